From an optimization exercise on the open Yosys and OpenROAD flow, aimed at small area; shortcuts taken in it are not production practice.
At most, simulation tests tie the RTL to the original design; equivalence was not proved.
The runs stand in the order in which they began. Some may have run side by side, so a run need not build on the results above it, and the first need not be the original design.
Not every run is shown, and edits may drop behaviour that the tests do not exercise.
The RTL of run 5 was laid out without a check of its function.
Power is estimated from default activity; no workload was simulated.

File: design/flow/run.sh
#!/bin/bash
# synth_recipe.tcl (not shown) runs the flow's synth.tcl, then flattens the netlist and writes it again
# the make line also repeats each setting of config.mk as NAME=value (left out here)
make -C /OpenROAD-flow-scripts/flow DESIGN_CONFIG=/design/flow/config.mk WORK_HOME=/design/flow/orfs CLKGATE_MAP_FILE= SYNTH_SCRIPT=/design/flow/synth_recipe.tcl finish
File: design/flow/design.v
module simproc_system #(
    parameter CLK_BITS = 10
) (
    input  logic                        clk,
    input  logic                        rst,
    input  logic    [CLK_BITS - 1 : 0]  clk_per_bit,
    input  logic                        uart_rx,
    output logic                        uart_tx,
    output logic                        halt,
    output logic                        done
);
    logic [7:0] cmd_byte;
    logic [7:0] addr_byte;
    logic [7:0] data_byte;
    logic [7:0] tx_reg;
    logic [7:0] mem_din;
    logic [7:0] mem_dout;
    logic [7:0] mem_addr;
    logic       mem_we;
    logic [7:0] din_b;
    logic [7:0] addr_b;
    logic       we_b;
    logic [7:0] dout_b;
    logic [7:0] rx_data;
    logic       rx_done;
    logic [7:0] tx_data;
    logic       tx_en;
    logic       tx_busy;
    logic       tx_done;
    logic [7:0] pc_set_val;
    logic       pc_set_wr;
    logic       run;
    logic [7:0] pc_val;
    dp_ram #(
        .DATA_WIDTH(8),
        .MEM_DEPTH(64)
    ) RAM1 (
        .clk(clk),
        .din_a(mem_din),
        .addr_a(mem_addr),
        .we_a(mem_we),
        .dout_a(mem_dout),
        .din_b(din_b),
        .addr_b(addr_b),
        .we_b(we_b),
        .dout_b(dout_b)
    );
    simproc CPU1 (
        .clk(clk),
        .rst(rst),
        .mem_din(mem_din),
        .mem_addr(mem_addr),
        .mem_we(mem_we),
        .mem_dout(mem_dout),
        .pc_set_val(pc_set_val),
        .pc_set_wr(pc_set_wr),
        .run(run),
        .pc_val(pc_val),
        .halt(halt),
        .done(done)
    );
    UART_wrapper #(
        .CLK_BITS(CLK_BITS),
        .DATA_WIDTH(8),
        .PARITY_BITS(0),
        .STOP_BITS(1)
    ) UART1 (
        .clk(clk),
        .rst(rst),
        .clk_per_bit(clk_per_bit),
        .TX_dataIn(tx_data),
        .TX_en(tx_en),
        .RX_dataIn(uart_rx),
        .TX_out(uart_tx),
        .TX_done(tx_done),
        .TX_busy(tx_busy),
        .RX_dataOut(rx_data),
        .RX_done(rx_done),
        .RX_parityError()
    );
    typedef enum logic [2:0] { 
        UART_IDLE,
        WAIT_CMD,
        WAIT_ADDR,
        WAIT_DATA,
        EXEC,
        SEND_RESP,
        SEND_WAIT
    } uart_state_t;
    typedef enum logic [7:0] {
        CMD_READ    = 8'hA3,
        CMD_WRITE   = 8'h5C,
        CMD_PING    = 8'hF0,
        CMD_RUN     = 8'h3F,
        CMD_HALT    = 8'hC7,
        CMD_STEP    = 8'h6D,
        CMD_SET_PC  = 8'h99,
        CMD_GET_PC  = 8'hB2 
    } cmd_t;
    uart_state_t uart_curr_state, uart_next_state;
    logic       tx_start;
    logic [7:0] tx_buffer;
    logic       run_reg;
    logic       step_pulse;
    always_comb begin
        uart_next_state = uart_curr_state;
        tx_data         = 8'h00;
        tx_en           = 0;
        tx_buffer       = 8'b0;
        run             = step_pulse | run_reg;
        pc_set_val      = 8'b0;
        pc_set_wr       = 0;
        din_b           = 8'b0;
        addr_b          = 8'b0;
        we_b            = 0;
        case(uart_curr_state)
            UART_IDLE: begin
                uart_next_state = WAIT_CMD;
            end
            WAIT_CMD: begin
                if (rx_done) begin
                    uart_next_state = WAIT_ADDR;
                end
            end
            WAIT_ADDR: begin
                if (rx_done) begin
                    uart_next_state = WAIT_DATA;
                end
            end
            WAIT_DATA: begin
                if (rx_done) begin
                    uart_next_state = EXEC;
                end
            end 
            EXEC: begin
                uart_next_state = WAIT_CMD;
                case (cmd_byte)
                    CMD_READ: begin
                        addr_b          = addr_byte;
                        tx_buffer       = dout_b;
                        uart_next_state = SEND_RESP;
                    end
                    CMD_WRITE: begin
                        addr_b          = addr_byte;
                        din_b           = data_byte;
                        we_b            = 1;
                        uart_next_state = WAIT_CMD;
                    end
                    CMD_PING: begin
                        tx_buffer       = 8'hAA;
                        uart_next_state = SEND_RESP;
                    end
                    CMD_RUN: begin
                        uart_next_state = WAIT_CMD;
                    end
                    CMD_HALT: begin
                        uart_next_state = WAIT_CMD;
                    end
                    CMD_STEP: begin
                        uart_next_state = WAIT_CMD;
                    end
                    CMD_SET_PC: begin
                        pc_set_val      = addr_byte;
                        pc_set_wr       = 1; 
                        uart_next_state = WAIT_CMD;
                    end
                    CMD_GET_PC: begin
                        tx_buffer       = pc_val;
                        uart_next_state = SEND_RESP;
                    end
                    default: begin
                        uart_next_state = WAIT_CMD;
                    end
                endcase
            end
            SEND_RESP: begin
                tx_data = tx_reg;
                tx_en   = 1;
                uart_next_state = SEND_WAIT;
            end
            SEND_WAIT: begin
                tx_data = tx_reg;
                if (tx_done) begin
                    uart_next_state = WAIT_CMD;
                end
                else begin
                    uart_next_state = SEND_WAIT;
                end
            end
            default: uart_next_state = UART_IDLE;
        endcase
    end
    always_ff @(posedge clk) begin
        if (rst) begin
            uart_curr_state <= UART_IDLE;
            cmd_byte        <= 8'b0;
            addr_byte       <= 8'b0;
            data_byte       <= 8'b0;
            tx_reg          <= 8'b0;
            run_reg         <= 0;
            step_pulse      <= 0;
        end
        else begin
            uart_curr_state <= uart_next_state;
            if (rx_done) begin
                case (uart_curr_state)
                    WAIT_CMD:   cmd_byte    <= rx_data;
                    WAIT_ADDR:  addr_byte   <= rx_data;
                    WAIT_DATA:  data_byte   <= rx_data;
                endcase
            end
            if (uart_curr_state == EXEC && uart_next_state == SEND_RESP) begin
                tx_reg <= tx_buffer;
            end
            if (uart_curr_state == EXEC && cmd_byte == CMD_RUN) begin
                run_reg <= 1;
            end
            else if (uart_curr_state == EXEC && cmd_byte == CMD_HALT) begin
                run_reg <= 0;
            end
            if (uart_curr_state == EXEC && cmd_byte == CMD_STEP) begin
                step_pulse <= 1;
            end
            else begin
                step_pulse <= 0;
            end
        end
    end
endmodule
module simproc (
    input  logic            clk,
    input  logic            rst,
    output logic    [7:0]   mem_din,
    output logic    [7:0]   mem_addr,
    output logic            mem_we,
    input  logic    [7:0]   mem_dout,
    input  logic    [7:0]   pc_set_val,
    input  logic            pc_set_wr,
    input  logic            run,
    output logic    [7:0]   pc_val,
    output logic            halt,
    output logic            done
);
    logic [2:0] alu_op;
    logic [7:0] alu_in_a;
    logic [7:0] alu_in_b;
    logic       alu_n, alu_z;
    logic [7:0] alu_out;
    logic       rf_write;
    logic [1:0] rf_reg_a_in;
    logic [1:0] rf_reg_b_in;
    logic [1:0] rf_reg_w_in;
    logic [7:0] rf_data_w_in;
    logic [7:0] rf_data_a_out;
    logic [7:0] rf_data_b_out;
    logic [7:0] pc_in;
    logic       pc_wr;
    logic [7:0] pc_out;
    ALU ALU1 (
        .ALUop(alu_op),
        .A(alu_in_a),
        .B(alu_in_b),
        .N(alu_n),
        .Z(alu_z),
        .ALUout(alu_out)
    );
    register_file RF1 (
        .clk(clk),
        .rst(rst),
        .RFWrite(rf_write),
        .regA(rf_reg_a_in),
        .regB(rf_reg_b_in),
        .regW(rf_reg_w_in),
        .dataW(rf_data_w_in),
        .dataA(rf_data_a_out),
        .dataB(rf_data_b_out)
    );
    program_counter PC1 (
        .clk(clk),
        .rst(rst),
        .pc_in(pc_in),
        .pc_wr(pc_wr),
        .pc_out(pc_out)
    );
    logic [7:0] instr_reg_in;
    logic [7:0] instr_reg_out;
    logic [7:0] mdr_in;
    logic [7:0] mdr_out;
    logic [7:0] reg_a_in;
    logic [7:0] reg_a_out;
    logic [7:0] reg_b_in;
    logic [7:0] reg_b_out;
    logic [7:0] alu_reg_in;
    logic [7:0] alu_reg_out;
    logic       n_flag_in, z_flag_in;
    logic       n_flag_out, z_flag_out;
    logic       ir_load;
    logic       mdr_load;
    logic       ab_load;
    logic       alu_out_load;
    logic       flag_wr;
    always_comb begin
        n_flag_in       = alu_n;
        z_flag_in       = alu_z;
        alu_reg_in      = alu_out;
        reg_a_in        = rf_data_a_out;
        reg_b_in        = rf_data_b_out;
        mdr_in          = mem_dout;
        instr_reg_in    = mem_dout;
        pc_val          = pc_out;
    end
    typedef enum logic[2:0] { 
        IDLE, CYCLE_1, CYCLE_2, CYCLE_3, CYCLE_4, CYCLE_5
    } state_t;
    typedef enum logic [2:0] {
        ALU_ADD  = 3'b000,
        ALU_SUB  = 3'b001,
        ALU_OR   = 3'b010,
        ALU_NAND = 3'b011,
        ALU_SHL  = 3'b100,
        ALU_SHR  = 3'b101
    } aluop_t;
    typedef enum logic [3:0] {
        OP_ADD   = 4'b0100,
        OP_SUB   = 4'b0110,
        OP_NAND  = 4'b1000,
        OP_ORI   = 4'b0111,   
        OP_LOAD  = 4'b0000,
        OP_STORE = 4'b0010,
        OP_BNZ   = 4'b1001,
        OP_BPZ   = 4'b0101,
        OP_BZ    = 4'b1010,
        OP_SHIFT = 4'b0011,   
        OP_JUMP  = 4'b0001    
    } opcode_t;
    typedef enum logic {
        SHIFT_R  = 1'b0,
        SHIFT_L  = 1'b1
    } shift_t;
    state_t curr_state, next_state;
    always_comb begin
        next_state      = curr_state;
        done            = 0;
        halt            = 0;
        pc_in           = 8'b0;
        pc_wr           = 0;
        alu_in_a        = 8'b0;
        alu_in_b        = 8'b0;
        mem_addr        = 8'b0;
        mem_we          = 0;
        mem_din         = 8'b0;
        ir_load         = 0;
        rf_write        = 0;
        rf_data_w_in    = 8'b0;
        alu_op          = ALU_ADD;
        alu_out_load    = 0;
        flag_wr         = 0;
        rf_reg_a_in     = 2'b0;
        rf_reg_b_in     = 2'b0;
        ab_load         = 0;
        mdr_load        = 0;
        rf_reg_w_in     = 2'b0;
        case (curr_state)
            IDLE: begin
                halt = 1;
                pc_in = pc_set_val;
                pc_wr = pc_set_wr;
                if (run) begin
                    next_state = CYCLE_1;
                end
                else begin
                    next_state = IDLE;
                end
            end
            CYCLE_1: begin
                mem_addr        = pc_out;
                ir_load         = 1;
                alu_in_a        = pc_out;
                alu_in_b        = 8'h01;
                alu_op          = ALU_ADD;
                pc_in           = alu_out;
                pc_wr           = 1;
                next_state      = CYCLE_2;
            end
            CYCLE_2: begin
                rf_reg_a_in     = instr_reg_out[7:6];
                rf_reg_b_in     = instr_reg_out[5:4];
                ab_load         = 1;
                next_state      = CYCLE_3;
            end
            CYCLE_3: begin
                next_state = IDLE;
                if (instr_reg_out[3:0] == OP_ADD || instr_reg_out[3:0] == OP_SUB ||
                    instr_reg_out[3:0] == OP_NAND) begin
                    case (instr_reg_out[3:0])
                        OP_ADD:  alu_op = ALU_ADD;
                        OP_SUB:  alu_op = ALU_SUB;
                        OP_NAND: alu_op = ALU_NAND;
                        default: alu_op = ALU_ADD;
                    endcase
                    alu_in_a        = reg_a_out;
                    alu_in_b        = reg_b_out;
                    alu_out_load    = 1;
                    flag_wr         = 1;
                    next_state = CYCLE_4;
                end
                else if (instr_reg_out[2:0] == OP_SHIFT[2:0]) begin
                    if (instr_reg_out[5] == 1)
                        alu_op = ALU_SHL;
                    else
                        alu_op = ALU_SHR;
                    alu_in_a        = reg_a_out;
                    alu_in_b        = {6'b0, instr_reg_out[4:3]};
                    alu_out_load    = 1;
                    flag_wr         = 1;
                    next_state      = CYCLE_4;
                end
                else if (instr_reg_out[3:0] == OP_LOAD) begin
                    mem_addr        = reg_b_out;
                    mdr_load        = 1;
                    next_state      = CYCLE_4;
                end
                else if (instr_reg_out[3:0] == OP_STORE) begin
                    mem_addr        = reg_b_out;
                    mem_din         = reg_a_out;
                    mem_we          = 1;
                    done            = 1;
                    if (run)
                        next_state = CYCLE_1;
                    else
                        next_state = IDLE;
                end
                else if (instr_reg_out[3:0] == OP_BNZ || instr_reg_out[3:0] == OP_BPZ ||
                    instr_reg_out[3:0] == OP_BZ || instr_reg_out[3:0] == OP_JUMP) begin
                    case (instr_reg_out[3:0])
                        OP_BNZ: if (!z_flag_out) pc_wr = 1;
                        OP_BPZ: if (!n_flag_out) pc_wr = 1;
                        OP_BZ:  if (z_flag_out)  pc_wr = 1;
                        OP_JUMP:                 pc_wr = 1;
                    endcase
                    alu_in_a        = pc_out;
                    alu_in_b        = {{4{instr_reg_out[7]}}, instr_reg_out[7:4]};
                    alu_op          = ALU_ADD;
                    pc_in           = alu_out;
                    done            = 1;
                    if (run)
                        next_state = CYCLE_1;
                    else
                        next_state = IDLE;
                end
                else if (instr_reg_out[2:0] == OP_ORI[2:0]) begin
                    rf_reg_a_in     = 2'b0;  
                    ab_load         = 1;
                    next_state      = CYCLE_4;
                end
            end
            CYCLE_4: begin
                next_state = IDLE;
                if (instr_reg_out[3:0] == OP_ADD || instr_reg_out[3:0] == OP_SUB ||
                    instr_reg_out[3:0] == OP_NAND || instr_reg_out[2:0] == OP_SHIFT[2:0]) 
                    begin
                    rf_reg_w_in     = instr_reg_out[7:6];
                    rf_data_w_in    = alu_reg_out;
                    rf_write        = 1;
                    done            = 1;
                    if (run)
                        next_state = CYCLE_1;
                    else
                        next_state = IDLE;
                end
                else if (instr_reg_out[3:0] == OP_LOAD) begin
                    rf_reg_w_in     = instr_reg_out[7:6];
                    rf_data_w_in    = mdr_out;
                    rf_write        = 1;
                    done            = 1;
                    if (run)
                        next_state = CYCLE_1;
                    else
                        next_state = IDLE;
                end
                else if (instr_reg_out[2:0] == OP_ORI[2:0]) begin
                    alu_in_a        = reg_a_out;
                    alu_in_b        = {3'b0, instr_reg_out[7:3]};
                    alu_op          = ALU_OR;
                    alu_out_load    = 1;
                    flag_wr         = 1;
                    next_state      = CYCLE_5;
                end
            end
            CYCLE_5: begin
                    rf_reg_w_in     = 2'b0;  
                    rf_data_w_in    = alu_reg_out;
                    rf_write        = 1;
                    done            = 1;
                    if (run)
                        next_state = CYCLE_1;
                    else
                        next_state = IDLE;
            end
            default: next_state = IDLE;
        endcase
    end
    always_ff @(posedge clk) begin
        if (rst) begin
            curr_state      <= IDLE;
            instr_reg_out   <= 8'b0;
            mdr_out         <= 8'b0;
            reg_a_out       <= 8'b0;
            reg_b_out       <= 8'b0;
            alu_reg_out     <= 8'b0;
            n_flag_out      <= 0;
            z_flag_out      <= 0;
        end
        else begin
            curr_state <= next_state;
            if (ir_load) begin
                instr_reg_out   <= instr_reg_in;
            end
            if (mdr_load) begin
                mdr_out         <= mdr_in;
            end
            if (ab_load) begin
                reg_a_out       <= reg_a_in;
                reg_b_out       <= reg_b_in;
            end
            if (alu_out_load) begin
                alu_reg_out     <= alu_reg_in;
            end
            if (flag_wr) begin
                n_flag_out      <= n_flag_in;
                z_flag_out      <= z_flag_in;
            end
        end
    end
endmodule
module register_file (
	input  logic            clk,
    input  logic            rst,
	input  logic            RFWrite,
	input  logic    [1:0]   regA,
	input  logic    [1:0]   regB,
	input  logic    [1:0]   regW,
	input  logic    [7:0]   dataW,
	output logic    [7:0]   dataA,
	output logic    [7:0]   dataB
);
    logic [7:0] rf[0:3];
	always_ff @ (posedge clk) begin
        if (rst) begin
            rf[0] <= 8'b0;
            rf[1] <= 8'b0;
            rf[2] <= 8'b0;
            rf[3] <= 8'b0;
        end
		else if (RFWrite) begin
            rf[regW] <= dataW;
		end
	end
	always_comb begin
        dataA = rf[regA];
        dataB = rf[regB];
    end
endmodule
module program_counter (
    input  logic            clk,
    input  logic            rst,
    input  logic    [7:0]   pc_in,
    input  logic            pc_wr,
    output logic    [7:0]   pc_out
); 
    always_ff @ (posedge clk) begin
        if (rst) begin
            pc_out <= 8'b0;
        end
        else if (pc_wr) begin
            pc_out <= pc_in;
        end
    end
endmodule
module ALU (
    input  logic    [2:0]   ALUop,
    input  logic    [7:0]   A,
    input  logic    [7:0]   B,
    output logic            N,
    output logic            Z,
    output logic    [7:0]   ALUout
);
    typedef enum logic [2:0] {
        ADD  = 3'b000,
        SUB  = 3'b001,
        OR   = 3'b010,
        NAND = 3'b011,
        SHL  = 3'b100,
        SHR  = 3'b101
    } aluop_t;
    always @ (*) begin
        case(ALUop) 
            ADD:        ALUout = A + B;
            SUB:        ALUout = A - B;
            OR:         ALUout = A | B;
            NAND:       ALUout = ~(A & B);
            SHL:        ALUout = A << B[1:0];
            SHR:        ALUout = A >> B[1:0];
            default:    ALUout = 8'h00; 
        endcase
    end
    assign N = ALUout[7];
    assign Z = ~(|ALUout);
endmodule
module dp_ram #(
    parameter DATA_WIDTH = 8,
    parameter MEM_DEPTH = 32
) (
    input  logic            clk,
	input  logic    [7:0]   din_a,
    input  logic    [7:0]   addr_a,
    input  logic            we_a,
    output logic    [7:0]   dout_a,
    input  logic    [7:0]   din_b,
    input  logic    [7:0]   addr_b,
    input  logic            we_b,
    output logic    [7:0]   dout_b
);
    logic [7:0] mem [0:MEM_DEPTH-1];
    localparam MEM_ABITS = $clog2(MEM_DEPTH);
    always_ff @ (posedge clk) begin
        if (we_a) begin
            mem[addr_a[MEM_ABITS-1:0]] <= din_a;
        end
        if (we_b) begin
            mem[addr_b[MEM_ABITS-1:0]] <= din_b;
        end
    end
    always_comb begin
        dout_a = mem[addr_a[MEM_ABITS-1:0]];
        dout_b = mem[addr_b[MEM_ABITS-1:0]];
    end    
endmodule
module UART_wrapper #(
    parameter CLK_BITS     = 8,  
    parameter DATA_WIDTH   = 8,
    parameter PARITY_BITS  = 0,
    parameter STOP_BITS    = 1
) (
    input  logic                    clk,
    input  logic                    rst,
    input  logic   [CLK_BITS-1:0]   clk_per_bit,
    input  logic   [DATA_WIDTH-1:0] TX_dataIn,
    input  logic                    TX_en,
    input  logic                    RX_dataIn,
    output logic                    TX_out,
    output logic                    TX_done,
    output logic                    TX_busy,
    output logic   [DATA_WIDTH-1:0] RX_dataOut,
    output logic                    RX_done,
    output logic                    RX_parityError
);
    UART_TX #(
        .CLK_BITS(CLK_BITS),
        .DATA_WIDTH(DATA_WIDTH),
        .PARITY_BITS(PARITY_BITS),
        .STOP_BITS(STOP_BITS)
        ) 
        UART_TX1 ( 
        .clk(clk),
        .rst(rst),
        .clk_per_bit(clk_per_bit),
        .dataIn(TX_dataIn),
        .TXen(TX_en),
        .TXout(TX_out),
        .TXdone(TX_done),
        .busy(TX_busy)
    );
    UART_RX #(
        .CLK_BITS(CLK_BITS),
        .DATA_WIDTH(DATA_WIDTH),
        .PARITY_BITS(PARITY_BITS),
        .STOP_BITS(STOP_BITS)
        )
        UART_RX1 (
        .clk(clk),
        .rst(rst),
        .clk_per_bit(clk_per_bit),
        .dataIn(RX_dataIn),
        .RXout(RX_dataOut),
        .RXdone(RX_done),
        .parityError(RX_parityError)
    );
endmodule
module UART_RX #(
    parameter CLK_BITS = 8,    
    parameter DATA_WIDTH = 8,
    parameter STOP_BITS = 2,   
    parameter PARITY_BITS = 1,
    parameter PACKET_SIZE = DATA_WIDTH + STOP_BITS + PARITY_BITS + 1
) ( 
    input  logic                                clk,
    input  logic                                rst,
    input  logic    [CLK_BITS - 1 : 0]          clk_per_bit,
    input  logic                                dataIn,
    output logic    [DATA_WIDTH - 1 : 0]        RXout,
    output logic                                RXdone,
    output logic                                parityError
);
    localparam indexBits = $clog2(PACKET_SIZE);
    logic   [indexBits - 1 : 0]     index;
    logic   [CLK_BITS - 1 : 0]      clkCount;
    logic                           regInMeta;
    logic                           regIn;
    logic                           parity;
    logic    [DATA_WIDTH - 1 : 0]    dataOut;
    logic                           dataDone;
    always_ff @(posedge clk) begin
        regInMeta <= dataIn;
        regIn <= regInMeta;
    end
    typedef enum logic [1:0] {
        IDLE,
        START,
        RECEIVE,
        DONE
    } 
    state_t;
    state_t state;
    always_ff @(posedge clk) begin
        if (rst) begin
            dataOut <= 0;
            state <= IDLE;
            index <= 1'b0;
            clkCount <= 0;
            dataDone <= 0;
        end
        else begin
            case (state)
                IDLE: begin
                    clkCount <= 0;
                    index <= 0;
                    dataOut <= 0;
                    dataDone <= 0;
                    if (regIn == 1'b0) begin     
                        state <= START;
                    end
                    else begin
                        state <= IDLE;
                    end
                end
                START: begin
                    if (clkCount == ((clk_per_bit - 1) >> 1)) begin
                        clkCount <= 0;
                        state <= RECEIVE;
                    end
                    else begin
                        clkCount <= clkCount + 1;
                        state <= START;
                    end
                end
                RECEIVE: begin
                    if (clkCount < clk_per_bit - 1) begin
                        clkCount <= clkCount + 1;
                        state <= RECEIVE;
                    end
                    else begin
                        clkCount <= 0;
                        if (index < DATA_WIDTH) begin
                            dataOut[index] <= regIn;
                            index <= index + 1;
                            state <= RECEIVE;
                        end
                        else if (index == DATA_WIDTH && PARITY_BITS > 0) begin
                            parity <= regIn;
                            state <= DONE;
                        end
                        else begin
                            state <= DONE;
                        end
                    end
                end
                DONE: begin
                    if (clkCount < clk_per_bit - 1) begin
                        clkCount <= clkCount + 1;
                        state <= DONE;
                    end
                    else begin
                        clkCount <= 0;
                        state <= IDLE;
                        dataDone <= 1'b1;
                        index <= 0;
                        RXout <= dataOut;
                    end
                end
                default: begin
                    state <= IDLE;
                end
            endcase
        end 
    end
    always_comb begin
        RXdone = dataDone;
        if (PARITY_BITS > 0) begin
            parityError = (^RXout) ^ parity;
        end
        else begin
            parityError = 0;
        end
    end
endmodule
module UART_TX #(
    parameter CLK_BITS = 8,          
    parameter DATA_WIDTH = 8,
    parameter STOP_BITS = 1,         
    parameter PARITY_BITS = 1,       
    parameter PACKET_SIZE = DATA_WIDTH + STOP_BITS + PARITY_BITS + 1 
) ( 
    input  logic                                clk,
    input  logic                                rst,
    input  logic      [CLK_BITS - 1 : 0]        clk_per_bit,
    input  logic      [DATA_WIDTH - 1 : 0]      dataIn,
    input  logic                                TXen,
    output logic                                TXout,
    output logic                                TXdone,
    output logic                                busy
);
    localparam indexBits = $clog2(PACKET_SIZE);
    logic   [PACKET_SIZE - 1 : 0]       packet;
    logic                               parityBit;
    logic   [indexBits - 1 : 0]         index;
    logic   [CLK_BITS - 1 : 0]          clkCount;
    typedef enum logic [1:0] {
        IDLE,
        TRANSMIT,
        DONE
    } 
    state_t;
    state_t state;
    always_comb begin
        parityBit = ^dataIn;     
    end
    always_ff @(posedge clk) begin
        if (rst) begin
            TXout       <= 1'b1;
            state       <= IDLE;
            busy        <= 1'b0;
            index       <= 1'b0;
            clkCount    <= 0;
            TXdone      <= 0;
        end
        else begin
            case (state)
                IDLE: begin
                    TXout       <= 1'b1;
                    index       <= 1'b0;
                    clkCount    <= 0;
                    TXdone      <= 0;
                    if (TXen) begin
                        if (PARITY_BITS > 0) begin
                            packet <= {{STOP_BITS{1'b1}}, parityBit, dataIn, 1'b0};
                        end 
                        else begin
                            packet <= {{STOP_BITS{1'b1}}, dataIn, 1'b0};
                        end
                        busy <= 1'b1;
                        state <= TRANSMIT;
                    end
                    else begin
                        state <= IDLE;
                    end
                end
                TRANSMIT: begin
                    TXout <= packet[index];
                    if (clkCount < clk_per_bit - 1) begin
                        clkCount <= clkCount + 1;
                        state <= TRANSMIT;
                    end
                    else begin
                        clkCount <= 0;
                        if (index == PACKET_SIZE - 1) begin
                            state <= DONE;
                        end
                        else begin
                            index <= index + 1;
                            state <= TRANSMIT;
                        end
                    end
                end
                DONE: begin
                    state       <= IDLE;
                    busy        <= 1'b0;
                    TXdone      <= 1'b1;
                    index       <= 1'b0;
                    clkCount    <= 0;
                end
                default: begin
                    state <= IDLE;
                end
            endcase
        end 
    end
endmodule
`default_nettype none
module tt_um_ieeeuoftasic_simproc (
    input  wire [7:0] ui_in,     
    output wire [7:0] uo_out,    
    input  wire [7:0] uio_in,    
    output wire [7:0] uio_out,   
    output wire [7:0] uio_oe,    
    input  wire       ena,       
    input  wire       clk,       
    input  wire       rst_n      
);
  wire rst;
  wire [9:0] clk_per_bit;
  assign clk_per_bit = {uio_in[7:0], 2'b00};  
  assign rst = ~rst_n;
  assign uio_oe = 8'b0000_0000;  
  assign uio_out = 8'b0000_0000;  
  assign uo_out[7:3] = 5'b0_0000;  
  simproc_system #(
     .CLK_BITS(10)
  ) U1 (
      .clk(clk),
      .rst(rst),
      .clk_per_bit(clk_per_bit),
      .uart_rx(ui_in[0]),
      .uart_tx(uo_out[0]),
      .halt(uo_out[1]),
      .done(uo_out[2])
  );
  wire _unused = &{ui_in[7:1], ena, 1'b0};
endmodule
File: design/flow/config.mk
export PLATFORM = sky130hd
export DESIGN_NAME = tt_um_ieeeuoftasic_simproc
export DESIGN_NICKNAME = tt_um_ieeeuoftasic_simproc
export VERILOG_FILES = /design/flow/design.v
export SDC_FILE = /design/flow/constraint.sdc
export NUM_CORES = 4
export LEC_CHECK = 0
export CAP_MARGIN = 20
export CORE_MARGIN = 2
export CORE_UTILIZATION = 45
export SLEW_MARGIN = 20
File: design/flow/constraint.sdc
create_clock -name core_clock -period 20.0 [get_ports {clk}]
set_input_delay 4.0000 -clock core_clock [delete_from_list [all_inputs] [get_ports {clk}]]
set_output_delay 4.0000 -clock core_clock [all_outputs]
set_load 0.01 [all_outputs]
==> results_dict.tcl, run 1 <==
set metrics [dict create \
    fill_cells 8329 \
    period_share_pct 36.11 \
    syn_area_sq_um 40500 \
    grt_overflow 0 \
    busiest_layer "met2" \
    skew_ns 0.03550 \
    required_ns 16.00 \
    finalCriticalPeriod_ns 7.221 \
    cts_buffers 81 \
    drt_iter0_drc 7000 \
    clkLatencyLatePin_ns 0.70 \
    cp.buffers_inverters 1 \
    reg2regPathDepth 7 \
    vias_per_cell 6.980 \
    num_rows 110 \
    die_x_microns 304.0 \
    regToRegStartpoint "U1.CPU1.curr_state[0]" \
    io_pins 43 \
    die-area_sq_um 92410 \
    routed_wl_microns 187300 \
    setup_viol 0 \
    synth_seq_area_share_pct 48.15 \
    fin_nets 4348 \
    endpoint "uo_out[2]" \
    slew_headroom_pct 11.46 \
    seq_area_sq_um 19520 \
    met2_usage_pct 53.98 \
    fin_cells 5540 \
    slew_violations 0 \
    cp_cell_sequence "nand2_1 > nor2_1 > nor3_1 > o21ai_0 > clkdlybuf4s50_1" \
    start_util_pct 45.20 \
    setup_tns_ns 0 \
    use_met3_pct 16.55 \
    hp-class "reg2reg" \
    grt_pass1_vias 34950 \
    placed_cells 5382 \
    dp_hpwl_microns 118900 \
    core_sq_um 89600 \
    fmax_mhz 138.5 \
    yosys.cell_types.count 106 \
    cts.clk_slew.worst_paths_ns 0.06 \
    grt_first_pass_wirelength_microns 263000 \
    synthArstFlopShare_pct 0 \
    slowest_stage "dfxtp_1" \
    postCtsSetupBuffers 0 \
    r2r_slack_ns 13.66 \
    htreeDepth 3 \
    hold_viol_final 0 \
    status "timing/DRC/antenna clean" \
    area_delta_synth_final_pct 9.809 \
    dr.pass1.iters 9 \
    postRouteAntennaNets 0 \
    end_kind "output pin" \
    r2r_end "U1.RAM1.mem[25][5]" \
    postSynthCellCount 4461 \
    grt_max_degree 66 \
    hold_buffers 0 \
    worstPathMaxFanout 20 \
    gr-usage-met1_pct 51.01 \
    arrival_ns 3.22 \
    num_vias 38670 \
    cap_violations 0 \
    cts.path.max_buffers 3 \
    multi_input_area_sq_um 19460 \
    worstSetupPathType "reg2out" \
    cts-root-buf "clkbuf_16" \
    post_cts_resized 0 \
    crit_start "U1.CPU1.instr_reg_out[0]" \
    largest_register_ffs 512 \
    gr-usage-all-layers_pct 39.53 \
    io_buffers 13 \
    wl_per_cell_microns 33.81 \
    synth_flop_cell "edfxtp_1" \
    ys.warnings.count 8 \
    clkSinkCount 694 \
    cp_top_family "flip-flops" \
    tightest_slew_ns 1.310 \
    start_kind "flip-flop" \
    drcViolationCount 0 \
    gp_congestion 1.070 \
    min_from "U1.UART1.UART_RX1.regInMeta" \
    die_h_microns 304.0 \
    synth_edf_count 560 \
    path_depth 5 \
    cts_tree "built" \
    cp_slowest_stage_delay_ns 0.83 \
    synth-seq-cells 694 \
    drive_gt1_share_pct 9.589 \
    grt_setup_unrepaired "false" \
    postSynthAreaPerCell_sq_um 9.078 \
    antenna_found_initial 11 \
]
==> worst min path at each step <==
| stage | depth (start not counted) | end | slack [ns] |
|---|---|---|---|
| floorplan | 0 | U1.UART1.UART_RX1.regIn | 0.31 |
| detailed placement | 0 | U1.UART1.UART_RX1.regIn | 0.31 |
| finish | 0 | U1.UART1.UART_RX1.regIn | 0.34 |
| CTS | 0 | U1.UART1.UART_RX1.regIn | 0.34 |
| global route | 0 | U1.UART1.UART_RX1.regIn | 0.35 |
| global placement | 0 | U1.UART1.UART_RX1.regIn | 0.32 |
==> cell usage after synthesis, drive strengths merged, types with 28 or more instances <==
cell type	n	area (sq um)
nand3	65	325.3
edfxtp	560	16820
o221ai	41	359.1
buf	106	553.0
and3	33	206.5
a21oi	204	1028
nor2	276	1064
a22oi	47	352.8
a31oi	49	312.8
nand2b	28	177.7
o211ai	32	240.2
o21ai	640	3207
mux2i	146	1461
ha	36	450.4
nor3	71	365.3
nand2	889	3337
and2	36	227.7
a211oi	52	442.9
nor2b	45	281.5
dfxtp	134	2683
a221oi	66	578.1
o22ai	154	963.4
clkbuf	316	1189
==> final cells by class <==
type,count,area share [%]
flip-flops and latches,694,43.89
well taps,1176,3.309
clock inverters,40,1.069
multi-input cells,3337,43.77
clock buffers,110,5.079
inverters,28,0.2476
diodes,5,0.02814
repair buffers,150,2.614
==> cells in the final DEF, fill, tap and decap left out, types with 83 or more instances in the layout <==
master       n
a21oi_1    200
buf_4      137
clkbuf_16   83
dfxtp_1    123
edfxtp_1   560
mux2i_1    146
nand2_1    877
nor2_1     255
o21ai_0    623
o22ai_1    150
==> per-stage QoR <==
stage	util, %	hold slack (ns)	area (sq um)	worst slack [ns]
floorplan	-	0.3096	40570	13.47
global placement	46.45	0.3213	41620	12.24
detailed placement	46.46	0.3121	41620	12.29
CTS	49.51	0.3419	44360	12.78
global route	49.62	0.3502	44460	12.60
finish	49.63	0.3406	44470	12.78
==> per-layer routing <==
| layer | wire length [microns] | share of wire [%] | vias up |
|---|---|---|---|
| met3 | 30420 | 16 | 920 |
| met2 | 73050 | 39 | 3426 |
| li1 | - | - | 16220 |
| met5 | 127 | 0.068 | - |
| met1 | 67980 | 36 | 18090 |
| met4 | 15750 | 8.4 | 12 |
==> worst register-to-register path: stages (launching register included) <==
cell	delay [ns]
dfxtp_1	0.78
and4bb_2	0.61
a31o_2	0.22
buf_4	0.47
nand2_1	0.86
nor2_2	1.19
nand2_1	0.72
o21ai_1	1.11
==> cell families (layout without fill, tap and decap cells) <==
family	count (synthesis)	count (layout)	share of synthesized area, %
other	1	26	0.009260
XOR/XNOR	42	42	0.9083
adder cells (fa/ha/maj)	37	37	1.162
buffers and inverters	450	328	4.573
AND/OR/NAND/NOR	1543	1543	16.71
multiplexers	187	187	5.203
AO/OA/AOI/OAI	1507	1507	23.29
flip-flops	694	694	48.15
Power of run 1 is not shown: the default activity estimate is doubtful for this run.
==> run 2: changes to the inputs <==
==> design/flow/design.v (replaced) <==
module simproc_system #(
    parameter CLK_BITS = 10
) (
    input  logic                        clk,
    input  logic                        rst,
    input  logic    [CLK_BITS - 1 : 0]  clk_per_bit,
    input  logic                        uart_rx,
    output logic                        uart_tx,
    output logic                        halt,
    output logic                        done
);
    logic [7:0] u;
    assign u = clk_per_bit[9:2];
    localparam logic [1:0] R_IDLE = 2'd0, R_START = 2'd1, R_RECV = 2'd2, R_DONE = 2'd3;
    logic       rx_meta, rx_in;
    logic [1:0] rx_state;
    logic [9:0] rx_cnt;
    logic [8:0] rx_sr;           
    logic       rx_done;
    logic       rx_tick;
    assign rx_tick = (rx_cnt == 10'd1);
    always_ff @(posedge clk) begin
        rx_meta <= uart_rx;
        rx_in   <= rx_meta;
    end
    always_ff @(posedge clk) begin
        if (rst) begin
            rx_state <= R_IDLE;
            rx_done  <= 1'b0;
        end else begin
            rx_done <= 1'b0;
            case (rx_state)
                R_IDLE:  if (!rx_in) rx_state <= R_START;
                R_START: if (rx_tick) rx_state <= R_RECV;
                R_RECV:  if (rx_tick && rx_sr[0]) rx_state <= R_DONE;
                default: if (rx_tick) begin
                    rx_state <= R_IDLE;
                    rx_done  <= 1'b1;
                end
            endcase
        end
    end
    always_ff @(posedge clk) begin
        if (rx_state == R_IDLE)
            rx_cnt <= {1'b0, u, 1'b0};
        else if (rx_tick)
            rx_cnt <= {u, 2'b00};
        else
            rx_cnt <= rx_cnt - 10'd1;
        if (rx_tick) begin
            if (rx_state == R_START)
                rx_sr <= 9'h100;
            else if (rx_state == R_RECV && !rx_sr[0])
                rx_sr <= {rx_in, rx_sr[8:1]};
        end
    end
    logic [7:0] rx_byte;
    assign rx_byte = rx_sr[8:1];
    localparam logic [2:0] S_WCMD = 3'd0, S_WADDR = 3'd1, S_WDATA = 3'd2, S_EXEC = 3'd3,
                           S_RESP = 3'd4, S_XMIT = 3'd5, S_XDONE = 3'd6, S_XFIN = 3'd7;
    localparam logic [3:0] K_NOP = 4'd0, K_READ = 4'd1, K_WRITE = 4'd2, K_PING = 4'd3,
                           K_RUN = 4'd4, K_HALT = 4'd5, K_STEP = 4'd6, K_SETPC = 4'd7,
                           K_GETPC = 4'd8;
    logic [2:0] cs;
    logic [3:0] ci;              
    logic [7:0] ad;              
    logic       late;            
    logic       run_reg, step_pulse;
    logic       tx_out;
    logic [9:0] tx_cnt;
    logic       tx_tick;
    logic [3:0] rx_code;
    always_comb begin
        case (rx_byte)
            8'hA3:   rx_code = K_READ;
            8'h5C:   rx_code = K_WRITE;
            8'hF0:   rx_code = K_PING;
            8'h3F:   rx_code = K_RUN;
            8'hC7:   rx_code = K_HALT;
            8'h6D:   rx_code = K_STEP;
            8'h99:   rx_code = K_SETPC;
            8'hB2:   rx_code = K_GETPC;
            default: rx_code = K_NOP;
        endcase
    end
    assign tx_tick = (tx_cnt == 10'd1);
    logic exec, is_read, is_ping, is_getpc, is_resp;
    assign exec     = (cs == S_EXEC);
    assign is_read  = (ci == K_READ);
    assign is_ping  = (ci == K_PING);
    assign is_getpc = (ci == K_GETPC);
    assign is_resp  = is_read | is_ping | is_getpc;
    logic [7:0] pc;
    logic       cpu_rd;          
    logic [7:0] rdata;
    logic [7:0] resp_val;
    always_comb begin
        if (is_ping)       resp_val = 8'hAA;
        else if (is_getpc) resp_val = pc;
        else               resp_val = rdata;
    end
    always_ff @(posedge clk) begin
        if (rst) begin
            cs         <= S_WCMD;
            run_reg    <= 1'b0;
            step_pulse <= 1'b0;
            tx_out     <= 1'b1;
        end else begin
            step_pulse <= exec && ci == K_STEP;
            if (exec && ci == K_RUN)  run_reg <= 1'b1;
            if (exec && ci == K_HALT) run_reg <= 1'b0;
            tx_out <= (cs == S_XMIT) ? (ci != 4'd0 ? ad[0] : 1'b0) : 1'b1;
            case (cs)
                S_WCMD:  if (rx_done) cs <= S_WADDR;
                S_WADDR: if (rx_done) cs <= S_WDATA;
                S_WDATA: if (rx_done) cs <= S_EXEC;
                S_EXEC:  cs <= is_resp ? S_RESP : S_WCMD;
                S_RESP:  cs <= S_XMIT;
                S_XMIT:  if (tx_tick && ci == 4'd9) cs <= S_XDONE;
                S_XDONE: cs <= S_XFIN;
                default: cs <= S_WCMD;
            endcase
        end
    end
    always_ff @(posedge clk) begin
        case (cs)
            S_WCMD:  if (rx_done) ci <= rx_code;
            S_RESP:  ci <= 4'd0;
            S_XMIT:  if (tx_tick) ci <= ci + 4'd1;
            default: ;
        endcase
        case (cs)
            S_WADDR: if (rx_done) ad <= rx_byte;
            S_EXEC:  if (is_resp && !(is_read && cpu_rd)) ad <= resp_val;
            S_RESP:  if (late) ad <= rdata;
            S_XMIT:  if (tx_tick && ci != 4'd0) ad <= {1'b1, ad[7:1]};
            default: ;
        endcase
        if (exec) late <= is_read && cpu_rd;
        if (cs == S_RESP || tx_tick)
            tx_cnt <= {u, 2'b00};
        else
            tx_cnt <= tx_cnt - 10'd1;
    end
    assign uart_tx = tx_out;
    logic run;
    assign run = step_pulse | run_reg;
    logic uart_we, pc_set_wr;
    assign uart_we   = exec && ci == K_WRITE;
    assign pc_set_wr = exec && ci == K_SETPC;
    logic [7:0] mem [0:63];
    logic [5:0] raddr, waddr;
    logic [7:0] wdata;
    logic       mem_we;
    logic       pend;            
    assign rdata = mem[raddr];
    always_ff @(posedge clk) begin
        if (mem_we) mem[waddr] <= wdata;
    end
    localparam logic [2:0] C_IDLE = 3'd0, C_1 = 3'd1, C_2 = 3'd2, C_3 = 3'd3,
                           C_4 = 3'd4, C_5 = 3'd5;
    logic [2:0] st;
    logic [7:0] ir;
    logic       nf, zf;
    logic [7:0] rf [0:3];
    logic [3:0] op;
    assign op = ir[3:0];
    logic op_arith, op_shift, op_load, op_store, op_br, op_ori;
    assign op_arith = (op == 4'b0100) || (op == 4'b0110) || (op == 4'b1000);
    assign op_shift = !op_arith && (op[2:0] == 3'b011);
    assign op_load  = (op == 4'b0000);
    assign op_store = (op == 4'b0010);
    assign op_br    = (op == 4'b1001) || (op == 4'b0101) || (op == 4'b1010) || (op == 4'b0001);
    assign op_ori   = (op[2:0] == 3'b111);
    logic [1:0] ra;
    logic [7:0] a, b;
    assign ra = op_ori ? 2'b00 : ir[7:6];
    assign a  = rf[ra];
    assign b  = rf[ir[5:4]];
    logic [7:0] alu;
    always_comb begin
        case (op)
            4'b0100: alu = a + b;
            4'b0110: alu = a - b;
            4'b1000: alu = ~(a & b);
            4'b0011, 4'b1011: alu = ir[5] ? (a << ir[4:3]) : (a >> ir[4:3]);
            default: alu = a | {3'b000, ir[7:3]};
        endcase
    end
    logic taken;
    always_comb begin
        case (op)
            4'b1001: taken = !zf;
            4'b0101: taken = !nf;
            4'b1010: taken = zf;
            default: taken = 1'b1;
        endcase
    end
    logic in_c3, fin;
    assign in_c3 = (st == C_3);
    assign cpu_rd = (st == C_1) || (in_c3 && op_load);
    always_comb begin
        case (st)
            C_3:     fin = op_store || op_br;
            C_4:     fin = !op_ori;
            C_5:     fin = 1'b1;
            default: fin = 1'b0;
        endcase
    end
    assign done = fin;
    assign halt = (st == C_IDLE);
    logic cpu_we;
    assign cpu_we = in_c3 && op_store;
    assign raddr  = (st == C_1) ? pc[5:0] : (in_c3 && op_load) ? b[5:0] : ad[5:0];
    assign mem_we = cpu_we || uart_we || pend;
    assign waddr  = cpu_we ? b[5:0] : ad[5:0];
    assign wdata  = cpu_we ? a : rx_byte;
    always_ff @(posedge clk) begin
        pend <= cpu_we && uart_we;
    end
    always_ff @(posedge clk) begin
        if (rst) begin
            st <= C_IDLE;
        end else begin
            case (st)
                C_IDLE:  if (run) st <= C_1;
                C_1:     st <= C_2;
                C_2:     st <= C_3;
                C_3:     begin
                    if (op_arith || op_shift || op_load || op_ori) st <= C_4;
                    else if (op_store || op_br) st <= run ? C_1 : C_IDLE;
                    else st <= C_IDLE;
                end
                C_4:     st <= op_ori ? C_5 : (run ? C_1 : C_IDLE);
                C_5:     st <= run ? C_1 : C_IDLE;
                default: st <= C_IDLE;
            endcase
        end
    end
    always_ff @(posedge clk) begin
        if (st == C_1)
            ir <= (pend && pc[5:0] == ad[5:0]) ? rx_byte : rdata;
    end
    always_ff @(posedge clk) begin
        if (rst) begin
            pc <= 8'h00;
        end else if (st == C_1) begin
            pc <= pc + 8'd1;
        end else if (in_c3 && op_br && taken) begin
            pc <= pc + {{4{ir[7]}}, ir[7:4]};
        end else if (st == C_IDLE && pc_set_wr) begin
            pc <= ad;
        end
    end
    logic rf_we, fl_we;
    assign rf_we = in_c3 && (op_arith || op_shift || op_load || op_ori);
    assign fl_we = in_c3 && (op_arith || op_shift || op_ori);
    always_ff @(posedge clk) begin
        if (rst) begin
            nf <= 1'b0;
            zf <= 1'b0;
            rf[0] <= 8'h00;
            rf[1] <= 8'h00;
            rf[2] <= 8'h00;
            rf[3] <= 8'h00;
        end else begin
            if (fl_we) begin
                nf <= alu[7];
                zf <= (alu == 8'h00);
            end
            if (rf_we) rf[ra] <= op_load ? rdata : alu;
        end
    end
endmodule
`default_nettype none
module tt_um_ieeeuoftasic_simproc (
    input  wire [7:0] ui_in,     
    output wire [7:0] uo_out,    
    input  wire [7:0] uio_in,    
    output wire [7:0] uio_out,   
    output wire [7:0] uio_oe,    
    input  wire       ena,       
    input  wire       clk,       
    input  wire       rst_n      
);
  wire rst;
  wire [9:0] clk_per_bit;
  assign clk_per_bit = {uio_in[7:0], 2'b00};  
  assign rst = ~rst_n;
  assign uio_oe = 8'b0000_0000;  
  assign uio_out = 8'b0000_0000;  
  assign uo_out[7:3] = 5'b0_0000;  
  simproc_system #(
     .CLK_BITS(10)
  ) U1 (
      .clk(clk),
      .rst(rst),
      .clk_per_bit(clk_per_bit),
      .uart_rx(ui_in[0]),
      .uart_tx(uo_out[0]),
      .halt(uo_out[1]),
      .done(uo_out[2])
  );
  wire _unused = &{ui_in[7:1], ena, 1'b0};
endmodule
==> results_dict.tcl, run 2 <==
set metrics [dict create \
    gr-usage-met1_pct 34.59 \
    grt_first_pass_wirelength_microns 125100 \
    grt_max_degree 100 \
    start_util_pct 45.45 \
    synth_edf_count 574 \
    slew_headroom_pct 21.27 \
    die_x_microns 258.9 \
    final_common_cell "edfxtp_1" \
    synth_top_area_share_pct 58.93 \
    p_switching_mw 0.8873 \
    setup_tns_ns 0 \
    die-area_sq_um 67050 \
    r2r_slack_ns 13.89 \
    regToRegStartpoint "U1.ir[3]" \
    worstSetupPathType "reg2out" \
    num_vias 20440 \
    vdd_drop_max_mv 0.05486 \
    syn_area_sq_um 29250 \
    cts.path.max_buffers 3 \
    slew_violations 0 \
    busiest_layer "met2" \
    gp_congestion 0.8937 \
    use_met3_pct 4.687 \
    status "timing/DRC/antenna clean" \
    largest_register_ffs 512 \
    n_antenna_cell 0 \
    synth_flop_cell "edfxtp_1" \
    hold_path_depth 0 \
    switching_share_pct 28.16 \
    vias_per_cell 6.198 \
    power.density_nw_per_um2 98.32 \
    io_buffers 13 \
    whs_endpoint "U1.rx_in" \
    dp_hpwl_microns 51810 \
    skew_ns 0.03856 \
    clockPowerShare_pct 37.8 \
    p_total_mw 3.150 \
    synth_seq_area_share_pct 62.15 \
    postSynthCellCount 2428 \
    synth_most_common_cell "edfxtp_1" \
    synthArstFlopShare_pct 0 \
    worstPathMaxFanout 26 \
    r2r_end "U1.rf[0][3]" \
    synth-seq-cells 621 \
    end_kind "output pin" \
    postSynthAreaPerCell_sq_um 12.05 \
    core_sq_um 64350 \
    cap_violations 0 \
    power_leakage_nw 10.80 \
    post_cts_resized 0 \
    drive_gt1_share_pct 8.473 \
    hold_buffers 0 \
    met2_usage_pct 39.51 \
    reg2regPathDepth 11 \
    final_cell_mix "edfxtp_1 (574), nand2_1 (329), nor2_1 (155), o21ai_0 (106), a21oi_1 (99)" \
    htreeDepth 3 \
    routed_wl_microns 84250 \
    cts_tree "built" \
    antenna_found_initial 0 \
    share_comb_of_total_power_pct 15.8 \
    wl_per_cell_microns 25.54 \
    yosys.cell_types.count 99 \
    drcViolationCount 0 \
    drt_iter0_drc 2297 \
    hold_viol_final 0 \
    hp-class "reg2reg" \
    min_from "U1.rx_meta" \
    post-synth-top-area-cell "edfxtp_1" \
    synth_commonest_cells "edfxtp_1 (574), nand2_1 (329), nor2_1 (155), o21ai_0 (109), a21oi_1 (99)" \
    postCtsSetupBuffers 0 \
    grt_overflow 0 \
    start_kind "flip-flop" \
    synth_area_leaders "edfxtp_1 (59%), nand2_1 (4.2%), dfxtp_1 (3.2%), mux2i_1 (2.9%), a211oi_1 (2.1%)" \
    cts-root-buf "clkbuf_16" \
    fmax_mhz 143.7 \
    grt_pass1_vias 19260 \
    period_share_pct 34.80 \
    ys.warnings.count 1 \
    num_rows 93 \
    tightest_slew_ns 1.179 \
    grt_setup_unrepaired "false" \
    clkSinkCount 621 \
    gr-usage-all-layers_pct 24.93 \
    required_ns 16.00 \
    p_int_mw 2.263 \
    dr.pass1.iters 8 \
    die_h_microns 258.9 \
    io_pins 43 \
    cts_buffers 67 \
    fin_nets 2439 \
    finalCriticalPeriod_ns 6.959 \
    clkLatencyLatePin_ns 0.63 \
    seqPwrFrac_pct 46.4 \
    arrival_ns 2.96 \
    setup_viol 0 \
    cts.clk_slew.worst_paths_ns 0.06 \
    postRouteAntennaNets 0 \
    area_delta_synth_final_pct 9.548 \
]
[run 2: cell count changes after synthesis, moves of 59 or more]
cell and change:
dfxtp_1 -87, a21oi_1 -103, nor2_1 -112, mux2i_1 -61
a221oi_1 -59, o22ai_1 -128, clkbuf_1 -230, nand2_1 -560
o21ai_0 -524
[run 2: cells by family (layout without fill, tap and decap cells)]
family                   Yosys count  count (layout)  synth area share (%)
AO/OA/AOI/OAI                    570             570                 13.54
XOR/XNOR                          41              41                 1.228
adder cells (fa/ha/maj)           30              30                 1.335
buffers and inverters            231             226                 3.867
flip-flops                       621             621                 62.15
multiplexers                     112             112                 4.449
other                              1              21               0.01282
AND/OR/NAND/NOR                  822             822                 13.42
[run 2: worst max path at each step]
stage | start | to | slack [ns] | cells after the start
after floorplan | U1.ir[3] | uo_out[2] | 13.85 | 9
after CTS | U1.ir[3] | uo_out[2] | 13.01 | 4
final | U1.ir[3] | uo_out[2] | 13.04 | 4
after detailed placement | rst_n | U1.rf[1][0] | 13.64 | 6
after global routing | U1.ir[3] | uo_out[2] | 12.87 | 4
after global placement | rst_n | U1.rf[1][0] | 13.66 | 6
[run 2: stage by stage]
stage	utilization (%)	instances	hold slack (ns)	area (sq um)	setup slack (ns)
6_report	49.79	3298	0.3269	32040	13.04
4_1_cts	49.78	3297	0.3301	32030	13.01
3_5_place_dp	46.55	3175	0.3164	29960	13.64
5_1_grt	49.79	3298	0.3435	32040	12.87
3_3_place_gp	46.55	3175	0.3153	29960	13.66
2_1_floorplan	-	2448	0.3096	29320	13.85
[run 2: power groups by stage]
| stage | Sequential, mW | Combinational (mW) | Clock [mW] |
|---|---|---|---|
| finish | 1.46 | 0.499 | 1.19 |
| global route | 1.46 | 0.538 | 1.25 |
| CTS | 1.46 | 0.490 | 1.20 |
| detailed placement | 1.49 | 0.487 | 0 |
| global placement | 1.49 | 0.481 | 0 |
| floorplan | 1.47 | 0.355 | 0 |
[run 2: metal layers]
layer  share of wire (%)  vias to the layer above
met5                   0                        -
met4                 3.2                        0
met3                 8.6                      184
met2                  47                     1015
met1                  42                    10090
li1                    -                     9154
[run 2: cell type report]
type	instances	area [sq um]
fill	5579	32310
inverter	46	173.9
multi-input combinational	1596	10070
sequential	621	18180
timing repair buffer	58	471.7
tap	855	1070
clock buffer	81	1782
clock inverter	41	292.8
[run 2: worst max-delay path, stage by stage, from the launching register on]
cell and delay (ns):
edfxtp_1 0.97, nor4bb_1 0.44, o21ai_0 0.21, o211ai_1 0.15
clkdlybuf4s50_1 0.57
==> run 3: changes to the inputs <==
--- a/design/flow/design.v
+++ b/design/flow/design.v
@@ -12,12 +12,46 @@
     logic [7:0] u;
     assign u = clk_per_bit[9:2];
+    logic       rx_done;
+    logic [7:0] rx_byte;
+    logic [7:0] pc, ad, rdata, wdata;
+    logic [5:0] raddr, waddr;
+    logic       cpu_rd, run, uart_we, pc_set_wr, mem_we;
+    uart_rx_unit RX (
+        .clk(clk), .rst(rst), .u(u), .uart_rx(uart_rx),
+        .rx_done(rx_done), .rx_byte(rx_byte)
+    );
+    cmd_unit CMD (
+        .clk(clk), .rst(rst), .u(u), .rx_done(rx_done), .rx_byte(rx_byte),
+        .pc(pc), .cpu_rd(cpu_rd), .rdata(rdata),
+        .uart_tx(uart_tx), .run(run), .uart_we(uart_we), .pc_set_wr(pc_set_wr), .ad(ad)
+    );
+    cpu_unit CPU (
+        .clk(clk), .rst(rst), .run(run), .uart_we(uart_we), .pc_set_wr(pc_set_wr),
+        .ad(ad), .rdata(rdata), .rx_byte(rx_byte),
+        .pc(pc), .cpu_rd(cpu_rd), .halt(halt), .done(done),
+        .raddr(raddr), .waddr(waddr), .wdata(wdata), .mem_we(mem_we)
+    );
+    mem_unit MEM (
+        .clk(clk), .raddr(raddr), .waddr(waddr), .wdata(wdata), .we(mem_we),
+        .rdata(rdata)
+    );
+endmodule
+module uart_rx_unit (
+    input  logic       clk,
+    input  logic       rst,
+    input  logic [7:0] u,
+    input  logic       uart_rx,
+    output logic       rx_done,
+    output logic [7:0] rx_byte
+);
     localparam logic [1:0] R_IDLE = 2'd0, R_START = 2'd1, R_RECV = 2'd2, R_DONE = 2'd3;
     logic       rx_meta, rx_in;
-    logic [1:0] rx_state;
-    logic [9:0] rx_cnt;
-    logic [8:0] rx_sr;           
-    logic       rx_done;
-    logic       rx_tick;
-    assign rx_tick = (rx_cnt == 10'd1);
+    logic [1:0] state;
+    logic [9:0] cnt;             
+    logic [8:0] sr;              
+    logic       start, tick;
+    assign start   = (state == R_START);
+    assign tick    = start ? (cnt == 10'd2) : (cnt == 10'd1);
+    assign rx_byte = sr[8:1];
     always_ff @(posedge clk) begin
         rx_meta <= uart_rx;
@@ -26,15 +60,15 @@
     always_ff @(posedge clk) begin
         if (rst) begin
-            rx_state <= R_IDLE;
-            rx_done  <= 1'b0;
+            state   <= R_IDLE;
+            rx_done <= 1'b0;
         end else begin
             rx_done <= 1'b0;
-            case (rx_state)
-                R_IDLE:  if (!rx_in) rx_state <= R_START;
-                R_START: if (rx_tick) rx_state <= R_RECV;
-                R_RECV:  if (rx_tick && rx_sr[0]) rx_state <= R_DONE;
-                default: if (rx_tick) begin
-                    rx_state <= R_IDLE;
-                    rx_done  <= 1'b1;
+            case (state)
+                R_IDLE:  if (!rx_in) state <= R_START;
+                R_START: if (tick) state <= R_RECV;
+                R_RECV:  if (tick && sr[0]) state <= R_DONE;
+                default: if (tick) begin
+                    state   <= R_IDLE;
+                    rx_done <= 1'b1;
                 end
             endcase
@@ -42,19 +76,31 @@
     end
     always_ff @(posedge clk) begin
-        if (rx_state == R_IDLE)
-            rx_cnt <= {1'b0, u, 1'b0};
-        else if (rx_tick)
-            rx_cnt <= {u, 2'b00};
+        if (state == R_IDLE || tick)
+            cnt <= {u, 2'b00};
         else
-            rx_cnt <= rx_cnt - 10'd1;
-        if (rx_tick) begin
-            if (rx_state == R_START)
-                rx_sr <= 9'h100;
-            else if (rx_state == R_RECV && !rx_sr[0])
-                rx_sr <= {rx_in, rx_sr[8:1]};
+            cnt <= cnt - {8'd0, start, !start};
+        if (tick) begin
+            if (start)
+                sr <= 9'h100;
+            else if (state == R_RECV && !sr[0])
+                sr <= {rx_in, sr[8:1]};
         end
     end
-    logic [7:0] rx_byte;
-    assign rx_byte = rx_sr[8:1];
+endmodule
+module cmd_unit (
+    input  logic       clk,
+    input  logic       rst,
+    input  logic [7:0] u,
+    input  logic       rx_done,
+    input  logic [7:0] rx_byte,
+    input  logic [7:0] pc,
+    input  logic       cpu_rd,
+    input  logic [7:0] rdata,
+    output logic       uart_tx,
+    output logic       run,
+    output logic       uart_we,
+    output logic       pc_set_wr,
+    output logic [7:0] ad
+);
     localparam logic [2:0] S_WCMD = 3'd0, S_WADDR = 3'd1, S_WDATA = 3'd2, S_EXEC = 3'd3,
                            S_RESP = 3'd4, S_XMIT = 3'd5, S_XDONE = 3'd6, S_XFIN = 3'd7;
@@ -64,8 +110,6 @@
     logic [2:0] cs;
     logic [3:0] ci;              
-    logic [7:0] ad;              
     logic       late;            
     logic       run_reg, step_pulse;
-    logic       tx_out;
     logic [9:0] tx_cnt;
     logic       tx_tick;
@@ -91,7 +135,4 @@
     assign is_getpc = (ci == K_GETPC);
     assign is_resp  = is_read | is_ping | is_getpc;
-    logic [7:0] pc;
-    logic       cpu_rd;          
-    logic [7:0] rdata;
     logic [7:0] resp_val;
     always_comb begin
@@ -105,10 +146,10 @@
             run_reg    <= 1'b0;
             step_pulse <= 1'b0;
-            tx_out     <= 1'b1;
+            uart_tx    <= 1'b1;
         end else begin
             step_pulse <= exec && ci == K_STEP;
             if (exec && ci == K_RUN)  run_reg <= 1'b1;
             if (exec && ci == K_HALT) run_reg <= 1'b0;
-            tx_out <= (cs == S_XMIT) ? (ci != 4'd0 ? ad[0] : 1'b0) : 1'b1;
+            uart_tx <= (cs == S_XMIT) ? (ci != 4'd0 ? ad[0] : 1'b0) : 1'b1;
             case (cs)
                 S_WCMD:  if (rx_done) cs <= S_WADDR;
@@ -143,19 +184,26 @@
             tx_cnt <= tx_cnt - 10'd1;
     end
-    assign uart_tx = tx_out;
-    logic run;
-    assign run = step_pulse | run_reg;
-    logic uart_we, pc_set_wr;
+    assign run       = step_pulse | run_reg;
     assign uart_we   = exec && ci == K_WRITE;
     assign pc_set_wr = exec && ci == K_SETPC;
-    logic [7:0] mem [0:63];
-    logic [5:0] raddr, waddr;
-    logic [7:0] wdata;
-    logic       mem_we;
-    logic       pend;            
-    assign rdata = mem[raddr];
-    always_ff @(posedge clk) begin
-        if (mem_we) mem[waddr] <= wdata;
-    end
+endmodule
+module cpu_unit (
+    input  logic       clk,
+    input  logic       rst,
+    input  logic       run,
+    input  logic       uart_we,
+    input  logic       pc_set_wr,
+    input  logic [7:0] ad,
+    input  logic [7:0] rdata,
+    input  logic [7:0] rx_byte,
+    output logic [7:0] pc,
+    output logic       cpu_rd,
+    output logic       halt,
+    output logic       done,
+    output logic [5:0] raddr,
+    output logic [5:0] waddr,
+    output logic [7:0] wdata,
+    output logic       mem_we
+);
     localparam logic [2:0] C_IDLE = 3'd0, C_1 = 3'd1, C_2 = 3'd2, C_3 = 3'd3,
                            C_4 = 3'd4, C_5 = 3'd5;
@@ -164,9 +212,13 @@
     logic       nf, zf;
     logic [7:0] rf [0:3];
+    logic       pend;            
     logic [3:0] op;
     assign op = ir[3:0];
-    logic op_arith, op_shift, op_load, op_store, op_br, op_ori;
-    assign op_arith = (op == 4'b0100) || (op == 4'b0110) || (op == 4'b1000);
-    assign op_shift = !op_arith && (op[2:0] == 3'b011);
+    logic op_add, op_sub, op_nand, op_arith, op_shift, op_load, op_store, op_br, op_ori;
+    assign op_add   = (op == 4'b0100);
+    assign op_sub   = (op == 4'b0110);
+    assign op_nand  = (op == 4'b1000);
+    assign op_arith = op_add | op_sub | op_nand;
+    assign op_shift = (op[2:0] == 3'b011);
     assign op_load  = (op == 4'b0000);
     assign op_store = (op == 4'b0010);
@@ -178,13 +230,28 @@
     assign a  = rf[ra];
     assign b  = rf[ir[5:4]];
+    logic [7:0] sum;
+    assign sum = a + (b ^ {8{op_sub}}) + {7'd0, op_sub};
+    logic [6:0] sh;              
+    logic       pass_a;
+    always_comb begin
+        sh = 7'd0;
+        if (op_shift) begin
+            if (ir[5]) sh[3 - ir[4:3]] = 1'b1;      
+            else       sh[3 + ir[4:3]] = 1'b1;      
+        end
+    end
+    assign pass_a = sh[3] | op_ori;
     logic [7:0] alu;
     always_comb begin
-        case (op)
-            4'b0100: alu = a + b;
-            4'b0110: alu = a - b;
-            4'b1000: alu = ~(a & b);
-            4'b0011, 4'b1011: alu = ir[5] ? (a << ir[4:3]) : (a >> ir[4:3]);
-            default: alu = a | {3'b000, ir[7:3]};
-        endcase
+        for (int i = 0; i < 8; i++) begin
+            alu[i] = (op_add | op_sub) & sum[i]
+                   | op_nand & ~(a[i] & b[i])
+                   | op_load & rdata[i]
+                   | pass_a & a[i]
+                   | (i < 5 ? op_ori & ir[(i + 3) % 8] : 1'b0);
+            for (int k = 0; k < 7; k++)
+                if (k != 3 && i + k - 3 >= 0 && i + k - 3 < 8)
+                    alu[i] = alu[i] | sh[k] & a[(i + k + 5) % 8];
+        end
     end
     logic taken;
@@ -197,20 +264,20 @@
         endcase
     end
-    logic in_c3, fin;
-    assign in_c3 = (st == C_3);
-    assign cpu_rd = (st == C_1) || (in_c3 && op_load);
+    logic in_c1, in_c3;
+    assign in_c1  = (st == C_1);
+    assign in_c3  = (st == C_3);
+    assign cpu_rd = in_c1 || (in_c3 && op_load);
     always_comb begin
         case (st)
-            C_3:     fin = op_store || op_br;
-            C_4:     fin = !op_ori;
-            C_5:     fin = 1'b1;
-            default: fin = 1'b0;
+            C_3:     done = op_store || op_br;
+            C_4:     done = !op_ori;
+            C_5:     done = 1'b1;
+            default: done = 1'b0;
         endcase
     end
-    assign done = fin;
     assign halt = (st == C_IDLE);
     logic cpu_we;
     assign cpu_we = in_c3 && op_store;
-    assign raddr  = (st == C_1) ? pc[5:0] : (in_c3 && op_load) ? b[5:0] : ad[5:0];
+    assign raddr  = in_c1 ? pc[5:0] : (in_c3 && op_load) ? b[5:0] : ad[5:0];
     assign mem_we = cpu_we || uart_we || pend;
     assign waddr  = cpu_we ? b[5:0] : ad[5:0];
@@ -239,14 +306,14 @@
     end
     always_ff @(posedge clk) begin
-        if (st == C_1)
+        if (in_c1)
             ir <= (pend && pc[5:0] == ad[5:0]) ? rx_byte : rdata;
     end
+    logic [7:0] pc_sum;
+    assign pc_sum = pc + (in_c1 ? 8'd1 : {{4{ir[7]}}, ir[7:4]});
     always_ff @(posedge clk) begin
         if (rst) begin
             pc <= 8'h00;
-        end else if (st == C_1) begin
-            pc <= pc + 8'd1;
-        end else if (in_c3 && op_br && taken) begin
-            pc <= pc + {{4{ir[7]}}, ir[7:4]};
+        end else if (in_c1 || (in_c3 && op_br && taken)) begin
+            pc <= pc_sum;
         end else if (st == C_IDLE && pc_set_wr) begin
             pc <= ad;
@@ -269,8 +336,49 @@
                 zf <= (alu == 8'h00);
             end
-            if (rf_we) rf[ra] <= op_load ? rdata : alu;
+            if (rf_we) rf[ra] <= alu;
         end
     end
 endmodule
+module mem_unit (
+    input  logic       clk,
+    input  logic [5:0] raddr,
+    input  logic [5:0] waddr,
+    input  logic [7:0] wdata,
+    input  logic       we,
+    output logic [7:0] rdata
+);
+    logic [7:0] mem [0:63];
+    always_ff @(posedge clk) begin
+        if (we) mem[waddr] <= wdata;
+    end
+    logic [65:0] sel;
+    always_comb begin
+        sel = 66'd0;
+        sel[raddr] = 1'b1;
+    end
+    genvar bi, k;
+    generate
+        for (bi = 0; bi < 8; bi++) begin : g_bit
+            logic [21:0] part;
+            for (k = 0; k < 22; k++) begin : g_slice
+                logic [2:0] d;
+                if (3 * k + 2 < 64) begin : g_full
+                    assign d = {mem[3 * k + 2][bi], mem[3 * k + 1][bi], mem[3 * k][bi]};
+                end else begin : g_part
+                    assign d = {2'b00, mem[3 * k][bi]};
+                end
+                ao222_slice S (.s(sel[3 * k + 2 : 3 * k]), .d(d), .y(part[k]));
+            end
+            assign rdata[bi] = ~&part;
+        end
+    endgenerate
+endmodule
+module ao222_slice (
+    input  logic [2:0] s,
+    input  logic [2:0] d,
+    output logic       y
+);
+    assign y = ~|(s & d);
+endmodule
 `default_nettype none
 module tt_um_ieeeuoftasic_simproc (
--- a/design/flow/config.mk
+++ b/design/flow/config.mk
@@ -10,2 +10,3 @@
 export CORE_UTILIZATION = 45
 export SLEW_MARGIN = 20
+export SYNTH_HIERARCHICAL = 1
==> results_dict.tcl, run 3 <==
set metrics [dict create \
    status "timing/DRC/antenna clean" \
    largest_register_ffs 512 \
    antenna_found_initial 0 \
    grt_max_degree 65 \
    cts.path.max_buffers 3 \
    dp_hpwl_microns 46740 \
    clkSinkCount 621 \
    post-synth-top-area-cell "edfxtp_1" \
    ys.warnings.count 10 \
    cts_tree "built" \
    regToRegStartpoint "U1.CPU.ir[1]" \
    slew_headroom_pct 23.52 \
    synth_edf_count 574 \
    drive_gt1_share_pct 10.75 \
    synthArstFlopShare_pct 0 \
    io_pins 43 \
    vias_per_cell 6.374 \
    area_delta_synth_final_pct 11.83 \
    final_cell_mix "edfxtp_1 (574), nor2_1 (240), a222oi_1 (178), clkbuf_16 (69), a21oi_1 (61)" \
    required_ns 20.55 \
    setup_tns_ns 0 \
    cp_cell_sequence "nor4_2 > buf_4 > nor2b_1 > a22oi_1 > nand2_1 > inv_1 > ha_1 > nand2b_1 > o32ai_2 > a21oi_1 > nor2_1 > a222oi_1 > nand4_1 > nor4_1 > nand4_1 > a22oi_1 > o21ai_0 > a221o_1 > nor4_2 > and2_1 > and4_1 > a31o_1" \
    r2r_slack_ns 11.51 \
    htreeDepth 3 \
    cts-root-buf "clkbuf_16" \
    syn_area_sq_um 26740 \
    postCtsSetupBuffers 0 \
    gr-usage-all-layers_pct 23.41 \
    gp_congestion 0.9384 \
    n_antenna_cell 0 \
    start_util_pct 45.39 \
    fill_cells 4876 \
    tightest_slew_ns 1.137 \
    final_common_cell "edfxtp_1" \
    cap_violations 0 \
    synth_commonest_cells "edfxtp_1 (574), nor2_1 (240), a222oi_1 (178), a21oi_1 (61), nand2_1 (53)" \
    fin_nets 1977 \
    hold_buffers 0 \
    io_buffers 13 \
    slowest_stage "a21oi_1" \
    die-area_sq_um 61390 \
    postSynthCellCount 1857 \
    hold_viol_final 0 \
    synth-seq-cells 621 \
    cts_buffers 66 \
    die_x_microns 247.8 \
    power.density_nw_per_um2 101.7 \
    num_rows 89 \
    fmax_mhz 117.8 \
    grt_setup_unrepaired "false" \
    power_leakage_nw 9.543 \
    period_share_pct 42.44 \
    routed_wl_microns 71340 \
    setup_viol 0 \
    worstSetupPathType "reg2reg" \
    grt_pass1_vias 16960 \
    min_from "U1.RX.rx_meta" \
    end_kind "flip-flop" \
    num_vias 17500 \
    cp_slowest_stage_delay_ns 0.92 \
    arrival_ns 9.04 \
    post_cts_resized 0 \
    synth_top_area_share_pct 64.46 \
    vdd_drop_max_mv 0.08568 \
    postRouteAntennaNets 0 \
    hp-class "reg2reg" \
    core_sq_um 58910 \
    worstPathMaxFanout 20 \
    grt_first_pass_wirelength_microns 106800 \
    slew_violations 0 \
    synth_area_leaders "edfxtp_1 (64%), a222oi_1 (6.7%), dfxtp_1 (3.5%), nor2_1 (3.4%), ha_1 (1.5%)" \
    synth_flop_cell "edfxtp_1" \
    cts.clk_slew.worst_paths_ns 0.06 \
    drt_iter0_drc 2605 \
    dr.pass1.iters 6 \
    clkLatencyLatePin_ns 0.62 \
    yosys.cell_types.count 99 \
    grt_overflow 0 \
    wl_per_cell_microns 25.99 \
    finalCriticalPeriod_ns 8.488 \
    synth_seq_area_share_pct 67.98 \
    whs_ns 0.3253 \
    start_kind "flip-flop" \
    drcViolationCount 0 \
    die_h_microns 247.8 \
    crit_start "U1.CPU.ir[1]" \
    skew_ns 0.03214 \
    postSynthAreaPerCell_sq_um 14.40 \
    synth_most_common_cell "edfxtp_1" \
]
## run 3: cell type report
cell class	count	area (sq um)	share of cell area, %
inverter	46	172.7	0.5774
timing repair buffer	39	325.3	1.088
multi-input combinational	1149	8154	27.27
tap	773	967.2	3.234
sequential	621	18180	60.79
clock buffer	89	1832	6.126
clock inverter	28	274.0	0.9164
## run 3: critical path: cells and delay by family (launching register included)
kind            cells  cell delay (ns)
compound gates      8             2.61
buf+inv             2             0.36
fa+ha+maj           1             0.36
flops               1             0.74
simple gates       11             4.32
## run 3: path summary, 6_finish.rpt
kind                  to  cells past startpoint
min          U1.RX.rx_in                      0
max reg2reg    U1.CPU.zf                     22
max            U1.CPU.zf                     22
min reg2reg  U1.RX.rx_in                      0
## run 3: per-layer routing
layer | wire [microns] | global-route usage, % | up-vias
li1 | - | - | 7710
met1 | 29720 | 31.68 | 8855
met2 | 33640 | 37.66 | 783
met3 | 5546 | 4.369 | 150
met4 | 2437 | 8.947 | 0
met5 | 0 | 0 | -
## run 3: per-stage QoR
step | util (%) | power [mW] | std cells | instance area, sq um | worst slack (ns)
floorplan | - | 1.749 | 1900 | 26900 | 14.09
global placement | 47.13 | 1.853 | 2627 | 27760 | 11.93
detailed placement | 47.16 | 1.862 | 2627 | 27780 | 11.86
CTS | 50.73 | 3.051 | 2744 | 29880 | 11.82
global route | 50.76 | 3.137 | 2745 | 29900 | 11.28
finish | 50.76 | 3.040 | 2745 | 29900 | 11.51
## run 3: cells by family after synthesis
logic type,Yosys count,share of synthesized area [%]
fa+ha+maj,35,1.722
other cells,2,0.02809
flops,621,67.98
compound gates,432,13.28
mux,38,1.886
xor+xnor,44,1.441
simple gates,555,11.14
buf+inv,130,2.527
## run 3: modules after synthesis, one instance, submodules excluded, excerpt
module / cells / cell area, sq um / flip-flops and latches / copies in the design
ao222_slice: 1 / 10.01 / 0 / 176
cmd_unit: 231 / 2023 / 29 / 1
cpu_unit: 522 / 4750 / 56 / 1
mem_unit: 795 / 16890 / 512 / 1
tt_um_ieeeuoftasic_simproc: 23 / 165.2 / 0 / 1
uart_rx_unit: 110 / 1152 / 24 / 1
## run 3: report_power, final
part,internal [mW],switching [mW]
clock network,0.698,0.500
logic,0.137,0.231
registers,1.43,0.0421
==> run 4: changes to the inputs <==
--- a/design/flow/config.mk
+++ b/design/flow/config.mk
@@ -9,4 +9,7 @@
 export CORE_MARGIN = 2
 export CORE_UTILIZATION = 45
+export CTS_BUF_LIST = sky130_fd_sc_hd__clkbuf_8
+export CTS_CLUSTER_DIAMETER = 60
+export CTS_CLUSTER_SIZE = 20
 export SLEW_MARGIN = 20
 export SYNTH_HIERARCHICAL = 1
==> results_dict.tcl, run 4 <==
set metrics [dict create \
    status "timing/DRC/antenna clean" \
    cp_top_family "simple AND/OR/NAND/NOR gates" \
    grt_max_degree 65 \
    worstPathMaxFanout 20 \
    io_buffers 13 \
    slew_headroom_pct 20.48 \
    yosys.cell_types.count 99 \
    placed_cell_area_sq_um 27780 \
    grt_setup_unrepaired "false" \
    dr.pass1.iters 6 \
    gp_congestion 0.9384 \
    area_delta_synth_final_pct 7.571 \
    cts_tree "built" \
    post-synth-top-area-cell "edfxtp_1" \
    cp_slowest_stage_delay_ns 0.95 \
    synth_commonest_cells "edfxtp_1 (574), nor2_1 (240), a222oi_1 (178), a21oi_1 (61), nand2_1 (53)" \
    drive_gt1_share_pct 10.04 \
    path_depth 22 \
    synth_seq_area_share_pct 67.98 \
    largest_register_ffs 512 \
    slowest_stage "a21oi_1" \
    crit_start "U1.CPU.ir[0]" \
    reg2regPathDepth 22 \
    postSynthCellCount 1857 \
    start_kind "flip-flop" \
    final_cell_mix "edfxtp_1 (574), nor2_1 (240), a222oi_1 (178), a21oi_1 (61), nand2_1 (53)" \
    hold_buffers 0 \
    start_util_pct 45.39 \
    placed_cells 2627 \
    synth_top_area_share_pct 64.46 \
    grt_first_pass_wirelength_microns 105600 \
    cts-root-buf "clkbuf_8" \
    synth-seq-cells 621 \
    required_ns 20.63 \
    num_rows 89 \
    wl_per_cell_microns 26.05 \
    dp_hpwl_microns 46740 \
    n_antenna_cell 0 \
    die_x_microns 247.8 \
    synth_top_family_by_area "compound AO/OA/AOI/OAI gates" \
    cts.path.max_buffers 3 \
    power_leakage_nw 9.012 \
    r2r_slack_ns 11.47 \
    slew_violations 0 \
    drt_iter0_drc 2458 \
    setup_tns_ns 0 \
    core_sq_um 58910 \
    antenna_found_initial 0 \
    cp_cell_sequence "nor4_2 > buf_4 > nor2b_1 > a22oi_1 > nand2_1 > inv_1 > ha_1 > nand2b_1 > o32ai_2 > a21oi_1 > nor2_1 > a222oi_1 > nand4_1 > nor4_1 > nand4_1 > a22oi_1 > o21ai_0 > a221o_1 > nor4_2 > and2_1 > and4_1 > a31o_1" \
    cp.buffers_inverters 2 \
    io_pins 43 \
    synth_edf_count 574 \
    dp_slack_ns 11.86 \
    fin_cells 2705 \
    endpoint "U1.CPU.zf" \
    fin_ws_ns 11.47 \
    syn_area_sq_um 26740 \
    fmax_mhz 117.2 \
    drcViolationCount 0 \
    worstSetupPathType "reg2reg" \
    synthAdderAreaFrac_pct 1.722 \
    regToRegStartpoint "U1.CPU.ir[0]" \
    hp-class "reg2reg" \
    cts.clk_slew.worst_paths_ns 0.10 \
    grt_overflow 0 \
    arrival_ns 9.16 \
    muxShareOfSynthArea_pct 1.886 \
    end_kind "flip-flop" \
    skew_ns 0.03635 \
    grt_pass1_vias 16570 \
    final_common_cell "edfxtp_1" \
    vias_per_cell 6.380 \
    clkSinkCount 621 \
    die_h_microns 247.8 \
    power.density_nw_per_um2 88.62 \
    ys.warnings.count 10 \
    whs_ns 0.3368 \
    postSynthAreaPerCell_sq_um 14.40 \
    postRouteAntennaNets 0 \
    setup_viol 0 \
    cap_violations 0 \
    synth_area_leaders "edfxtp_1 (64%), a222oi_1 (6.7%), dfxtp_1 (3.5%), nor2_1 (3.4%), ha_1 (1.5%)" \
    synth_most_common_cell "edfxtp_1" \
    routed_wl_microns 70480 \
    r2r_end "U1.CPU.zf" \
    tightest_slew_ns 1.193 \
    clkLatencyLatePin_ns 0.70 \
    postCtsSetupBuffers 0 \
    htreeDepth 2 \
    hold_viol_final 0 \
    post_cts_resized 0 \
    vdd_drop_max_mv 0.08782 \
    design_area_sq_um 28760 \
    synthArstFlopShare_pct 0 \
    synth-simple-area-share_pct 11.14 \
    period_share_pct 42.65 \
    fin_nets 1957 \
    num_vias 17260 \
    finalCriticalPeriod_ns 8.529 \
    synth_xor_area_share_pct 1.441 \
    synth_flop_cell "edfxtp_1" \
    gr-usage-all-layers_pct 23.08 \
    cts_buffers 46 \
    die-area_sq_um 61390 \
    synth_compound_area_share_pct 13.27 \
]
==> run 4: cell counts after synthesis <==
Identical to the previous run, type by type.
==> run 4: how the worst min path moves through the flow <==
| stage | from | end | slack [ns] | depth (start not counted) |
|---|---|---|---|---|
| after floorplan | U1.RX.rx_meta | U1.RX.rx_in | 0.31 | 0 |
| after global placement | U1.RX.rx_meta | U1.RX.rx_in | 0.31 | 0 |
| after detailed placement | U1.RX.rx_meta | U1.RX.rx_in | 0.31 | 0 |
| after CTS | U1.RX.rx_meta | U1.RX.rx_in | 0.34 | 0 |
| after global routing | U1.RX.rx_meta | U1.RX.rx_in | 0.34 | 0 |
| final | U1.RX.rx_meta | U1.RX.rx_in | 0.34 | 0 |
==> run 4: metal layers <==
metal	global-route usage, %	routed length, microns
met1	31.43	29090
met2	37.57	33190
met3	4.271	5790
met4	7.450	2399
met5	0	0
==> run 4: kinds of logic (layout without fill, tap and decap cells) <==
group                    count (synthesis)  in the layout
adder cells (fa/ha/maj)                 35             35
XOR/XNOR                                44             44
buffers and inverters                  130            162
AND/OR/NAND/NOR                        555            555
AO/OA/AOI/OAI                          432            432
flip-flops                             621            621
other                                    2             45
multiplexers                            38             38
==> run 4: modules after synthesis, one instance, submodules excluded, a selection <==
module	cells inside	copies in the design
cpu_unit	522	1
tt_um_ieeeuoftasic_simproc	23	1
ao222_slice	1	176
uart_rx_unit	110	1
mem_unit	795	1
cmd_unit	231	1
==> run 4: per-stage QoR <==
stage                     total power, mW  util (%)
after CTS                           2.561     48.80
final                               2.549     48.83
after global routing                2.646     48.83
after detailed placement            1.862     47.16
after global placement              1.853     47.13
after floorplan                     1.749         -
==> run 4: layout make-up <==
type / count / area, sq um
clock buffers: 48 / 660.6
repair buffers: 39 / 325.3
clock inverters: 29 / 306.5
flip-flops and latches: 621 / 18180
fillers: 4991 / 30140
inverters: 46 / 172.7
well taps: 773 / 967.2
multi-input cells: 1149 / 8154
==> run 4: worst reg2reg max path: stages (launching register included) <==
cell	delay (ns)
edfxtp_1	0.74
nor4_2	0.38
buf_4	0.23
nor2b_1	0.48
a22oi_1	0.13
nand2_1	0.45
inv_1	0.15
ha_1	0.36
nand2b_1	0.17
o32ai_2	0.10
a21oi_1	0.95
nor2_1	0.48
a222oi_1	0.60
nand4_1	0.34
nor4_1	0.65
nand4_1	0.48
a22oi_1	0.30
o21ai_0	0.12
a221o_1	0.29
nor4_2	0.53
and2_1	0.21
and4_1	0.19
a31o_1	0.14
==> run 4: report_power, final <==
part | switching [mW] | internal (mW) | total, mW | leakage, nW
logic | 0.230 | 0.137 | 0.367 | 2.92
clock network | 0.450 | 0.260 | 0.710 | 0.503
registers | 0.0421 | 1.43 | 1.47 | 5.59
total | 0.723 | 1.83 | 2.55 | 9.01
==> run 5: changes to the inputs <==
--- a/design/flow/design.v
+++ b/design/flow/design.v
@@ -141,4 +141,11 @@
         else               resp_val = rdata;
     end
+    logic       ad_en;
+    logic [7:0] ad_d;
+    assign ad_en = (cs == S_WADDR && rx_done)
+                 || (exec && is_resp && !(is_read && cpu_rd))
+                 || (cs == S_RESP && late)
+                 || (cs == S_XMIT && tx_tick && ci != 4'd0);
+    assign ad_d  = (cs == S_WADDR) ? rx_byte : (cs == S_XMIT) ? {1'b1, ad[7:1]} : resp_val;
     always_ff @(posedge clk) begin
         if (rst) begin
@@ -171,11 +178,5 @@
             default: ;
         endcase
-        case (cs)
-            S_WADDR: if (rx_done) ad <= rx_byte;
-            S_EXEC:  if (is_resp && !(is_read && cpu_rd)) ad <= resp_val;
-            S_RESP:  if (late) ad <= rdata;
-            S_XMIT:  if (tx_tick && ci != 4'd0) ad <= {1'b1, ad[7:1]};
-            default: ;
-        endcase
+        if (ad_en) ad <= ad_d;
         if (exec) late <= is_read && cpu_rd;
         if (cs == S_RESP || tx_tick)
@@ -228,31 +229,10 @@
     logic [7:0] a, b;
     assign ra = op_ori ? 2'b00 : ir[7:6];
-    assign a  = rf[ra];
-    assign b  = rf[ir[5:4]];
-    logic [7:0] sum;
-    assign sum = a + (b ^ {8{op_sub}}) + {7'd0, op_sub};
-    logic [6:0] sh;              
-    logic       pass_a;
-    always_comb begin
-        sh = 7'd0;
-        if (op_shift) begin
-            if (ir[5]) sh[3 - ir[4:3]] = 1'b1;      
-            else       sh[3 + ir[4:3]] = 1'b1;      
-        end
-    end
-    assign pass_a = sh[3] | op_ori;
+    rf_read RR (.r0(rf[0]), .r1(rf[1]), .r2(rf[2]), .r3(rf[3]), .ra(ra), .rb(ir[5:4]), .a(a), .b(b));
     logic [7:0] alu;
-    always_comb begin
-        for (int i = 0; i < 8; i++) begin
-            alu[i] = (op_add | op_sub) & sum[i]
-                   | op_nand & ~(a[i] & b[i])
-                   | op_load & rdata[i]
-                   | pass_a & a[i]
-                   | (i < 5 ? op_ori & ir[(i + 3) % 8] : 1'b0);
-            for (int k = 0; k < 7; k++)
-                if (k != 3 && i + k - 3 >= 0 && i + k - 3 < 8)
-                    alu[i] = alu[i] | sh[k] & a[(i + k + 5) % 8];
-        end
-    end
+    alu_unit ALU (
+        .a(a), .b(b), .ir(ir), .rdata(rdata), .op_add(op_add), .op_sub(op_sub),
+        .op_nand(op_nand), .op_shift(op_shift), .op_load(op_load), .op_ori(op_ori), .alu(alu)
+    );
     logic taken;
     always_comb begin
@@ -279,8 +259,11 @@
     logic cpu_we;
     assign cpu_we = in_c3 && op_store;
-    assign raddr  = in_c1 ? pc[5:0] : (in_c3 && op_load) ? b[5:0] : ad[5:0];
+    logic [7:0] ir_d;
+    mem_ports MP (
+        .in_c1(in_c1), .ld(in_c3 && op_load), .cpu_we(cpu_we), .pend(pend),
+        .pc(pc), .b(b), .a(a), .ad(ad), .rx_byte(rx_byte), .rdata(rdata),
+        .raddr(raddr), .waddr(waddr), .wdata(wdata), .ir_d(ir_d)
+    );
     assign mem_we = cpu_we || uart_we || pend;
-    assign waddr  = cpu_we ? b[5:0] : ad[5:0];
-    assign wdata  = cpu_we ? a : rx_byte;
     always_ff @(posedge clk) begin
         pend <= cpu_we && uart_we;
@@ -306,37 +289,34 @@
     end
     always_ff @(posedge clk) begin
-        if (in_c1)
-            ir <= (pend && pc[5:0] == ad[5:0]) ? rx_byte : rdata;
+        if (in_c1) ir <= ir_d;
     end
     logic [7:0] pc_sum;
     assign pc_sum = pc + (in_c1 ? 8'd1 : {{4{ir[7]}}, ir[7:4]});
+    logic       pc_en;
+    logic [7:0] pc_d;
+    assign pc_en = rst || in_c1 || (in_c3 && op_br && taken) || (halt && pc_set_wr);
+    assign pc_d  = {8{!rst}} & (halt ? ad : pc_sum);
     always_ff @(posedge clk) begin
-        if (rst) begin
-            pc <= 8'h00;
-        end else if (in_c1 || (in_c3 && op_br && taken)) begin
-            pc <= pc_sum;
-        end else if (st == C_IDLE && pc_set_wr) begin
-            pc <= ad;
-        end
+        if (pc_en) pc <= pc_d;
     end
     logic rf_we, fl_we;
     assign rf_we = in_c3 && (op_arith || op_shift || op_load || op_ori);
     assign fl_we = in_c3 && (op_arith || op_shift || op_ori);
+    logic [7:0] rf_d;
+    assign rf_d = {8{!rst}} & alu;
     always_ff @(posedge clk) begin
-        if (rst) begin
-            nf <= 1'b0;
-            zf <= 1'b0;
-            rf[0] <= 8'h00;
-            rf[1] <= 8'h00;
-            rf[2] <= 8'h00;
-            rf[3] <= 8'h00;
-        end else begin
-            if (fl_we) begin
-                nf <= alu[7];
-                zf <= (alu == 8'h00);
-            end
-            if (rf_we) rf[ra] <= alu;
+        if (rst || fl_we) begin
+            nf <= rf_d[7];
+            zf <= !rst && (alu == 8'h00);
         end
     end
+    genvar w;
+    generate
+        for (w = 0; w < 4; w++) begin : g_rf
+            always_ff @(posedge clk) begin
+                if (rst || (rf_we && ra == w)) rf[w] <= rf_d;
+            end
+        end
+    endgenerate
 endmodule
 module mem_unit (
@@ -352,7 +332,7 @@
         if (we) mem[waddr] <= wdata;
     end
-    logic [65:0] sel;
+    logic [63:0] sel;
     always_comb begin
-        sel = 66'd0;
+        sel = 64'd0;
         sel[raddr] = 1'b1;
     end
@@ -361,13 +341,12 @@
         for (bi = 0; bi < 8; bi++) begin : g_bit
             logic [21:0] part;
-            for (k = 0; k < 22; k++) begin : g_slice
-                logic [2:0] d;
-                if (3 * k + 2 < 64) begin : g_full
-                    assign d = {mem[3 * k + 2][bi], mem[3 * k + 1][bi], mem[3 * k][bi]};
-                end else begin : g_part
-                    assign d = {2'b00, mem[3 * k][bi]};
-                end
-                ao222_slice S (.s(sel[3 * k + 2 : 3 * k]), .d(d), .y(part[k]));
+            for (k = 0; k < 21; k++) begin : g_slice
+                ao222_slice S (
+                    .s(sel[3 * k + 2 : 3 * k]),
+                    .d({mem[3 * k + 2][bi], mem[3 * k + 1][bi], mem[3 * k][bi]}),
+                    .y(part[k])
+                );
             end
+            assign part[21] = ~(sel[63] & mem[63][bi]);
             assign rdata[bi] = ~&part;
         end
@@ -381,4 +360,74 @@
     assign y = ~|(s & d);
 endmodule
+module rf_read (
+    input  logic [7:0] r0, r1, r2, r3,
+    input  logic [1:0] ra, rb,
+    output logic [7:0] a, b
+);
+    always_comb begin
+        case (ra)
+            2'd0:    a = r0;
+            2'd1:    a = r1;
+            2'd2:    a = r2;
+            default: a = r3;
+        endcase
+        case (rb)
+            2'd0:    b = r0;
+            2'd1:    b = r1;
+            2'd2:    b = r2;
+            default: b = r3;
+        endcase
+    end
+endmodule
+module mem_ports (
+    input  logic       in_c1, ld, cpu_we, pend,
+    input  logic [7:0] pc, b, a, ad, rx_byte, rdata,
+    output logic [5:0] raddr, waddr,
+    output logic [7:0] wdata, ir_d
+);
+    assign raddr = in_c1 ? pc[5:0] : ld ? b[5:0] : ad[5:0];
+    assign waddr = cpu_we ? b[5:0] : ad[5:0];
+    assign wdata = cpu_we ? a : rx_byte;
+    assign ir_d  = (pend && pc[5:0] == ad[5:0]) ? rx_byte : rdata;
+endmodule
+module alu_unit (
+    input  logic [7:0] a, b, ir, rdata,
+    input  logic       op_add, op_sub, op_nand, op_shift, op_load, op_ori,
+    output logic [7:0] alu
+);
+    logic [7:0] sum;
+    logic [8:0] c;
+    logic [7:0] bb;
+    assign bb   = b ^ {8{op_sub}};
+    always_comb begin
+        c[0] = op_sub;
+        for (int i = 0; i < 8; i++) begin
+            sum[i]   = a[i] ^ bb[i] ^ c[i];
+            c[i + 1] = (a[i] & bb[i]) | (c[i] & (a[i] ^ bb[i]));
+        end
+    end
+    logic [6:0] sh;              
+    logic       pass_a;
+    always_comb begin
+        sh = 7'd0;
+        if (op_shift) begin
+            if (ir[5]) sh[3 - ir[4:3]] = 1'b1;      
+            else       sh[3 + ir[4:3]] = 1'b1;      
+        end
+    end
+    assign pass_a = sh[3] | op_ori;
+    always_comb begin
+        for (int i = 0; i < 8; i++) begin
+            alu[i] = (op_add | op_sub) & sum[i]
+                   | op_nand & ~(a[i] & b[i])
+                   | op_load & rdata[i]
+                   | pass_a & a[i]
+                   | (i < 5 ? op_ori & ir[(i + 3) % 8] : 1'b0);
+            for (int k = 0; k < 7; k++)
+                if (k != 3 && i + k - 3 >= 0 && i + k - 3 < 8)
+                    alu[i] = alu[i] | sh[k] & a[(i + k + 5) % 8];
+        end
+    end
+endmodule
 `default_nettype none
 module tt_um_ieeeuoftasic_simproc (
--- a/design/flow/config.mk
+++ b/design/flow/config.mk
@@ -8,8 +8,8 @@
 export CAP_MARGIN = 20
 export CORE_MARGIN = 2
-export CORE_UTILIZATION = 45
+export CORE_UTILIZATION = 65
 export CTS_BUF_LIST = sky130_fd_sc_hd__clkbuf_8
-export CTS_CLUSTER_DIAMETER = 60
-export CTS_CLUSTER_SIZE = 20
+export CTS_CLUSTER_DIAMETER = 50
+export CTS_CLUSTER_SIZE = 16
 export SLEW_MARGIN = 20
 export SYNTH_HIERARCHICAL = 1
==> results_dict.tcl, run 5 <==
set metrics [dict create \
    synth_seq_area_share_pct 70.01 \
    synth_compound_area_share_pct 11.19 \
    vdd_drop_max_mv 0.08560 \
    final_common_cell "edfxtp_1" \
    synth_most_common_cell "edfxtp_1" \
    post_cts_resized 0 \
    start_util_pct 65.72 \
    synth_area_leaders "edfxtp_1 (67%), a222oi_1 (6.6%), dfxtp_1 (2.7%), nor2_1 (2.5%), mux4_2 (1.4%)" \
    drive_gt1_share_pct 11.36 \
    cts.clk_slew.worst_paths_ns 0.08 \
    fill_cells 2710 \
    status "timing/DRC/antenna clean" \
    io_buffers 13 \
    placed_cell_area_sq_um 26710 \
    grt_setup_unrepaired "false" \
    hp-class "reg2reg" \
    reg2regPathDepth 24 \
    grt_overflow 0 \
    power_leakage_nw 8.786 \
    cts.path.max_buffers 3 \
    postSynthAreaPerCell_sq_um 15.33 \
    synth-simple-area-share_pct 10.24 \
    period_share_pct 38.19 \
    vias_per_cell 6.978 \
    setup_viol 0 \
    muxShareOfSynthArea_pct 3.319 \
    hold_viol_final 0 \
    design_area_sq_um 27750 \
    gr-usage-all-layers_pct 29.85 \
    arrival_ns 8.10 \
    cap_violations 0 \
    drcViolationCount 0 \
    clkLatencyLatePin_ns 0.68 \
    synthArstFlopShare_pct 0 \
    finalCriticalPeriod_ns 7.637 \
    final_cell_mix "edfxtp_1 (584), a222oi_1 (172), nor2_1 (171), nand2_1 (67), clkbuf_8 (54)" \
    dr.pass1.iters 10 \
    routed_wl_microns 61460 \
    num_rows 73 \
    synth_top_area_share_pct 67.32 \
    worstSetupPathType "reg2reg" \
    slew_violations 0 \
    n_antenna_cell 0 \
    postRouteAntennaNets 0 \
    syn_area_sq_um 26050 \
    synth_xor_area_share_pct 1.076 \
    cp_slowest_stage_delay_ns 0.74 \
    worstPathMaxFanout 23 \
    dp_hpwl_microns 40200 \
    yosys.cell_types.count 95 \
    power.density_nw_per_um2 93.42 \
    cts_tree "built" \
    fmax_mhz 130.9 \
    synth-seq-cells 619 \
    grt_max_degree 65 \
    tightest_slew_ns 1.144 \
    postCtsSetupBuffers 0 \
    path_depth 24 \
    required_ns 20.46 \
    hold_buffers 0 \
    largest_register_ffs 512 \
    cts_buffers 52 \
    slowest_stage "edfxtp_1" \
    core_sq_um 39640 \
    setup_tns_ns 0 \
    ys.warnings.count 14 \
    die-area_sq_um 41690 \
    cp_top_family "simple AND/OR/NAND/NOR gates" \
    fin_nets 1786 \
    hold_path_depth 0 \
    postSynthCellCount 1699 \
    drt_iter0_drc 2286 \
    start_kind "flip-flop" \
    grt_first_pass_wirelength_microns 92150 \
    synth_edf_count 584 \
    critPathMostFrequentCell "nor4_1" \
    gp_congestion 0.8833 \
    cts-root-buf "clkbuf_8" \
    cp_cell_sequence "nor2_1 > nand2_1 > nor3_1 > buf_4 > mux2i_1 > o21ai_1 > buf_4 > inv_1 > ha_1 > or3b_1 > o31a_1 > nand3_1 > nor2_1 > a222oi_1 > nand4_1 > nor4_1 > o311ai_2 > a22o_1 > a221oi_1 > o221ai_1 > a221o_1 > nor4_1 > nand2_1 > nor4_1" \
    skew_ns 0.03476 \
    die_h_microns 204.2 \
    synthAdderAreaFrac_pct 1.623 \
    num_vias 15950 \
    synth_commonest_cells "edfxtp_1 (584), a222oi_1 (172), nor2_1 (171), nand2_1 (67), nand3_1 (44)" \
    wl_per_cell_microns 26.89 \
    die_x_microns 204.2 \
    antenna_found_initial 1 \
    synth_top_family_by_area "compound AO/OA/AOI/OAI gates" \
    area_delta_synth_final_pct 6.508 \
    cp.buffers_inverters 3 \
    synth_flop_cell "edfxtp_1" \
    post-synth-top-area-cell "edfxtp_1" \
    clkSinkCount 619 \
    io_pins 43 \
    slew_headroom_pct 23.57 \
    htreeDepth 2 \
    grt_pass1_vias 15120 \
    end_kind "flip-flop" \
]
## run 5: power by group
part	internal (mW)	switching, mW
combinational	0.151	0.224
sequential	1.44	0.0428
clock	0.311	0.421
## run 5: per-module statistics from Yosys (local to each module, per instance), a selection
module                      cell area [sq um]  times used  cells  flops+latches
tt_um_ieeeuoftasic_simproc              165.2           1     23              0
cmd_unit                                 1903           1    200             29
mem_ports                               451.7           1     51              0
alu_unit                                762.0           1     96              0
ao222_slice                             10.01         168      1              0
mem_unit                                17080           1    830            512
uart_rx_unit                             1152           1    110             24
rf_read                                 392.9           1     20              0
cpu_unit                                 2464           1    201             54
## run 5: kinds of logic after synthesis
group	count (synthesis)
compound gates	335
xor+xnor	32
fa+ha+maj	29
buf+inv	121
flops	619
mux	63
other cells	1
simple gates	499
## run 5: per-stage QoR
step	hold slack [ns]	utilization (%)	total power, mW	instances	setup slack (ns)
floorplan	0.3096	-	1.772	1719	14.14
global placement	0.3206	67.32	1.870	2209	12.64
detailed placement	0.3180	67.38	1.880	2209	12.59
CTS	0.3452	69.94	2.598	2286	12.54
global route	0.3594	69.99	2.683	2286	12.01
finish	0.3417	69.99	2.592	2286	12.36
## run 5: cell type report
type                    instances  area, sq um  area share (%)
clock buffers                  54        743.2           2.679
clock inverters                23        274.0          0.9876
inverters                      38        142.6          0.5141
multi-input cells             979         7298           26.30
flip-flops and latches        619        18240           65.73
well taps                     525        656.9           2.368
repair buffers                 48        392.9           1.416
## run 5: per-layer routing
| layer | vias up | routed length (microns) | GRT usage, % |
|---|---|---|---|
| li1 | 7041 | - | - |
| met1 | 7943 | 24240 | 42.57 |
| met2 | 847 | 29760 | 48.21 |
| met3 | 120 | 5453 | 3.827 |
| met4 | 0 | 2001 | 10.33 |
| met5 | - | 0 | 0 |
## run 5: worst paths after layout
path / slack, ns / startpoint / to
max: 12.36 / U1.CPU.ir[3] / U1.CPU.zf
min reg2reg: 0.34 / U1.RX.rx_meta / U1.RX.rx_in
max reg2reg: 12.36 / U1.CPU.ir[3] / U1.CPU.zf
min: 0.34 / U1.RX.rx_meta / U1.RX.rx_in
==> run 6: changes to the inputs <==
--- a/design/flow/design.v
+++ b/design/flow/design.v
@@ -329,11 +329,25 @@
 );
     logic [7:0] mem [0:63];
-    always_ff @(posedge clk) begin
-        if (we) mem[waddr] <= wdata;
+    logic [7:0] wlo, whi;
+    logic [7:0] rlo, rhi;
+    always_comb begin
+        for (int i = 0; i < 8; i++) begin
+            wlo[i] = we && waddr[2:0] == i;
+            whi[i] = waddr[5:3] == i;
+            rlo[i] = raddr[2:0] == i;
+            rhi[i] = raddr[5:3] == i;
+        end
     end
+    genvar wi;
+    generate
+        for (wi = 0; wi < 64; wi++) begin : g_word
+            always_ff @(posedge clk) begin
+                if (wlo[wi % 8] && whi[wi / 8]) mem[wi] <= wdata;
+            end
+        end
+    endgenerate
     logic [63:0] sel;
     always_comb begin
-        sel = 64'd0;
-        sel[raddr] = 1'b1;
+        for (int i = 0; i < 64; i++) sel[i] = rlo[i % 8] & rhi[i / 8];
     end
     genvar bi, k;
==> results_dict.tcl, run 6 <==
set metrics [dict create \
    cts-root-buf "clkbuf_8" \
    io_pins 43 \
    fin_ws_ns 12.97 \
    synth_top_area_share_pct 68.54 \
    antenna_found_initial 2 \
    postSynthCellCount 1634 \
    synth_most_common_cell "edfxtp_1" \
    grt_overflow 0 \
    seqPwrFrac_pct 59.8 \
    clockPowerShare_pct 27.5 \
    postRouteAntennaNets 0 \
    grt_pass1_vias 14590 \
    die-area_sq_um 40960 \
    p_int_mw 1.837 \
    syn_area_sq_um 25580 \
    skew_ns 0.02546 \
    period_share_pct 35.17 \
    post-synth-top-area-cell "edfxtp_1" \
    final_cell_mix "edfxtp_1 (584), nor2_1 (187), a222oi_1 (173), nand2_1 (66), clkbuf_8 (50)" \
    final_common_cell "edfxtp_1" \
    hold_buffers 0 \
    synthArstFlopShare_pct 0 \
    grt_max_degree 65 \
    switching_share_pct 25.90 \
    num_vias 15300 \
    fill_cells 2612 \
    vdd_drop_max_mv 0.09842 \
    status "timing/DRC/antenna clean" \
    fmax_mhz 142.2 \
    synth_edf_count 584 \
    regToRegStartpoint "U1.CPU.ir[5]" \
    end_kind "flip-flop" \
    r2r_end "U1.CPU.zf" \
    cts.path.max_buffers 3 \
    drcViolationCount 0 \
    core_sq_um 38740 \
    synth_area_leaders "edfxtp_1 (69%), a222oi_1 (6.8%), nor2_1 (2.7%), dfxtp_1 (2.7%), mux4_2 (1.4%)" \
    worstPathMaxFanout 17 \
    tightest_slew_ns 1.072 \
    power.density_nw_per_um2 91.66 \
    routed_wl_microns 59610 \
    gr-usage-all-layers_pct 29.35 \
    n_antenna_cell 0 \
    die_x_microns 202.4 \
    whs_endpoint "U1.RX.rx_in" \
    drive_gt1_share_pct 9.247 \
    yosys.cell_types.count 86 \
    met2_usage_pct 45.50 \
    required_ns 20.48 \
    slew_violations 0 \
    dp_hpwl_microns 38460 \
    io_buffers 13 \
    share_comb_of_total_power_pct 12.7 \
    min_from "U1.RX.rx_meta" \
    finalCriticalPeriod_ns 7.033 \
    busiest_layer "met2" \
    placed_cell_area_sq_um 26120 \
    htreeDepth 2 \
    gp_congestion 0.8589 \
    fin_nets 1704 \
    start_kind "flip-flop" \
    slew_headroom_pct 27.79 \
    vias_per_cell 6.939 \
    placed_cells 2126 \
    p_total_mw 2.479 \
    r2r_slack_ns 12.97 \
    clkSinkCount 619 \
    gr-usage-met1_pct 43.18 \
    clkLatencyLatePin_ns 0.69 \
    area_delta_synth_final_pct 5.697 \
    design_area_sq_um 27040 \
    fin_cells 2205 \
    power_leakage_nw 8.590 \
    post_cts_resized 0 \
    arrival_ns 7.51 \
    grt_setup_unrepaired "false" \
    largest_register_ffs 512 \
    setup_viol 0 \
    grt_first_pass_wirelength_microns 89420 \
    reg2regPathDepth 16 \
    cts.clk_slew.worst_paths_ns 0.10 \
    use_met3_pct 5.256 \
    hp-class "reg2reg" \
    drt_iter0_drc 2254 \
    die_h_microns 202.4 \
    synth_seq_area_share_pct 71.28 \
    dr.pass1.iters 9 \
    worstSetupPathType "reg2reg" \
    hold_path_depth 0 \
    postCtsSetupBuffers 0 \
    ys.warnings.count 15 \
    setup_tns_ns 0 \
    synth_flop_cell "edfxtp_1" \
    synth-seq-cells 619 \
    cap_violations 0 \
    hold_viol_final 0 \
    synth_commonest_cells "edfxtp_1 (584), nor2_1 (187), a222oi_1 (173), nand2_1 (66), nand4_1 (41)" \
    wl_per_cell_microns 27.03 \
    p_switching_mw 0.6421 \
    dp_slack_ns 13.12 \
    postSynthAreaPerCell_sq_um 15.66 \
    start_util_pct 66.05 \
    cts_tree "built" \
    cts_buffers 50 \
    num_rows 72 \
]
## run 6: critical path, stage by stage, from the launching register on
cell and delay (ns):
edfxtp_1 0.88, mux4_2 0.45, mux2i_1 0.09, o21ai_0 0.74, nand3b_1 0.77, nor2_1 0.37
a222oi_1 0.52, nand4_1 0.24, or4_1 0.64, a2111o_1 0.53, a22o_1 0.24, a221oi_1 0.28
o221ai_1 0.18, a221o_1 0.29, nor4_1 0.30, nand2_1 0.10, nor4_1 0.19
## run 6: cell type report
class                   count  area [sq um]  area share [%]
clock buffers              50         688.2           2.545
repair buffers             31         265.3          0.9809
inverters                  28         105.1          0.3887
well taps                 518         648.1           2.397
multi-input cells         930          6864           25.38
clock inverters            29         234.0          0.8652
flip-flops and latches    619         18240           67.44
## run 6: per-stage QoR
stage / utilization [%] / hold WS (ns)
6_report: 69.81 / 0.3336
5_1_grt: 69.81 / 0.3557
4_1_cts: 69.80 / 0.3335
3_5_place_dp: 67.42 / 0.3121
3_3_place_gp: 67.40 / 0.3129
2_1_floorplan: - / 0.3096
## run 6: cells by family after synthesis
logic type | synth area share [%]
xor gates and xnor gates | 1.095
other | 0.01466
muxes | 3.418
AOI/OAI and AO/OA | 10.60
DFF | 71.28
adders and majority gates | 1.457
buffers and inverters | 2.240
and+or+nand+nor | 9.893
## run 6: Yosys stat by module (local to each module, per instance), a selection
| module | cell area, sq um | copies in the design | cells | flip-flops and latches |
|---|---|---|---|---|
| mem_unit | 16670 | 1 | 763 | 512 |
| tt_um_ieeeuoftasic_simproc | 165.2 | 1 | 23 | 0 |
| cpu_unit | 2464 | 1 | 201 | 54 |
| cmd_unit | 1833 | 1 | 200 | 29 |
| ao222_slice | 10.01 | 168 | 1 | 0 |
| mem_ports | 451.7 | 1 | 51 | 0 |
| alu_unit | 777.0 | 1 | 98 | 0 |
| uart_rx_unit | 1152 | 1 | 110 | 24 |
| rf_read | 392.9 | 1 | 20 | 0 |
## run 6: worst max-delay path by stage
| stage | start | cells after the start | slack, ns | end |
|---|---|---|---|---|
| 5_1_grt | U1.CPU.ir[5] | 16 | 12.73 | U1.CPU.zf |
| 6_report | U1.CPU.ir[5] | 16 | 12.97 | U1.CPU.zf |
| 2_1_floorplan | rst_n | 4 | 14.71 | U1.CPU.rf[3][0] |
| 3_3_place_gp | U1.CPU.ir[5] | 16 | 13.10 | U1.CPU.zf |
| 3_5_place_dp | U1.CPU.ir[5] | 16 | 13.12 | U1.CPU.zf |
| 4_1_cts | U1.CPU.ir[5] | 16 | 13.09 | U1.CPU.zf |
## run 6: per-layer routing
layer  share of wire, %  vias to the layer above
met5              0.013                        -
met4                2.7                        2
met3                9.4                      105
met2                 47                      731
met1                 41                     7696
li1                   -                     6766
## run 6: power by group through the flow
stage          Sequential (mW)  Combinational [mW]  Clock (mW)
2_1_floorplan             1.50               0.234           0
3_3_place_gp              1.51               0.303           0
3_5_place_dp              1.51               0.310           0
4_1_cts                   1.48               0.312       0.686
5_1_grt                   1.49               0.347       0.728
6_report                  1.48               0.316       0.680
==> run 7: changes to the inputs <==
--- a/design/flow/config.mk
+++ b/design/flow/config.mk
@@ -6,5 +6,5 @@
 export NUM_CORES = 4
 export LEC_CHECK = 0
-export CAP_MARGIN = 20
+export CAP_MARGIN = 0
 export CORE_MARGIN = 2
 export CORE_UTILIZATION = 65
@@ -12,4 +12,4 @@
 export CTS_CLUSTER_DIAMETER = 50
 export CTS_CLUSTER_SIZE = 16
-export SLEW_MARGIN = 20
+export SLEW_MARGIN = 0
 export SYNTH_HIERARCHICAL = 1
==> results_dict.tcl, run 7 <==
set metrics [dict create \
    status "timing/DRC/antenna clean" \
    cap_violations 0 \
    vdd_drop_max_mv 0.09505 \
    hold_path_depth 0 \
    grt_overflow 0 \
    synth-seq-cells 619 \
    io_buffers 13 \
    postCtsSetupBuffers 0 \
    antenna_found_initial 1 \
    fmax_mhz 139.5 \
    tightest_slew_ns 1.195 \
    synth_area_leaders "edfxtp_1 (69%), a222oi_1 (6.8%), nor2_1 (2.7%), dfxtp_1 (2.7%), mux4_2 (1.4%)" \
    synth_compound_area_share_pct 10.60 \
    final_cell_mix "edfxtp_1 (584), nor2_1 (187), a222oi_1 (173), nand2_1 (66), clkbuf_8 (52)" \
    postSynthCellCount 1634 \
    dp_hpwl_microns 38470 \
    htreeDepth 2 \
    gr-usage-all-layers_pct 29.49 \
    synth_top_family_by_area "compound AO/OA/AOI/OAI gates" \
    area_delta_synth_final_pct 5.614 \
    gp_congestion 0.8589 \
    grt_first_pass_wirelength_microns 90070 \
    die-area_sq_um 40960 \
    grt_setup_unrepaired "false" \
    synthArstFlopShare_pct 0 \
    cts.clk_slew.worst_paths_ns 0.09 \
    whs_endpoint "U1.RX.rx_in" \
    num_rows 72 \
    synth_commonest_cells "edfxtp_1 (584), nor2_1 (187), a222oi_1 (173), nand2_1 (66), nand4_1 (41)" \
    core_sq_um 38740 \
    hold_buffers 0 \
    synth-simple-area-share_pct 9.893 \
    synth_top_area_share_pct 68.54 \
    setup_tns_ns 0 \
    synth_seq_area_share_pct 71.28 \
    clkLatencyLatePin_ns 0.67 \
    regToRegStartpoint "U1.CPU.ir[5]" \
    reg2regPathDepth 16 \
    slowest_stage "edfxtp_1" \
    n_antenna_cell 0 \
    cts.path.max_buffers 3 \
    grt_max_degree 65 \
    power.density_nw_per_um2 91.38 \
    die_h_microns 202.4 \
    num_vias 15370 \
    period_share_pct 35.84 \
    cp.buffers_inverters 0 \
    dr.pass1.iters 8 \
    drive_gt1_share_pct 9.394 \
    vias_per_cell 6.986 \
    die_x_microns 202.4 \
    drcViolationCount 0 \
    fin_util_pct 69.75 \
    r2r_end "U1.CPU.zf" \
    postSynthAreaPerCell_sq_um 15.66 \
    cts-root-buf "clkbuf_8" \
    postRouteAntennaNets 0 \
    required_ns 20.45 \
    power_leakage_nw 8.568 \
    post_cts_resized 0 \
    ys.warnings.count 15 \
    io_pins 43 \
    final_common_cell "edfxtp_1" \
    finalCriticalPeriod_ns 7.168 \
    post-synth-top-area-cell "edfxtp_1" \
    design_area_sq_um 27020 \
    min_from "U1.RX.rx_meta" \
    muxShareOfSynthArea_pct 3.418 \
    fin_nets 1704 \
    setup_viol 0 \
    synth_flop_cell "edfxtp_1" \
    cp_top_family "compound AO/OA/AOI/OAI gates" \
    routed_wl_microns 59970 \
    start_kind "flip-flop" \
    grt_pass1_vias 14740 \
    r2r_slack_ns 12.83 \
    start_util_pct 66.05 \
    skew_ns 0.03667 \
    yosys.cell_types.count 86 \
    largest_register_ffs 512 \
    hp-class "reg2reg" \
    fill_cells 2594 \
    cp_cell_sequence "mux4_2 > mux2i_1 > o21ai_0 > nand3b_1 > nor2_1 > a222oi_1 > nand4_1 > or4_1 > a2111o_1 > a22o_1 > a221oi_1 > o221ai_1 > a221o_1 > nor4_1 > nand2_1 > nor4_1" \
    synthAdderAreaFrac_pct 1.457 \
    hold_viol_final 0 \
    p_total_mw 2.469 \
    syn_area_sq_um 25580 \
    cts_tree "built" \
    critPathMostFrequentCell "nor4_1" \
    worstPathMaxFanout 17 \
    synth_most_common_cell "edfxtp_1" \
    clkSinkCount 619 \
    end_kind "flip-flop" \
    synth_edf_count 584 \
    wl_per_cell_microns 27.26 \
    slew_headroom_pct 20.36 \
    cp_slowest_stage_delay_ns 0.88 \
    arrival_ns 7.61 \
    synth_xor_area_share_pct 1.095 \
    drt_iter0_drc 2443 \
    slew_violations 0 \
    worstSetupPathType "reg2reg" \
    placed_cell_area_sq_um 26110 \
    cts_buffers 50 \
]
-- run 7: final cells by class --
| type | instances | area [sq um] | share of cell area [%] |
|---|---|---|---|
| clock inverter | 22 | 188.9 | 0.6992 |
| tap | 518 | 648.1 | 2.399 |
| sequential | 619 | 18240 | 67.49 |
| inverter | 28 | 105.1 | 0.3890 |
| multi-input combinational | 930 | 6860 | 25.39 |
| timing repair buffer | 31 | 265.3 | 0.9817 |
| clock buffer | 52 | 715.7 | 2.649 |
-- run 7: through the flow --
step	hold slack (ns)	setup WS [ns]	instances
floorplan	0.3096	14.71	1654
detailed placement	0.3121	13.07	2126
global placement	0.3129	13.10	2126
CTS	0.3282	13.02	2200
finish	0.3302	12.83	2200
global route	0.3450	12.69	2200
-- run 7: modules after synthesis (local to each module, per instance), excerpt --
module | copies in the design | cells inside | flops+latches
mem_unit | 1 | 763 | 512
cpu_unit | 1 | 201 | 54
cmd_unit | 1 | 200 | 29
uart_rx_unit | 1 | 110 | 24
alu_unit | 1 | 98 | 0
mem_ports | 1 | 51 | 0
rf_read | 1 | 20 | 0
tt_um_ieeeuoftasic_simproc | 1 | 23 | 0
ao222_slice | 168 | 1 | 0
-- run 7: layer usage --
layer | vias up | global-route usage [%] | routed length [microns]
li1 | 6755 | - | -
met1 | 7743 | 43.81 | 24690
met2 | 765 | 45.77 | 28050
met3 | 104 | 4.628 | 5520
met4 | 2 | 8.863 | 1688
met5 | - | 0.7143 | 14
-- run 7: worst max path at each step --
stage,slack [ns],start,cells past startpoint,end
after floorplan,14.71,rst_n,4,U1.CPU.rf[3][0]
after detailed placement,13.07,U1.CPU.ir[5],16,U1.CPU.zf
after CTS,13.02,U1.CPU.ir[5],16,U1.CPU.zf
after global routing,12.69,U1.CPU.ir[3],20,U1.CPU.zf
after global placement,13.10,U1.CPU.ir[5],16,U1.CPU.zf
final,12.83,U1.CPU.ir[5],16,U1.CPU.zf
-- run 7: kinds of logic after synthesis --
| group | after synthesis |
|---|---|
| AO/OA/AOI/OAI | 313 |
| buffers and inverters | 105 |
| AND/OR/NAND/NOR | 475 |
| XOR/XNOR | 32 |
| adder cells (fa/ha/maj) | 25 |
| other | 1 |
| multiplexers | 64 |
| flip-flops | 619 |
-- run 7: power by group --
group | internal, mW | total [mW] | leakage [nW] | switching [mW]
registers | 1.44 | 1.48 | 5.60 | 0.0413
logic | 0.128 | 0.316 | 2.50 | 0.188
clock network | 0.261 | 0.670 | 0.474 | 0.409
==> run 8: changes to the inputs <==
==> design/flow/flow/run.sh (new file) <==
#!/bin/bash
set -euo pipefail
work=$(pwd)
here=$(cd "$(dirname "${BASH_SOURCE[0]}")" && pwd)

# The standard flow's synthesis script with the ABC mapping script swapped
{
  echo 'proc abc {args} {'
  echo '  set i [lsearch -exact $args -script]'
  echo '  if {$i >= 0} { lset args [expr {$i + 1}] $::env(AREA_ABC_SCRIPT) }'
  echo '  yosys abc {*}$args'
  echo '}'
  cat "$work/synth_recipe.tcl"
} > "$work/synth_area.tcl"

cts="-sink_clustering_enable -repair_clock_nets -sink_clustering_size 16"
cts="$cts -sink_clustering_max_diameter 50 -buf_list sky130_fd_sc_hd__clkbuf_8"
cts="$cts -dont_use_dummy_load"

bash "$work/standard.sh" \
  "SYNTH_SCRIPT=$work/synth_area.tcl" \
  "AREA_ABC_SCRIPT=$here/abc_area.script" \
  "CTS_ARGS=$cts" \
  finish > "$work/standard.log" 2>&1
==> design/flow/flow/abc_area.script (new file) <==
strash
&get -n
&fraig -x
&put
scorr
dc2
strash
&get -n
&dch -f
&nf -R 1000 -p
&put
==> design/flow/standard.sh (new file) <==
#!/bin/bash
# synth_recipe.tcl (not shown) runs the flow's synth.tcl, then flattens the netlist and writes it again
# the make line also repeats each setting of config.mk as NAME=value (left out here)
make -C /OpenROAD-flow-scripts/flow DESIGN_CONFIG=/design/flow/config.mk WORK_HOME=/design/flow/orfs CLKGATE_MAP_FILE= SYNTH_SCRIPT=/design/flow/synth_recipe.tcl "${@:-finish}"
--- a/design/flow/config.mk
+++ b/design/flow/config.mk
@@ -6,5 +6,5 @@
 export NUM_CORES = 4
 export LEC_CHECK = 0
-export CAP_MARGIN = 0
+export CAP_MARGIN = 20
 export CORE_MARGIN = 2
 export CORE_UTILIZATION = 65
@@ -12,4 +12,4 @@
 export CTS_CLUSTER_DIAMETER = 50
 export CTS_CLUSTER_SIZE = 16
-export SLEW_MARGIN = 0
+export SLEW_MARGIN = 20
 export SYNTH_HIERARCHICAL = 1
removed: design/flow/run.sh
==> results_dict.tcl, run 8 <==
set metrics [dict create \
    hold_viol_final 0 \
    largest_register_ffs 512 \
    hp-class "reg2reg" \
    grt_overflow 0 \
    cts.path.max_buffers 3 \
    grt_setup_unrepaired "false" \
    period_share_pct 35.76 \
    final_common_cell "edfxtp_1" \
    skew_ns 0.08812 \
    synth_flop_cell "edfxtp_1" \
    power.density_nw_per_um2 87.97 \
    postRouteAntennaNets 0 \
    synth_commonest_cells "edfxtp_1 (584), nor2_1 (210), a222oi_1 (200), nand2_1 (124)" \
    area_delta_synth_final_pct 5.919 \
    slew_violations 0 \
    drive_gt1_share_pct 4.706 \
    clkLatencyLatePin_ns 0.67 \
    ys.warnings.count 15 \
    syn_area_sq_um 24860 \
    worstSetupPathType "reg2reg" \
    placed_cells 2161 \
    dr.pass1.iters 8 \
    tightest_slew_ns 1.094 \
    power_leakage_nw 8.192 \
    die-area_sq_um 39820 \
    required_ns 20.44 \
    post_cts_resized 0 \
    grt_first_pass_wirelength_microns 88870 \
    grt_max_degree 65 \
    cap_violations 0 \
    die_h_microns 199.6 \
    antenna_found_initial 0 \
    cts_tree "built" \
    setup_viol 0 \
    synth_edf_count 584 \
    fin_util_pct 69.90 \
    synthArstFlopShare_pct 0 \
    fin_nets 1746 \
    grt_pass1_vias 14670 \
    synth_area_leaders "edfxtp_1 (71%), a222oi_1 (8.1%), nor2_1 (3.2%), dfxtp_1 (2.8%), nand2_1 (1.9%)" \
    gp_congestion 0.8757 \
    wl_per_cell_microns 27.21 \
    finalCriticalPeriod_ns 7.151 \
    r2r_slack_ns 12.85 \
    fmax_mhz 139.8 \
    postSynthAreaPerCell_sq_um 15.27 \
    n_antenna_cell 0 \
    clkSinkCount 619 \
    htreeDepth 2 \
    final_cell_mix "edfxtp_1 (584), nor2_1 (210), a222oi_1 (200), nand2_1 (124), clkbuf_8 (50)" \
    post-synth-top-area-cell "edfxtp_1" \
    slew_headroom_pct 26.04 \
    io_pins 43 \
    hold_buffers 0 \
    num_rows 71 \
    yosys.cell_types.count 51 \
    min_from "U1.RX.rx_meta" \
    io_buffers 13 \
    cts.clk_slew.worst_paths_ns 0.09 \
    vias_per_cell 7.012 \
    synth-seq-cells 619 \
    dp_slack_ns 13.18 \
    drt_iter0_drc 2634 \
    core_sq_um 37670 \
    reg2regPathDepth 18 \
    gr-usage-all-layers_pct 30.69 \
    fin_cells 2211 \
    fin_ws_ns 12.85 \
    regToRegStartpoint "U1.CPU.ir[5]" \
    dp_hpwl_microns 38110 \
    num_vias 15500 \
    hold_path_depth 0 \
    synth_top_area_share_pct 70.55 \
    die_x_microns 199.6 \
    worstPathMaxFanout 11 \
    synth_seq_area_share_pct 73.37 \
    vdd_drop_max_mv 0.08253 \
    end_kind "flip-flop" \
    start_kind "flip-flop" \
    routed_wl_microns 60170 \
    cts-root-buf "clkbuf_8" \
    crit_start "U1.CPU.ir[5]" \
    start_util_pct 65.99 \
    synth_most_common_cell "edfxtp_1" \
    drcViolationCount 0 \
    postCtsSetupBuffers 0 \
    cts_buffers 50 \
    postSynthCellCount 1628 \
    status "timing/DRC/antenna clean" \
    arrival_ns 7.59 \
    setup_tns_ns 0 \
]
-- run 8: changes by cell type in the layout (fill, tap and decap cells not counted), sizes merged, moves of 10 or more --
| cell | before | now |
|---|---|---|
| or4 | 13 | 3 |
| mux2i | 21 | 6 |
| nor2 | 188 | 210 |
| clkinv | 7 | 23 |
| inv | 39 | 0 |
| mux4 | 16 | 0 |
| a222oi | 173 | 200 |
| nor2b | 28 | 39 |
| nand2 | 66 | 124 |
-- run 8: final timing paths --
kind / end
setup / recovery: U1.CPU.zf
hold / removal: U1.RX.rx_in
setup reg to reg: U1.CPU.zf
hold reg to reg: U1.RX.rx_in
-- run 8: cell type report --
cell class	instances	area (sq um)
Tap cell	511	639.4
Fill cell	2549	11340
Inverter	23	86.33
Timing Repair Buffer	31	265.3
Sequential cell	619	18240
Multi-Input combinational cell	977	6412
Clock buffer	50	688.2
-- run 8: critical path: stages, from the launching register on --
cell and delay [ns]:
edfxtp_1 0.57, nor2b_1 0.61, a222oi_1 0.24, nand2_1 0.29, mux2i_1 0.12, o21ai_0 0.52
or3b_1 0.77, nor2_1 0.34, a222oi_1 0.63, nand4_1 0.29, nor4_1 0.63, nand3_1 0.40
a222oi_1 0.48, nand2_1 0.10, a221oi_1 0.25, nand3_1 0.14, nor4_1 0.25, nand2_1 0.10
nor3_1 0.22
-- run 8: power by group --
group	total [mW]	switching (mW)	internal (mW)
Combinational	0.248	0.155	0.0934
Clock	0.600	0.377	0.223
Sequential	1.47	0.0311	1.44
-- run 8: per-layer routing --
metal / up-vias / share of wire, % / GRT usage (%)
li1: 6811 / - / -
met1: 7615 / 38 / 44.04
met2: 930 / 47 / 47.83
met3: 147 / 11 / 5.975
met4: 0 / 3.5 / 10.48
met5: - / 0 / 0
-- run 8: logic make-up (layout without fill, tap and decap cells) --
group | count (synthesis) | count (layout) | synth area share, %
flip-flops | 619 | 619 | 73.37
AND/OR/NAND/NOR | 548 | 548 | 10.49
AO/OA/AOI/OAI | 321 | 321 | 10.98
buffers and inverters | 52 | 104 | 1.223
XOR/XNOR | 35 | 35 | 1.233
adder cells (fa/ha/maj) | 26 | 26 | 1.540
multiplexers | 26 | 26 | 1.148
other | 1 | 21 | 0.01509
-- run 8: modules after synthesis, one instance, submodules excluded, excerpt --
module	cells inside	copies in the design
alu_unit	91	1
cpu_unit	182	1
mem_unit	759	1
mem_ports	52	1
rf_read	56	1
ao222_slice	1	168
cmd_unit	191	1
uart_rx_unit	106	1
tt_um_ieeeuoftasic_simproc	23	1
-- run 8: per-stage QoR --
step / area [sq um] / power, mW / hold slack [ns]
floorplan: 24930 / 1.666 / 0.3096
global placement: 25630 / 1.730 / 0.3172
detailed placement: 25630 / 1.740 / 0.3212
CTS: 26320 / 2.318 / 0.3413
global route: 26330 / 2.395 / 0.3455
finish: 26330 / 2.316 / 0.3388
==> run 9: changes to the inputs <==
--- a/design/flow/design.v
+++ b/design/flow/design.v
@@ -16,5 +16,5 @@
     logic [7:0] pc, ad, rdata, wdata;
     logic [5:0] raddr, waddr;
-    logic       cpu_rd, run, uart_we, pc_set_wr, mem_we;
+    logic       cpu_rd, cpu_mid, run, uart_we, pc_set_wr, mem_we;
     uart_rx_unit RX (
         .clk(clk), .rst(rst), .u(u), .uart_rx(uart_rx),
@@ -23,5 +23,5 @@
     cmd_unit CMD (
         .clk(clk), .rst(rst), .u(u), .rx_done(rx_done), .rx_byte(rx_byte),
-        .pc(pc), .cpu_rd(cpu_rd), .rdata(rdata),
+        .pc(pc), .cpu_rd(cpu_rd), .cpu_mid(cpu_mid), .rdata(rdata),
         .uart_tx(uart_tx), .run(run), .uart_we(uart_we), .pc_set_wr(pc_set_wr), .ad(ad)
     );
@@ -29,5 +29,5 @@
         .clk(clk), .rst(rst), .run(run), .uart_we(uart_we), .pc_set_wr(pc_set_wr),
         .ad(ad), .rdata(rdata), .rx_byte(rx_byte),
-        .pc(pc), .cpu_rd(cpu_rd), .halt(halt), .done(done),
+        .pc(pc), .cpu_rd(cpu_rd), .cpu_mid(cpu_mid), .halt(halt), .done(done),
         .raddr(raddr), .waddr(waddr), .wdata(wdata), .mem_we(mem_we)
     );
@@ -96,4 +96,5 @@
     input  logic [7:0] pc,
     input  logic       cpu_rd,
+    input  logic       cpu_mid,
     input  logic [7:0] rdata,
     output logic       uart_tx,
@@ -110,5 +111,4 @@
     logic [2:0] cs;
     logic [3:0] ci;              
-    logic       late;            
     logic       run_reg, step_pulse;
     logic [9:0] tx_cnt;
@@ -145,5 +145,5 @@
     assign ad_en = (cs == S_WADDR && rx_done)
                  || (exec && is_resp && !(is_read && cpu_rd))
-                 || (cs == S_RESP && late)
+                 || (cs == S_RESP && is_read && cpu_mid)
                  || (cs == S_XMIT && tx_tick && ci != 4'd0);
     assign ad_d  = (cs == S_WADDR) ? rx_byte : (cs == S_XMIT) ? {1'b1, ad[7:1]} : resp_val;
@@ -179,5 +179,4 @@
         endcase
         if (ad_en) ad <= ad_d;
-        if (exec) late <= is_read && cpu_rd;
         if (cs == S_RESP || tx_tick)
             tx_cnt <= {u, 2'b00};
@@ -200,4 +199,5 @@
     output logic [7:0] pc,
     output logic       cpu_rd,
+    output logic       cpu_mid,
     output logic       halt,
     output logic       done,
@@ -248,4 +248,5 @@
     assign in_c3  = (st == C_3);
     assign cpu_rd = in_c1 || (in_c3 && op_load);
+    assign cpu_mid = (st == C_2) || (st == C_4 && op_load);
     always_comb begin
         case (st)
==> results_dict.tcl, run 9 <==
set metrics [dict create \
    whs_ns 0.3325 \
    cap_violations 0 \
    synth_compound_area_share_pct 11.13 \
    required_ns 20.44 \
    cts.path.max_buffers 3 \
    dr.pass1.iters 10 \
    num_vias 15430 \
    postSynthCellCount 1624 \
    arrival_ns 7.71 \
    finalCriticalPeriod_ns 7.273 \
    synth_commonest_cells "edfxtp_1 (583), nor2_1 (205), a222oi_1 (199), nand2_1 (114), a21oi_1 (46)" \
    end_kind "flip-flop" \
    cp_slowest_stage_delay_ns 0.74 \
    start_util_pct 65.96 \
    start_kind "flip-flop" \
    wl_per_cell_microns 27.32 \
    gr-usage-met1_pct 44.69 \
    use_met3_pct 5.080 \
    fin_nets 1740 \
    synth_most_common_cell "edfxtp_1" \
    muxShareOfSynthArea_pct 1.269 \
    cts_tree "built" \
    fill_cells 2632 \
    cts-root-buf "clkbuf_8" \
    post-synth-top-area-cell "edfxtp_1" \
    cp.buffers_inverters 0 \
    ys.warnings.count 15 \
    synth-simple-area-share_pct 10.25 \
    slowest_stage "or3b_1" \
    routed_wl_microns 60240 \
    tightest_slew_ns 1.016 \
    cp_top_family "simple AND/OR/NAND/NOR gates" \
    antenna_found_initial 0 \
    io_buffers 13 \
    setup_viol 0 \
    core_sq_um 37670 \
    synthAdderAreaFrac_pct 1.541 \
    power_leakage_nw 8.175 \
    synth_top_family_by_area "compound AO/OA/AOI/OAI gates" \
    synth_flop_cell "edfxtp_1" \
    postSynthAreaPerCell_sq_um 15.30 \
    hold_viol_final 0 \
    drive_gt1_share_pct 4.664 \
    synth_xor_area_share_pct 1.269 \
    num_rows 71 \
    worstPathMaxFanout 8 \
    dp_slack_ns 13.08 \
    drcViolationCount 0 \
    io_pins 43 \
    die_x_microns 199.5 \
    met2_usage_pct 48.69 \
    post_cts_resized 0 \
    worstSetupPathType "reg2reg" \
    p_total_mw 2.319 \
    grt_max_degree 65 \
    synth_top_area_share_pct 70.46 \
    grt_first_pass_wirelength_microns 89960 \
    htreeDepth 2 \
    cp_cell_sequence "or4_1 > nor2_1 > mux2i_1 > o21ai_0 > or3b_1 > nor2_1 > a222oi_1 > nand4_1 > nor4_1 > nand3_1 > a222oi_1 > nand2_1 > a21oi_1 > nand2_1 > nor4_1 > nand2_1 > nor3_1" \
    largest_register_ffs 512 \
    syn_area_sq_um 24850 \
    period_share_pct 36.37 \
    hp-class "reg2reg" \
    skew_ns 0.1088 \
    synth_seq_area_share_pct 73.28 \
    grt_overflow 0 \
    slew_headroom_pct 31.76 \
    synthArstFlopShare_pct 0 \
    cts.clk_slew.worst_paths_ns 0.10 \
    slew_violations 0 \
    drt_iter0_drc 2674 \
    hold_buffers 0 \
    die_h_microns 199.5 \
    busiest_layer "met2" \
    synth_area_leaders "edfxtp_1 (70%), a222oi_1 (8.0%), nor2_1 (3.1%), dfxtp_1 (2.8%), nand2_1 (1.7%)" \
    clkSinkCount 618 \
    grt_pass1_vias 14700 \
    postCtsSetupBuffers 0 \
    synth_edf_count 583 \
    postRouteAntennaNets 0 \
    n_antenna_cell 0 \
    grt_setup_unrepaired "false" \
    power.density_nw_per_um2 88.09 \
    vdd_drop_max_mv 0.09117 \
    final_cell_mix "edfxtp_1 (583), nor2_1 (205), a222oi_1 (199), nand2_1 (114), clkbuf_8 (51)" \
    gp_congestion 0.8708 \
    fmax_mhz 137.5 \
    die-area_sq_um 39800 \
    status "timing/DRC/antenna clean" \
    yosys.cell_types.count 51 \
    cts_buffers 51 \
    clkLatencyLatePin_ns 0.67 \
    setup_tns_ns 0 \
    critPathMostFrequentCell "nand2_1" \
    final_common_cell "edfxtp_1" \
    fin_ws_ns 12.73 \
    area_delta_synth_final_pct 5.973 \
    vias_per_cell 6.996 \
    gr-usage-all-layers_pct 30.93 \
    synth-seq-cells 618 \
    dp_hpwl_microns 38500 \
]
[run 9: cell types whose count changed after synthesis, moves of 3 or more]
cell | previous run | this run
a21oi_1 | 39 | 46
a22oi_1 | 2 | 6
a31oi_1 | 9 | 6
mux2i_1 | 6 | 9
nand2_1 | 124 | 114
nand3_1 | 30 | 35
nor2_1 | 210 | 205
o21a_1 | 1 | 4
[run 9: cell type report]
class,count,area (sq um),share of cell area [%]
Clock buffer,51,701.9,2.666
Multi-Input combinational cell,973,6447,24.49
Tap cell,511,639.4,2.428
Timing Repair Buffer,28,242.7,0.9219
Inverter,24,90.09,0.3422
Sequential cell,618,18210,69.15
[run 9: where the power goes]
group | switching (mW) | total (mW) | internal, mW | leakage, nW
logic | 0.157 | 0.251 | 0.0935 | 2.22
registers | 0.0319 | 1.47 | 1.44 | 5.59
clock network | 0.375 | 0.602 | 0.227 | 0.367
[run 9: routing by layer]
metal | up-vias | part of all wire (%)
li1 | 6795 | -
met1 | 7646 | 40
met2 | 856 | 47
met3 | 129 | 10
met4 | 0 | 3.2
met5 | - | 0
[run 9: worst paths after layout]
check | startpoint | slack (ns) | end | depth (start not counted)
setup / recovery | U1.CPU.ir[2] | 12.73 | U1.CPU.zf | 17
hold / removal | U1.RX.rx_meta | 0.33 | U1.RX.rx_in | 0
setup reg to reg | U1.CPU.ir[2] | 12.73 | U1.CPU.zf | 17
hold reg to reg | U1.RX.rx_meta | 0.33 | U1.RX.rx_in | 0
[run 9: cells by family after synthesis]
logic type               count (synthesis)
AND/OR/NAND/NOR                        533
flip-flops                             618
adder cells (fa/ha/maj)                 26
XOR/XNOR                                36
other                                    1
buffers and inverters                   53
AO/OA/AOI/OAI                          328
multiplexers                            29
[run 9: modules after synthesis, one instance, submodules excluded, a selection]
module | times used | area (sq um) | cells
ao222_slice | 168 | 10.01 | 1
cpu_unit | 1 | 2341 | 184
mem_unit | 1 | 16510 | 759
tt_um_ieeeuoftasic_simproc | 1 | 165.2 | 23
alu_unit | 1 | 675.6 | 91
uart_rx_unit | 1 | 1097 | 106
cmd_unit | 1 | 1622 | 185
rf_read | 1 | 325.3 | 56
[run 9: per-stage QoR]
step	instances	utilization, %	instance area (sq um)
final	2205	69.90	26330
after global routing	2205	69.90	26330
after CTS	2205	69.85	26310
after detailed placement	2154	67.98	25610
after global placement	2154	67.98	25610
after floorplan	1644	-	24920
==> run 10: changes to the inputs <==
--- a/design/flow/flow/run.sh
+++ b/design/flow/flow/run.sh
@@ -22,3 +22,5 @@
   "AREA_ABC_SCRIPT=$here/abc_area.script" \
   "CTS_ARGS=$cts" \
+  "BUFFER_PORTS_ARGS=-buffer_cell sky130_fd_sc_hd__buf_1" \
+  "RECOVER_POWER=100" \
   finish > "$work/standard.log" 2>&1
==> results_dict.tcl, run 10 <==
set metrics [dict create \
    dp_slack_ns 13.05 \
    synth_edf_count 583 \
    clockPowerShare_pct 26.0 \
    cts_buffers 50 \
    final_cell_mix "edfxtp_1 (583), nor2_1 (205), a222oi_1 (199), nand2_1 (114), clkbuf_8 (50)" \
    fill_cells 2667 \
    synth_area_leaders "edfxtp_1 (70%), a222oi_1 (8.0%), nor2_1 (3.1%), dfxtp_1 (2.8%), nand2_1 (1.7%)" \
    p_switching_mw 0.5675 \
    num_vias 15560 \
    drive_gt1_share_pct 3.662 \
    vias_per_cell 7.059 \
    design_area_sq_um 26170 \
    yosys.cell_types.count 51 \
    finalCriticalPeriod_ns 7.237 \
    synth_seq_area_share_pct 73.28 \
    syn_area_sq_um 24850 \
    drt_iter0_drc 2501 \
    io_pins 43 \
    fmax_mhz 138.2 \
    htreeDepth 2 \
    grt_pass1_vias 14640 \
    power.density_nw_per_um2 88.52 \
    clkSinkCount 618 \
    area_delta_synth_final_pct 5.323 \
    arrival_ns 7.65 \
    status "failed layout checks" \
    routed_wl_microns 60890 \
    dp_hpwl_microns 38540 \
    setup_viol 0 \
    cp_slowest_stage_delay_ns 0.79 \
    dr.pass1.iters 8 \
    antenna_found_initial 0 \
    clkLatencyLatePin_ns 0.69 \
    fin_cells 2204 \
    whs_ns 0.3303 \
    violations "max-capacitance violations, max-slew violations" \
    postSynthAreaPerCell_sq_um 15.30 \
    slowest_stage "nand3b_1" \
    gp_congestion 0.8512 \
    worstSetupPathType "reg2reg" \
    grt_max_degree 65 \
    fin_nets 1739 \
    cts.path.max_buffers 3 \
    start_util_pct 65.96 \
    grt_overflow 0 \
    grt_setup_unrepaired "false" \
    slew_violations 529 \
    core_sq_um 37670 \
    ys.warnings.count 15 \
    end_kind "flip-flop" \
    p_int_mw 1.749 \
    fin_ws_ns 12.76 \
    cap_violations 9 \
    synth_top_area_share_pct 70.46 \
    largest_register_ffs 512 \
    gr-usage-all-layers_pct 31.01 \
    num_rows 71 \
    die_h_microns 199.5 \
    cts_tree "built" \
    slew_headroom_pct -110.8 \
    cts-root-buf "clkbuf_8" \
    power_leakage_nw 8.077 \
    cp_cell_sequence "or4_1 > nor2_1 > mux2i_1 > o21ai_0 > nand3b_1 > nor2_1 > a222oi_1 > nand4_1 > nor4_1 > nand3_1 > a222oi_1 > nand3_1 > nor3_1 > nand2_1 > nor3_1" \
    synthArstFlopShare_pct 0 \
    hold_viol_final 0 \
    die-area_sq_um 39800 \
    post-synth-top-area-cell "edfxtp_1" \
    skew_ns 0.07905 \
    grt_first_pass_wirelength_microns 89490 \
    seqPwrFrac_pct 63.3 \
    placed_cells 2154 \
    required_ns 20.41 \
    postRouteAntennaNets 0 \
    n_antenna_cell 0 \
    post_cts_resized 0 \
    placed_cell_area_sq_um 25520 \
    cts.clk_slew.worst_paths_ns 0.08 \
    die_x_microns 199.5 \
    drcViolationCount 0 \
    synth_most_common_cell "edfxtp_1" \
    period_share_pct 36.19 \
    setup_tns_ns 0 \
    hp-class "reg2reg" \
    postCtsSetupBuffers 0 \
    synth_commonest_cells "edfxtp_1 (583), nor2_1 (205), a222oi_1 (199), nand2_1 (114), a21oi_1 (46)" \
    vdd_drop_max_mv 0.09086 \
    wl_per_cell_microns 27.63 \
    worstPathMaxFanout 8 \
    io_buffers 13 \
    switching_share_pct 24.50 \
    postSynthCellCount 1624 \
    final_common_cell "edfxtp_1" \
    share_comb_of_total_power_pct 10.7 \
    tightest_slew_ns 3.161 \
    start_kind "flip-flop" \
    synth-seq-cells 618 \
    synth_flop_cell "edfxtp_1" \
    hold_buffers 0 \
]
run 10: per-module statistics from Yosys, one instance, submodules excluded, excerpt:
| module | copies in the design | flip-flops and latches |
|---|---|---|
| cpu_unit | 1 | 54 |
| uart_rx_unit | 1 | 24 |
| alu_unit | 1 | 0 |
| mem_ports | 1 | 0 |
| rf_read | 1 | 0 |
| tt_um_ieeeuoftasic_simproc | 1 | 0 |
| ao222_slice | 168 | 0 |
run 10: final timing paths:
| kind | from | endpoint | slack (ns) | depth (start not counted) |
|---|---|---|---|---|
| min reg2reg | U1.RX.rx_meta | U1.RX.rx_in | 0.33 | 0 |
| min | U1.RX.rx_meta | U1.RX.rx_in | 0.33 | 0 |
| max | U1.CPU.ir[2] | U1.CPU.zf | 12.76 | 15 |
| max reg2reg | U1.CPU.ir[2] | U1.CPU.zf | 12.76 | 15 |
run 10: cells by family (layout without fill, tap and decap cells):
logic type                 count (synthesis)  in the layout  synth area share, %
DFF                                      618            618                73.28
and+or+nand+nor                          533            533                10.25
AOI/OAI and AO/OA                        328            328                11.13
buffers and inverters                     53            102                1.239
xor gates and xnor gates                  36             36                1.269
muxes                                     29             29                1.269
adders and majority gates                 26             26                1.541
other                                      1             21              0.01509
run 10: power by group through the flow:
stage	logic [mW]	clock network [mW]	registers (mW)
2_1_floorplan	0.177	0	1.49
3_3_place_gp	0.235	0	1.49
3_5_place_dp	0.243	0	1.49
4_1_cts	0.244	0.608	1.47
5_1_grt	0.273	0.649	1.47
6_report	0.248	0.603	1.47
run 10: metrics by stage:
step / total power [mW] / util, %
2_1_floorplan: 1.664 / -
3_3_place_gp: 1.727 / 67.76
3_5_place_dp: 1.737 / 67.76
4_1_cts: 2.318 / 69.58
5_1_grt: 2.393 / 69.47
6_report: 2.316 / 69.47
run 10: layout make-up:
class | instances | area [sq um] | area share (%)
Clock buffer | 50 | 688.2 | 2.630
Inverter | 24 | 90.09 | 0.3443
Multi-Input combinational cell | 973 | 6430 | 24.57
Sequential cell | 618 | 18210 | 69.58
Tap cell | 511 | 639.4 | 2.443
Timing Repair Buffer | 28 | 112.6 | 0.4303
run 10: worst max-delay path, delay by kind of cell (launching register included):
kind             cells  cell delay, ns
AO/OA/AOI/OAI        3            1.64
flip-flops           1            0.47
multiplexers         1            0.17
AND/OR/NAND/NOR     11            4.73
run 10: routing by layer:
layer | wire, microns | GRT usage (%) | vias to the layer above
li1 | - | - | 6811
met1 | 24090 | 45.55 | 7787
met2 | 28860 | 48.41 | 841
met3 | 6063 | 4.591 | 118
met4 | 1872 | 10.29 | 0
met5 | 0 | 0 | -
==> run 11: changes to the inputs <==
--- a/design/flow/flow/run.sh
+++ b/design/flow/flow/run.sh
@@ -23,4 +23,3 @@
   "CTS_ARGS=$cts" \
   "BUFFER_PORTS_ARGS=-buffer_cell sky130_fd_sc_hd__buf_1" \
-  "RECOVER_POWER=100" \
   finish > "$work/standard.log" 2>&1
==> results_dict.tcl, run 11 <==
set metrics [dict create \
    status "timing/DRC/antenna clean" \
    gp_congestion 0.8512 \
    setup_viol 0 \
    cp_cell_sequence "or4_1 > nor2_1 > mux2i_1 > o21ai_0 > nand3b_1 > nor2_1 > a222oi_1 > nand4_1 > nor4_1 > nand3_1 > a222oi_1 > nand3_1 > nor3_1 > nand2_1 > nor3_1" \
    grt_overflow 0 \
    fin_cells 2204 \
    synth-seq-cells 618 \
    fin_nets 1739 \
    grt_first_pass_wirelength_microns 89490 \
    r2r_end "U1.CPU.zf" \
    dr.pass1.iters 8 \
    min_from "U1.RX.rx_meta" \
    core_sq_um 37670 \
    post-synth-top-area-cell "edfxtp_1" \
    cp.buffers_inverters 0 \
    start_kind "flip-flop" \
    drive_gt1_share_pct 4.607 \
    synth_commonest_cells "edfxtp_1 (583), nor2_1 (205), a222oi_1 (199), nand2_1 (114), a21oi_1 (46)" \
    cts_buffers 50 \
    slew_violations 0 \
    routed_wl_microns 60850 \
    design_area_sq_um 26230 \
    postSynthAreaPerCell_sq_um 15.30 \
    io_pins 43 \
    postCtsSetupBuffers 0 \
    placed_cells 2154 \
    postSynthCellCount 1624 \
    cts.path.max_buffers 3 \
    grt_max_degree 65 \
    fill_cells 2652 \
    synth_top_area_share_pct 70.46 \
    skew_ns 0.07636 \
    grt_setup_unrepaired "false" \
    die_x_microns 199.5 \
    cp_top_family "simple AND/OR/NAND/NOR gates" \
    die_h_microns 199.5 \
    synth_most_common_cell "edfxtp_1" \
    power_leakage_nw 8.129 \
    end_kind "flip-flop" \
    vias_per_cell 7.081 \
    area_delta_synth_final_pct 5.565 \
    synth_seq_area_share_pct 73.28 \
    final_common_cell "edfxtp_1" \
    slowest_stage "nand3b_1" \
    clkSinkCount 618 \
    seq_area_sq_um 18210 \
    num_rows 71 \
    worstSetupPathType "reg2reg" \
    io_buffers 13 \
    worstPathMaxFanout 8 \
    slew_headroom_pct 27.68 \
    tightest_slew_ns 1.070 \
    required_ns 20.41 \
    hold_viol_final 0 \
    syn_area_sq_um 24850 \
    antenna_found_initial 0 \
    setup_tns_ns 0 \
    finalCriticalPeriod_ns 7.249 \
    hold_buffers 0 \
    period_share_pct 36.24 \
    cts-root-buf "clkbuf_8" \
    hp-class "reg2reg" \
    power.density_nw_per_um2 88.38 \
    synthArstFlopShare_pct 0 \
    cts.clk_slew.worst_paths_ns 0.08 \
    drcViolationCount 0 \
    placed_cell_area_sq_um 25520 \
    reg2regPathDepth 15 \
    postRouteAntennaNets 0 \
    fmax_mhz 138.0 \
    post_cts_resized 0 \
    cts_tree "built" \
    cp_slowest_stage_delay_ns 0.81 \
    synth_edf_count 583 \
    yosys.cell_types.count 51 \
    clkLatencyLatePin_ns 0.69 \
    r2r_slack_ns 12.75 \
    final_cell_mix "edfxtp_1 (583), nor2_1 (205), a222oi_1 (199), nand2_1 (114), clkbuf_8 (50)" \
    whs_endpoint "U1.RX.rx_in" \
    largest_register_ffs 512 \
    multi_input_area_sq_um 6441 \
    n_antenna_cell 0 \
    grt_pass1_vias 14640 \
    arrival_ns 7.66 \
    ys.warnings.count 15 \
    gr-usage-all-layers_pct 31.01 \
    cap_violations 0 \
    wl_per_cell_microns 27.61 \
    start_util_pct 65.96 \
    drt_iter0_drc 2510 \
    synth_flop_cell "edfxtp_1" \
    hold_path_depth 0 \
    dp_hpwl_microns 38540 \
    num_vias 15610 \
    die-area_sq_um 39800 \
    synth_area_leaders "edfxtp_1 (70%), a222oi_1 (8.0%), nor2_1 (3.1%), dfxtp_1 (2.8%), nand2_1 (1.7%)" \
    regToRegStartpoint "U1.CPU.ir[2]" \
    vdd_drop_max_mv 0.09091 \
    htreeDepth 2 \
]
run 11: cell counts after synthesis:
No cell type changed its count.
run 11: metrics by stage:
stage / utilization [%] / hold slack (ns) / setup WS (ns) / power (mW)
6_report: 69.63 / 0.3305 / 12.75 / 2.318
3_5_place_dp: 67.76 / 0.3136 / 13.05 / 1.737
5_1_grt: 69.63 / 0.3446 / 12.41 / 2.394
2_1_floorplan: - / 0.3096 / 13.33 / 1.664
3_3_place_gp: 67.76 / 0.3106 / 13.13 / 1.727
4_1_cts: 69.58 / 0.3336 / 13.00 / 2.318
run 11: per-module statistics from Yosys, one instance, submodules excluded, a selection:
module | area, sq um | cells inside
tt_um_ieeeuoftasic_simproc | 165.2 | 23
ao222_slice | 10.01 | 1
uart_rx_unit | 1097 | 106
cmd_unit | 1622 | 185
mem_ports | 425.4 | 52
cpu_unit | 2341 | 184
mem_unit | 16510 | 759
rf_read | 325.3 | 56
alu_unit | 675.6 | 91
run 11: cell families after synthesis:
family / after synthesis / synth area share (%)
other cells: 1 / 0.01509
xor+xnor: 36 / 1.269
compound gates: 328 / 11.13
mux: 29 / 1.269
buf+inv: 53 / 1.239
simple gates: 533 / 10.25
flops: 618 / 73.28
fa+ha+maj: 26 / 1.541
run 11: worst max path at each step:
stage	from	end	slack [ns]	cells after the start
floorplan	U1.CPU.ir[0]	uo_out[2]	13.33	4
CTS	U1.CPU.ir[2]	U1.CPU.zf	13.00	17
global placement	U1.CPU.ir[2]	U1.CPU.zf	13.13	17
global route	U1.CPU.ir[2]	U1.CPU.zf	12.41	17
detailed placement	U1.CPU.ir[2]	U1.CPU.zf	13.05	17
finish	U1.CPU.ir[2]	U1.CPU.zf	12.75	15
run 11: report_power, final:
group	switching, mW	internal [mW]	total (mW)
clock	0.380	0.223	0.603
combinational	0.157	0.0914	0.249
sequential	0.0310	1.43	1.47
run 11: area by class of cell:
class | count | area share [%]
Sequential cell | 618 | 69.42
Clock buffer | 50 | 2.624
Inverter | 24 | 0.3435
Timing Repair Buffer | 28 | 0.6154
Tap cell | 511 | 2.438
Multi-Input combinational cell | 973 | 24.56
run 11: metal layers:
| metal | part of all wire [%] | vias to the layer above | track usage, % |
|---|---|---|---|
| li1 | - | 6808 | - |
| met1 | 40 | 7855 | 45.55 |
| met2 | 47 | 837 | 48.41 |
| met3 | 9.7 | 107 | 4.591 |
| met4 | 2.9 | 0 | 10.29 |
| met5 | 0 | - | 0 |
run 11: worst register-to-register path: stages (launching register included):
cell	delay, ns
edfxtp_1	0.47
or4_1	0.64
nor2_1	0.66
mux2i_1	0.17
o21ai_0	0.59
nand3b_1	0.81
nor2_1	0.36
a222oi_1	0.61
nand4_1	0.37
nor4_1	0.73
nand3_1	0.40
a222oi_1	0.44
nand3_1	0.18
nor3_1	0.25
nand2_1	0.09
nor3_1	0.28
==> run 12: changes to the inputs <==
--- a/design/flow/flow/run.sh
+++ b/design/flow/flow/run.sh
@@ -14,6 +14,6 @@
 } > "$work/synth_area.tcl"
 
-cts="-sink_clustering_enable -repair_clock_nets -sink_clustering_size 16"
-cts="$cts -sink_clustering_max_diameter 50 -buf_list sky130_fd_sc_hd__clkbuf_8"
+cts="-sink_clustering_enable -repair_clock_nets -sink_clustering_size 20"
+cts="$cts -sink_clustering_max_diameter 35 -buf_list sky130_fd_sc_hd__clkbuf_8"
 cts="$cts -dont_use_dummy_load"
 
==> results_dict.tcl, run 12 <==
set metrics [dict create \
    status "timing/DRC/antenna clean" \
    grt_setup_unrepaired "false" \
    end_kind "flip-flop" \
    cp_cell_sequence "or4_1 > nor2_1 > mux2i_1 > o21ai_0 > nand3b_1 > nor2_1 > a222oi_1 > nand4_1 > nor4_1 > nand3_1 > a222oi_1 > nand3_1 > nor3_1 > nand2_1 > nor3_1" \
    postSynthAreaPerCell_sq_um 15.30 \
    dr.pass1.iters 12 \
    antenna_found_initial 0 \
    worstSetupPathType "reg2reg" \
    hold_buffers 0 \
    n_antenna_cell 0 \
    vias_per_cell 7.059 \
    cp_slowest_stage_delay_ns 0.80 \
    cp.buffers_inverters 0 \
    worstPathMaxFanout 8 \
    num_rows 71 \
    htreeDepth 3 \
    drt_iter0_drc 2491 \
    grt_overflow 0 \
    clkSinkCount 618 \
    r2r_slack_ns 12.75 \
    die-area_sq_um 39800 \
    cts.clk_slew.worst_paths_ns 0.05 \
    postCtsSetupBuffers 0 \
    cap_violations 0 \
    cp_top_family "simple AND/OR/NAND/NOR gates" \
    gr-usage-all-layers_pct 31.39 \
    setup_tns_ns 0 \
    grt_first_pass_wirelength_microns 90400 \
    final_cell_mix "edfxtp_1 (583), nor2_1 (205), a222oi_1 (199), nand2_1 (114), clkbuf_8 (90)" \
    synth_seq_area_share_pct 73.28 \
    slew_violations 0 \
    postRouteAntennaNets 0 \
    skew_ns 0.08490 \
    io_pins 43 \
    gp_congestion 0.8512 \
    fin_ws_ns 12.75 \
    final_common_cell "edfxtp_1" \
    crit_start "U1.CPU.ir[2]" \
    postSynthCellCount 1624 \
    period_share_pct 36.24 \
    power.density_nw_per_um2 94.62 \
    cts-root-buf "clkbuf_8" \
    fin_nets 1779 \
    synth-seq-cells 618 \
    drcViolationCount 0 \
    vdd_drop_max_mv 0.08418 \
    synth_flop_cell "edfxtp_1" \
    post_cts_resized 0 \
    io_buffers 13 \
    core_sq_um 37670 \
    cts_tree "built" \
    die_h_microns 199.5 \
    slowest_stage "nand3b_1" \
    ys.warnings.count 15 \
    largest_register_ffs 512 \
    start_kind "flip-flop" \
    wl_per_cell_microns 27.36 \
    min_from "U1.RX.rx_meta" \
    post-synth-top-area-cell "edfxtp_1" \
    arrival_ns 7.62 \
    synth_most_common_cell "edfxtp_1" \
    setup_viol 0 \
    start_util_pct 65.96 \
    power_leakage_nw 8.416 \
    synth_edf_count 583 \
    whs_ns 0.3152 \
    fin_util_pct 71.06 \
    required_ns 20.38 \
    yosys.cell_types.count 51 \
    regToRegStartpoint "U1.CPU.ir[2]" \
    dp_hpwl_microns 38540 \
    synth_commonest_cells "edfxtp_1 (583), nor2_1 (205), a222oi_1 (199), nand2_1 (114), a21oi_1 (46)" \
    fmax_mhz 138.0 \
    dp_slack_ns 13.05 \
    die_x_microns 199.5 \
    p_total_mw 2.532 \
    num_vias 15840 \
    syn_area_sq_um 24850 \
    tightest_slew_ns 1.071 \
    grt_max_degree 65 \
    slew_headroom_pct 28.46 \
    cts.path.max_buffers 3 \
    finalCriticalPeriod_ns 7.249 \
    synth_area_leaders "edfxtp_1 (70%), a222oi_1 (8.0%), nor2_1 (3.1%), dfxtp_1 (2.8%), nand2_1 (1.7%)" \
    synthArstFlopShare_pct 0 \
    routed_wl_microns 61390 \
    grt_pass1_vias 14920 \
    clkLatencyLatePin_ns 0.68 \
    hold_viol_final 0 \
    hp-class "reg2reg" \
    drive_gt1_share_pct 6.809 \
    synth_top_area_share_pct 70.46 \
    area_delta_synth_final_pct 7.730 \
    cts_buffers 90 \
]
-- run 12: per-module statistics from Yosys (local to each module, per instance), a selection --
module                      times used  cells
cpu_unit                             1    184
tt_um_ieeeuoftasic_simproc           1     23
uart_rx_unit                         1    106
cmd_unit                             1    185
mem_ports                            1     52
alu_unit                             1     91
mem_unit                             1    759
ao222_slice                        168      1
rf_read                              1     56
-- run 12: path summary, 6_finish.rpt --
| check | end | depth (start not counted) |
|---|---|---|
| setup / recovery | U1.CPU.zf | 15 |
| hold / removal | U1.RX.rx_in | 0 |
| setup reg to reg | U1.CPU.zf | 15 |
| hold reg to reg | U1.RX.rx_in | 0 |
-- run 12: worst reg2reg max path, stage by stage, from the launching register on --
cell and delay (ns):
edfxtp_1 0.47, or4_1 0.64, nor2_1 0.68, mux2i_1 0.18, o21ai_0 0.59, nand3b_1 0.80
nor2_1 0.36, a222oi_1 0.59, nand4_1 0.37, nor4_1 0.71, nand3_1 0.39, a222oi_1 0.43
nand3_1 0.17, nor3_1 0.24, nand2_1 0.09, nor3_1 0.31
-- run 12: metrics by stage --
stage / area [sq um] / cells
finish: 26770 / 2244
global route: 26770 / 2244
CTS: 26760 / 2244
detailed placement: 25520 / 2154
global placement: 25520 / 2154
floorplan: 24920 / 1644
-- run 12: where the power goes --
group	internal [mW]	switching, mW	leakage [nW]
Sequential	1.44	0.0310	5.59
Clock	0.395	0.419	0.647
Combinational	0.0916	0.158	2.18
-- run 12: final cells by class --
class,instances,area [sq um]
inverter,24,90.09
sequential,618,18210
tap,511,639.4
multi-input combinational,973,6429
timing repair buffer,28,161.4
clock buffer,90,1239
fill,2603,10900
-- run 12: layer usage --
layer | routed length [microns] | vias to the layer above | track usage, %
li1 | - | 6881 | -
met1 | 24250 | 7948 | 45.40
met2 | 29160 | 908 | 48.33
met3 | 6233 | 103 | 5.941
met4 | 1744 | 0 | 11.39
met5 | 0 | - | 0
-- run 12: logic make-up (layout without fill, tap and decap cells) --
family	after synthesis	count (layout)	share of synthesized area (%)
multiplexers	29	29	1.269
adder cells (fa/ha/maj)	26	26	1.541
XOR/XNOR	36	36	1.269
other	1	21	0.01509
buffers and inverters	53	142	1.239
AO/OA/AOI/OAI	328	328	11.13
AND/OR/NAND/NOR	533	533	10.25
flip-flops	618	618	73.28
==> run 13: changes to the inputs <==
--- a/design/flow/flow/run.sh
+++ b/design/flow/flow/run.sh
@@ -14,6 +14,6 @@
 } > "$work/synth_area.tcl"
 
-cts="-sink_clustering_enable -repair_clock_nets -sink_clustering_size 20"
-cts="$cts -sink_clustering_max_diameter 35 -buf_list sky130_fd_sc_hd__clkbuf_8"
+cts="-sink_clustering_enable -repair_clock_nets -sink_clustering_size 16"
+cts="$cts -sink_clustering_max_diameter 80 -buf_list sky130_fd_sc_hd__clkbuf_8"
 cts="$cts -dont_use_dummy_load"
 
==> results_dict.tcl, run 13 <==
set metrics [dict create \
    grt_max_degree 65 \
    setup_tns_ns 0 \
    clkSinkCount 618 \
    end_kind "flip-flop" \
    synthArstFlopShare_pct 0 \
    grt_pass1_vias 14560 \
    dp_slack_ns 13.05 \
    status "timing/DRC/antenna clean" \
    met1_length_microns 23880 \
    fin_nets 1733 \
    synth_top_area_share_pct 70.46 \
    synth_edf_count 583 \
    hold_viol_final 0 \
    synth_most_common_cell "edfxtp_1" \
    cts_buffers 44 \
    postSynthAreaPerCell_sq_um 15.30 \
    required_ns 20.43 \
    fin_ws_ns 12.74 \
    setup_viol 0 \
    power_leakage_nw 8.086 \
    postCtsSetupBuffers 0 \
    synth-seq-cells 618 \
    period_share_pct 36.28 \
    p_total_mw 2.278 \
    postRouteAntennaNets 0 \
    drcViolationCount 0 \
    slew_headroom_pct 26.87 \
    synth_area_leaders "edfxtp_1 (70%), a222oi_1 (8.0%), nor2_1 (3.1%), dfxtp_1 (2.8%), nand2_1 (1.7%)" \
    yosys.cell_types.count 51 \
    io_buffers 13 \
    whs_ns 0.3341 \
    die_h_microns 199.5 \
    grt_setup_unrepaired "false" \
    start_kind "flip-flop" \
    cts_tree "built" \
    dr.pass1.iters 9 \
    drive_gt1_share_pct 4.268 \
    dp_hpwl_microns 38540 \
    synth_commonest_cells "edfxtp_1 (583), nor2_1 (205), a222oi_1 (199), nand2_1 (114), a21oi_1 (46)" \
    vdd_drop_max_mv 0.09660 \
    post_cts_resized 0 \
    post-synth-top-area-cell "edfxtp_1" \
    ys.warnings.count 15 \
    cts-root-buf "clkbuf_8" \
    synth_flop_cell "edfxtp_1" \
    core_sq_um 37670 \
    num_rows 71 \
    routed_wl_microns 60610 \
    worstPathMaxFanout 8 \
    fmax_mhz 137.8 \
    hold_buffers 0 \
    final_cell_mix "edfxtp_1 (583), nor2_1 (205), a222oi_1 (199), nand2_1 (114), a21oi_1 (45)" \
    htreeDepth 2 \
    met2_length_microns 28780 \
    cts.path.max_buffers 3 \
    slew_violations 0 \
    worstSetupPathType "reg2reg" \
    placed_cell_area_sq_um 25520 \
    final_common_cell "edfxtp_1" \
    syn_area_sq_um 24850 \
    finalCriticalPeriod_ns 7.255 \
    gp_congestion 0.8512 \
    io_pins 43 \
    arrival_ns 7.69 \
    synth_seq_area_share_pct 73.28 \
    die_x_microns 199.5 \
    die-area_sq_um 39800 \
    cap_violations 0 \
    cts.clk_slew.worst_paths_ns 0.10 \
    start_util_pct 65.96 \
    drt_iter0_drc 2574 \
    grt_first_pass_wirelength_microns 89080 \
    n_antenna_cell 0 \
    gr-usage-all-layers_pct 30.88 \
    postSynthCellCount 1624 \
    skew_ns 0.04166 \
    vias_per_cell 7.089 \
    antenna_found_initial 0 \
    wl_met3_microns 6063 \
    num_vias 15580 \
    design_area_sq_um 26150 \
    power.density_nw_per_um2 87.14 \
    top_layer "met4" \
    hp-class "reg2reg" \
    largest_register_ffs 512 \
    wl_per_cell_microns 27.58 \
    grt_overflow 0 \
    tightest_slew_ns 1.082 \
    area_delta_synth_final_pct 5.233 \
    clkLatencyLatePin_ns 0.66 \
]
==> run 13: layout make-up <==
| type | count | area, sq um |
|---|---|---|
| sequential | 618 | 18210 |
| fill | 2665 | 11520 |
| multi-input combinational | 973 | 6441 |
| tap | 511 | 639.4 |
| clock buffer | 44 | 605.6 |
| timing repair buffer | 28 | 161.4 |
| inverter | 24 | 90.09 |
==> run 13: through the flow <==
step                utilization, %  instances
floorplan                        -       1644
global placement             67.76       2154
detailed placement           67.76       2154
CTS                          69.36       2198
global route                 69.41       2198
finish                       69.41       2198
==> run 13: kinds of logic after synthesis <==
kind of cell	Yosys count	share of synthesized area (%)
flops	618	73.28
xor+xnor	36	1.269
buf+inv	53	1.239
other cells	1	0.01509
mux	29	1.269
compound gates	328	11.13
fa+ha+maj	26	1.541
simple gates	533	10.25
==> run 13: path summary, 6_finish.rpt <==
kind,start,to,slack (ns),cells after the start
worst min-delay path,U1.RX.rx_meta,U1.RX.rx_in,0.33,0
worst max register to register,U1.CPU.ir[2],U1.CPU.zf,12.74,15
worst min register to register,U1.RX.rx_meta,U1.RX.rx_in,0.33,0
worst max-delay path,U1.CPU.ir[2],U1.CPU.zf,12.74,15
==> run 13: report_power, final <==
part,total [mW],internal [mW],switching [mW]
clock,0.565,0.198,0.367
sequential,1.47,1.43,0.0310
combinational,0.248,0.0913,0.157
total,2.28,1.72,0.555
==> run 13: per-layer routing <==
metal / GRT usage, % / vias to the layer above
met4: 9.986 / 0
met2: 48.26 / 895
met3: 5.165 / 117
met1: 45.00 / 7778
met5: 0 / -
li1: - / 6791
==> run 13: modules after synthesis, one instance, submodules excluded, excerpt <==
module	cell area (sq um)	times used	flops+latches	cells
mem_ports	425.4	1	0	52
cpu_unit	2341	1	54	184
mem_unit	16510	1	512	759
tt_um_ieeeuoftasic_simproc	165.2	1	0	23
uart_rx_unit	1097	1	24	106
rf_read	325.3	1	0	56
ao222_slice	10.01	168	0	1
alu_unit	675.6	1	0	91
cmd_unit	1622	1	28	185
==> run 13: worst max-delay path, stage by stage, from the launching register on <==
cell and delay, ns:
edfxtp_1 0.49, or4_1 0.64, nor2_1 0.66, mux2i_1 0.17, o21ai_0 0.60, nand3b_1 0.80, nor2_1 0.35, a222oi_1 0.60
nand4_1 0.35, nor4_1 0.78, nand3_1 0.41, a222oi_1 0.44, nand3_1 0.17, nor3_1 0.23, nand2_1 0.09, nor3_1 0.26
==> run 14: changes to the inputs <==
--- a/design/flow/flow/run.sh
+++ b/design/flow/flow/run.sh
@@ -14,6 +14,6 @@
 } > "$work/synth_area.tcl"
 
-cts="-sink_clustering_enable -repair_clock_nets -sink_clustering_size 16"
-cts="$cts -sink_clustering_max_diameter 80 -buf_list sky130_fd_sc_hd__clkbuf_8"
+cts="-sink_clustering_enable -repair_clock_nets -sink_clustering_size 18"
+cts="$cts -sink_clustering_max_diameter 70 -buf_list sky130_fd_sc_hd__clkbuf_8"
 cts="$cts -dont_use_dummy_load"
 
==> results_dict.tcl, run 14 <==
set metrics [dict create \
    synth_edf_count 583 \
    cp_top_family "simple AND/OR/NAND/NOR gates" \
    end_kind "flip-flop" \
    routed_wl_microns 60670 \
    worstPathMaxFanout 8 \
    cp_slowest_stage_delay_ns 0.83 \
    drive_gt1_share_pct 4.097 \
    slew_headroom_pct 25.96 \
    io_pins 43 \
    drcViolationCount 0 \
    vdd_drop_max_mv 0.09793 \
    cp_cell_sequence "or4_1 > nor2_1 > mux2i_1 > o21ai_0 > nand3b_1 > nor2_1 > a222oi_1 > nand4_1 > nor4_1 > nand3_1 > a222oi_1 > nand3_1 > nor3_1 > nand2_1 > nor3_1" \
    fill_cells 2668 \
    skew_ns 0.07369 \
    required_ns 20.43 \
    setup_tns_ns 0 \
    met1_length_microns 24220 \
    status "timing/DRC/antenna clean" \
    placed_cells 2154 \
    gr-usage-all-layers_pct 30.80 \
    cts-root-buf "clkbuf_8" \
    die_h_microns 199.5 \
    postSynthCellCount 1624 \
    fin_cells 2195 \
    core_sq_um 37670 \
    postRouteAntennaNets 0 \
    switching_share_pct 24.43 \
    die-area_sq_um 39800 \
    syn_area_sq_um 24850 \
    num_vias 15490 \
    io_buffers 13 \
    slowest_stage "nand3b_1" \
    synthArstFlopShare_pct 0 \
    n_antenna_cell 0 \
    grt_setup_unrepaired "false" \
    hold_path_depth 0 \
    yosys.cell_types.count 51 \
    area_delta_synth_final_pct 5.066 \
    synth_most_common_cell "edfxtp_1" \
    whs_ns 0.3351 \
    reg2regPathDepth 15 \
    cts.clk_slew.worst_paths_ns 0.11 \
    period_share_pct 35.53 \
    path_depth 15 \
    cts_buffers 41 \
    dr.pass1.iters 13 \
    cts_tree "built" \
    dp_hpwl_microns 38540 \
    cap_violations 0 \
    fin_nets 1730 \
    synth_flop_cell "edfxtp_1" \
    die_x_microns 199.5 \
    fmax_mhz 140.7 \
    ys.warnings.count 15 \
    gp_congestion 0.8512 \
    largest_register_ffs 512 \
    antenna_found_initial 0 \
    hold_buffers 0 \
    cp.buffers_inverters 0 \
    final_cell_mix "edfxtp_1 (583), nor2_1 (205), a222oi_1 (199), nand2_1 (114), a21oi_1 (45)" \
    start_kind "flip-flop" \
    grt_max_degree 65 \
    synth_commonest_cells "edfxtp_1 (583), nor2_1 (205), a222oi_1 (199), nand2_1 (114), a21oi_1 (46)" \
    synth_area_leaders "edfxtp_1 (70%), a222oi_1 (8.0%), nor2_1 (3.1%), dfxtp_1 (2.8%), nand2_1 (1.7%)" \
    drt_iter0_drc 2527 \
    start_util_pct 65.96 \
    wl_met3_microns 5925 \
    cts.path.max_buffers 3 \
    post-synth-top-area-cell "edfxtp_1" \
    wl_per_cell_microns 27.64 \
    arrival_ns 7.54 \
    post_cts_resized 0 \
    finalCriticalPeriod_ns 7.107 \
    grt_overflow 0 \
    worstSetupPathType "reg2reg" \
    power.density_nw_per_um2 86.75 \
    tightest_slew_ns 1.096 \
    synth_top_area_share_pct 70.46 \
    vias_per_cell 7.058 \
    postSynthAreaPerCell_sq_um 15.30 \
    synth_seq_area_share_pct 73.28 \
    slew_violations 0 \
    setup_viol 0 \
    share_comb_of_total_power_pct 11.0 \
    final_common_cell "edfxtp_1" \
    clkSinkCount 618 \
    top_layer "met4" \
    hp-class "reg2reg" \
    grt_first_pass_wirelength_microns 88930 \
    power_leakage_nw 8.065 \
    seqPwrFrac_pct 64.7 \
    hold_viol_final 0 \
    p_total_mw 2.265 \
    grt_pass1_vias 14470 \
    met2_length_microns 28570 \
    clkLatencyLatePin_ns 0.66 \
    p_int_mw 1.711 \
    num_rows 71 \
    clockPowerShare_pct 24.3 \
    htreeDepth 2 \
    synth-seq-cells 618 \
    p_switching_mw 0.5533 \
    postCtsSetupBuffers 0 \
]
[run 14: cell count changes in the layout (fill, tap and decap cells not counted)]
cell      before  now
clkbuf_8      44   41
[run 14: worst register-to-register path: cells and delay by family (launching register included)]
kind | cells | cell delay [ns]
simple gates | 11 | 4.72
compound gates | 3 | 1.57
flops | 1 | 0.47
mux | 1 | 0.18
[run 14: cell families after synthesis]
group	Yosys count	synth area share, %
buf+inv	53	1.239
fa+ha+maj	26	1.541
xor+xnor	36	1.269
mux	29	1.269
other cells	1	0.01509
simple gates	533	10.25
compound gates	328	11.13
flops	618	73.28
[run 14: modules after synthesis (local to each module, per instance), a selection]
module                      cells  copies in the design  flip-flops and latches
rf_read                        56                     1                       0
uart_rx_unit                  106                     1                      24
ao222_slice                     1                   168                       0
cpu_unit                      184                     1                      54
tt_um_ieeeuoftasic_simproc     23                     1                       0
alu_unit                       91                     1                       0
cmd_unit                      185                     1                      28
mem_unit                      759                     1                     512
mem_ports                      52                     1                       0
[run 14: metrics by stage]
step / area, sq um / utilization [%] / setup slack, ns
5_1_grt: 26100 / 69.30 / 12.46
2_1_floorplan: 24920 / - / 13.33
3_3_place_gp: 25520 / 67.76 / 13.13
3_5_place_dp: 25520 / 67.76 / 13.05
6_report: 26100 / 69.30 / 12.89
4_1_cts: 26090 / 69.25 / 13.03
[run 14: path summary, 6_finish.rpt]
kind / from / endpoint / slack [ns]
max: U1.CPU.ir[2] / U1.CPU.zf / 12.89
min reg2reg: U1.RX.rx_meta / U1.RX.rx_in / 0.34
min: U1.RX.rx_meta / U1.RX.rx_in / 0.34
max reg2reg: U1.CPU.ir[2] / U1.CPU.zf / 12.89
[run 14: routing by layer]
| metal | global-route usage, % | vias to the layer above |
|---|---|---|
| met2 | 48.14 | 830 |
| met5 | 0 | - |
| met3 | 4.895 | 119 |
| met1 | 44.83 | 7756 |
| li1 | - | 6787 |
| met4 | 10.51 | 0 |
[run 14: power by group through the flow]
stage               combinational, mW  clock [mW]  sequential, mW
floorplan                       0.177           0            1.49
global placement                0.235           0            1.49
detailed placement              0.243           0            1.49
CTS                             0.244       0.555            1.47
global route                    0.274       0.595            1.47
finish                          0.248       0.551            1.47
[run 14: final cells by class]
cell class	instances	area [sq um]	share of cell area [%]
Clock buffer	41	564.3	2.162
Inverter	24	90.09	0.3451
Multi-Input combinational cell	973	6441	24.68
Sequential cell	618	18210	69.75
Tap cell	511	639.4	2.449
Timing Repair Buffer	28	161.4	0.6183
==> run 15: changes to the inputs <==
--- a/design/flow/config.mk
+++ b/design/flow/config.mk
@@ -8,5 +8,5 @@
 export CAP_MARGIN = 20
 export CORE_MARGIN = 2
-export CORE_UTILIZATION = 65
+export CORE_UTILIZATION = 75
 export CTS_BUF_LIST = sky130_fd_sc_hd__clkbuf_8
 export CTS_CLUSTER_DIAMETER = 50
==> results_dict.tcl, run 15 <==
set metrics [dict create \
    status "timing/DRC/antenna clean" \
    yosys.cell_types.count 51 \
    final_common_cell "edfxtp_1" \
    skew_ns 0.07521 \
    cp.buffers_inverters 0 \
    synth_edf_count 583 \
    io_pins 43 \
    core_sq_um 32620 \
    cp_cell_sequence "or4_1 > nor2_1 > mux2i_1 > o21ai_0 > nand3b_1 > nor2_1 > a222oi_1 > nand4_1 > nor4_1 > nand3_1 > a222oi_1 > nand2_1 > a221oi_1 > nand3_1 > nor4_1 > nand2_1 > nor3_1" \
    die_h_microns 186.0 \
    drcViolationCount 0 \
    grt_max_degree 65 \
    cts.clk_slew.worst_paths_ns 0.12 \
    setup_tns_ns 0 \
    io_buffers 13 \
    power.density_nw_per_um2 86.74 \
    p_total_mw 2.257 \
    hold_viol_final 0 \
    worstPathMaxFanout 8 \
    die_x_microns 186.0 \
    arrival_ns 7.59 \
    clkSinkCount 618 \
    setup_viol 0 \
    cap_violations 0 \
    final_cell_mix "edfxtp_1 (583), nor2_1 (205), a222oi_1 (199), nand2_1 (114), a21oi_1 (45)" \
    post-synth-top-area-cell "edfxtp_1" \
    vias_per_cell 7.490 \
    grt_first_pass_wirelength_microns 88390 \
    die-area_sq_um 34600 \
    dr.pass1.iters 10 \
    largest_register_ffs 512 \
    cts.path.max_buffers 3 \
    num_vias 15950 \
    synth_flop_cell "edfxtp_1" \
    htreeDepth 2 \
    gr-usage-all-layers_pct 34.87 \
    cts-root-buf "clkbuf_8" \
    grt_pass1_vias 14750 \
    power_leakage_nw 8.075 \
    drt_iter0_drc 2937 \
    clkLatencyLatePin_ns 0.61 \
    n_antenna_cell 0 \
    start_kind "flip-flop" \
    area_delta_synth_final_pct 4.709 \
    slew_violations 0 \
    postSynthCellCount 1624 \
    cp_slowest_stage_delay_ns 0.82 \
    postCtsSetupBuffers 0 \
    required_ns 20.37 \
    grt_setup_unrepaired "false" \
    cts_buffers 41 \
    fill_cells 1795 \
    synth-seq-cells 618 \
    postRouteAntennaNets 0 \
    synth_most_common_cell "edfxtp_1" \
    wl_per_cell_microns 27.75 \
    synth_seq_area_share_pct 73.28 \
    routed_wl_microns 59090 \
    hp-class "reg2reg" \
    finalCriticalPeriod_ns 7.230 \
    postSynthAreaPerCell_sq_um 15.30 \
    synth_area_leaders "edfxtp_1 (70%), a222oi_1 (8.0%), nor2_1 (3.1%), dfxtp_1 (2.8%), nand2_1 (1.7%)" \
    hold_buffers 0 \
    slew_headroom_pct 31.41 \
    grt_overflow 0 \
    num_rows 66 \
    cts_tree "built" \
    end_kind "flip-flop" \
    slowest_stage "nand3b_1" \
    period_share_pct 36.15 \
    post_cts_resized 0 \
    synth_commonest_cells "edfxtp_1 (583), nor2_1 (205), a222oi_1 (199), nand2_1 (114), a21oi_1 (46)" \
    drive_gt1_share_pct 4.090 \
    syn_area_sq_um 24850 \
    worstSetupPathType "reg2reg" \
    synth_top_area_share_pct 70.46 \
    fmax_mhz 138.3 \
    vdd_drop_max_mv 0.09432 \
    fin_nets 1733 \
    gp_congestion 0.8875 \
    start_util_pct 76.17 \
    cp_top_family "simple AND/OR/NAND/NOR gates" \
    dp_hpwl_microns 37630 \
    tightest_slew_ns 1.021 \
    synthArstFlopShare_pct 0 \
    antenna_found_initial 0 \
    ys.warnings.count 15 \
]
==> run 15: layer usage <==
layer  global-route usage, %  up-vias  wire (microns)
met2                   54.93     1213           27890
met4                   12.85        0            2454
met5                       0        -               0
met1                   50.29     7778           21510
met3                   5.615      173            7235
li1                        -     6783               -
==> run 15: cell type report <==
cell class | count | area [sq um] | share of cell area [%]
Sequential cell | 618 | 18210 | 69.99
Multi-Input combinational cell | 973 | 6416 | 24.66
Tap cell | 442 | 553.0 | 2.126
Inverter | 24 | 90.09 | 0.3463
Clock buffer | 41 | 564.3 | 2.169
Timing Repair Buffer | 31 | 183.9 | 0.7070
==> run 15: modules after synthesis (local to each module, per instance), excerpt <==
module,times used,flops+latches
alu_unit,1,0
tt_um_ieeeuoftasic_simproc,1,0
ao222_slice,168,0
mem_ports,1,0
rf_read,1,0
cmd_unit,1,28
cpu_unit,1,54
uart_rx_unit,1,24
mem_unit,1,512
==> run 15: metrics by stage <==
stage | hold slack [ns] | util, % | cell area [sq um] | instances | setup WS [ns]
CTS | 0.3446 | 79.74 | 26010 | 2129 | 13.08
detailed placement | 0.3222 | 78.01 | 25450 | 2088 | 13.19
floorplan | 0.3096 | - | 24920 | 1644 | 13.33
global placement | 0.3140 | 78.01 | 25450 | 2088 | 13.20
global route | 0.3481 | 79.75 | 26020 | 2129 | 12.60
finish | 0.3396 | 79.75 | 26020 | 2129 | 12.77
==> run 15: worst paths after layout <==
path	from	endpoint	slack (ns)	cells past startpoint
setup / recovery	U1.CPU.ir[2]	U1.CPU.zf	12.77	17
hold / removal	U1.RX.rx_meta	U1.RX.rx_in	0.34	0
setup reg to reg	U1.CPU.ir[2]	U1.CPU.zf	12.77	17
hold reg to reg	U1.RX.rx_meta	U1.RX.rx_in	0.34	0
==> run 15: where the power goes <==
part	switching (mW)	internal (mW)	total [mW]
clock network	0.360	0.185	0.545
registers	0.0303	1.43	1.46
logic	0.155	0.0912	0.246
==> run 15: cells by family (layout without fill, tap and decap cells) <==
family	after synthesis	after routing	synth area share, %
compound gates	328	328	11.13
xor+xnor	36	36	1.269
fa+ha+maj	26	26	1.541
buf+inv	53	96	1.239
flops	618	618	73.28
mux	29	29	1.269
other cells	1	21	0.01509
simple gates	533	533	10.25
==> run 16: changes to the inputs <==
--- a/design/flow/flow/run.sh
+++ b/design/flow/flow/run.sh
@@ -15,5 +15,5 @@
 
 cts="-sink_clustering_enable -repair_clock_nets -sink_clustering_size 18"
-cts="$cts -sink_clustering_max_diameter 70 -buf_list sky130_fd_sc_hd__clkbuf_8"
+cts="$cts -sink_clustering_max_diameter 70 -buf_list \"sky130_fd_sc_hd__clkbuf_4 sky130_fd_sc_hd__clkbuf_8\""
 cts="$cts -dont_use_dummy_load"
 
--- a/design/flow/config.mk
+++ b/design/flow/config.mk
@@ -8,5 +8,5 @@
 export CAP_MARGIN = 20
 export CORE_MARGIN = 2
-export CORE_UTILIZATION = 75
+export CORE_UTILIZATION = 65
 export CTS_BUF_LIST = sky130_fd_sc_hd__clkbuf_8
 export CTS_CLUSTER_DIAMETER = 50
==> results_dict.tcl, run 16 <==
set metrics [dict create \
    stop_stage "4_1_cts" \
    postSynthCellCount 1624 \
    num_rows 71 \
    synth_flop_cell "edfxtp_1" \
    io_pins 43 \
    dp_hpwl_microns 38540 \
    dp_slack_ns 13.05 \
    placed_cells 2154 \
    synth_most_common_cell "edfxtp_1" \
    synthArstFlopShare_pct 0 \
    post-synth-top-area-cell "edfxtp_1" \
    firstError "[ERROR STA-0564] clock_tree_synthesis positional arguments not supported." \
    ys.warnings.count 15 \
    yosys.cell_types.count 51 \
    synth_commonest_cells "edfxtp_1 (583), nor2_1 (205), a222oi_1 (199), nand2_1 (114), a21oi_1 (46)" \
    start_util_pct 65.96 \
    synth-seq-cells 618 \
    die_x_microns 199.5 \
    synth_area_leaders "edfxtp_1 (70%), a222oi_1 (8.0%), nor2_1 (3.1%), dfxtp_1 (2.8%), nand2_1 (1.7%)" \
    io_buffers 13 \
    synth_seq_area_share_pct 73.28 \
    synth_top_area_share_pct 70.46 \
    die_h_microns 199.5 \
    status "did not finish" \
    postSynthAreaPerCell_sq_um 15.30 \
    synth_edf_count 583 \
    gp_congestion 0.8512 \
    syn_area_sq_um 24850 \
]
-- run 16: kinds of logic after synthesis --
| logic type | after synthesis | synth area share [%] |
|---|---|---|
| fa+ha+maj | 26 | 1.541 |
| buf+inv | 53 | 1.239 |
| other cells | 1 | 0.01509 |
| simple gates | 533 | 10.25 |
| mux | 29 | 1.269 |
| compound gates | 328 | 11.13 |
| xor+xnor | 36 | 1.269 |
| flops | 618 | 73.28 |
-- run 16: metrics by stage --
| step | power [mW] | area, sq um |
|---|---|---|
| 3_5_place_dp | 1.737 | 25520 |
| 3_3_place_gp | 1.727 | 25520 |
| 2_1_floorplan | 1.664 | 24920 |
-- run 16: power by group through the flow --
stage / combinational [mW] / clock (mW) / sequential (mW)
floorplan: 0.177 / 0 / 1.49
global placement: 0.235 / 0 / 1.49
detailed placement: 0.243 / 0 / 1.49
-- run 16: per-module statistics from Yosys (local to each module, per instance), a selection --
| module | cells | area (sq um) | flip-flops and latches |
|---|---|---|---|
| cpu_unit | 184 | 2341 | 54 |
| alu_unit | 91 | 675.6 | 0 |
| tt_um_ieeeuoftasic_simproc | 23 | 165.2 | 0 |
| uart_rx_unit | 106 | 1097 | 24 |
| ao222_slice | 1 | 10.01 | 0 |
| mem_unit | 759 | 16510 | 512 |
| rf_read | 56 | 325.3 | 0 |
| cmd_unit | 185 | 1622 | 28 |
| mem_ports | 52 | 425.4 | 0 |
-- run 16: how the worst max path moves through the flow --
stage / from / to / slack [ns] / cells after the start
after detailed placement: U1.CPU.ir[2] / U1.CPU.zf / 13.05 / 17
after floorplan: U1.CPU.ir[0] / uo_out[2] / 13.33 / 4
after global placement: U1.CPU.ir[2] / U1.CPU.zf / 13.13 / 17
==> run 17: changes to the inputs <==
--- a/design/flow/flow/run.sh
+++ b/design/flow/flow/run.sh
@@ -15,5 +15,5 @@
 
 cts="-sink_clustering_enable -repair_clock_nets -sink_clustering_size 18"
-cts="$cts -sink_clustering_max_diameter 70 -buf_list \"sky130_fd_sc_hd__clkbuf_4 sky130_fd_sc_hd__clkbuf_8\""
+cts="$cts -sink_clustering_max_diameter 70 -buf_list {sky130_fd_sc_hd__clkbuf_4 sky130_fd_sc_hd__clkbuf_8}"
 cts="$cts -dont_use_dummy_load"
 
==> results_dict.tcl, run 17 <==
set metrics [dict create \
    yosys.cell_types.count 51 \
    met2_usage_pct 48.14 \
    slew_violations 0 \
    core_sq_um 37670 \
    postSynthCellCount 1624 \
    hold_buffers 0 \
    die_x_microns 199.5 \
    cts.path.max_buffers 3 \
    drt_iter0_drc 2527 \
    power_leakage_nw 8.065 \
    antenna_found_initial 0 \
    hold_viol_final 0 \
    worstSetupPathType "reg2reg" \
    synthArstFlopShare_pct 0 \
    synth_area_leaders "edfxtp_1 (70%), a222oi_1 (8.0%), nor2_1 (3.1%), dfxtp_1 (2.8%), nand2_1 (1.7%)" \
    gr-usage-all-layers_pct 30.80 \
    fill_cells 2668 \
    skew_ns 0.07369 \
    fmax_mhz 140.7 \
    slowest_stage "nand3b_1" \
    clkLatencyLatePin_ns 0.66 \
    synth_flop_cell "edfxtp_1" \
    drive_gt1_share_pct 4.097 \
    setup_tns_ns 0 \
    gr-usage-met1_pct 44.83 \
    setup_viol 0 \
    grt_setup_unrepaired "false" \
    cts_buffers 41 \
    cp_cell_sequence "or4_1 > nor2_1 > mux2i_1 > o21ai_0 > nand3b_1 > nor2_1 > a222oi_1 > nand4_1 > nor4_1 > nand3_1 > a222oi_1 > nand3_1 > nor3_1 > nand2_1 > nor3_1" \
    grt_max_degree 65 \
    cp_top_family "simple AND/OR/NAND/NOR gates" \
    n_antenna_cell 0 \
    post-synth-top-area-cell "edfxtp_1" \
    required_ns 20.43 \
    reg2regPathDepth 15 \
    synth_edf_count 583 \
    fin_nets 1730 \
    cts-root-buf "clkbuf_8" \
    vdd_drop_max_mv 0.09793 \
    whs_endpoint "U1.RX.rx_in" \
    routed_wl_microns 60670 \
    synth_most_common_cell "edfxtp_1" \
    end_kind "flip-flop" \
    period_share_pct 35.53 \
    cts_tree "built" \
    synth_top_area_share_pct 70.46 \
    die-area_sq_um 39800 \
    r2r_end "U1.CPU.zf" \
    arrival_ns 7.54 \
    regToRegStartpoint "U1.CPU.ir[2]" \
    cp.buffers_inverters 0 \
    grt_first_pass_wirelength_microns 88930 \
    start_util_pct 65.96 \
    hp-class "reg2reg" \
    synth_commonest_cells "edfxtp_1 (583), nor2_1 (205), a222oi_1 (199), nand2_1 (114), a21oi_1 (46)" \
    fin_util_pct 69.30 \
    syn_area_sq_um 24850 \
    cp_slowest_stage_delay_ns 0.83 \
    start_kind "flip-flop" \
    power.density_nw_per_um2 86.75 \
    use_met3_pct 4.895 \
    dr.pass1.iters 13 \
    slew_headroom_pct 25.96 \
    tightest_slew_ns 1.096 \
    worstPathMaxFanout 8 \
    seq_area_sq_um 18210 \
    gp_congestion 0.8512 \
    design_area_sq_um 26100 \
    die_h_microns 199.5 \
    io_buffers 13 \
    synth_seq_area_share_pct 73.28 \
    htreeDepth 2 \
    num_rows 71 \
    wl_per_cell_microns 27.64 \
    cap_violations 0 \
    io_pins 43 \
    cts.clk_slew.worst_paths_ns 0.11 \
    area_delta_synth_final_pct 5.066 \
    r2r_slack_ns 12.89 \
    postSynthAreaPerCell_sq_um 15.30 \
    postRouteAntennaNets 0 \
    final_cell_mix "edfxtp_1 (583), nor2_1 (205), a222oi_1 (199), nand2_1 (114), a21oi_1 (45)" \
    busiest_layer "met2" \
    multi_input_area_sq_um 6441 \
    post_cts_resized 0 \
    status "timing/DRC/antenna clean" \
    finalCriticalPeriod_ns 7.107 \
    synth-seq-cells 618 \
    final_common_cell "edfxtp_1" \
    placed_cell_area_sq_um 25520 \
    hold_path_depth 0 \
    clkSinkCount 618 \
    min_from "U1.RX.rx_meta" \
    drcViolationCount 0 \
    num_vias 15490 \
    dp_hpwl_microns 38540 \
    largest_register_ffs 512 \
    postCtsSetupBuffers 0 \
    vias_per_cell 7.058 \
    grt_overflow 0 \
    grt_pass1_vias 14470 \
    ys.warnings.count 15 \
]
## run 17: cell counts after synthesis
No cell type changed its count.
## run 17: final cells by class
type | count | area share, %
multi-input combinational | 973 | 24.68
timing repair buffer | 28 | 0.6183
inverter | 24 | 0.3451
sequential | 618 | 69.75
clock buffer | 41 | 2.162
tap | 511 | 2.449
## run 17: where the power goes
| part | leakage [nW] | switching [mW] | internal (mW) |
|---|---|---|---|
| sequential | 5.59 | 0.0311 | 1.43 |
| clock | 0.295 | 0.366 | 0.185 |
| combinational | 2.18 | 0.157 | 0.0913 |
| total | 8.06 | 0.553 | 1.71 |
## run 17: how the worst max path moves through the flow
stage	start	endpoint	slack (ns)	cells after the start
floorplan	U1.CPU.ir[0]	uo_out[2]	13.33	4
global placement	U1.CPU.ir[2]	U1.CPU.zf	13.13	17
detailed placement	U1.CPU.ir[2]	U1.CPU.zf	13.05	17
CTS	U1.CPU.ir[2]	U1.CPU.zf	13.03	17
global route	U1.CPU.ir[2]	U1.CPU.zf	12.46	17
finish	U1.CPU.ir[2]	U1.CPU.zf	12.89	15
## run 17: per-module statistics from Yosys (local to each module, per instance), a selection
module / cells inside / flip-flops and latches / copies in the design / cell area (sq um)
mem_unit: 759 / 512 / 1 / 16510
cpu_unit: 184 / 54 / 1 / 2341
uart_rx_unit: 106 / 24 / 1 / 1097
alu_unit: 91 / 0 / 1 / 675.6
mem_ports: 52 / 0 / 1 / 425.4
rf_read: 56 / 0 / 1 / 325.3
ao222_slice: 1 / 0 / 168 / 10.01
## run 17: cells by family (layout without fill, tap and decap cells)
family	after synthesis	count (layout)	synth area share (%)
DFF	618	618	73.28
and+or+nand+nor	533	533	10.25
AOI/OAI and AO/OA	328	328	11.13
buffers and inverters	53	93	1.239
xor gates and xnor gates	36	36	1.269
muxes	29	29	1.269
adders and majority gates	26	26	1.541
other	1	21	0.01509
## run 17: per-stage QoR
stage               worst slack [ns]  cells  hold slack (ns)  power [mW]
floorplan                      13.33   1644           0.3096       1.664
CTS                            13.03   2195           0.3389       2.264
global route                   12.46   2195           0.3495       2.339
detailed placement             13.05   2154           0.3136       1.737
finish                         12.89   2195           0.3351       2.265
global placement               13.13   2154           0.3106       1.727
## run 17: routing by layer
layer  wire (microns)  share of wire [%]  up-vias
li1                 -                  -     6787
met3             5925                9.8      119
met1            24220                 40     7756
met4             1955                3.2        0
met2            28570                 47      830
met5                0                  0        -
==> run 18: changes to the inputs <==
--- a/design/flow/flow/run.sh
+++ b/design/flow/flow/run.sh
@@ -15,5 +15,5 @@
 
 cts="-sink_clustering_enable -repair_clock_nets -sink_clustering_size 18"
-cts="$cts -sink_clustering_max_diameter 70 -buf_list {sky130_fd_sc_hd__clkbuf_4 sky130_fd_sc_hd__clkbuf_8}"
+cts="$cts -sink_clustering_max_diameter 70 -buf_list sky130_fd_sc_hd__clkbuf_8"
 cts="$cts -dont_use_dummy_load"
 
--- a/design/flow/config.mk
+++ b/design/flow/config.mk
@@ -12,4 +12,5 @@
 export CTS_CLUSTER_DIAMETER = 50
 export CTS_CLUSTER_SIZE = 16
+export GPL_TIMING_DRIVEN = 0
 export SLEW_MARGIN = 20
 export SYNTH_HIERARCHICAL = 1
==> results_dict.tcl, run 18 <==
set metrics [dict create \
    gp_congestion 0.8734 \
    crit_start "U1.CPU.ir[2]" \
    critPathMostFrequentCell "nand2_1" \
    setup_viol 0 \
    finalCriticalPeriod_ns 7.115 \
    synth-seq-cells 618 \
    hold_viol_final 0 \
    power.density_nw_per_um2 86.28 \
    slew_headroom_pct 28.18 \
    synth_seq_area_share_pct 73.28 \
    hp-class "reg2reg" \
    slowest_stage "nand3b_1" \
    design_area_sq_um 26260 \
    cp.buffers_inverters 0 \
    gr-usage-met1_pct 42.99 \
    switching_share_pct 24.37 \
    drcViolationCount 0 \
    die-area_sq_um 39800 \
    arrival_ns 7.55 \
    start_kind "flip-flop" \
    yosys.cell_types.count 51 \
    p_switching_mw 0.5520 \
    seqPwrFrac_pct 64.7 \
    cts.path.max_buffers 3 \
    postSynthCellCount 1624 \
    largest_register_ffs 512 \
    use_met3_pct 6.143 \
    met2_usage_pct 48.17 \
    postSynthAreaPerCell_sq_um 15.30 \
    required_ns 20.44 \
    synth_commonest_cells "edfxtp_1 (583), nor2_1 (205), a222oi_1 (199), nand2_1 (114), a21oi_1 (46)" \
    grt_setup_unrepaired "false" \
    worstSetupPathType "reg2reg" \
    vdd_drop_max_mv 0.1070 \
    cts_buffers 41 \
    path_depth 17 \
    dp_hpwl_microns 38180 \
    htreeDepth 2 \
    clkLatencyLatePin_ns 0.65 \
    synth_most_common_cell "edfxtp_1" \
    p_int_mw 1.713 \
    post-synth-top-area-cell "edfxtp_1" \
    drt_iter0_drc 2485 \
    r2r_slack_ns 12.89 \
    io_buffers 13 \
    setup_tns_ns 0 \
    io_pins 43 \
    tightest_slew_ns 1.063 \
    start_util_pct 65.96 \
    area_delta_synth_final_pct 5.680 \
    regToRegStartpoint "U1.CPU.ir[2]" \
    synthArstFlopShare_pct 0 \
    cts_tree "built" \
    synth_area_leaders "edfxtp_1 (70%), a222oi_1 (8.0%), nor2_1 (3.1%), dfxtp_1 (2.8%), nand2_1 (1.7%)" \
    final_cell_mix "edfxtp_1 (583), nor2_1 (205), a222oi_1 (199), nand2_1 (114), a21oi_1 (45)" \
    end_kind "flip-flop" \
    postCtsSetupBuffers 0 \
    cp_cell_sequence "or4_1 > nor2_1 > mux2i_1 > o21ai_0 > nand3b_1 > nor2_1 > a222oi_1 > nand4_1 > nor4_1 > nand3_1 > a222oi_1 > nand2_1 > a21oi_1 > nand2_1 > nor4_1 > nand2_1 > nor3_1" \
    vias_per_cell 6.988 \
    routed_wl_microns 59660 \
    dr.pass1.iters 8 \
    slew_violations 0 \
    post_cts_resized 0 \
    status "timing/DRC/antenna clean" \
    die_x_microns 199.5 \
    fmax_mhz 140.6 \
    cts.clk_slew.worst_paths_ns 0.11 \
    reg2regPathDepth 17 \
    gr-usage-all-layers_pct 30.46 \
    fin_util_pct 69.71 \
    postRouteAntennaNets 0 \
    share_comb_of_total_power_pct 11.0 \
    die_h_microns 199.5 \
    cp_top_family "simple AND/OR/NAND/NOR gates" \
    final_common_cell "edfxtp_1" \
    synth_edf_count 583 \
    synth_flop_cell "edfxtp_1" \
    cts-root-buf "clkbuf_8" \
    grt_first_pass_wirelength_microns 88130 \
    wl_per_cell_microns 26.96 \
    power_leakage_nw 8.194 \
    grt_pass1_vias 14650 \
    period_share_pct 35.57 \
    num_rows 71 \
    antenna_found_initial 0 \
    cap_violations 0 \
    r2r_end "U1.CPU.zf" \
    drive_gt1_share_pct 5.170 \
    endpoint "U1.CPU.zf" \
    fin_nets 1748 \
    cp_slowest_stage_delay_ns 0.81 \
    grt_overflow 0 \
    placed_cell_area_sq_um 25690 \
    busiest_layer "met2" \
    n_antenna_cell 0 \
    num_vias 15460 \
    core_sq_um 37670 \
    grt_max_degree 65 \
    clkSinkCount 618 \
    ys.warnings.count 15 \
    hold_buffers 0 \
    syn_area_sq_um 24850 \
    worstPathMaxFanout 8 \
    synth_top_area_share_pct 70.46 \
    skew_ns 0.06509 \
    clockPowerShare_pct 24.3 \
]
-- run 18: cell counts after synthesis --
No cell type changed its count.
-- run 18: power groups by stage --
stage,clock [mW],combinational (mW),sequential (mW)
finish,0.549,0.250,1.47
global route,0.601,0.276,1.47
CTS,0.554,0.245,1.47
detailed placement,0,0.243,1.50
global placement,0,0.237,1.49
floorplan,0,0.177,1.49
-- run 18: cell families after synthesis --
group,after synthesis,share of synthesized area (%)
other,1,0.01509
buffers and inverters,53,1.239
AOI/OAI and AO/OA,328,11.13
adders and majority gates,26,1.541
xor gates and xnor gates,36,1.269
and+or+nand+nor,533,10.25
muxes,29,1.269
DFF,618,73.28
-- run 18: per-module statistics from Yosys, one instance, submodules excluded, a selection --
module / times used / flip-flops and latches / cells
uart_rx_unit: 1 / 24 / 106
tt_um_ieeeuoftasic_simproc: 1 / 0 / 23
alu_unit: 1 / 0 / 91
mem_unit: 1 / 512 / 759
rf_read: 1 / 0 / 56
mem_ports: 1 / 0 / 52
ao222_slice: 168 / 0 / 1
cmd_unit: 1 / 28 / 185
cpu_unit: 1 / 54 / 184
-- run 18: worst min path at each step --
stage | startpoint | to | slack [ns] | depth (start not counted)
2_1_floorplan | U1.RX.rx_meta | U1.RX.rx_in | 0.31 | 0
3_3_place_gp | U1.RX.rx_meta | U1.RX.rx_in | 0.34 | 0
3_5_place_dp | U1.RX.rx_meta | U1.RX.rx_in | 0.34 | 0
4_1_cts | U1.RX.rx_meta | U1.RX.rx_in | 0.36 | 0
5_1_grt | U1.RX.rx_meta | U1.RX.rx_in | 0.36 | 0
6_report | U1.RX.rx_meta | U1.RX.rx_in | 0.35 | 0
-- run 18: layer usage --
| layer | wire length (microns) | share of wire [%] |
|---|---|---|
| met1 | 23170 | 39 |
| met2 | 28350 | 48 |
| met3 | 6287 | 11 |
| met4 | 1849 | 3.1 |
| met5 | 0 | 0 |
-- run 18: final cells by class --
| class | count | area (sq um) |
|---|---|---|
| clock buffers | 41 | 564.3 |
| well taps | 511 | 639.4 |
| flip-flops and latches | 618 | 18210 |
| fillers | 2618 | 11410 |
| inverters | 24 | 90.09 |
| plain buffers | 29 | 217.7 |
| repair buffers | 17 | 71.32 |
| multi-input cells | 973 | 6466 |
-- run 18: per-stage QoR --
step / worst slack (ns) / instances / total power, mW / hold WS, ns
after floorplan: 13.33 / 1644 / 1.664 / 0.3096
after global placement: 12.38 / 2168 / 1.730 / 0.3446
after detailed placement: 13.15 / 2172 / 1.738 / 0.3438
after CTS: 13.08 / 2213 / 2.266 / 0.3630
after global routing: 12.68 / 2213 / 2.348 / 0.3613
final: 12.89 / 2213 / 2.265 / 0.3525
==> run 19: changes to the inputs <==
--- a/design/flow/config.mk
+++ b/design/flow/config.mk
@@ -12,5 +12,5 @@
 export CTS_CLUSTER_DIAMETER = 50
 export CTS_CLUSTER_SIZE = 16
-export GPL_TIMING_DRIVEN = 0
+export PLACE_DENSITY = 0.85
 export SLEW_MARGIN = 20
 export SYNTH_HIERARCHICAL = 1
==> results_dict.tcl, run 19 <==
set metrics [dict create \
    status "timing/DRC/antenna clean" \
    synth_seq_area_share_pct 73.28 \
    clockPowerShare_pct 24.1 \
    post_cts_resized 0 \
    postCtsSetupBuffers 0 \
    start_kind "flip-flop" \
    grt_pass1_vias 15080 \
    crit_start "U1.CPU.ir[2]" \
    synth_most_common_cell "edfxtp_1" \
    worstPathMaxFanout 8 \
    synth_commonest_cells "edfxtp_1 (583), nor2_1 (205), a222oi_1 (199), nand2_1 (114), a21oi_1 (46)" \
    hold_buffers 0 \
    p_total_mw 2.258 \
    cp_cell_sequence "or4_1 > nor2_1 > mux2i_1 > o21ai_0 > or3b_1 > nor2_1 > a222oi_1 > nand4_1 > nor4_1 > nand3_1 > a222oi_1 > nand2_1 > a221oi_1 > nand3_1 > nor4_1 > nand2_1 > nor3_1" \
    power.density_nw_per_um2 86.64 \
    grt_setup_unrepaired "false" \
    synth_flop_cell "edfxtp_1" \
    syn_area_sq_um 24850 \
    worstSetupPathType "reg2reg" \
    busiest_layer "met2" \
    io_buffers 13 \
    grt_max_degree 65 \
    final_cell_mix "edfxtp_1 (583), nor2_1 (205), a222oi_1 (199), nand2_1 (114), a21oi_1 (46)" \
    cp_slowest_stage_delay_ns 0.71 \
    die_x_microns 199.5 \
    placed_cell_area_sq_um 25510 \
    hp-class "reg2reg" \
    gr-usage-met1_pct 40.38 \
    htreeDepth 2 \
    grt_first_pass_wirelength_microns 88500 \
    p_switching_mw 0.5511 \
    num_rows 71 \
    routed_wl_microns 59040 \
    design_area_sq_um 26070 \
    postSynthCellCount 1624 \
    gr-usage-all-layers_pct 30.03 \
    synth_top_area_share_pct 70.46 \
    cts_buffers 40 \
    setup_viol 0 \
    synth-seq-cells 618 \
    fin_nets 1728 \
    cp_top_family "simple AND/OR/NAND/NOR gates" \
    use_met3_pct 5.536 \
    slew_violations 0 \
    dp_hpwl_microns 37850 \
    setup_tns_ns 0 \
    regToRegStartpoint "U1.CPU.ir[2]" \
    synthArstFlopShare_pct 0 \
    post-synth-top-area-cell "edfxtp_1" \
    fin_ws_ns 12.82 \
    synth_edf_count 583 \
    cts.path.max_buffers 3 \
    cts-root-buf "clkbuf_8" \
    gp_congestion 0.9461 \
    end_kind "flip-flop" \
    cts.clk_slew.worst_paths_ns 0.12 \
    area_delta_synth_final_pct 4.915 \
    slew_headroom_pct 29.97 \
    wl_per_cell_microns 26.92 \
    switching_share_pct 24.40 \
    hold_viol_final 0 \
    fill_cells 2435 \
    postSynthAreaPerCell_sq_um 15.30 \
    final_common_cell "edfxtp_1" \
    cap_violations 0 \
    vdd_drop_max_mv 0.08607 \
    yosys.cell_types.count 51 \
    dr.pass1.iters 8 \
    fin_util_pct 69.20 \
    drive_gt1_share_pct 3.805 \
    period_share_pct 35.90 \
    met2_usage_pct 48.96 \
    cp.buffers_inverters 0 \
    finalCriticalPeriod_ns 7.180 \
    p_int_mw 1.707 \
    antenna_found_initial 0 \
    start_util_pct 65.96 \
    clkLatencyLatePin_ns 0.67 \
    tightest_slew_ns 1.036 \
    seqPwrFrac_pct 64.9 \
    r2r_slack_ns 12.82 \
    io_pins 43 \
    die_h_microns 199.5 \
    n_antenna_cell 0 \
    postRouteAntennaNets 0 \
    fmax_mhz 139.3 \
    dp_slack_ns 13.11 \
    cts_tree "built" \
    min_from "U1.RX.rx_meta" \
    arrival_ns 7.61 \
    ys.warnings.count 15 \
    drt_iter0_drc 2607 \
    num_vias 15820 \
    required_ns 20.43 \
    power_leakage_nw 8.054 \
    drcViolationCount 0 \
    skew_ns 0.06530 \
    clkSinkCount 618 \
    vias_per_cell 7.213 \
    largest_register_ffs 512 \
    core_sq_um 37670 \
    grt_overflow 0 \
    share_comb_of_total_power_pct 11.0 \
    synth_area_leaders "edfxtp_1 (70%), a222oi_1 (8.0%), nor2_1 (3.1%), dfxtp_1 (2.8%), nand2_1 (1.7%)" \
    die-area_sq_um 39800 \
    slowest_stage "nor2_1" \
]
run 19: cell families after synthesis:
| family | share of synthesized area (%) |
|---|---|
| AO/OA/AOI/OAI | 11.13 |
| other | 0.01509 |
| multiplexers | 1.269 |
| AND/OR/NAND/NOR | 10.25 |
| XOR/XNOR | 1.269 |
| flip-flops | 73.28 |
| adder cells (fa/ha/maj) | 1.541 |
| buffers and inverters | 1.239 |
run 19: metal layers:
metal  wire length, microns  up-vias
li1                       -     6765
met5                      0        -
met4                   2445        0
met3                   7435      180
met2                  28490     1162
met1                  20670     7711
run 19: layout make-up:
type                    instances  area (sq um)  area share (%)
flip-flops and latches        618         18210           69.85
multi-input cells             973          6425           24.65
well taps                     511         639.4           2.453
clock buffers                  40         550.5           2.112
repair buffers                 27         153.9          0.5904
inverters                      24         90.09          0.3456
run 19: metrics by stage:
step                      hold WS (ns)  instances
after global placement          0.3100       2153
after CTS                       0.3404       2193
final                           0.3383       2193
after global routing            0.3507       2193
after detailed placement        0.3147       2153
after floorplan                 0.3096       1644
run 19: modules after synthesis (local to each module, per instance), excerpt:
module / cells inside / copies in the design
cpu_unit: 184 / 1
ao222_slice: 1 / 168
tt_um_ieeeuoftasic_simproc: 23 / 1
uart_rx_unit: 106 / 1
mem_unit: 759 / 1
mem_ports: 52 / 1
cmd_unit: 185 / 1
alu_unit: 91 / 1
rf_read: 56 / 1
run 19: final timing paths:
kind / end / depth (start not counted)
max: U1.CPU.zf / 17
min: U1.RX.rx_in / 0
max reg2reg: U1.CPU.zf / 17
min reg2reg: U1.RX.rx_in / 0
run 19: power by group through the flow:
| stage | combinational [mW] | sequential, mW | clock, mW |
|---|---|---|---|
| detailed placement | 0.240 | 1.50 | 0 |
| floorplan | 0.177 | 1.49 | 0 |
| global route | 0.272 | 1.47 | 0.580 |
| CTS | 0.242 | 1.47 | 0.540 |
| finish | 0.248 | 1.47 | 0.544 |
| global placement | 0.228 | 1.49 | 0 |
==> run 20: changes to the inputs <==
--- a/design/flow/design.v
+++ b/design/flow/design.v
@@ -105,5 +105,5 @@
 );
     localparam logic [2:0] S_WCMD = 3'd0, S_WADDR = 3'd1, S_WDATA = 3'd2, S_EXEC = 3'd3,
-                           S_RESP = 3'd4, S_XMIT = 3'd5, S_XDONE = 3'd6, S_XFIN = 3'd7;
+                           S_RESP = 3'd4, S_XMIT = 3'd5, S_RESP2 = 3'd6, S_XFIN = 3'd7;
     localparam logic [3:0] K_NOP = 4'd0, K_READ = 4'd1, K_WRITE = 4'd2, K_PING = 4'd3,
                            K_RUN = 4'd4, K_HALT = 4'd5, K_STEP = 4'd6, K_SETPC = 4'd7,
@@ -153,10 +153,8 @@
             run_reg    <= 1'b0;
             step_pulse <= 1'b0;
-            uart_tx    <= 1'b1;
         end else begin
             step_pulse <= exec && ci == K_STEP;
             if (exec && ci == K_RUN)  run_reg <= 1'b1;
             if (exec && ci == K_HALT) run_reg <= 1'b0;
-            uart_tx <= (cs == S_XMIT) ? (ci != 4'd0 ? ad[0] : 1'b0) : 1'b1;
             case (cs)
                 S_WCMD:  if (rx_done) cs <= S_WADDR;
@@ -164,7 +162,7 @@
                 S_WDATA: if (rx_done) cs <= S_EXEC;
                 S_EXEC:  cs <= is_resp ? S_RESP : S_WCMD;
-                S_RESP:  cs <= S_XMIT;
-                S_XMIT:  if (tx_tick && ci == 4'd9) cs <= S_XDONE;
-                S_XDONE: cs <= S_XFIN;
+                S_RESP:  cs <= S_RESP2;
+                S_RESP2: cs <= S_XMIT;
+                S_XMIT:  if (tx_tick && ci == 4'd9) cs <= S_XFIN;
                 default: cs <= S_WCMD;
             endcase
@@ -179,9 +177,10 @@
         endcase
         if (ad_en) ad <= ad_d;
-        if (cs == S_RESP || tx_tick)
+        if (cs == S_RESP2 || tx_tick)
             tx_cnt <= {u, 2'b00};
         else
             tx_cnt <= tx_cnt - 10'd1;
     end
+    assign uart_tx   = (cs != S_XMIT) || (ci != 4'd0 && ad[0]);
     assign run       = step_pulse | run_reg;
     assign uart_we   = exec && ci == K_WRITE;
@@ -230,8 +229,9 @@
     assign ra = op_ori ? 2'b00 : ir[7:6];
     rf_read RR (.r0(rf[0]), .r1(rf[1]), .r2(rf[2]), .r3(rf[3]), .ra(ra), .rb(ir[5:4]), .a(a), .b(b));
-    logic [7:0] alu;
+    logic [7:0] alu, pc_sum;
     alu_unit ALU (
         .a(a), .b(b), .ir(ir), .rdata(rdata), .op_add(op_add), .op_sub(op_sub),
-        .op_nand(op_nand), .op_shift(op_shift), .op_load(op_load), .op_ori(op_ori), .alu(alu)
+        .op_nand(op_nand), .op_shift(op_shift), .op_load(op_load), .op_ori(op_ori),
+        .op_br(op_br), .in_c1(in_c1), .pc(pc), .sum(pc_sum), .alu(alu)
     );
     logic taken;
@@ -292,6 +292,4 @@
         if (in_c1) ir <= ir_d;
     end
-    logic [7:0] pc_sum;
-    assign pc_sum = pc + (in_c1 ? 8'd1 : {{4{ir[7]}}, ir[7:4]});
     logic       pc_en;
     logic [7:0] pc_d;
@@ -409,15 +407,18 @@
     input  logic [7:0] a, b, ir, rdata,
     input  logic       op_add, op_sub, op_nand, op_shift, op_load, op_ori,
+    input  logic       op_br, in_c1,
+    input  logic [7:0] pc,
+    output logic [7:0] sum,
     output logic [7:0] alu
 );
-    logic [7:0] sum;
     logic [8:0] c;
-    logic [7:0] bb;
-    assign bb   = b ^ {8{op_sub}};
+    logic [7:0] aa, bb;
+    assign aa = (in_c1 || op_br) ? pc : a;
+    assign bb = in_c1 ? 8'd0 : op_br ? {{4{ir[7]}}, ir[7:4]} : b ^ {8{op_sub}};
     always_comb begin
-        c[0] = op_sub;
+        c[0] = in_c1 | op_sub;
         for (int i = 0; i < 8; i++) begin
-            sum[i]   = a[i] ^ bb[i] ^ c[i];
-            c[i + 1] = (a[i] & bb[i]) | (c[i] & (a[i] ^ bb[i]));
+            sum[i]   = aa[i] ^ bb[i] ^ c[i];
+            c[i + 1] = (aa[i] & bb[i]) | (c[i] & (aa[i] ^ bb[i]));
         end
     end
--- a/design/flow/config.mk
+++ b/design/flow/config.mk
@@ -12,5 +12,4 @@
 export CTS_CLUSTER_DIAMETER = 50
 export CTS_CLUSTER_SIZE = 16
-export PLACE_DENSITY = 0.85
 export SLEW_MARGIN = 20
 export SYNTH_HIERARCHICAL = 1
==> results_dict.tcl, run 20 <==
set metrics [dict create \
    status "timing/DRC/antenna clean" \
    grt_pass1_vias 14510 \
    vias_per_cell 7.031 \
    cp.buffers_inverters 0 \
    final_cell_mix "edfxtp_1 (583), nor2_1 (221), a222oi_1 (196), nand2_1 (110), a21oi_1 (42)" \
    cts_buffers 41 \
    drive_gt1_share_pct 4.080 \
    synth_most_common_cell "edfxtp_1" \
    synth_commonest_cells "edfxtp_1 (583), nor2_1 (221), a222oi_1 (196), nand2_1 (110), a21oi_1 (43)" \
    reg2regPathDepth 17 \
    r2r_slack_ns 12.95 \
    largest_register_ffs 512 \
    area_delta_synth_final_pct 5.069 \
    grt_overflow 0 \
    synth_flop_cell "edfxtp_1" \
    dr.pass1.iters 8 \
    routed_wl_microns 60400 \
    synth_area_leaders "edfxtp_1 (71%), a222oi_1 (7.9%), nor2_1 (3.3%), dfxtp_1 (2.7%), nand2_1 (1.7%)" \
    p_switching_mw 0.5639 \
    setup_viol 0 \
    cts.path.max_buffers 3 \
    clockPowerShare_pct 24.1 \
    tightest_slew_ns 1.043 \
    cp_top_family "simple AND/OR/NAND/NOR gates" \
    slowest_stage "nand3b_1" \
    grt_first_pass_wirelength_microns 89090 \
    period_share_pct 35.27 \
    ys.warnings.count 15 \
    gr-usage-all-layers_pct 30.99 \
    cap_violations 0 \
    htreeDepth 2 \
    arrival_ns 7.49 \
    core_sq_um 37580 \
    skew_ns 0.05904 \
    antenna_found_initial 0 \
    r2r_end "U1.CPU.zf" \
    cts-root-buf "clkbuf_8" \
    power.density_nw_per_um2 87.59 \
    min_from "U1.RX.rx_meta" \
    p_int_mw 1.717 \
    cts.clk_slew.worst_paths_ns 0.11 \
    dp_hpwl_microns 38440 \
    die_h_microns 199.3 \
    required_ns 20.44 \
    num_vias 15480 \
    hold_path_depth 0 \
    n_antenna_cell 0 \
    p_total_mw 2.281 \
    fill_cells 2593 \
    worstSetupPathType "reg2reg" \
    num_rows 71 \
    drcViolationCount 0 \
    power_leakage_nw 8.014 \
    vdd_drop_max_mv 0.07061 \
    synth_seq_area_share_pct 73.40 \
    post_cts_resized 0 \
    fin_nets 1733 \
    setup_tns_ns 0 \
    io_buffers 13 \
    switching_share_pct 24.73 \
    start_kind "flip-flop" \
    synthArstFlopShare_pct 0 \
    synth-seq-cells 617 \
    hold_viol_final 0 \
    hp-class "reg2reg" \
    wl_per_cell_microns 27.43 \
    cts_tree "built" \
    die-area_sq_um 39700 \
    grt_setup_unrepaired "false" \
    multi_input_area_sq_um 6356 \
    slew_violations 0 \
    clkLatencyLatePin_ns 0.65 \
    cp_slowest_stage_delay_ns 0.69 \
    grt_max_degree 65 \
    start_util_pct 65.94 \
    io_pins 43 \
    final_common_cell "edfxtp_1" \
    share_comb_of_total_power_pct 11.8 \
    cp_cell_sequence "or4_1 > nor2_1 > mux2i_1 > o21ai_0 > nand3b_1 > nor2_1 > a222oi_1 > nand4_1 > nor4_1 > nand3_1 > a22oi_1 > o21ai_0 > a221oi_1 > nand3_1 > nor4_1 > nand2_1 > nor3_1" \
    post-synth-top-area-cell "edfxtp_1" \
    whs_endpoint "U1.RX.rx_in" \
    slew_headroom_pct 30.21 \
    syn_area_sq_um 24780 \
    finalCriticalPeriod_ns 7.053 \
    gp_congestion 0.8696 \
    drt_iter0_drc 2254 \
    clkSinkCount 617 \
    hold_buffers 0 \
    postRouteAntennaNets 0 \
    die_x_microns 199.3 \
    regToRegStartpoint "U1.CPU.ir[3]" \
    yosys.cell_types.count 47 \
    seq_area_sq_um 18190 \
    end_kind "flip-flop" \
    postSynthAreaPerCell_sq_um 15.22 \
    fin_util_pct 69.29 \
    synth_edf_count 583 \
    fmax_mhz 141.8 \
    worstPathMaxFanout 12 \
    seqPwrFrac_pct 64.2 \
    postCtsSetupBuffers 0 \
    synth_top_area_share_pct 70.65 \
    postSynthCellCount 1628 \
]
-- run 20: worst max-delay path by stage --
stage	startpoint	cells past startpoint	end	slack (ns)
2_1_floorplan	U1.CPU.ir[0]	5	uo_out[2]	13.24
3_3_place_gp	U1.CPU.ir[3]	17	U1.CPU.zf	13.19
3_5_place_dp	U1.CPU.ir[3]	17	U1.CPU.zf	13.12
4_1_cts	U1.CPU.ir[3]	17	U1.CPU.zf	13.05
5_1_grt	U1.CPU.ir[3]	17	U1.CPU.zf	12.60
6_report	U1.CPU.ir[3]	17	U1.CPU.zf	12.95
-- run 20: Yosys stat by module (local to each module, per instance), a selection --
| module | cell area (sq um) | flip-flops and latches | times used | cells inside |
|---|---|---|---|---|
| cmd_unit | 1625 | 27 | 1 | 194 |
| uart_rx_unit | 1097 | 24 | 1 | 106 |
| alu_unit | 863.3 | 0 | 1 | 116 |
| mem_ports | 425.4 | 0 | 1 | 52 |
| ao222_slice | 10.01 | 0 | 168 | 1 |
| mem_unit | 16510 | 512 | 1 | 759 |
| cpu_unit | 2084 | 54 | 1 | 154 |
-- run 20: cell families after synthesis --
group | Yosys count | share of synthesized area [%]
compound gates | 330 | 11.12
xor+xnor | 29 | 1.025
fa+ha+maj | 21 | 1.303
buf+inv | 57 | 1.303
flops | 617 | 73.40
mux | 36 | 1.555
other cells | 1 | 0.01513
simple gates | 537 | 10.28
-- run 20: final cells by class --
| cell class | count | share of cell area, % |
|---|---|---|
| multi-input combinational | 974 | 24.41 |
| tap | 511 | 2.456 |
| inverter | 28 | 0.4037 |
| sequential | 617 | 69.85 |
| timing repair buffer | 31 | 0.7064 |
| clock buffer | 41 | 2.167 |
-- run 20: stage by stage --
stage               setup slack, ns  instances  hold WS, ns  instance area, sq um
floorplan                     13.24       1648       0.3096                 24860
global placement              13.19       2161       0.3641                 25470
detailed placement            13.12       2161       0.3606                 25470
CTS                           13.05       2202       0.3750                 26030
global route                  12.60       2202       0.3782                 26040
finish                        12.95       2202       0.3714                 26040
-- run 20: routing by layer --
| layer | track usage [%] | vias to the layer above | part of all wire (%) |
|---|---|---|---|
| met1 | 44.96 | 7700 | 39 |
| met2 | 47.83 | 867 | 47 |
| li1 | - | 6789 | - |
| met3 | 6.093 | 127 | 11 |
| met4 | 10.36 | 0 | 3.2 |
| met5 | 0 | - | 0 |
-- run 20: power by group through the flow --
stage	logic, mW	clock network (mW)	registers, mW
finish	0.268	0.549	1.46
global route	0.297	0.595	1.47
CTS	0.264	0.555	1.46
detailed placement	0.262	0	1.49
global placement	0.257	0	1.49
floorplan	0.190	0	1.48
==> run 21: changes to the inputs <==
--- a/design/flow/config.mk
+++ b/design/flow/config.mk
@@ -12,4 +12,5 @@
 export CTS_CLUSTER_DIAMETER = 50
 export CTS_CLUSTER_SIZE = 16
+export PLACE_DENSITY = 0.85
 export SLEW_MARGIN = 20
 export SYNTH_HIERARCHICAL = 1
==> results_dict.tcl, run 21 <==
set metrics [dict create \
    status "timing/DRC/antenna clean" \
    num_rows 71 \
    synth_most_common_cell "edfxtp_1" \
    worstSetupPathType "reg2reg" \
    cts-root-buf "clkbuf_8" \
    slew_violations 0 \
    vias_per_cell 7.153 \
    wl_per_cell_microns 26.70 \
    met1_length_microns 20650 \
    cts.path.max_buffers 3 \
    grt_pass1_vias 14790 \
    io_pins 43 \
    tightest_slew_ns 1.007 \
    fmax_mhz 137.3 \
    grt_overflow 0 \
    hp-class "reg2reg" \
    core_sq_um 37580 \
    finalCriticalPeriod_ns 7.282 \
    synth_top_area_share_pct 70.65 \
    whs_ns 0.3367 \
    io_buffers 13 \
    wl_met3_microns 7509 \
    hold_viol_final 0 \
    yosys.cell_types.count 47 \
    worstPathMaxFanout 12 \
    postRouteAntennaNets 0 \
    synthArstFlopShare_pct 0 \
    area_delta_synth_final_pct 4.893 \
    cts_buffers 40 \
    cap_violations 0 \
    power.density_nw_per_um2 87.41 \
    dr.pass1.iters 7 \
    clkSinkCount 617 \
    post-synth-top-area-cell "edfxtp_1" \
    drive_gt1_share_pct 3.739 \
    setup_tns_ns 0 \
    synth-seq-cells 617 \
    postSynthAreaPerCell_sq_um 15.22 \
    start_kind "flip-flop" \
    power_leakage_nw 7.990 \
    grt_setup_unrepaired "false" \
    met2_length_microns 27990 \
    required_ns 20.42 \
    grt_max_degree 65 \
    antenna_found_initial 0 \
    ys.warnings.count 15 \
    die-area_sq_um 39700 \
    vdd_drop_max_mv 0.08885 \
    post_cts_resized 0 \
    die_h_microns 199.3 \
    cts.clk_slew.worst_paths_ns 0.11 \
    gr-usage-all-layers_pct 29.87 \
    drcViolationCount 0 \
    grt_first_pass_wirelength_microns 87300 \
    setup_viol 0 \
    arrival_ns 7.70 \
    hold_buffers 0 \
    end_kind "flip-flop" \
    skew_ns 0.06190 \
    synth_edf_count 583 \
    largest_register_ffs 512 \
    synth_commonest_cells "edfxtp_1 (583), nor2_1 (221), a222oi_1 (196), nand2_1 (110), a21oi_1 (43)" \
    postCtsSetupBuffers 0 \
    gp_congestion 0.9255 \
    htreeDepth 2 \
    n_antenna_cell 0 \
    num_vias 15710 \
    synth_seq_area_share_pct 73.40 \
    final_cell_mix "edfxtp_1 (583), nor2_1 (221), a222oi_1 (196), nand2_1 (110), a21oi_1 (42)" \
    drt_iter0_drc 2884 \
    cts_tree "built" \
    postSynthCellCount 1628 \
    final_common_cell "edfxtp_1" \
    synth_flop_cell "edfxtp_1" \
    period_share_pct 36.41 \
    fin_cells 2196 \
    dp_hpwl_microns 37810 \
    routed_wl_microns 58630 \
    start_util_pct 65.94 \
    syn_area_sq_um 24780 \
    synth_area_leaders "edfxtp_1 (71%), a222oi_1 (7.9%), nor2_1 (3.3%), dfxtp_1 (2.7%), nand2_1 (1.7%)" \
    top_layer "met4" \
    clkLatencyLatePin_ns 0.66 \
    die_x_microns 199.3 \
    slew_headroom_pct 32.65 \
    fin_nets 1727 \
    placed_cells 2156 \
]
-- run 21: cell counts after synthesis --
Identical to the previous run, type by type.
-- run 21: path summary, 6_finish.rpt --
path,startpoint,endpoint,slack (ns),cells past startpoint
worst max register to register,U1.CPU.ir[3],U1.CPU.zf,12.72,17
worst max-delay path,U1.CPU.ir[3],U1.CPU.zf,12.72,17
worst min-delay path,U1.RX.rx_meta,U1.RX.rx_in,0.34,0
worst min register to register,U1.RX.rx_meta,U1.RX.rx_in,0.34,0
-- run 21: Yosys stat by module, one instance, submodules excluded, a selection --
module	flip-flops and latches	area [sq um]	cells
alu_unit	0	863.3	116
cmd_unit	27	1625	194
cpu_unit	54	2084	154
mem_ports	0	425.4	52
mem_unit	512	16510	759
ao222_slice	0	10.01	1
uart_rx_unit	24	1097	106
rf_read	0	325.3	56
tt_um_ieeeuoftasic_simproc	0	165.2	23
-- run 21: where the power goes --
group | internal (mW) | switching, mW | total (mW) | leakage, nW
clock | 0.181 | 0.361 | 0.542 | 0.288
combinational | 0.0968 | 0.170 | 0.266 | 2.13
sequential | 1.43 | 0.0304 | 1.46 | 5.58
total | 1.71 | 0.561 | 2.27 | 7.99
-- run 21: area by class of cell --
cell class	count	area (sq um)
flip-flops and latches	617	18190
multi-input cells	974	6364
inverters	28	105.1
well taps	511	639.4
fillers	2420	11580
clock buffers	40	550.5
repair buffers	26	146.4
-- run 21: kinds of logic (layout without fill, tap and decap cells) --
family / count (synthesis) / count (layout) / synth area share (%)
and+or+nand+nor: 537 / 537 / 10.28
DFF: 617 / 617 / 73.40
xor gates and xnor gates: 29 / 29 / 1.025
muxes: 36 / 36 / 1.555
other: 1 / 21 / 0.01513
AOI/OAI and AO/OA: 330 / 330 / 11.12
adders and majority gates: 21 / 21 / 1.303
buffers and inverters: 57 / 94 / 1.303
-- run 21: per-stage QoR --
stage	cell area [sq um]	setup slack (ns)	util, %	total power [mW]
3_5_place_dp	25430	13.18	67.69	1.750
4_1_cts	25980	13.14	69.15	2.263
5_1_grt	25990	12.63	69.17	2.342
2_1_floorplan	24860	13.24	-	1.675
3_3_place_gp	25430	13.30	67.68	1.738
6_report	25990	12.72	69.17	2.272
-- run 21: worst max-delay path, stage by stage, from the launching register on --
cell	delay (ns)
edfxtp_1	0.59
or4_1	0.64
nor2_1	0.68
mux2i_1	0.16
o21ai_0	0.59
nand3b_1	0.73
nor2_1	0.34
a222oi_1	0.58
nand4_1	0.27
nor4_1	0.81
nand3_1	0.38
a222oi_1	0.39
o21ai_0	0.15
a21oi_1	0.17
nand3_1	0.11
nor4_1	0.19
nand2_1	0.11
nor3_1	0.20
-- run 21: layer usage --
metal  up-vias  global-route usage, %
met5         -                      0
met1      7594                  40.06
met3       178                  6.380
li1       6787                      -
met4         0                  11.97
met2      1148                  48.37

afterwards: timing with drivers on the ports:
In the flow no input, the clock included, has a driving cell. The finished layouts below were timed again as built, in two steps. Step 1: set_driving_cell puts a clkbuf_16 on clk and a buf_2 on each other input, an assumption about the parent block. Step 2 moves the port delays by t, midway between the first and last clock arrival at a register: inputs arrive t later, outputs are due t later. That takes back most of the time a late clock gives input paths. Slacks: ideal / step 1 / step 2; pairs: ideal / step 1.
run | t (ns) | setup slack, ns | hold slack, ns | worst slew at a driven data input, ns | cell pins on the clock port's net
run 1 | 0.749 | 12.779 / 12.709 / 12.213 | 0.341 / 0.341 / 0.341 | 0.03 | 1
run 2 | 0.676 | 13.041 / 12.977 / 13.598 | 0.327 / 0.327 / 0.327 | 0.03 | 1
run 3 | 0.661 | 11.512 / 11.512 / 11.512 | 0.325 / 0.325 / 0.325 | 0.03 | 1
run 4 | 0.732 | 11.471 / 11.471 / 11.471 | 0.337 / 0.337 / 0.337 | 0.04 | 1
run 5 | 0.720 | 12.363 / 12.363 / 12.363 | 0.342 / 0.342 / 0.342 | 0.04 | 1
run 6 | 0.726 | 12.967 / 12.967 / 12.967 | 0.334 / 0.334 / 0.334 | 0.03 | 1
run 7 | 0.710 | 12.832 / 12.832 / 12.832 | 0.330 / 0.330 / 0.330 | 0.03 | 1
run 8 | 0.682 | 12.849 / 12.849 / 12.849 | 0.339 / 0.339 / 0.339 | 0.03 | 1
run 9 | 0.669 | 12.727 / 12.727 / 12.727 | 0.333 / 0.333 / 0.333 | 0.03 | 1
run 10 | 0.708 | 12.763 / 12.763 / 12.763 | 0.330 / 0.330 / 0.330 | 0.03 | 1
run 11 | 0.708 | 12.751 / 12.751 / 12.751 | 0.330 / 0.330 / 0.330 | 0.03 | 1
run 12 | 0.685 | 12.751 / 12.751 / 12.751 | 0.315 / 0.315 / 0.315 | 0.03 | 1
run 13 | 0.688 | 12.745 / 12.745 / 12.745 | 0.334 / 0.334 / 0.334 | 0.04 | 1
run 14 | 0.675 | 12.893 / 12.893 / 12.893 | 0.335 / 0.335 / 0.335 | 0.04 | 1
run 15 | 0.631 | 12.770 / 12.770 / 12.770 | 0.340 / 0.340 / 0.340 | 0.03 | 1
run 17 | 0.675 | 12.893 / 12.893 / 12.893 | 0.335 / 0.335 / 0.335 | 0.04 | 1
run 18 | 0.667 | 12.885 / 12.885 / 12.885 | 0.352 / 0.352 / 0.352 | 0.04 | 1
run 19 | 0.687 | 12.820 / 12.820 / 12.820 | 0.338 / 0.338 / 0.338 | 0.03 | 1
run 20 | 0.676 | 12.947 / 12.947 / 12.947 | 0.371 / 0.371 / 0.371 | 0.03 | 1
run 21 | 0.674 | 12.718 / 12.718 / 12.718 | 0.337 / 0.337 / 0.337 | 0.03 | 1
The setup slack of run 1, which loses most, moves by -0.070 ns with the drivers and by -0.566 ns with both steps.
